Source: an optimization exercise on an open RTL-to-GDS flow (aim: small area, a short achievable clock period and few clock cycles). Production flows keep margins and buffers that such runs may drop.
The RTL was checked by simulation tests, not by an equivalence proof against the original design.
Runs are listed by start time; runs that overlapped did not see each other's results, and the first one shown may already differ from the original design.
Not every run is shown, and edits may drop behaviour that the tests do not exercise.
No activity file was given, so power comes from the tool's default toggle rates.

==> design/flow/design.v <==
`timescale 1ns / 1ps
`timescale 1ns / 1ps
 `timescale 1ns / 1ps
module adder(
input   [3:0] id_alu_op_r,
input  [31:0] id_ra_value_r,
input  [31:0] alu_opb_w,
output        adder_c_w,
output [31:0] adder_out_w,
output        adder_n_w,
output        adder_v_w,
output        adder_z_w
);
wire adder_sub_w = (4'd1 == id_alu_op_r || 4'd5 == id_alu_op_r || 4'd6 == id_alu_op_r);
wire [31:0] adder_opa_w = id_ra_value_r;
wire [31:0] adder_opb_w = adder_sub_w ? ~alu_opb_w : alu_opb_w;
wire        adder_cin_w = adder_sub_w ? 1'b1 : 1'b0;
assign adder_n_w = adder_out_w[31];
assign adder_v_w = (adder_opa_w[31] == adder_opb_w[31] && adder_out_w[31] != adder_opb_w[31]);
assign adder_z_w = (32'h0 == adder_out_w);
assign { adder_c_w, adder_out_w } = { 1'b0, adder_opa_w } + { 1'b0, adder_opb_w } + adder_cin_w;
endmodule
`timescale 1ns / 1ps
module shifter(
input         id_a_signed_r,
input  [31:0] id_ra_value_r,
input   [4:0] alu_opb_w,
output [31:0] sh_left_w,
output [31:0] sh_right_w
);
wire sh_fill_w = id_a_signed_r && id_ra_value_r[31];
wire [31:0] sl_0_w = alu_opb_w[0] ? { id_ra_value_r[30:0], 1'b0 } : id_ra_value_r;
wire [31:0] sl_1_w = alu_opb_w[1] ? { sl_0_w[29:0],  2'b0 } : sl_0_w;
wire [31:0] sl_2_w = alu_opb_w[2] ? { sl_1_w[27:0],  4'b0 } : sl_1_w;
wire [31:0] sl_3_w = alu_opb_w[3] ? { sl_2_w[23:0],  8'b0 } : sl_2_w;
wire [31:0] sl_4_w = alu_opb_w[4] ? { sl_3_w[15:0], 16'b0 } : sl_3_w;
wire [31:0] sr_0_w = alu_opb_w[0] ? {  {1{sh_fill_w}}, id_ra_value_r[31:1] } : id_ra_value_r;
wire [31:0] sr_1_w = alu_opb_w[1] ? {  {2{sh_fill_w}}, sr_0_w[31:2] }  : sr_0_w;
wire [31:0] sr_2_w = alu_opb_w[2] ? {  {4{sh_fill_w}}, sr_1_w[31:4] }  : sr_1_w;
wire [31:0] sr_3_w = alu_opb_w[3] ? {  {8{sh_fill_w}}, sr_2_w[31:8] }  : sr_2_w;
wire [31:0] sr_4_w = alu_opb_w[4] ? { {16{sh_fill_w}}, sr_3_w[31:16] } : sr_3_w;
assign sh_left_w  = sl_4_w;
assign sh_right_w = sr_4_w;
endmodule
`timescale 1ns / 1ps
module multiplier(
input  [31:0] id_ra_value_r,
input  [31:0] id_rb_value_r,
input         id_a_signed_r,
input         id_b_signed_r,
output [63:0] mul_res_w
);
wire mul_div_negative_w = (id_a_signed_r && id_ra_value_r[31]) ^ (id_b_signed_r && id_rb_value_r[31]);
wire [31:0] mul_div_a_w = (id_a_signed_r && id_ra_value_r[31]) ? -id_ra_value_r : id_ra_value_r;
wire [31:0] mul_div_b_w = (id_b_signed_r && id_rb_value_r[31]) ? -id_rb_value_r : id_rb_value_r;
wire [63:0] mul_opa_a_w = { {32{id_a_signed_r & id_ra_value_r[31]}}, id_ra_value_r };
wire [63:0] mul_opa_b_w = { {32{id_b_signed_r & id_rb_value_r[31]}}, id_rb_value_r };
assign mul_res_w = mul_opa_a_w * mul_opa_b_w;
endmodule
`timescale 1ns / 1ps
 `timescale 1ns / 1ps
module divider(
input clk_i,
input reset_i,
input [3:0] id_alu_op_r,
input mul_div_negative_w,
input mul_div_a_neg_w,
input [31:0] mul_div_a_w,
input [31:0] mul_div_b_w,
output [31:0] div_quotient_w,
output [31:0] div_remainder_w,
output ex_stall_div_w
    );
    reg         div_busy_r;
    reg         div_ready_r;
    reg   [4:0] div_count_r;
    reg  [31:0] div_rem_r;
    reg  [31:0] div_quot_r;
    reg  [31:0] div_b_val;
    reg         div_neg;
    reg         div_rem_neg;
    wire [33:0] div_sub_w = { 1'b0, div_rem_r[31:0], div_quot_r[31] } - { 2'b0, div_b_val };
    wire div_request_w  = (4'd11 == id_alu_op_r || 4'd12 == id_alu_op_r);
    wire [31:0] div_out_spc = (mul_div_b_w == 32'd0) ? 32'hffff_ffff : (mul_div_a_w == 32'b0) ? 32'd0 : (mul_div_b_w == mul_div_a_w) ? 32'd1 : 32'd0;
    wire [31:0] div_rem_spc = (mul_div_b_w == 32'd0) ? mul_div_a_w : 32'd0;
    wire div_spc_case = (mul_div_b_w == 32'd0) || (mul_div_a_w == 32'b0) || (mul_div_b_w == mul_div_a_w);
    assign div_quotient_w  = div_neg ? -div_quot_r : div_quot_r;
    assign div_remainder_w = div_rem_neg ? -div_rem_r : div_rem_r;
    always @(posedge clk_i) begin
      if (reset_i) begin
        div_busy_r  <= 1'b0;
        div_ready_r <= 1'b0;
        div_count_r <= 5'd0;
        div_quot_r  <= 32'h0;
        div_rem_r   <= 32'h0;
        div_b_val   <= 32'h0;
        div_neg     <= 0;
        div_rem_neg <= 0;
      end else begin
        if (div_busy_r) begin
          div_count_r <= div_count_r - 5'd1;
          div_quot_r  <= { div_quot_r[30:0], !div_sub_w[33] };
          if (div_sub_w[33])
            div_rem_r <= { div_rem_r[30:0], div_quot_r[31] };
          else
            div_rem_r <= div_sub_w[31:0];
          if (div_count_r == 5'd0) begin
            div_busy_r  <= 1'b0;
            div_ready_r <= 1'b1;
          end
        end else if (div_ready_r) begin
          div_ready_r <= 1'b0;
        end else if (div_request_w) begin
            if(div_spc_case) begin
                div_count_r <= 5'd0;
                div_busy_r  <= 1'b0;
                div_quot_r  <= div_out_spc;
                div_rem_r   <= div_rem_spc;
                div_ready_r <= 1'b1;
                div_neg     <= mul_div_negative_w && (mul_div_b_w != 32'd0);
                div_rem_neg <= mul_div_a_neg_w;
            end
            else begin
                div_count_r <= 5'd31;
                div_busy_r  <= 1'b1;
                div_quot_r  <= mul_div_a_w;
                div_rem_r   <= 32'h0;
                div_b_val   <= mul_div_b_w;
                div_neg     <= mul_div_negative_w;
                div_rem_neg <= mul_div_a_neg_w;
            end
        end
      end
    end
    assign ex_stall_div_w = div_request_w && !div_ready_r;
endmodule
`timescale 1ns / 1ps
module hazard_detection (
   input         reset_i,
   input   [4:0] id_ra_index_w,
   input   [4:0] id_rb_index_w,
   input   [4:0] id_rd_index_r,
   input   [4:0] ex_rd_index_r,
   input   [4:0] mem_rd_index_w,
   input  [31:0] id_ra_value_r,
   input  [31:0] id_rb_value_r,
   input  [31:0] ex_alu_res_r,
   input  [31:0] mem_wb_alu_result_r,
   input  [31:0] mem_rdata_w,
   input         mem_access_w,
   output [31:0] exe_ra_r,
   output [31:0] exe_rb_r
);
    wire ex_hazard_w_a;
    wire ex_hazard_w_b;
    wire mem_hazard_w_a;
    wire mem_hazard_w_b;
    wire [31:0] rd_value_w;
    assign ex_hazard_w_a  = reset_i      ? 0 : (ex_rd_index_r != 5'd0) && (id_ra_index_w == ex_rd_index_r );
    assign ex_hazard_w_b  = reset_i      ? 0 : (ex_rd_index_r != 5'd0) && (id_rb_index_w == ex_rd_index_r) ;
    assign rd_value_w     = mem_access_w ? mem_rdata_w : mem_wb_alu_result_r;
    assign mem_hazard_w_a = reset_i      ? 0 : (mem_rd_index_w != 5'd0) && (id_ra_index_w == mem_rd_index_w );
    assign mem_hazard_w_b = reset_i      ? 0 : (mem_rd_index_w != 5'd0) && (id_rb_index_w == mem_rd_index_w );
    assign exe_ra_r = reset_i  ? 32'b0 : ex_hazard_w_a ? ex_alu_res_r : ( mem_hazard_w_a ? rd_value_w : id_ra_value_r);
    assign exe_rb_r = reset_i  ? 32'b0 : ex_hazard_w_b ? ex_alu_res_r : ( mem_hazard_w_b ? rd_value_w : id_rb_value_r);
endmodule
`timescale 1ns / 1ps
 `timescale 1ns / 1ps
module stage1 (
input             clk_i,
input             reset_i,
input      [31:0] irdata_i,      
input             branch_taken_w,
input      [31:0] jump_addr_w,  
input             ex_stall_w,
output reg [31:0] id_pc_r,
output reg [31:0] id_next_pc_r,
output reg  [4:0] id_rd_index_r,
output reg  [4:0] addr_1,
output reg  [4:0] addr_2,
output reg        id_a_signed_r,
output reg        id_b_signed_r,
output reg  [3:0] id_alu_op_r,
output reg [31:0] id_imm_r,
output reg        id_op_imm_r,
output reg        id_mem_rd_r,
output reg        id_mem_wr_r,
output reg        id_mem_signed_r,
output reg  [1:0] id_mem_size_r,
output reg  [2:0] id_branch_r,
output reg        id_reg_jump_r,
output reg [31:0] iaddr_o,
output reg        ird_o
);
wire [31:0] if_opcode_w = irdata_i;
reg [6:0] op_w;
reg [4:0] rd_w ;
reg [2:0] f3_w ;
reg [4:0] ra_w;
reg [4:0] rb_w ;
reg [6:0] f7_w ;
reg op_branch_w,op_load_w,op_store_w,op_alu_imm_w,op_alu_reg_w;
reg op_f7_main_w,op_f7_alt_w,op_f7_mul_w;
reg lui_w,auipc_w;
reg jal_w,jalr_w,beq_w,bne_w,blt_w,bltu_w,bgeu_w,bge_w;
reg lb_w,lh_w,lw_w,lbu_w,lhu_w;
reg sb_w,sh_w,sw_w;
reg addi_w,slti_w,sltiu_w,xori_w,ori_w,andi_w,slli_w,srli_w,srai_w;
reg add_w,sub_w,slt_w,sltu_w,xor_w,or_w,and_w,sll_w,srl_w,sra_w;
reg mul_w,mulh_w,mulhsu_w,mulhu_w,div_w,divu_w,rem_w,remu_w;
reg load_w,store_w,alu_imm_w,alu_reg_w,branch_w,jump_w,id_illegal_w;
reg [31:0] id_i_imm_w,id_s_imm_w,id_b_imm_w,id_u_imm_w,id_j_imm_w,id_imm_w;
reg [4:0] id_rd_index_w,id_ra_index_w,id_rb_index_w;
reg [3:0] id_alu_op_w;
reg [2:0] id_branch_w;
reg [1:0] id_mem_size_w;
always @(*) begin
op_w = if_opcode_w[6:0];
rd_w = if_opcode_w[11:7];
f3_w = if_opcode_w[14:12];
ra_w = if_opcode_w[19:15];
rb_w = if_opcode_w[24:20];
f7_w = if_opcode_w[31:25];
op_branch_w  = (7'b1100011 == op_w);
op_load_w    = (7'b0000011 == op_w);
op_store_w   = (7'b0100011 == op_w);
op_alu_imm_w = (7'b0010011 == op_w);
op_alu_reg_w = (7'b0110011 == op_w);
op_f7_main_w = (7'b0000000 == f7_w);
op_f7_alt_w  = (7'b0100000 == f7_w);
op_f7_mul_w  = (7'b0000001 == f7_w);
lui_w    = (7'b0110111 == op_w);
auipc_w  = (7'b0010111 == op_w);
jal_w    = (7'b1101111 == op_w);
jalr_w   = (7'b1100111 == op_w) && (3'b000 == f3_w);
beq_w    = op_branch_w  && (3'b000 == f3_w);
bne_w    = op_branch_w  && (3'b001 == f3_w);
blt_w    = op_branch_w  && (3'b100 == f3_w);
bge_w    = op_branch_w  && (3'b101 == f3_w);
bltu_w   = op_branch_w  && (3'b110 == f3_w);
bgeu_w   = op_branch_w  && (3'b111 == f3_w);
lb_w     = op_load_w    && (3'b000 == f3_w);
lh_w     = op_load_w    && (3'b001 == f3_w);
lw_w     = op_load_w    && (3'b010 == f3_w);
lbu_w    = op_load_w    && (3'b100 == f3_w);
lhu_w    = op_load_w    && (3'b101 == f3_w);
sb_w     = op_store_w   && (3'b000 == f3_w);
sh_w     = op_store_w   && (3'b001 == f3_w);
sw_w     = op_store_w   && (3'b010 == f3_w);
addi_w   = op_alu_imm_w && (3'b000 == f3_w);
slti_w   = op_alu_imm_w && (3'b010 == f3_w);
sltiu_w  = op_alu_imm_w && (3'b011 == f3_w);
xori_w   = op_alu_imm_w && (3'b100 == f3_w);
ori_w    = op_alu_imm_w && (3'b110 == f3_w);
andi_w   = op_alu_imm_w && (3'b111 == f3_w);
slli_w   = op_alu_imm_w && (3'b001 == f3_w) && op_f7_main_w;
srli_w   = op_alu_imm_w && (3'b101 == f3_w) && op_f7_main_w;
srai_w   = op_alu_imm_w && (3'b101 == f3_w) && op_f7_alt_w;
add_w    = op_alu_reg_w && (3'b000 == f3_w) && op_f7_main_w;
sub_w    = op_alu_reg_w && (3'b000 == f3_w) && op_f7_alt_w;
slt_w    = op_alu_reg_w && (3'b010 == f3_w) && op_f7_main_w;
sltu_w   = op_alu_reg_w && (3'b011 == f3_w) && op_f7_main_w;
xor_w    = op_alu_reg_w && (3'b100 == f3_w) && op_f7_main_w;
or_w     = op_alu_reg_w && (3'b110 == f3_w) && op_f7_main_w;
and_w    = op_alu_reg_w && (3'b111 == f3_w) && op_f7_main_w;
sll_w    = op_alu_reg_w && (3'b001 == f3_w) && op_f7_main_w;
srl_w    = op_alu_reg_w && (3'b101 == f3_w) && op_f7_main_w;
sra_w    = op_alu_reg_w && (3'b101 == f3_w) && op_f7_alt_w;
mul_w    = op_alu_reg_w && (3'b000 == f3_w) && op_f7_mul_w;
mulh_w   = op_alu_reg_w && (3'b001 == f3_w) && op_f7_mul_w;
mulhsu_w = op_alu_reg_w && (3'b010 == f3_w) && op_f7_mul_w;
mulhu_w  = op_alu_reg_w && (3'b011 == f3_w) && op_f7_mul_w;
div_w    = op_alu_reg_w && (3'b100 == f3_w) && op_f7_mul_w;
divu_w   = op_alu_reg_w && (3'b101 == f3_w) && op_f7_mul_w;
rem_w    = op_alu_reg_w && (3'b110 == f3_w) && op_f7_mul_w;
remu_w   = op_alu_reg_w && (3'b111 == f3_w) && op_f7_mul_w;
load_w    = lb_w || lh_w || lw_w || lbu_w || lhu_w;
store_w   = sb_w || sh_w || sw_w;
alu_imm_w = addi_w || slti_w || sltiu_w || xori_w || ori_w || andi_w ||
                slli_w || srli_w || srai_w || lui_w || auipc_w;
alu_reg_w = add_w || sub_w || slt_w || sltu_w || xor_w || or_w || and_w ||
                sll_w || srl_w || sra_w || mul_w || mulh_w || mulhsu_w ||
                mulhu_w || div_w || divu_w || rem_w || remu_w;
branch_w  = beq_w || bne_w || blt_w || bge_w || bltu_w || bgeu_w;
jump_w    = jal_w || jalr_w;
id_illegal_w = !(load_w || store_w || alu_imm_w || alu_reg_w || jump_w || branch_w);
id_i_imm_w = { {20{if_opcode_w[31]}}, if_opcode_w[31:20] };
id_s_imm_w = { {20{if_opcode_w[31]}}, if_opcode_w[31:25], if_opcode_w[11:7] };
id_b_imm_w = { {19{if_opcode_w[31]}}, if_opcode_w[31], if_opcode_w[7], if_opcode_w[30:25], if_opcode_w[11:8], 1'b0 };
id_u_imm_w = { if_opcode_w[31:12], 12'h0 };
id_j_imm_w = { {11{if_opcode_w[31]}}, if_opcode_w[31], if_opcode_w[19:12], if_opcode_w[20], if_opcode_w[30:21], 1'b0 };
id_imm_w =
	(lui_w || auipc_w)              ? id_u_imm_w :
	(branch_w)                      ? id_b_imm_w :
	(load_w || jalr_w || alu_imm_w) ? id_i_imm_w :
	(store_w)                       ? id_s_imm_w :
	(jal_w)                         ? id_j_imm_w : 32'h0;
id_rd_index_w = (branch_w || store_w)           ? 5'd0 : rd_w;
id_ra_index_w = (lui_w || auipc_w || jal_w)     ? 5'd0 : ra_w;
id_rb_index_w = (load_w || jump_w || alu_imm_w) ? 5'd0 : rb_w;
id_alu_op_w =
	(add_w || addi_w || lui_w || load_w || store_w) ? 4'd0 :
	(andi_w || and_w)                    ? 4'd2 :
	(ori_w || or_w)                      ? 4'd3 :
	(xori_w || xor_w)                    ? 4'd4 :
	(slti_w || slt_w)                    ? 4'd5 :
	(sltiu_w || sltu_w)                  ? 4'd6 :
	(sll_w || slli_w)                    ? 4'd7 :
	(srl_w || srli_w || sra_w || srai_w) ? 4'd8 :
	(mulh_w || mulhsu_w || mulhu_w)      ? 4'd10 :
	(mul_w)                              ? 4'd9 :
	(div_w || divu_w)                    ? 4'd11 :
	(rem_w || remu_w)                    ? 4'd12 :
	(jal_w || jalr_w)                    ? 4'd13 :
	(auipc_w)                            ? 4'd14 : 4'd1;
id_branch_w =
	beq_w  ? 3'd2 :
	bne_w  ? 3'd3 :
	blt_w  ? 3'd4 :
	bge_w  ? 3'd5 :
	bltu_w ? 3'd6 :
	bgeu_w ? 3'd7 :
	jump_w ? 3'd1 : 3'd0;
id_mem_size_w =
	(lb_w || lbu_w || sb_w) ? 2'd0 :
	(lh_w || lhu_w || sh_w) ? 2'd1 : 2'd2;
end
reg  [31:0] if_pc_r;
reg  [29:0] if_addr_r;
reg         div_instr;
wire [31:0] if_next_pc_w   = if_pc_r + 4;
wire [29:0] if_next_addr_w = reset_i ? 0 
							: branch_taken_w ? jump_addr_w[31:2] 
							: (div_instr || ex_stall_w) ? if_addr_r 
							: if_addr_r + 30'h0000_0001;
always@(posedge clk_i or posedge reset_i) begin
	if (reset_i) begin
		if_addr_r <= 'h0; 
	end else begin
		if_addr_r <= if_next_addr_w;
	end
end
always @(posedge clk_i or posedge reset_i) begin
	if (reset_i) begin
		if_pc_r <= 32'h0;
	end else begin
		if_pc_r <= (if_next_addr_w<<2);
	end
end
always @(posedge clk_i or posedge reset_i) begin
	if (reset_i) begin
		div_instr <= 0;
	end else begin
		if(div_instr == 1) begin
			div_instr <= 0;
		end
		else begin
			if((!branch_taken_w) && (id_alu_op_w == 4'd11) && (!ex_stall_w)) begin
				div_instr <= 1;
			end
		end
	end
end
always @(posedge clk_i or posedge reset_i) begin
	if (reset_i) begin
		id_pc_r         <= 4;
		id_next_pc_r    <= 8;
		id_rd_index_r   <= 5'd0;
		id_imm_r        <= 32'h0;
		id_a_signed_r   <= 1'b0;
		id_b_signed_r   <= 1'b0;
		id_op_imm_r     <= 1'b0;
		id_alu_op_r     <= 4'd0;
		id_mem_rd_r     <= 1'b0;
		id_mem_wr_r     <= 1'b0;
		id_mem_signed_r <= 1'b0;
		id_mem_size_r   <= 2'd0;
		id_branch_r     <= 3'd0;
		id_reg_jump_r   <= 1'b0;
		addr_1          <= 0;
		addr_2          <= 0;
		iaddr_o         <= 0;
		ird_o           <= 0;
	end
	else if (branch_taken_w) begin
		id_pc_r         <= if_pc_r;
		id_next_pc_r    <= if_next_pc_w;
		id_rd_index_r   <= 5'd0;
		id_imm_r        <= 32'h0;
		id_a_signed_r   <= 1'b0;
		id_b_signed_r   <= 1'b0;
		id_op_imm_r     <= 1'b0;
		id_alu_op_r     <= 4'd0;
		id_mem_rd_r     <= 1'b0;
		id_mem_wr_r     <= 1'b0;
		id_mem_signed_r <= 1'b0;
		id_mem_size_r   <= 2'd0;
		id_branch_r     <= 3'd0;
		id_reg_jump_r   <= 1'b0;
		addr_1          <= 0;
		addr_2          <= 0;
		iaddr_o         <= if_next_addr_w<<2;
		ird_o           <= 1;
	end
	else if(div_instr || ex_stall_w) begin
		id_pc_r         <= if_pc_r;
		id_next_pc_r    <= if_next_pc_w;
		id_rd_index_r   <= id_rd_index_r;
		id_imm_r        <= id_imm_r;
		id_a_signed_r   <= id_a_signed_r;
		id_b_signed_r   <= id_b_signed_r;
		id_op_imm_r     <= id_op_imm_r;
		id_alu_op_r     <= id_alu_op_r;
		id_mem_rd_r     <= id_mem_rd_r;
		id_mem_wr_r     <= id_mem_wr_r;
		id_mem_signed_r <= id_mem_signed_r;
		id_mem_size_r   <= id_mem_size_r;
		id_branch_r     <= id_branch_r;
		id_reg_jump_r   <= id_reg_jump_r;
		addr_1          <= addr_1;
		addr_2          <= addr_2;
		iaddr_o         <= if_next_addr_w<<2;
		ird_o           <= 1;
	end
	else begin
		id_pc_r         <= if_pc_r;
		id_next_pc_r    <= if_next_pc_w;
		id_rd_index_r   <= id_rd_index_w;
		id_imm_r        <= id_imm_w;
		id_a_signed_r   <= mulh_w || mulhsu_w || div_w || rem_w || sra_w || srai_w;
		id_b_signed_r   <= mulh_w || div_w || rem_w;
		id_op_imm_r     <= alu_imm_w || jal_w || load_w || store_w;
		id_alu_op_r     <= id_alu_op_w;
		id_mem_rd_r     <= load_w;
		id_mem_wr_r     <= store_w;
		id_mem_signed_r <= !lbu_w && !lhu_w;
		id_mem_size_r   <= id_mem_size_w;
		id_branch_r     <= id_branch_w;
		id_reg_jump_r   <= jalr_w;
		addr_1          <= id_ra_index_w;
		addr_2          <= id_rb_index_w;
		iaddr_o         <= if_next_addr_w<<2;
		ird_o           <= 1;
	end
end
endmodule 
`timescale 1ns / 1ps
 `timescale 1ns / 1ps
module exe_stage(
input             clk_i,
input             reset_i,
input       [3:0] id_alu_op_r,
input      [31:0] id_ra_value_r,
input      [31:0] id_rb_value_r,
input             id_a_signed_r,
input             id_b_signed_r,
input       [4:0] id_rd_index_r,
input      [31:0] id_imm_r,
input             id_op_imm_r,
input      [31:0] id_pc_reg,
input      [31:0] id_next_pc_r,
input             id_reg_jump_r, 
input       [2:0] id_branch_r,
input             id_mem_rd_r,
input             id_mem_wr_r,
input       [1:0] id_mem_size_r,
input             id_mem_signed_r, 
output reg        branch_taken_w,
output reg [31:0] jump_addr_w,
output reg  [4:0] ex_rd_index_r,
output reg [31:0] ex_alu_res_r,
output reg [31:0] ex_mem_data_r,
output reg        ex_mem_rd_r,
output reg        ex_mem_wr_r,
output reg        ex_mem_signed_r,
output reg  [1:0] ex_mem_size_r,
output            ex_stall_w
);
reg [31:0] ex_alu_res_w_internal;
reg epoch;
reg b_w;
reg [31:0] jump_addr_r;
wire [31:0] alu_opb_w = id_op_imm_r ? id_imm_r : id_rb_value_r;
wire adder_c_w;
wire [31:0] adder_out_w;
wire adder_n_w;
wire adder_v_w;
wire adder_z_w;
wire [31:0] sh_left_w;
wire [31:0] sh_right_w;
wire mul_div_negative_w = (id_a_signed_r && id_ra_value_r[31]) ^ (id_b_signed_r && id_rb_value_r[31]);
wire [31:0] mul_div_a_w = (id_a_signed_r && id_ra_value_r[31]) ? -id_ra_value_r : id_ra_value_r;
wire [31:0] mul_div_b_w = (id_b_signed_r && id_rb_value_r[31]) ? -id_rb_value_r : id_rb_value_r;
wire [63:0] mul_res_w;
wire ex_stall_mul_w;
wire [31:0] div_quotient_w;
wire [31:0] div_remainder_w;
wire ex_stall_div_w;
wire exe_bubble_w = b_w && epoch;
assign ex_stall_w = ex_stall_div_w;
adder adder_from_alu(
    .id_alu_op_r(id_alu_op_r),
    .id_ra_value_r(id_ra_value_r),
    .alu_opb_w(alu_opb_w),
    .adder_c_w(adder_c_w),
    .adder_out_w(adder_out_w),
    .adder_n_w(adder_n_w),
    .adder_v_w(adder_v_w),
    .adder_z_w(adder_z_w)
);
shifter shifter_from_alu(
    .id_a_signed_r(id_a_signed_r),
    .id_ra_value_r(id_ra_value_r),
    .alu_opb_w(alu_opb_w[4:0]),
    .sh_left_w(sh_left_w),
    .sh_right_w(sh_right_w)
);
multiplier multiplier_from_alu(
    .id_ra_value_r(id_ra_value_r),
    .id_rb_value_r(id_rb_value_r),
    .id_a_signed_r(id_a_signed_r),
    .id_b_signed_r(id_b_signed_r),
    .mul_res_w(mul_res_w)
);
divider divider_from_alu(
    .clk_i(clk_i),
    .reset_i(reset_i || branch_taken_w),
    .id_alu_op_r(id_alu_op_r),
    .mul_div_negative_w(mul_div_negative_w),
    .mul_div_a_neg_w(id_a_signed_r && id_ra_value_r[31]),
    .mul_div_a_w(mul_div_a_w),
    .mul_div_b_w(mul_div_b_w),
    .div_quotient_w(div_quotient_w),
    .div_remainder_w(div_remainder_w),
    .ex_stall_div_w(ex_stall_div_w)
);
always @(*) begin
b_w = (3'd1 == id_branch_r) ? 1'b1 :
      (3'd2   == id_branch_r) ? adder_z_w :
      (3'd3   == id_branch_r) ? !adder_z_w :
      (3'd4   == id_branch_r) ? adder_n_w != adder_v_w :
      (3'd5   == id_branch_r) ? adder_n_w == adder_v_w :
      (3'd6  == id_branch_r) ? !adder_c_w :
      (3'd7  == id_branch_r) ? adder_c_w : 1'b0; 
jump_addr_r = (id_reg_jump_r ? id_ra_value_r : id_pc_reg) + id_imm_r;
case (id_alu_op_r)
    4'd0   : ex_alu_res_w_internal = adder_out_w;
    4'd1   : ex_alu_res_w_internal = adder_out_w;
    4'd2   : ex_alu_res_w_internal = id_ra_value_r & alu_opb_w;
    4'd3    : ex_alu_res_w_internal = id_ra_value_r | alu_opb_w;
    4'd4   : ex_alu_res_w_internal = id_ra_value_r ^ alu_opb_w;
    4'd5   : ex_alu_res_w_internal = (adder_n_w != adder_v_w) ? 32'h1 : 32'h0;
    4'd6  : ex_alu_res_w_internal = (adder_c_w == 1'b0) ? 32'h1 : 32'h0;
    4'd7   : ex_alu_res_w_internal = sh_left_w;
    4'd8   : ex_alu_res_w_internal = sh_right_w;
    4'd9  : ex_alu_res_w_internal = mul_res_w[31:0];
    4'd10  : ex_alu_res_w_internal = mul_res_w[63:32];
    4'd11   : ex_alu_res_w_internal = div_quotient_w;
    4'd12   : ex_alu_res_w_internal = div_remainder_w;
    4'd13   : ex_alu_res_w_internal = id_next_pc_r;
    4'd14 : ex_alu_res_w_internal = jump_addr_r;
    default   : ex_alu_res_w_internal = 32'h0;
endcase
end
always @(posedge clk_i or posedge reset_i) begin
   if(reset_i) begin
      epoch<=1;
   end else if(exe_bubble_w) begin
      epoch<=0;
   end else begin
      epoch<=1;
   end
end
always @(posedge clk_i or posedge reset_i) begin
       if (reset_i) begin
            ex_rd_index_r   <= 5'd2;  
            ex_alu_res_r    <= 32'h2000;
            ex_mem_data_r   <= 32'h0;
            ex_mem_rd_r     <= 1'b0;
            ex_mem_wr_r     <= 1'b0;
            ex_mem_signed_r <= 1'b0;
            ex_mem_size_r   <= 2'd0;
            branch_taken_w  <= 0;
            jump_addr_w     <= 0;
        end
        else if(~epoch) begin
            ex_rd_index_r   <= 5'd0;  
            ex_alu_res_r    <= 0;
            ex_mem_data_r   <= 32'h0;
            ex_mem_rd_r     <= 1'b0;
            ex_mem_wr_r     <= 1'b0;
            ex_mem_signed_r <= 1'b0;
            ex_mem_size_r   <= 2'd0;
            branch_taken_w  <= 0;
            jump_addr_w     <= 0;
            end
       else begin
            ex_rd_index_r   <= id_rd_index_r;
            ex_alu_res_r    <= ex_alu_res_w_internal;
            ex_mem_data_r   <= id_rb_value_r;
            ex_mem_rd_r     <= id_mem_rd_r;
            ex_mem_wr_r     <= id_mem_wr_r;
            ex_mem_signed_r <= id_mem_signed_r;
            ex_mem_size_r   <= id_mem_size_r;
            jump_addr_w     <= jump_addr_r;
            branch_taken_w  <= b_w;
        end
    end
endmodule
`timescale 1ns / 1ps
 `timescale 1ns / 1ps
module mem_stage(
   input             clk_i,
   input             reset_i,
   input      [31:0] ex_alu_res_r, 
   input      [31:0] ex_mem_data_r,
   input             ex_mem_rd_r,
   input             ex_mem_wr_r,
   input             ex_mem_signed_r,
   input       [1:0] ex_mem_size_r,
   input      [31:0] drdata_i,
   input       [4:0] ex_rd_index_w,
   output reg  [4:0] mem_rd_index_w,
   output reg [31:0] mem_wb_alu_result_r,
   output     [31:0] daddr_o,
   output     [31:0] dwdata_o,
   output      [1:0] dsize_o,
   output            drd_o,
   output            dwr_o,
   output     [31:0] mem_rdata_for_hazard,
   output reg        mem_access_w,
   output reg [31:0] mem_rdata_w,
   output      [3:0] dbe_w
);
   assign daddr_o  = ex_alu_res_r;
   assign dsize_o  = ex_mem_size_r; 
   assign drd_o    = ex_mem_rd_r ;
   assign dwr_o    = ex_mem_wr_r ;
   wire [7:0] rdata_byte_w =
      (2'b00 == ex_alu_res_r[1:0]) ? drdata_i[7:0] :
      (2'b01 == ex_alu_res_r[1:0]) ? drdata_i[15:8] :
      (2'b10 == ex_alu_res_r[1:0]) ? drdata_i[23:16] : drdata_i[31:24];
   wire [15:0] rdata_half_w =
      ex_alu_res_r[1] ? drdata_i[31:16] : drdata_i[15:0];
   wire [31:0] drdata_o1 =
      (2'd0 == ex_mem_size_r) ? { 24'b0, rdata_byte_w } :
      (2'd1 == ex_mem_size_r) ? { 16'b0, rdata_half_w } : drdata_i;
   wire [31:0] mem_rdata_w_internal = 
      (2'd0 == ex_mem_size_r) ? { {24{ex_mem_signed_r & drdata_o1[7]}}, drdata_o1[7:0] } :
      (2'd1 == ex_mem_size_r) ? { {16{ex_mem_signed_r & drdata_o1[15]}}, drdata_o1[15:0] } : drdata_o1;
   assign mem_rdata_for_hazard = mem_rdata_w;
   wire [31:0] dwdata_w =
      (2'd0 == ex_mem_size_r) ? {4{ex_mem_data_r[7:0]}} :
      (2'd1 == ex_mem_size_r) ? {2{ex_mem_data_r[15:0]}} : ex_mem_data_r;
   assign dwdata_o = dwdata_w;
   wire [3:0] dbe_byte_w = 
      (2'b00 == ex_alu_res_r[1:0]) ? 4'b0001 :
      (2'b01 == ex_alu_res_r[1:0]) ? 4'b0010 :
      (2'b10 == ex_alu_res_r[1:0]) ? 4'b0100 : 4'b1000;
   wire [3:0] dbe_half_w =
      ex_alu_res_r[1] ? 4'b1100 : 4'b0011;
   assign dbe_w =
      (2'd0 == ex_mem_size_r) ? dbe_byte_w :
      (2'd1 == ex_mem_size_r) ? dbe_half_w : 4'b1111;
   wire mem_access_r = (ex_mem_rd_r || ex_mem_wr_r);
   always @(posedge clk_i or posedge reset_i) begin
      if(reset_i) begin
         mem_rd_index_w      <= 0;
         mem_wb_alu_result_r <= 0;
		 mem_rdata_w         <= 0;
         mem_access_w        <= 0;
      end
      else begin
         mem_rd_index_w      <= ex_rd_index_w;
         mem_wb_alu_result_r <= ex_alu_res_r;
         mem_rdata_w         <= mem_rdata_w_internal;
         mem_access_w        <= mem_access_r;
      end
    end
endmodule
`timescale 1ns / 1ps
module register_file (
	input 			clk_i,
	input 			reset_i,
	input  [4:0]	addr_1,
	input  [4:0]	addr_2,
	input [31:0]	data_in,
	input  [4:0]	data_write_address,
	input 			write_enable_w,
	output [31:0]	out_1,
	output [31:0]	out_2
);
reg [31:0]	reg_file [31:0];
assign out_1 = reg_file[addr_1];
assign out_2 = reg_file[addr_2];
wire 	  we = (data_write_address == 0) ? 1'b0 : write_enable_w; 
integer i;
always @(posedge clk_i) begin
	if(reset_i) begin
		for (i=0; i<32; i=i+1) begin
			reg_file[i] <= 32'b0;
		end
	end
	else begin
		if(we) begin
			reg_file[data_write_address] <= data_in;
		end
	end
end
endmodule 
`timescale 1ns / 1ps
module top(
input         clk_i,
input         reset_i,
input  [31:0] irdata_i,
output        ird_o,
output [31:0] iaddr_o,
output [31:0] daddr_o,
output [31:0] dwdata_o,
input  [31:0] drdata_i,
output  [1:0] dsize_o,
output  [3:0] dbe_w,
output        drd_o,
output        dwr_o
);
wire [31:0] exe_ra_r;
wire [31:0] exe_rb_r;
wire [31:0] id_pc_r;
wire [31:0] id_next_pc_r;
wire  [4:0] id_rd_index_r;
wire  [4:0] addr_1;
wire  [4:0] addr_2;
wire [31:0] id_imm_r;
wire        id_a_signed_r;
wire        id_b_signed_r;
wire        id_op_imm_r;
wire  [3:0] id_alu_op_r;
wire        id_mem_rd_r;
wire        id_mem_wr_r;
wire        id_mem_signed_r;
wire  [1:0] id_mem_size_r;
wire  [2:0] id_branch_r;
wire        id_reg_jump_r;
wire        branch_taken_w;
wire [31:0] jump_addr_w;
wire        ex_stall_w;
wire  [4:0] ex_rd_index_r;
wire [31:0] ex_alu_res_r;
wire [31:0] ex_mem_data_r;
wire        ex_mem_rd_r;
wire        ex_mem_wr_r;
wire        ex_mem_signed_r;
wire  [1:0] ex_mem_size_r;
wire  [4:0] mem_rd_index_w;
wire [31:0] mem_wb_alu_result_r;
wire        mem_access_w;
wire [31:0] mem_rdata_w;
wire [31:0] mem_rdata_for_hazard;
wire [31:0] rd_value_w;
wire [31:0] id_ra_value_r;
wire [31:0] id_rb_value_r;
hazard_detection hazard_detection_from_top(
	.reset_i(reset_i),
	.id_ra_index_w(addr_1),
	.id_rb_index_w(addr_2),
	.id_rd_index_r(id_rd_index_r),
	.ex_rd_index_r(ex_rd_index_r),
	.mem_rd_index_w(mem_rd_index_w),
	.id_ra_value_r(id_ra_value_r),
	.id_rb_value_r(id_rb_value_r),
	.ex_alu_res_r(ex_alu_res_r),
	.mem_wb_alu_result_r(mem_wb_alu_result_r),
	.mem_rdata_w(mem_rdata_for_hazard),
	.mem_access_w(mem_access_w),
	.exe_ra_r(exe_ra_r),
	.exe_rb_r(exe_rb_r)
);
stage1 if_id_from_top(
	.clk_i(clk_i),
	.reset_i(reset_i),
	.irdata_i(irdata_i),
	.id_branch_r(id_branch_r),
	.id_reg_jump_r(id_reg_jump_r),
	.ex_stall_w(ex_stall_w),
	.id_pc_r(id_pc_r),
	.id_next_pc_r(id_next_pc_r),
	.addr_1(addr_1),
	.addr_2(addr_2),
	.id_rd_index_r(id_rd_index_r),
	.id_alu_op_r(id_alu_op_r),
	.id_a_signed_r(id_a_signed_r),
	.id_b_signed_r(id_b_signed_r),
	.id_op_imm_r(id_op_imm_r),
	.id_imm_r(id_imm_r),
	.id_mem_rd_r(id_mem_rd_r),
	.id_mem_wr_r(id_mem_wr_r),
	.id_mem_signed_r(id_mem_signed_r),
	.id_mem_size_r(id_mem_size_r),
	.branch_taken_w(branch_taken_w), 
	.jump_addr_w(jump_addr_w), 
	.iaddr_o(iaddr_o),
	.ird_o(ird_o)
);
exe_stage exe_Stage_from_top(
	.clk_i(clk_i),
	.reset_i(reset_i),
	.id_alu_op_r(id_alu_op_r),
	.id_op_imm_r(id_op_imm_r),
	.id_a_signed_r(id_a_signed_r),
	.id_b_signed_r(id_b_signed_r),
	.id_ra_value_r(exe_ra_r),
	.id_rb_value_r(exe_rb_r),
	.id_imm_r(id_imm_r),
	.id_rd_index_r(id_rd_index_r),
	.id_pc_reg(id_pc_r),
	.id_next_pc_r(id_next_pc_r),
	.id_branch_r(id_branch_r),
	.id_reg_jump_r(id_reg_jump_r),
	.id_mem_rd_r(id_mem_rd_r),
	.id_mem_wr_r(id_mem_wr_r),
	.id_mem_signed_r(id_mem_signed_r),
	.id_mem_size_r(id_mem_size_r),
	.ex_rd_index_r(ex_rd_index_r),
	.ex_alu_res_r(ex_alu_res_r),
	.ex_mem_data_r(ex_mem_data_r),
	.ex_mem_rd_r(ex_mem_rd_r),
	.ex_mem_wr_r(ex_mem_wr_r),
	.ex_mem_signed_r(ex_mem_signed_r),
	.ex_mem_size_r(ex_mem_size_r),
	.branch_taken_w(branch_taken_w),
	.jump_addr_w(jump_addr_w),
	.ex_stall_w(ex_stall_w)
);
mem_stage mem_stage_from_top(
	.clk_i(clk_i),
	.reset_i(reset_i),
	.ex_alu_res_r(ex_alu_res_r),
	.ex_mem_data_r(ex_mem_data_r),
	.ex_mem_rd_r(ex_mem_rd_r),
	.ex_mem_wr_r(ex_mem_wr_r),
	.ex_mem_signed_r(ex_mem_signed_r),
	.ex_mem_size_r(ex_mem_size_r),
	.drdata_i(drdata_i),
	.ex_rd_index_w(ex_rd_index_r),
	.mem_rd_index_w(mem_rd_index_w),
	.mem_wb_alu_result_r(mem_wb_alu_result_r),
	.mem_access_w(mem_access_w),
	.mem_rdata_w(mem_rdata_w),
	.daddr_o(daddr_o),
	.dwdata_o(dwdata_o),
	.dsize_o(dsize_o),
	.drd_o(drd_o),
	.dwr_o(dwr_o),
	.dbe_w(dbe_w),
	.mem_rdata_for_hazard(mem_rdata_for_hazard)
);
assign rd_value_w = mem_access_w ? mem_rdata_w : mem_wb_alu_result_r; 
register_file register_file_from_top(
	.clk_i(clk_i),
	.reset_i(reset_i),
	.addr_1(addr_1),
	.addr_2(addr_2),
	.out_1(id_ra_value_r),
	.out_2(id_rb_value_r),
	.data_in(rd_value_w),
	.data_write_address(mem_rd_index_w),
	.write_enable_w(1'b1)
);
endmodule
==> design/flow/run.sh <==
#!/bin/bash
# synth_recipe.tcl (not shown) runs the flow's synth.tcl, then flattens the netlist and writes it again
# the make line also repeats each setting of config.mk as NAME=value (left out here)
make -C /OpenROAD-flow-scripts/flow DESIGN_CONFIG=/design/flow/config.mk WORK_HOME=/design/flow/orfs CLKGATE_MAP_FILE= SYNTH_SCRIPT=/design/flow/synth_recipe.tcl finish
==> design/flow/config.mk <==
export PLATFORM = sky130hd
export DESIGN_NAME = top
export DESIGN_NICKNAME = top
export VERILOG_FILES = /design/flow/design.v
export SDC_FILE = /design/flow/constraint.sdc
export NUM_CORES = 4
export LEC_CHECK = 0
export CAP_MARGIN = 20
export CORE_MARGIN = 2
export CORE_UTILIZATION = 30
export SLEW_MARGIN = 20
==> design/flow/constraint.sdc <==
create_clock -name core_clock -period 16.5 [get_ports {clk_i}]
set_input_delay 3.3000 -clock core_clock [delete_from_list [all_inputs] [get_ports {clk_i}]]
set_output_delay 3.3000 -clock core_clock [all_outputs]
set_load 0.01 [all_outputs]
==> results of run 1 <==
==> where the power goes <==
part           leakage, nW  internal, mW  switching [mW]
logic                 39.7          5.32            11.1
clock network         2.34          1.96            1.59
registers             15.7          4.18           0.467
total                 57.7          11.5            13.1
==> flip-flops by register name (all words and copies together) (netlist names), 30 cells and up <==
register,cells
exe_Stage_from_top.divider_from_alu.div_b_val,32
exe_Stage_from_top.divider_from_alu.div_quot_r,32
exe_Stage_from_top.divider_from_alu.div_rem_r,32
exe_Stage_from_top.ex_alu_res_r,32
exe_Stage_from_top.ex_mem_data_r,32
exe_Stage_from_top.jump_addr_w,30
if_id_from_top.id_imm_r,32
if_id_from_top.id_next_pc_r,30
if_id_from_top.id_pc_r,30
if_id_from_top.if_addr_r,30
mem_stage_from_top.mem_rdata_w,32
mem_stage_from_top.mem_wb_alu_result_r,32
register_file_from_top.reg_file,1024
==> Yosys cell counts, types with 88 or more instances <==
cell type and number:
a21o_1 93, a21oi_1 380, a22oi_1 194, a31oi_1 111, and2_1 191, buf_1 96
buf_2 96, clkbuf_1 628, dfrtp_1 326, dfxtp_1 105, edfxtp_1 1024, fa_1 1129
ha_1 379, inv_1 1277, mux2_2 99, mux2i_1 549, mux4_2 344, nand2_1 1502
nand3_1 191, nor2_1 1543, nor3_1 95, o211ai_1 88, o21ai_0 322, xnor2_1 245
xor2_1 154
==> logic make-up after synthesis <==
group | Yosys count | synth area share
DFF | 1460 | 0.3292
and+or+nand+nor | 3974 | 0.1375
AOI/OAI and AO/OA | 1794 | 0.09748
other | 2 | 0.00006010
xor gates and xnor gates | 399 | 0.02796
adders and majority gates | 1508 | 0.2188
muxes | 1003 | 0.1172
buffers and inverters | 2209 | 0.07177
==> metrics by stage <==
| stage | power, mW | std cells | hold WS (ps) | setup slack, ps |
|---|---|---|---|---|
| after detailed placement | 20.36 | 17520 | 429.5 | 1666 |
| after global placement | 20.40 | 17520 | 419.1 | 1658 |
| final | 24.60 | 17830 | 436.1 | 2051 |
| after floorplan | 13.98 | 12380 | 415.3 | 3116 |
| after global routing | 25.76 | 17800 | 460.3 | 1550 |
| after CTS | 23.99 | 17790 | 449.5 | 2440 |
==> worst max-delay path, delay by kind of cell <==
| family | cells | cell delay, ps |
|---|---|---|
| compound gates | 9 | 2710 |
| simple gates | 10 | 2290 |
| fa+ha+maj | 9 | 4330 |
| mux | 1 | 240 |
| buf+inv | 12 | 2200 |
==> worst max-delay path by stage <==
stage            start                             endpoint  slack, ps
2_1_floorplan  reset_i  exe_Stage_from_top.ex_alu_res_r[30]       3120
3_3_place_gp   reset_i  exe_Stage_from_top.ex_alu_res_r[30]       1660
3_5_place_dp   reset_i  exe_Stage_from_top.ex_alu_res_r[30]       1670
4_1_cts        reset_i  exe_Stage_from_top.ex_alu_res_r[30]       2440
5_1_grt        reset_i  exe_Stage_from_top.ex_alu_res_r[30]       1550
6_report       reset_i  exe_Stage_from_top.ex_alu_res_r[19]       2050
==> metal layers <==
| layer | track usage | wire [um] | part of all wire | vias to the layer above |
|---|---|---|---|---|
| met1 | 0.3265 | 203600 | 0.36 | 52450 |
| met4 | 0.1932 | 50550 | 0.090 | 40 |
| met3 | 0.07929 | 73750 | 0.13 | 1720 |
| li1 | - | - | - | 41680 |
| met2 | 0.3764 | 233900 | 0.42 | 7596 |
| met5 | 0 | 230 | 0.00041 | - |
==> cell type report <==
class,count,area share
multi-input cells,8713,0.5482
flip-flops and latches,1460,0.2968
well taps,5497,0.04957
inverters,1290,0.03495
repair buffers,563,0.03469
clock buffers,204,0.03025
clock inverters,71,0.004905
diodes,34,0.0006131
==> impl_metrics.json, run 1 <==
{
  "dieArea_um2": 421700,
  "p_per_area_nw_per_um2": 177.3,
  "numCtsBuffers": 157,
  "post-route-period-util": 0.8757,
  "wire_per_inst_um": 31.52,
  "slowest_stage": "a21boi_0",
  "critPathRequiredTime_ps": 17210,
  "synth_cell_types": 124,
  "clkLatencyLatePin_ps": 900,
  "maxCapViolCount": 0,
  "hold_end": "if_id_from_top.id_pc_r[27]",
  "hold_buffers": 0,
  "async_flop_share": 0.2267,
  "crit_arrival_ps": 15160,
  "rows": 237,
  "multi_input_area_um2": 76070,
  "num_io_pins": 171,
  "post_cts_buffers": 0,
  "drc_errors": 0,
  "cts_resized": 0,
  "start_util": 0.3006,
  "fin_tns_setup_ps": 0,
  "globalRoute.totalOverflow": 0,
  "cts-root-buf": "clkbuf_16",
  "crit_top_cell": "fa_1",
  "cts-htree-levels": 4,
  "core_area_um2": 415700,
  "yosysTopAreaCellShare": 0.2461,
  "synth_top_area_cell": "edfxtp_1",
  "nNetsFinal": 13760,
  "avgSynthCellArea_um2": 10.12,
  "grt_util_all_layers": 0.2601,
  "synthCells": 12350,
  "vdd_drop_max_v": 0.0005719,
  "vias_per_cell": 5.803,
  "antenna_found_initial": 56,
  "critPathLaunchType": "input port",
  "clock_skew_ps": 120.6,
  "synth-seq-cells": 1460,
  "ys.flop_type": "edfxtp_1",
  "timing.rr.end": "exe_Stage_from_top.ex_alu_res_r[30]",
  "worstHoldStart": "if_id_from_top.if_addr_r[25]",
  "fmax_ghz": 0.06921,
  "critPathKind": "input port to flip-flop",
  "cts_tree": "done",
  "synth_enable_flop_cells": 1024,
  "crit_fanout": 27,
  "final-max-slew-violation-count": 0,
  "final_layout_size_suffix_gt1_frac": 0.1102,
  "rsz0062_at_grt": "no",
  "grt_pass1_vias": 100600,
  "dp_hpwl_um": 403000,
  "leakagePower_nw": 57.71,
  "clock_path_buffers": 4,
  "slew_headroom": 0.1578,
  "grt_max_degree": 141,
  "seqCellArea_um2": 41190,
  "yosysSeqAreaShare": 0.3292,
  "first_iter_violations": 15430,
  "ff2ff_path_depth": 36,
  "max_stage_delay_ps": 730,
  "ys_warn_count": 5,
  "grt_pass1_wl_um": 784600,
  "cts_sinks": 1460,
  "r2r-start": "if_id_from_top.addr_2[0]",
  "critPathCaptureType": "flip-flop",
  "fin_area_um2": 138800,
  "yosys-top-cells-area": "edfxtp_1 25%, fa_1 18%, dfrtp_1 6.5%, mux4_2 6.2%, nor2_1 4.6%",
  "period_minus_slack_ps": 14450,
  "holdPathStages": 0,
  "vias": 103500,
  "die_w_um": 649.4,
  "status": "complete, no violations",
  "clk_pin_slew_ps": 60,
  "drt-total-wl_um": 562000,
  "layout_common_cells": "1530 x nor2_1, 1447 x nand2_1, 1274 x inv_1",
  "dr.pass1.iters": 7,
  "final_hold_viol_count": 0,
  "gp_congestion": 1.058,
  "antenna_left": 0,
  "io_buffer_count": 168,
  "setup_violations": 0,
  "die_y_um": 649.4,
  "syn2layout_area_growth_pct": 11.04,
  "final_common_cell": "nor2_1",
  "regToRegSetupSlack_ps": 2860,
  "tightest_slew_ps": 1228,
  "fin_util": 0.3338,
  "fillers": 42150,
  "dpl_cell_area_um2": 133700,
  "hp-class": "flip-flop to flip-flop",
  "syn_area_um2": 125000
}
Testbench counts, summed over its fixed seeds: cycles 15,369.
==> run 2: changes to the inputs <==
==> design/flow/design.v (replaced) <==
`timescale 1ns / 1ps
`timescale 1ns / 1ps
module mul_step (
	input  [32:0] m,
	input   [8:0] digit,
	input  [32:0] h,
	output [41:0] sum
);
wire signed [32:0] ms = m;
wire signed  [8:0] ds = digit;
wire signed [41:0] pp = ms * ds;
assign sum = { {9{h[32]}}, h } + pp;
endmodule
`timescale 1ns / 1ps
module muldiv (
	input             clk_i,
	input             reset_i,
	input             req,       
	input       [2:0] f3,        
	input      [31:0] a,
	input      [31:0] b,
	output reg        done,
	output reg [31:0] res
);
localparam ST_IDLE = 2'd0, ST_MUL = 2'd1, ST_DNORM = 2'd2, ST_DITER = 2'd3;
reg  [1:0] st_r;
reg [32:0] h_r;      
reg [31:0] l_r;      
reg [32:0] m_r;      
reg  [4:0] cnt_r;
reg        neg_q_r;
reg        neg_r_r;
function [5:0] clz32(input [31:0] x);
	integer j;
	begin
		clz32 = 6'd32;
		for (j = 0; j < 32; j = j + 1)
			if (x[j]) clz32 = 6'd31 - j;
	end
endfunction
wire        mul_a_signed = f3[0] ^ f3[1];               
wire        mul_b_signed = (f3[1:0] == 2'b01);          
wire        mul_last     = (cnt_r[1:0] == 2'd3);
wire  [8:0] digit        = { mul_last & mul_b_signed & l_r[7], l_r[7:0] };
wire [41:0] mul_sum;
mul_step mul_step_i (.m(m_r), .digit(digit), .h(h_r), .sum(mul_sum));
wire        div_signed = !f3[0];
wire        a_neg      = div_signed & a[31];
wire        b_neg      = div_signed & b[31];
wire [31:0] a_mag      = a_neg ? -a : a;
wire [31:0] b_mag      = b_neg ? -b : b;
wire  [5:0] za         = clz32(h_r[31:0]);
wire  [5:0] zb         = clz32(m_r[31:0]);
wire        d_zero     = (m_r[31:0] == 32'h0);
wire        r_zero     = (h_r[31:0] == 32'h0);
wire        trivial    = d_zero | r_zero | (zb < za);
wire  [4:0] shamt      = zb[4:0] - za[4:0];
wire [31:0] rem_triv   = neg_r_r ? -h_r[31:0] : h_r[31:0];
wire [32:0] diff       = { 1'b0, h_r[31:0] } - { 1'b0, m_r[31:0] };
wire        ge         = !diff[32];
wire [31:0] rn         = ge ? diff[31:0] : h_r[31:0];
wire [31:0] qn         = { l_r[30:0], ge };
always @(*) begin
	done = 1'b0;
	res  = 32'h0;
	case (st_r)
		ST_MUL: begin
			done = mul_last;
			res  = (f3[1:0] == 2'b00) ? { mul_sum[7:0], l_r[31:8] } : mul_sum[39:8];
		end
		ST_DNORM: begin
			done = trivial;
			res  = f3[1] ? rem_triv : (d_zero ? 32'hffff_ffff : 32'h0);
		end
		ST_DITER: begin
			done = (cnt_r == 5'd0);
			res  = f3[1] ? (neg_r_r ? -rn : rn) : (neg_q_r ? -qn : qn);
		end
		default: ;
	endcase
end
always @(posedge clk_i or posedge reset_i) begin
	if (reset_i)
		st_r <= ST_IDLE;
	else case (st_r)
		ST_IDLE:  if (req) st_r <= f3[2] ? ST_DNORM : ST_MUL;
		ST_MUL:   if (mul_last) st_r <= ST_IDLE;
		ST_DNORM: st_r <= trivial ? ST_IDLE : ST_DITER;
		ST_DITER: if (cnt_r == 5'd0) st_r <= ST_IDLE;
	endcase
end
always @(posedge clk_i) begin
	case (st_r)
		ST_IDLE: begin
			if (!f3[2]) begin
				m_r   <= { mul_a_signed & a[31], a };
				h_r   <= 33'h0;
				l_r   <= b;
				cnt_r <= 5'd0;
			end else begin
				h_r     <= { 1'b0, a_mag };
				m_r     <= { 1'b0, b_mag };
				l_r     <= 32'h0;
				neg_q_r <= a_neg ^ b_neg;
				neg_r_r <= a_neg;
			end
		end
		ST_MUL: begin
			h_r   <= mul_sum[40:8];
			l_r   <= { mul_sum[7:0], l_r[31:8] };
			cnt_r <= cnt_r + 5'd1;
		end
		ST_DNORM: begin
			m_r   <= { 1'b0, m_r[31:0] << shamt };
			cnt_r <= shamt;
		end
		ST_DITER: begin
			h_r   <= { 1'b0, rn };
			l_r   <= qn;
			m_r   <= { 1'b0, m_r[32:1] };
			cnt_r <= cnt_r - 5'd1;
		end
	endcase
end
endmodule
`timescale 1ns / 1ps
 `timescale 1ns / 1ps
module register_file (
	input         clk_i,
	input         reset_i,
	input   [4:0] ra1,
	input   [4:0] ra2,
	input   [4:0] wa,       
	input  [31:0] wd,
	output reg [31:0] rd1,
	output reg [31:0] rd2
);
reg  [31:1] valid_r;
wire [1023:0] rows;
assign rows[31:0] = 32'h0;
genvar i;
generate
	for (i = 1; i < 32; i = i + 1) begin : g_row
		reg [31:0] q;
		always @(posedge clk_i)
			if (wa == i) q <= wd;
		assign rows[32*i +: 32] = q;
	end
endgenerate
always @(posedge clk_i or posedge reset_i) begin
	if (reset_i)
		valid_r <= 31'h0;
	else if (wa != 5'd0)
		valid_r[wa] <= 1'b1;
end
wire [31:0] v = {valid_r, 1'b0};
integer k;
always @(*) begin
	rd1 = 32'h0;
	rd2 = 32'h0;
	for (k = 1; k < 32; k = k + 1) begin
		rd1 = rd1 | ({32{ra1 == k && v[k]}} & rows[32*k +: 32]);
		rd2 = rd2 | ({32{ra2 == k && v[k]}} & rows[32*k +: 32]);
	end
	rd1 = rd1 | ({32{ra1 == 5'd2 && !v[2]}} & 32'h2000);
	rd2 = rd2 | ({32{ra2 == 5'd2 && !v[2]}} & 32'h2000);
end
endmodule
`timescale 1ns / 1ps
 `timescale 1ns / 1ps
module top(
input         clk_i,
input         reset_i,
input  [31:0] irdata_i,
output        ird_o,
output [31:0] iaddr_o,
output [31:0] daddr_o,
output [31:0] dwdata_o,
input  [31:0] drdata_i,
output  [1:0] dsize_o,
output  [3:0] dbe_w,
output        drd_o,
output        dwr_o
);
reg  [29:0] pc_r;
reg         ird_r;
assign iaddr_o = { pc_r, 2'b00 };
assign ird_o   = ird_r;
wire [31:0] ins = irdata_i;
wire  [4:0] opc = ins[6:2];
wire  [2:0] f3  = ins[14:12];
wire op_lui    = (opc == 5'b01101);
wire op_auipc  = (opc == 5'b00101);
wire op_jal    = (opc == 5'b11011);
wire op_jalr   = (opc == 5'b11001);
wire op_branch = (opc == 5'b11000);
wire op_load   = (opc == 5'b00000);
wire op_store  = (opc == 5'b01000);
wire op_imm    = (opc == 5'b00100);
wire op_reg    = (opc == 5'b01100);
wire [31:0] imm_i = { {20{ins[31]}}, ins[31:20] };
wire [31:0] imm_s = { {20{ins[31]}}, ins[31:25], ins[11:7] };
wire [31:0] imm_b = { {20{ins[31]}}, ins[7], ins[30:25], ins[11:8], 1'b0 };
wire [31:0] imm_u = { ins[31:12], 12'h0 };
wire [31:0] imm_j = { {12{ins[31]}}, ins[19:12], ins[20], ins[30:21], 1'b0 };
wire [31:0] dec_imm = (op_lui | op_auipc) ? imm_u :
                      op_store            ? imm_s :
                      op_branch           ? imm_b :
                      op_jal              ? imm_j : imm_i;
wire dec_writes = op_lui | op_auipc | op_jal | op_jalr | op_load | op_imm | op_reg;
reg         e_v;
reg   [4:0] e_rs1, e_rs2, e_rd;
reg  [31:0] e_imm;
reg  [29:0] e_pc;
reg   [2:0] e_f3;
reg         e_alt;         
reg         e_useimm;      
reg         e_alu;         
reg         e_md;          
reg         e_upper;       
reg         e_lui;
reg         e_link;        
reg         e_jal, e_jalr, e_branch, e_load, e_store;
reg   [4:0] m_rd;
reg  [31:0] m_res;
reg  [31:0] m_wdata;
reg   [3:0] m_be;
reg   [1:0] m_size;
reg         m_lsigned;
reg         m_load, m_store;
wire [31:0] rf_rd1, rf_rd2;
wire  [4:0] wb_rd;
wire [31:0] wb_data;
register_file register_file_i (
	.clk_i(clk_i), .reset_i(reset_i),
	.ra1(e_rs1), .ra2(e_rs2),
	.wa(wb_rd), .wd(wb_data),
	.rd1(rf_rd1), .rd2(rf_rd2)
);
wire fwd1 = (m_rd != 5'd0) && (m_rd == e_rs1);
wire fwd2 = (m_rd != 5'd0) && (m_rd == e_rs2);
wire [31:0] opa = fwd1 ? m_res : rf_rd1;
wire [31:0] rs2v = fwd2 ? m_res : rf_rd2;
wire [31:0] opb = e_useimm ? e_imm : rs2v;
wire        is_sub = e_branch | (e_alu & ((e_f3 == 3'b000 & e_alt & !e_useimm) | (e_f3[2:1] == 2'b01)));
wire [32:0] sum = { 1'b0, opa } + { 1'b0, is_sub ? ~opb : opb } + { 32'h0, is_sub };
wire        ltu = !sum[32];
wire        lt  = (opa[31] == opb[31]) ? sum[31] : opa[31];
wire        eq  = (opa == opb);
wire  [4:0] shamt = opb[4:0];
wire [31:0] shl = opa << shamt;
wire signed [32:0] shr_in = { e_alt & opa[31], opa };
wire signed [32:0] shr_w  = shr_in >>> shamt;
wire [31:0] shr = shr_w[31:0];
wire [31:0] pc_w    = { e_pc, 2'b00 };
wire [31:0] pc_imm  = (e_lui ? 32'h0 : pc_w) + e_imm;
wire [31:0] pc_4    = { e_pc + 30'd1, 2'b00 };
wire        md_done;
wire [31:0] md_res;
muldiv muldiv_i (
	.clk_i(clk_i), .reset_i(reset_i),
	.req(e_v & e_md), .f3(e_f3),
	.a(opa), .b(rs2v),
	.done(md_done), .res(md_res)
);
wire stall = e_v & e_md & !md_done;
wire br_cond = e_f3[2] ? (e_f3[1] ? ltu : lt) : eq;
wire taken   = e_v & (e_jal | e_jalr | (e_branch & (br_cond ^ e_f3[0])));
wire [29:0] target = e_jalr ? sum[31:2] : pc_imm[31:2];
reg [31:0] alu_res;
always @(*) begin
	case (e_f3)
		3'b000: alu_res = sum[31:0];
		3'b001: alu_res = shl;
		3'b010: alu_res = { 31'h0, lt };
		3'b011: alu_res = { 31'h0, ltu };
		3'b100: alu_res = opa ^ opb;
		3'b101: alu_res = shr;
		3'b110: alu_res = opa | opb;
		default: alu_res = opa & opb;
	endcase
end
wire [31:0] ex_res = e_md    ? md_res :
                     e_link  ? pc_4 :
                     e_upper ? pc_imm :
                     e_alu   ? alu_res : sum[31:0];
wire [1:0] ex_size = e_f3[1:0];
wire [31:0] st_data = (ex_size == 2'd0) ? {4{rs2v[7:0]}} :
                      (ex_size == 2'd1) ? {2{rs2v[15:0]}} : rs2v;
wire [3:0] st_be = (ex_size == 2'd0) ? (4'b0001 << sum[1:0]) :
                   (ex_size == 2'd1) ? (sum[1] ? 4'b1100 : 4'b0011) : 4'b1111;
wire ex_go = e_v & !stall;
always @(posedge clk_i or posedge reset_i) begin
	if (reset_i) begin
		pc_r    <= 30'h0;
		ird_r   <= 1'b0;
		e_v     <= 1'b0;
		m_rd    <= 5'd0;
		m_load  <= 1'b0;
		m_store <= 1'b0;
	end else begin
		ird_r <= 1'b1;
		if (taken)
			pc_r <= target;
		else if (!stall)
			pc_r <= pc_r + 30'd1;
		if (taken)
			e_v <= 1'b0;
		else if (!stall)
			e_v <= 1'b1;
		m_rd    <= ex_go ? e_rd : 5'd0;
		m_load  <= ex_go & e_load;
		m_store <= ex_go & e_store;
	end
end
always @(posedge clk_i) begin
	if (!stall) begin
		e_rs1    <= ins[19:15];
		e_rs2    <= ins[24:20];
		e_rd     <= dec_writes ? ins[11:7] : 5'd0;
		e_imm    <= dec_imm;
		e_pc     <= pc_r;
		e_f3     <= f3;
		e_alt    <= ins[30];
		e_useimm <= op_imm | op_load | op_store | op_jalr;
		e_alu    <= op_imm | (op_reg & !ins[25]);
		e_md     <= op_reg & ins[25];
		e_upper  <= op_lui | op_auipc;
		e_lui    <= op_lui;
		e_link   <= op_jal | op_jalr;
		e_jal    <= op_jal;
		e_jalr   <= op_jalr;
		e_branch <= op_branch;
		e_load   <= op_load;
		e_store  <= op_store;
	end
	m_res     <= ex_res;
	m_wdata   <= st_data;
	m_be      <= st_be;
	m_size    <= ex_size;
	m_lsigned <= !e_f3[2];
end
assign daddr_o  = m_res;
assign dwdata_o = m_wdata;
assign dbe_w    = m_be;
assign dsize_o  = m_size;
assign drd_o    = m_load;
assign dwr_o    = m_store;
wire  [7:0] ld_byte = drdata_i[8*m_res[1:0] +: 8];
wire [15:0] ld_half = m_res[1] ? drdata_i[31:16] : drdata_i[15:0];
wire [31:0] ld_data = (m_size == 2'd0) ? { {24{m_lsigned & ld_byte[7]}}, ld_byte } :
                      (m_size == 2'd1) ? { {16{m_lsigned & ld_half[15]}}, ld_half } : drdata_i;
assign wb_rd   = m_rd;
assign wb_data = m_load ? ld_data : m_res;
endmodule
==> run 2 against run 1 <==
Routed wire length decreased by 12%; power decreased by 17%; maximum frequency increased by 29%; sequential share of layout area increased by 8.6 points; sequential cell count decreased by 128; critical endpoint is now pc_r[28].
==> impl_metrics.json, run 2 <==
{
  "crit_path_start": "e_rs2[4]",
  "synthSimpleGateAreaFrac": 0.1526,
  "globalRoute.totalOverflow": 0,
  "p_per_area_nw_per_um2": 199.5,
  "critPathCaptureType": "flip-flop",
  "final-max-slew-violation-count": 0,
  "worstHoldStart": "e_store",
  "clkLatencyLatePin_ps": 900,
  "hp-class": "flip-flop to flip-flop",
  "synthCells": 8714,
  "post_cts_buffers": 0,
  "grt_util_all_layers": 0.3139,
  "antenna_left": 0,
  "ff2ff_path_depth": 31,
  "drc_errors": 0,
  "vias_per_cell": 6.638,
  "regToRegSetupSlack_ps": 5300,
  "slew_headroom": 0.1164,
  "io_buffer_count": 166,
  "crit_arrival_ps": 11930,
  "hold_buffers": 0,
  "first_iter_violations": 17360,
  "cts_sinks": 1332,
  "die_w_um": 548.7,
  "vias": 85220,
  "crit_fanout": 51,
  "slowest_stage": "edfxtp_1",
  "synth_top_area_cell": "edfxtp_1",
  "cts_resized": 0,
  "clock_skew_ps": 83.82,
  "largestRegisters": "register_file_i.g_row.q (992), muldiv_i.h_r (33), muldiv_i.m_r (33)",
  "r2r-start": "e_rs2[4]",
  "nNetsFinal": 9387,
  "rsz0062_at_grt": "no",
  "avgSynthCellArea_um2": 10.21,
  "clock_path_buffers": 4,
  "tightest_slew_ps": 1325,
  "crit_top_cell": "buf_4",
  "fin_tns_setup_ps": 0,
  "cts_tree": "done",
  "yosysTopAreaCellShare": 0.4012,
  "dieArea_um2": 301000,
  "fmax_ghz": 0.08930,
  "muxShareOfSynthArea": 0.03542,
  "placed_cells": 12510,
  "drt-total-wl_um": 491900,
  "critPathLaunchType": "flip-flop",
  "gp_congestion": 1.043,
  "synth_top_family_by_area": "compound AO/OA/AOI/OAI gates",
  "synth.most_common_cell": "edfxtp_1",
  "syn_area_um2": 88990,
  "critPathKind": "flip-flop to flip-flop",
  "synth_enable_flop_cells": 1189,
  "dr.pass1.iters": 13,
  "grt_pass1_vias": 79520,
  "regMostFlops": "register_file_i.g_row.q",
  "synth_cell_types": 115,
  "vdd_drop_max_v": 0.0003054,
  "num_io_pins": 171,
  "leakagePower_nw": 37.43,
  "endpoint": "pc_r[28]",
  "start_util": 0.3021,
  "rows": 199,
  "numCtsBuffers": 159,
  "yosysSeqAreaShare": 0.4374,
  "synthAdderAreaFrac": 0.1031,
  "synth-xor-area-share": 0.03435,
  "maxCapViolCount": 0,
  "syn2layout_area_growth_pct": 14.32,
  "clk_pin_slew_ps": 60,
  "whs_ps": 481.5,
  "async_flop_share": 0.05405,
  "antenna_found_initial": 40,
  "core_area_um2": 294600,
  "max_stage_delay_ps": 940,
  "final_common_cell": "edfxtp_1",
  "die_y_um": 548.7,
  "synth_compound_area_frac": 0.1887,
  "layout.cells.non_filler": 12840,
  "post-route-period-util": 0.6786,
  "ys_warn_count": 3,
  "timing.rr.end": "pc_r[28]",
  "wire_per_inst_um": 38.31,
  "status": "complete, no violations",
  "cts-root-buf": "clkbuf_16",
  "synth-seq-cells": 1332,
  "yosys-top-cells-area": "edfxtp_1 40%, fa_1 6.2%, a22oi_1 5.4%, ha_1 4.1%, nand2_1 3.6%",
  "ys.flop_type": "edfxtp_1",
  "final_layout_size_suffix_gt1_frac": 0.1019,
  "grt_pass1_wl_um": 661900,
  "dp_hpwl_um": 324900,
  "setup_violations": 0,
  "final_hold_viol_count": 0,
  "grt_max_degree": 67,
  "largest_reg_flops": 992,
  "synth_common_cells": "1189 x edfxtp_1, 862 x nand2_1, 639 x a22oi_1",
  "period_minus_slack_ps": 11200,
  "cts-htree-levels": 4,
  "critPathRequiredTime_ps": 17230,
  "layout_common_cells": "1189 x edfxtp_1, 860 x nand2_1, 639 x a22oi_1"
}
## run 2: changes by cell type in the layout (fill, tap and decap cells not counted), sizes merged, moves of 334 or more
cell	delta
fa	-853
nand2	-640
mux4	-334
a22oi	+444
mux2i	-367
nor2	-1052
inv	-841
## run 2: cells by family after synthesis
logic type      after synthesis
mux                         278
simple gates               2733
fa+ha+maj                   568
other cells                   2
flops                      1332
buf+inv                    1071
xor+xnor                    349
compound gates             2381
## run 2: worst min-delay path by stage
| stage | cells after the start | end |
|---|---|---|
| 2_1_floorplan | 0 | m_size[1] |
| 3_3_place_gp | 1 | m_store |
| 3_5_place_dp | 1 | m_store |
| 4_1_cts | 1 | m_store |
| 5_1_grt | 1 | m_store |
| 6_report | 1 | m_store |
## run 2: layout make-up
type / count / area (um2)
fill: 29320 / 192800
multi-input combinational: 6312 / 46610
sequential: 1332 / 38930
tap: 3919 / 4903
clock buffer: 191 / 4223
timing repair buffer: 502 / 4184
inverter: 446 / 1679
clock inverter: 87 / 1091
antenna: 49 / 122.6
## run 2: power breakdown
part,internal (mW),switching (mW)
Sequential,4.57,0.718
Combinational,3.69,7.59
Clock,2.19,1.55
## run 2: metal layers
metal,global-route usage,share of wire,vias up
met1,0.3741,0.34,41790
met3,0.1290,0.15,2329
met4,0.2521,0.099,26
met5,0.009022,0.0013,-
met2,0.4421,0.40,8138
li1,-,-,32940
## run 2: worst max-delay path, delay by kind of cell (launching register included)
| family | cells | cell delay, ps |
|---|---|---|
| buffers and inverters | 6 | 2200 |
| DFF | 1 | 940 |
| and+or+nand+nor | 7 | 2790 |
| xor gates and xnor gates | 1 | 160 |
| adders and majority gates | 1 | 380 |
| AOI/OAI and AO/OA | 16 | 4500 |
## run 2: metrics by stage
| stage | utilization | instance area (um2) | power, mW | setup slack (ps) |
|---|---|---|---|---|
| finish | 0.3454 | 101700 | 20.30 | 5302 |
| floorplan | - | 89000 | 11.91 | 8268 |
| global placement | 0.3267 | 96230 | 16.02 | 5300 |
| CTS | 0.3448 | 101600 | 19.87 | 6035 |
| global route | 0.3451 | 101600 | 21.08 | 5181 |
| detailed placement | 0.3268 | 96260 | 16.09 | 6046 |
Testbench counts for the RTL of run 2, summed over its fixed seeds: cycles 14,346.
==> run 3: changes to the inputs <==
==> design/flow/design.v (replaced) <==
`timescale 1ns / 1ps
`timescale 1ns / 1ps
module ks_add #(parameter W = 32, parameter L = 6) (    
	input  [W-1:0] a,
	input  [W-1:0] b,
	input          cin,
	output [W-1:0] s,
	output         cout
);
reg [W:0] g, p;
integer l;
always @(*) begin
	g = { a & b, cin };
	p = { a ^ b, 1'b0 };
	for (l = 0; l < L; l = l + 1) begin
		g = g | (p & (g << (1 << l)));
		p = p & (p << (1 << l));
	end
end
assign s    = (a ^ b) ^ g[W-1:0];
assign cout = g[W];
endmodule
`timescale 1ns / 1ps
module booth_enc (
	input   [8:0] d,        
	output [12:0] enc       
);
wire [9:0] dx = { d, 1'b0 };    
genvar i;
generate
	for (i = 0; i < 4; i = i + 1) begin : g_grp
		wire b2 = dx[2*i+2], b1 = dx[2*i+1], b0 = dx[2*i];
		assign enc[3*i+2] = b2 & !(b1 & b0);                             
		assign enc[3*i+1] = (b2 & !b1 & !b0) | (!b2 & b1 & b0);           
		assign enc[3*i]   = b1 ^ b0;                                      
	end
endgenerate
assign enc[12] = d[7] & !d[8];
endmodule
module mul_step (
	input  [32:0] m,
	input  [12:0] enc,
	input  [32:0] h,
	output [41:0] sum
);
function [33:0] bsel(input [32:0] mm, input neg, input two, input one);
	reg [33:0] r;
	begin
		r = two ? { mm, 1'b0 } : (one ? { mm[32], mm } : 34'h0);
		bsel = neg ? ~r : r;
	end
endfunction
wire [33:0] b0 = bsel(m, enc[2],  enc[1],  enc[0]);
wire [33:0] b1 = bsel(m, enc[5],  enc[4],  enc[3]);
wire [33:0] b2 = bsel(m, enc[8],  enc[7],  enc[6]);
wire [33:0] b3 = bsel(m, enc[11], enc[10], enc[9]);
wire [41:0] r0 = { {8{b0[33]}}, b0 };
wire [41:0] r1 = { {6{b1[33]}}, b1, 2'b00 };
wire [41:0] r2 = { {4{b2[33]}}, b2, 4'h0 };
wire [41:0] r3 = { {2{b3[33]}}, b3, 6'h00 };
wire [41:0] r4 = { {1{enc[12] & m[32]}}, {33{enc[12]}} & m, 1'b0, enc[11], 1'b0, enc[8], 1'b0, enc[5], 1'b0, enc[2] };
wire [41:0] rh = { {9{h[32]}}, h };
wire [41:0] s1a = r0 ^ r1 ^ r2;
wire [41:0] c1a = ((r0 & r1) | (r0 & r2) | (r1 & r2)) << 1;
wire [41:0] s1b = r3 ^ r4 ^ rh;
wire [41:0] c1b = ((r3 & r4) | (r3 & rh) | (r4 & rh)) << 1;
wire [41:0] s2  = s1a ^ c1a ^ s1b;
wire [41:0] c2  = ((s1a & c1a) | (s1a & s1b) | (c1a & s1b)) << 1;
wire [41:0] s3  = s2 ^ c2 ^ c1b;
wire [41:0] c3  = ((s2 & c2) | (s2 & c1b) | (c2 & c1b)) << 1;
wire cout_unused;
ks_add #(.W(42), .L(6)) cpa (.a(s3), .b(c3), .cin(1'b0), .s(sum), .cout(cout_unused));
endmodule
`timescale 1ns / 1ps
module muldiv (
	input             clk_i,
	input             reset_i,
	input             accept,    
	input       [2:0] f3_i,
	input       [4:0] rd_i,
	input      [31:0] a,
	input      [31:0] b,
	output            busy,
	output reg        done,
	output reg  [4:0] rd,
	output reg [31:0] res
);
localparam ST_IDLE = 3'd0, ST_MUL = 3'd1, ST_DNORM = 3'd2, ST_DITER = 3'd3, ST_DFIN = 3'd4;
reg  [2:0] st_r;
reg  [2:0] f3;
reg [32:0] h_r;      
reg [31:0] l_r;      
reg [32:0] m_r;      
reg [12:0] enc_r;    
reg  [4:0] cnt_r;
reg        neg_q_r;
reg        neg_r_r;
assign busy = (st_r != ST_IDLE);
function [5:0] clz32(input [31:0] x);
	integer j;
	begin
		clz32 = 6'd32;
		for (j = 0; j < 32; j = j + 1)
			if (x[j]) clz32 = 6'd31 - j;
	end
endfunction
wire        a_mul_signed = f3_i[0] ^ f3_i[1];           
wire        mul_b_signed = (f3[1:0] == 2'b01);          
wire        mul_last     = (cnt_r[1:0] == 2'd3);
wire        next_last    = (cnt_r[1:0] == 2'd2);
wire [12:0] enc_first, enc_next;
wire [41:0] mul_sum;
booth_enc booth_first (.d({ 1'b0, b[7:0] }), .enc(enc_first));
booth_enc booth_next  (.d({ next_last & mul_b_signed & l_r[15], l_r[15:8] }), .enc(enc_next));
mul_step mul_step_i (.m(m_r), .enc(enc_r), .h(h_r), .sum(mul_sum));
wire        div_signed = !f3_i[0];
wire        a_neg      = div_signed & a[31];
wire        b_neg      = div_signed & b[31];
wire [31:0] a_mag      = a_neg ? -a : a;
wire [31:0] b_mag      = b_neg ? -b : b;
wire  [5:0] za         = clz32(h_r[31:0]);
wire  [5:0] zb         = clz32(m_r[31:0]);
wire        d_zero     = (m_r[31:0] == 32'h0);
wire        r_zero     = (h_r[31:0] == 32'h0);
wire        trivial    = d_zero | r_zero | (zb < za);
wire  [4:0] shamt      = zb[4:0] - za[4:0];
wire [32:0] diff       = { 1'b0, h_r[31:0] } - { 1'b0, m_r[31:0] };
wire        ge         = !diff[32];
wire [31:0] rn         = ge ? diff[31:0] : h_r[31:0];
wire [31:0] qn         = { l_r[30:0], ge };
wire        in_norm  = (st_r == ST_DNORM);
wire [31:0] div_mag  = f3[1] ? h_r[31:0] : (in_norm ? {32{d_zero}} : l_r);
wire        div_neg  = f3[1] ? neg_r_r : (neg_q_r & !in_norm);
wire [31:0] div_res  = div_neg ? -div_mag : div_mag;
wire [31:0] mul_res  = (f3[1:0] == 2'b00) ? { mul_sum[7:0], l_r[31:8] } : mul_sum[39:8];
always @(*) begin
	done = 1'b0;
	res  = div_res;
	case (st_r)
		ST_MUL:   begin done = mul_last; res = mul_res; end
		ST_DNORM: done = trivial;
		ST_DFIN:  done = 1'b1;
		default:  ;
	endcase
end
always @(posedge clk_i or posedge reset_i) begin
	if (reset_i)
		st_r <= ST_IDLE;
	else case (st_r)
		ST_IDLE:  if (accept) st_r <= f3_i[2] ? ST_DNORM : ST_MUL;
		ST_MUL:   if (mul_last) st_r <= ST_IDLE;
		ST_DNORM: st_r <= trivial ? ST_IDLE : ST_DITER;
		ST_DITER: if (cnt_r == 5'd0) st_r <= ST_DFIN;
		default:  st_r <= ST_IDLE;
	endcase
end
always @(posedge clk_i) begin
	case (st_r)
		ST_IDLE: begin
			f3 <= f3_i;
			rd <= rd_i;
			if (!f3_i[2]) begin
				m_r   <= { a_mul_signed & a[31], a };
				h_r   <= 33'h0;
				l_r   <= b;
				enc_r <= enc_first;
				cnt_r <= 5'd0;
			end else begin
				h_r     <= { 1'b0, a_mag };
				m_r     <= { 1'b0, b_mag };
				l_r     <= 32'h0;
				neg_q_r <= a_neg ^ b_neg;
				neg_r_r <= a_neg;
			end
		end
		ST_MUL: begin
			h_r   <= mul_sum[40:8];
			l_r   <= { mul_sum[7:0], l_r[31:8] };
			enc_r <= enc_next;
			cnt_r <= cnt_r + 5'd1;
		end
		ST_DNORM: begin
			m_r   <= { 1'b0, m_r[31:0] << shamt };
			cnt_r <= shamt;
		end
		ST_DITER: begin
			h_r   <= { 1'b0, rn };
			l_r   <= qn;
			m_r   <= { 1'b0, m_r[32:1] };
			cnt_r <= cnt_r - 5'd1;
		end
		default: ;
	endcase
end
endmodule
`timescale 1ns / 1ps
 `timescale 1ns / 1ps
module register_file (
	input         clk_i,
	input         reset_i,
	input   [4:0] ra1,
	input   [4:0] ra2,
	input   [4:0] wa,       
	input  [31:0] wd,
	output reg [31:0] rd1,
	output reg [31:0] rd2
);
reg  [31:1] valid_r;
wire [1023:0] rows;
assign rows[31:0] = 32'h0;
genvar i;
generate
	for (i = 1; i < 32; i = i + 1) begin : g_row
		reg [31:0] q;
		always @(posedge clk_i)
			if (wa == i) q <= wd;
		assign rows[32*i +: 32] = q;
	end
endgenerate
always @(posedge clk_i or posedge reset_i) begin
	if (reset_i)
		valid_r <= 31'h0;
	else if (wa != 5'd0)
		valid_r[wa] <= 1'b1;
end
wire [31:0] v = { valid_r, 1'b0 };
integer k;
always @(*) begin
	rd1 = 32'h0;
	rd2 = 32'h0;
	for (k = 1; k < 32; k = k + 1) begin
		rd1 = rd1 | ({32{ra1 == k && v[k]}} & rows[32*k +: 32]);
		rd2 = rd2 | ({32{ra2 == k && v[k]}} & rows[32*k +: 32]);
	end
	rd1 = rd1 | ({32{ra1 == 5'd2 && !v[2]}} & 32'h2000);
	rd2 = rd2 | ({32{ra2 == 5'd2 && !v[2]}} & 32'h2000);
end
endmodule
`timescale 1ns / 1ps
 `timescale 1ns / 1ps
module top(
input         clk_i,
input         reset_i,
input  [31:0] irdata_i,
output        ird_o,
output [31:0] iaddr_o,
output [31:0] daddr_o,
output [31:0] dwdata_o,
input  [31:0] drdata_i,
output  [1:0] dsize_o,
output  [3:0] dbe_w,
output        drd_o,
output        dwr_o
);
reg  [29:0] pc_r;
reg         ird_r;
assign iaddr_o = { pc_r, 2'b00 };
assign ird_o   = ird_r;
wire [31:0] ins = irdata_i;
wire  [4:0] opc = ins[6:2];
wire  [2:0] f3  = ins[14:12];
wire  [4:0] rs1 = ins[19:15];
wire  [4:0] rs2 = ins[24:20];
wire op_lui    = (opc == 5'b01101);
wire op_auipc  = (opc == 5'b00101);
wire op_jal    = (opc == 5'b11011);
wire op_jalr   = (opc == 5'b11001);
wire op_branch = (opc == 5'b11000);
wire op_load   = (opc == 5'b00000);
wire op_store  = (opc == 5'b01000);
wire op_imm    = (opc == 5'b00100);
wire op_reg    = (opc == 5'b01100);
wire op_alu    = op_imm | (op_reg & !ins[25]);
wire [31:0] imm_i = { {20{ins[31]}}, ins[31:20] };
wire [31:0] imm_s = { {20{ins[31]}}, ins[31:25], ins[11:7] };
wire [31:0] imm_b = { {20{ins[31]}}, ins[7], ins[30:25], ins[11:8], 1'b0 };
wire [31:0] imm_u = { ins[31:12], 12'h0 };
wire [31:0] imm_j = { {12{ins[31]}}, ins[19:12], ins[20], ins[30:21], 1'b0 };
wire [31:0] dec_imm = (op_lui | op_auipc) ? imm_u :
                      op_store            ? imm_s :
                      op_branch           ? imm_b :
                      op_jal              ? imm_j : imm_i;
wire dec_writes = op_lui | op_auipc | op_jal | op_jalr | op_load | op_imm | op_reg;
wire  [4:0] dec_rd = dec_writes ? ins[11:7] : 5'd0;
wire dec_br_next  = op_branch & (imm_b == 32'd4);
wire dec_jal_next = op_jal & (imm_j == 32'd4);
reg         e_v;
reg  [31:0] e_a, e_b;           
reg         e_fwd1, e_fwd2;     
reg   [4:0] e_rd;
reg  [31:0] e_imm;
reg  [29:0] e_pc;
reg   [2:0] e_f3;
reg         e_useimm;           
reg         e_sub;              
reg         e_md;               
reg         e_lui;
reg         e_jal, e_jalr, e_branch, e_load, e_store;
reg         e_r_sum, e_r_shl, e_r_shr, e_r_lt, e_r_ltu, e_r_xor, e_r_or, e_r_and, e_r_pc4, e_r_pcimm;
reg         e_sra;
reg   [4:0] m_rd;
reg  [31:0] m_res;
reg  [31:0] m_wdata;
reg   [3:0] m_be;
reg   [1:0] m_size;
reg         m_lsigned;
reg         m_load, m_store;
wire [31:0] rf_rd1, rf_rd2;
wire  [4:0] wb_rd;
wire [31:0] wb_data;
register_file register_file_i (
	.clk_i(clk_i), .reset_i(reset_i),
	.ra1(rs1), .ra2(rs2),
	.wa(wb_rd), .wd(wb_data),
	.rd1(rf_rd1), .rd2(rf_rd2)
);
wire [31:0] f_a = (wb_rd != 5'd0 && rs1 == wb_rd) ? wb_data : rf_rd1;
wire [31:0] f_b = (wb_rd != 5'd0 && rs2 == wb_rd) ? wb_data : rf_rd2;
wire [31:0] opa  = e_fwd1 ? m_res : e_a;
wire [31:0] rs2v = e_fwd2 ? m_res : e_b;
wire [31:0] opb  = e_useimm ? e_imm : rs2v;
wire [31:0] sum;
wire        sum_c;
ks_add #(.W(32), .L(6)) alu_add (.a(opa), .b(e_sub ? ~opb : opb), .cin(e_sub), .s(sum), .cout(sum_c));
wire        ltu = !sum_c;
wire        lt  = (opa[31] == opb[31]) ? sum[31] : opa[31];
wire        eq  = (opa == opb);
wire  [4:0] shamt = opb[4:0];
wire [31:0] shl = opa << shamt;
wire signed [32:0] shr_in = { e_sra & opa[31], opa };
wire signed [32:0] shr_w  = shr_in >>> shamt;
wire [31:0] shr = shr_w[31:0];
wire [31:0] pc_imm;
wire        pc_imm_c;
ks_add #(.W(32), .L(6)) pc_add (.a(e_lui ? 32'h0 : { e_pc, 2'b00 }), .b(e_imm), .cin(1'b0), .s(pc_imm), .cout(pc_imm_c));
wire [31:0] pc_4 = { e_pc + 30'd1, 2'b00 };
wire        md_busy, md_done;
wire  [4:0] md_rd;
wire [31:0] md_res;
wire        md_accept = e_v & e_md & !md_busy;
muldiv muldiv_i (
	.clk_i(clk_i), .reset_i(reset_i),
	.accept(md_accept), .f3_i(e_f3), .rd_i(e_rd),
	.a(opa), .b(rs2v),
	.busy(md_busy), .done(md_done), .rd(md_rd), .res(md_res)
);
wire exec = e_v & !e_md & !md_busy;
wire advance = !e_v | (!md_busy & !e_md) | md_done;
wire br_cond = e_f3[2] ? (e_f3[1] ? ltu : lt) : eq;
wire taken   = exec & (e_jal | e_jalr | (e_branch & (br_cond ^ e_f3[0])));
wire [29:0] target = e_jalr ? sum[31:2] : pc_imm[31:2];
wire [31:0] ex_res = ({32{e_r_sum}}   & sum)
                   | ({32{e_r_shl}}   & shl)
                   | ({32{e_r_shr}}   & shr)
                   | ({32{e_r_lt}}    & { 31'h0, lt })
                   | ({32{e_r_ltu}}   & { 31'h0, ltu })
                   | ({32{e_r_xor}}   & (opa ^ opb))
                   | ({32{e_r_or}}    & (opa | opb))
                   | ({32{e_r_and}}   & (opa & opb))
                   | ({32{e_r_pc4}}   & pc_4)
                   | ({32{e_r_pcimm}} & pc_imm);
wire [1:0] ex_size = e_f3[1:0];
wire [31:0] st_data = (ex_size == 2'd0) ? {4{rs2v[7:0]}} :
                      (ex_size == 2'd1) ? {2{rs2v[15:0]}} : rs2v;
wire [3:0] st_be = (ex_size == 2'd0) ? (4'b0001 << sum[1:0]) :
                   (ex_size == 2'd1) ? (sum[1] ? 4'b1100 : 4'b0011) : 4'b1111;
wire [4:0] rd_to_m = md_done ? md_rd : (exec ? e_rd : 5'd0);
always @(posedge clk_i or posedge reset_i) begin
	if (reset_i) begin
		pc_r    <= 30'h0;
		ird_r   <= 1'b0;
		e_v     <= 1'b0;
		m_rd    <= 5'd0;
		m_load  <= 1'b0;
		m_store <= 1'b0;
	end else begin
		ird_r <= 1'b1;
		if (taken)
			pc_r <= target;
		else if (advance)
			pc_r <= pc_r + 30'd1;
		e_v     <= !taken;
		m_rd    <= rd_to_m;
		m_load  <= exec & e_load;
		m_store <= exec & e_store;
	end
end
always @(posedge clk_i) begin
	e_a      <= f_a;
	e_b      <= f_b;
	e_fwd1   <= (rd_to_m != 5'd0) && (rs1 == rd_to_m);
	e_fwd2   <= (rd_to_m != 5'd0) && (rs2 == rd_to_m);
	e_rd     <= dec_rd;
	e_imm    <= dec_imm;
	e_pc     <= pc_r;
	e_f3     <= f3;
	e_useimm <= op_imm | op_load | op_store | op_jalr;
	e_sub    <= op_branch | (op_reg & !ins[25] & f3 == 3'b000 & ins[30]) | (op_alu & f3[2:1] == 2'b01);
	e_md     <= op_reg & ins[25];
	e_lui    <= op_lui;
	e_jal    <= op_jal & !dec_jal_next;
	e_jalr   <= op_jalr;
	e_branch <= op_branch & !dec_br_next;
	e_load   <= op_load;
	e_store  <= op_store;
	e_sra    <= ins[30];
	e_r_sum  <= op_load | op_store | (op_alu & f3 == 3'b000);
	e_r_shl  <= op_alu & f3 == 3'b001;
	e_r_lt   <= op_alu & f3 == 3'b010;
	e_r_ltu  <= op_alu & f3 == 3'b011;
	e_r_xor  <= op_alu & f3 == 3'b100;
	e_r_shr  <= op_alu & f3 == 3'b101;
	e_r_or   <= op_alu & f3 == 3'b110;
	e_r_and  <= op_alu & f3 == 3'b111;
	e_r_pc4  <= op_jal | op_jalr;
	e_r_pcimm <= op_lui | op_auipc;
	m_res     <= md_done ? md_res : ex_res;
	m_wdata   <= st_data;
	m_be      <= st_be;
	m_size    <= ex_size;
	m_lsigned <= !e_f3[2];
end
assign daddr_o  = m_res;
assign dwdata_o = m_wdata;
assign dbe_w    = m_be;
assign dsize_o  = m_size;
assign drd_o    = m_load;
assign dwr_o    = m_store;
wire  [7:0] ld_byte = drdata_i[8*m_res[1:0] +: 8];
wire [15:0] ld_half = m_res[1] ? drdata_i[31:16] : drdata_i[15:0];
wire [31:0] ld_data = (m_size == 2'd0) ? { {24{m_lsigned & ld_byte[7]}}, ld_byte } :
                      (m_size == 2'd1) ? { {16{m_lsigned & ld_half[15]}}, ld_half } : drdata_i;
assign wb_rd   = m_rd;
assign wb_data = m_load ? ld_data : m_res;
endmodule
==> design/flow/flow/run.sh (new file) <==
#!/bin/bash
set -euo pipefail
bash standard.sh SETUP_SLACK_MARGIN=10 finish > flow_make.log 2>&1
==> design/flow/standard.sh (new file) <==
#!/bin/bash
# synth_recipe.tcl (not shown) runs the flow's synth.tcl, then flattens the netlist and writes it again
# the make line also repeats each setting of config.mk as NAME=value (left out here)
make -C /OpenROAD-flow-scripts/flow DESIGN_CONFIG=/design/flow/config.mk WORK_HOME=/design/flow/orfs CLKGATE_MAP_FILE= SYNTH_SCRIPT=/design/flow/synth_recipe.tcl "${@:-finish}"
removed: design/flow/run.sh
==> run 3 against run 2 <==
Core utilization rose by 0.053 points; cell count fell by 6.4%; hold slack got worse by 40 ps; routed wire length fell by 13%; highest routed layer unchanged; register-to-register slack improved by 4700 ps; synthesized area fell by 4.0%; worst setup slack improved by 4500 ps; clock skew fell by 6.6 ps; critical path depth fell by 22; synthesized cell count fell by 6.3%; non-clock buffer count fell by 49; via count fell by 8.3%.
==> impl_metrics.json, run 3 <==
{
  "status": "complete, no violations",
  "fin_ws_ps": 9818,
  "grt_util_all_layers": 0.2855,
  "clkLatencyLatePin_ps": 820,
  "globalRoute.totalOverflow": 0,
  "grtUsageMet1": 0.3359,
  "rows": 195,
  "cts_tree": "done",
  "slowest_stage": "and3_2",
  "clk_pin_slew_ps": 60,
  "hp-class": "flip-flop to flip-flop",
  "ys_warn_count": 6,
  "yosysTopAreaCellShare": 0.3927,
  "grt_max_degree": 68,
  "cts-root-buf": "clkbuf_16",
  "wire_per_inst_um": 35.78,
  "setup_violations": 0,
  "cp_cell_sequence": "clkdlybuf4s50_1, nor3b_1, and3_2, buf_4, a22o_1, a221oi_1, nand4_1, nor3_1, a31oi_1",
  "io_buffer_count": 166,
  "crit_path_start": "irdata_i[24]",
  "fin_tns_setup_ps": 0,
  "cts_sinks": 1417,
  "die_w_um": 537.6,
  "post-route-period-util": 0.4050,
  "tightest_slew_ps": 1386,
  "final-max-slew-violation-count": 0,
  "dpl_cell_area_um2": 91740,
  "critPathCaptureType": "flip-flop",
  "synth_cell_types": 95,
  "max_stage_delay_ps": 840,
  "vias_per_cell": 6.504,
  "numCtsBuffers": 148,
  "start_util": 0.3021,
  "ys.flop_type": "edfxtp_1",
  "async_flop_share": 0.05152,
  "critPathRequiredTime_ps": 17140,
  "worstHoldStart": "e_store",
  "avgSynthCellArea_um2": 10.46,
  "die_y_um": 537.6,
  "vias": 78180,
  "dr.pass1.iters": 14,
  "whs_ps": 441.6,
  "synth-seq-cells": 1417,
  "use_met3": 0.09779,
  "maxCapViolCount": 0,
  "place_ws_ps": 8511,
  "rsz0062_at_grt": "yes",
  "critPathLaunchType": "input port",
  "synth_common_cells": "1117 x edfxtp_1, 651 x nand2_1, 519 x clkbuf_1",
  "grt_pass1_wl_um": 582700,
  "synth.most_common_cell": "edfxtp_1",
  "crit_fanout": 18,
  "yosysSeqAreaShare": 0.4673,
  "syn_area_um2": 85410,
  "dp_hpwl_um": 275200,
  "slew_headroom": 0.07598,
  "final_layout_size_suffix_gt1_frac": 0.1034,
  "drc_errors": 0,
  "num_io_pins": 171,
  "antenna_left": 0,
  "grt_pass1_vias": 73420,
  "synthCells": 8167,
  "cts-htree-levels": 4,
  "largest_reg_flops": 992,
  "clock_path_buffers": 3,
  "crit_buf_inv": 2,
  "clock_skew_ps": 77.23,
  "drt-total-wl_um": 430100,
  "core_area_um2": 282800,
  "critPathKind": "input port to flip-flop",
  "yosys-top-cells-area": "edfxtp_1 39%, dfxtp_1 5.3%, ha_1 3.6%, mux2i_1 3.5%, fa_1 3.4%",
  "nNetsFinal": 8596,
  "antenna_found_initial": 41,
  "regMostFlops": "register_file_i.g_row.q",
  "layout_common_cells": "1117 x edfxtp_1, 651 x nand2_1, 403 x nor2_1",
  "synth_top_area_cell": "edfxtp_1",
  "gp_congestion": 1.031,
  "fmax_ghz": 0.1497,
  "path_delay_family": "simple AND/OR/NAND/NOR gates",
  "period_minus_slack_ps": 6682,
  "first_iter_violations": 15310,
  "top_usage_layer": "met2",
  "synth_enable_flop_cells": 1117,
  "dieArea_um2": 289000,
  "final_common_cell": "edfxtp_1",
  "crit_arrival_ps": 7320,
  "fin_area_um2": 97820,
  "final_hold_viol_count": 0,
  "use_met2": 0.4294,
  "r2r-start": "muldiv_i.enc_r[7]",
  "syn2layout_area_growth_pct": 14.53,
  "largestRegisters": "register_file_i.g_row.q (992), muldiv_i.h_r (33), muldiv_i.m_r (33)"
}
[run 3: changes by cell type after synthesis, sizes merged, moves of 136 or more]
cell	before	now
nand2	863	651
dfxtp	71	227
and3	254	117
and2	179	43
a22o	40	280
a22oi	639	384
a221oi	63	317
[run 3: logic make-up after synthesis]
kind of cell	after synthesis	share of synthesized area
buffers and inverters	1024	0.04587
adders and majority gates	391	0.06993
xor gates and xnor gates	439	0.04502
AOI/OAI and AO/OA	2522	0.2108
muxes	384	0.05098
DFF	1417	0.4673
and+or+nand+nor	1988	0.1100
other	2	0.00008793
[run 3: through the flow]
stage,utilization,cells
after floorplan,-,8168
after global placement,0.3244,11690
after detailed placement,0.3244,11690
after CTS,0.3442,12000
after global routing,0.3459,12010
final,0.3459,12020
[run 3: area by class of cell]
class,count,area [um2]
antenna,13,32.53
sequential,1417,39920
clock buffer,196,4140
inverter,392,1488
fill,27960,185000
timing repair buffer,453,3953
tap,3743,4683
clock inverter,78,867.1
multi-input combinational,5727,42730
[run 3: path summary, 6_finish.rpt]
check / endpoint / slack, ps / cells after the start
max: e_b[8] / 9820 / 9
min: m_store / 440 / 1
max reg2reg: m_res[23] / 10040 / 22
min reg2reg: m_store / 440 / 1
max in group asynchronous: muldiv_i.st_r[1] / 12430 / 3
min in group asynchronous: register_file_i.valid_r[1] / 2780 / 2
[run 3: repair_timing]
| action | CTS | global route |
|---|---|---|
| pin swaps | 7 | 13 |
| buffers inserted | 29 | 11 |
| hold buffers | 0 | 0 |
| resized for setup | 57 | 53 |
| setup endpoints to repair | 80 | 74 |
[run 3: metal layers]
metal,vias up,wire length [um]
li1,31220,-
met2,7088,183500
met5,-,263
met3,2014,59780
met4,14,41060
met1,37840,145500
Testbench counts for the RTL of run 3, summed over its fixed seeds: cycles 14,281.
Power of run 3 is not shown: default switching activity piles up to over one toggle a cycle in this logic, so the estimate is an artifact.
==> run 4: changes to the inputs <==
--- a/design/flow/design.v
+++ b/design/flow/design.v
@@ -324,15 +324,18 @@
 ks_add #(.W(32), .L(6)) alu_add (.a(opa), .b(e_sub ? ~opb : opb), .cin(e_sub), .s(sum), .cout(sum_c));
 wire        ltu = !sum_c;
 wire        lt  = (opa[31] == opb[31]) ? sum[31] : opa[31];
-wire        eq  = (opa == opb);
+wire        br_ge_c;
+wire [31:0] br_diff_unused;
+ks_add #(.W(32), .L(6)) br_cmp (.a(opa), .b(~rs2v), .cin(1'b1), .s(br_diff_unused), .cout(br_ge_c));
+wire        br_eq  = (opa == rs2v);
+wire        br_ltu = !br_ge_c;
+wire        br_lt  = (opa[31] == rs2v[31]) ? br_ltu : opa[31];
 wire  [4:0] shamt = opb[4:0];
 wire [31:0] shl = opa << shamt;
 wire signed [32:0] shr_in = { e_sra & opa[31], opa };
 wire signed [32:0] shr_w  = shr_in >>> shamt;
 wire [31:0] shr = shr_w[31:0];
-wire [31:0] pc_imm;
-wire        pc_imm_c;
-ks_add #(.W(32), .L(6)) pc_add (.a(e_lui ? 32'h0 : { e_pc, 2'b00 }), .b(e_imm), .cin(1'b0), .s(pc_imm), .cout(pc_imm_c));
+wire [31:0] pc_imm = (e_lui ? 32'h0 : { e_pc, 2'b00 }) + e_imm;
 wire [31:0] pc_4 = { e_pc + 30'd1, 2'b00 };
 wire        md_busy, md_done;
 wire  [4:0] md_rd;
@@ -346,7 +349,7 @@
 );
 wire exec = e_v & !e_md & !md_busy;
 wire advance = !e_v | (!md_busy & !e_md) | md_done;
-wire br_cond = e_f3[2] ? (e_f3[1] ? ltu : lt) : eq;
+wire br_cond = e_f3[2] ? (e_f3[1] ? br_ltu : br_lt) : br_eq;
 wire taken   = exec & (e_jal | e_jalr | (e_branch & (br_cond ^ e_f3[0])));
 wire [29:0] target = e_jalr ? sum[31:2] : pc_imm[31:2];
 wire [31:0] ex_res = ({32{e_r_sum}}   & sum)
@@ -395,7 +398,7 @@
 	e_pc     <= pc_r;
 	e_f3     <= f3;
 	e_useimm <= op_imm | op_load | op_store | op_jalr;
-	e_sub    <= op_branch | (op_reg & !ins[25] & f3 == 3'b000 & ins[30]) | (op_alu & f3[2:1] == 2'b01);
+	e_sub    <= (op_reg & !ins[25] & f3 == 3'b000 & ins[30]) | (op_alu & f3[2:1] == 2'b01);
 	e_md     <= op_reg & ins[25];
 	e_lui    <= op_lui;
 	e_jal    <= op_jal & !dec_jal_next;
==> design/flow/flow/run.sh (replaced) <==
#!/bin/bash
set -euo pipefail
bash standard.sh SETUP_SLACK_MARGIN=11 finish > flow_make.log 2>&1
--- a/design/flow/config.mk
+++ b/design/flow/config.mk
@@ -7,5 +7,6 @@
 export LEC_CHECK = 0
 export CAP_MARGIN = 20
 export CORE_MARGIN = 2
-export CORE_UTILIZATION = 30
+export CORE_UTILIZATION = 40
+export CTS_BUF_LIST = sky130_fd_sc_hd__clkbuf_8
 export SLEW_MARGIN = 20
==> run 4 against run 3 <==
Routed wire length up 7.5%; synthesized cell count up 3.1%; worst setup slack better by 740 ps; via count up 6.8%; core utilization up 13 points; clock skew up 27 ps; hold slack worse by 5.3 ps; first-iteration DRC count up 12%; die area down 24%; non-clock buffer count up 178; clock-buffer cell count up 55.
==> impl_metrics.json, run 4 <==
{
  "status": "complete, no violations",
  "worstHoldStart": "e_load",
  "globalRoute.totalOverflow": 0,
  "numCtsBuffers": 230,
  "num_io_pins": 171,
  "io_buffer_count": 166,
  "synth_common_cells": "1117 x edfxtp_1, 790 x nand2_1, 518 x clkbuf_1",
  "rsz0062_at_grt": "yes",
  "crit_fanout": 4,
  "drc_errors": 0,
  "critPathCaptureType": "flip-flop",
  "timing.rr.end": "m_res[22]",
  "ys.flop_type": "edfxtp_1",
  "vias": 83470,
  "avgSynthCellArea_um2": 10.32,
  "synth.most_common_cell": "edfxtp_1",
  "max_stage_delay_ps": 540,
  "hp-class": "flip-flop to flip-flop",
  "regToRegSetupSlack_ps": 10560,
  "yosysTopAreaCellShare": 0.3859,
  "period_minus_slack_ps": 5940,
  "layout_common_cells": "1117 x edfxtp_1, 783 x nand2_1, 449 x inv_1",
  "layout.cells.non_filler": 11710,
  "die_y_um": 470.2,
  "gp_congestion": 1.025,
  "setup_violations": 0,
  "async_flop_share": 0.05152,
  "wire_per_inst_um": 39.47,
  "dieArea_um2": 221100,
  "r2r-start": "muldiv_i.enc_r[6]",
  "tightest_slew_ps": 1186,
  "start_util": 0.4014,
  "final_layout_size_suffix_gt1_frac": 0.1609,
  "placed_cells": 11100,
  "largestRegisters": "register_file_i.g_row.q (992), muldiv_i.h_r (33), muldiv_i.m_r (33)",
  "synthCells": 8423,
  "cts-htree-levels": 4,
  "crit_arrival_ps": 6650,
  "drt-total-wl_um": 462200,
  "crit_buf_inv": 6,
  "critPathKind": "flip-flop to flip-flop",
  "final-max-slew-violation-count": 0,
  "syn_area_um2": 86920,
  "critPathRequiredTime_ps": 17210,
  "dp_hpwl_um": 288900,
  "vias_per_cell": 7.129,
  "die_w_um": 470.2,
  "fmax_ghz": 0.1683,
  "regMostFlops": "register_file_i.g_row.q",
  "slew_headroom": 0.2025,
  "cts_tree": "done",
  "ys_warn_count": 6,
  "antenna_left": 0,
  "hold_buffers": 0,
  "nNetsFinal": 9134,
  "clock_skew_ps": 103.9,
  "slowest_stage": "or4b_4",
  "hold_end": "m_load",
  "post-route-period-util": 0.3600,
  "grt_util_all_layers": 0.3999,
  "final_hold_viol_count": 0,
  "yosys-top-cells-area": "edfxtp_1 39%, dfxtp_1 5.2%, ha_1 4.0%, nand2_1 3.4%, fa_1 3.3%",
  "cp_cell_sequence": "buf_12, nor2b_4, buf_12, buf_8, a22oi_2, xnor2_2, fa_2, fa_1, inv_1, fa_1, inv_1, ha_4, nand2_2, or4b_4, o211ai_1, buf_4, o311ai_4, a21oi_2, xnor2_2, nand2_1, o211ai_1, a32oi_2",
  "path_delay_family": "adder cells",
  "maxCapViolCount": 0,
  "fin_tns_setup_ps": 0,
  "grt_pass1_vias": 78160,
  "clk_pin_slew_ps": 70,
  "synth_top_area_cell": "edfxtp_1",
  "ff2ff_path_depth": 22,
  "dr.pass1.iters": 12,
  "holdPathStages": 1,
  "cts_sinks": 1417,
  "largest_reg_flops": 992,
  "grt_max_degree": 79,
  "clkLatencyLatePin_ps": 1040,
  "rows": 171,
  "antenna_found_initial": 36,
  "yosysSeqAreaShare": 0.4592,
  "final_common_cell": "edfxtp_1",
  "synth_cell_types": 110,
  "clock_path_buffers": 3,
  "first_iter_violations": 17110,
  "synth_enable_flop_cells": 1117,
  "synth-seq-cells": 1417,
  "cts-root-buf": "clkbuf_8",
  "syn2layout_area_growth_pct": 17.38,
  "core_area_um2": 216500,
  "critPathLaunchType": "flip-flop",
  "grt_pass1_wl_um": 624600
}
==> run 4: changes by cell type after synthesis, sizes merged, moves of 30 or more <==
cell	before	now
nand2	651	790
nand3	204	117
o211ai	81	160
mux2i	301	228
o21ai	397	468
a22oi	384	315
ha	247	279
nand4	143	173
==> run 4: worst reg2reg max path, stage by stage, from the launching register on <==
cell	delay (ps)
edfxtp_1	420
buf_12	160
nor2b_4	130
buf_12	130
buf_8	130
a22oi_2	210
xnor2_2	160
fa_2	480
fa_1	490
inv_1	50
fa_1	470
inv_1	60
ha_4	290
nand2_2	80
or4b_4	540
o211ai_1	90
buf_4	190
o311ai_4	170
a21oi_2	220
xnor2_2	190
nand2_1	100
o211ai_1	490
a32oi_2	400
==> run 4: cell type report <==
type                    instances  area [um2]
flip-flops and latches       1417       39960
well taps                    2854        3571
inverters                     413        1570
clock inverters               174        1530
diodes                         17       42.54
fillers                     19940      114500
repair buffers                631        5973
clock buffers                 251        3455
multi-input cells            5952       45930
==> run 4: kinds of logic (layout without fill, tap and decap cells) <==
group,count (synthesis),after routing,synth area share
compound gates,2722,2722,0.2246
xor+xnor,414,414,0.04172
fa+ha+maj,423,423,0.07333
buf+inv,1059,1469,0.04720
flops,1417,1417,0.4592
mux,296,296,0.03996
other cells,2,20,0.00008640
simple gates,2090,2094,0.1140
==> run 4: timing repair <==
action,CTS,global route
pin swaps,107,135
buffers inserted,105,49
gates cloned,15,1
gates resized for setup,424,242
endpoints found under the setup margin,287,173
==> run 4: worst max path at each step <==
| stage | start | to | slack (ps) | cells after the start |
|---|---|---|---|---|
| after global routing | muldiv_i.enc_r[9] | m_res[22] | 10500 | 22 |
| after CTS | muldiv_i.enc_r[4] | m_res[21] | 10710 | 21 |
| final | muldiv_i.enc_r[6] | m_res[22] | 10560 | 22 |
| after floorplan | drdata_i[31] | register_file_i.g_row[10].q[21] | 10840 | 5 |
| after global placement | muldiv_i.enc_r[6] | m_res[25] | 8620 | 19 |
| after detailed placement | muldiv_i.enc_r[6] | m_res[25] | 8560 | 19 |
==> run 4: per-stage QoR <==
| step | setup slack, ps | hold slack, ps | area (um2) | util |
|---|---|---|---|---|
| 2_1_floorplan | 10840 | 373.6 | 86930 | - |
| 3_3_place_gp | 8621 | 407.8 | 92420 | 0.4268 |
| 3_5_place_dp | 8557 | 411.8 | 92440 | 0.4269 |
| 4_1_cts | 10710 | 435.7 | 100600 | 0.4647 |
| 5_1_grt | 10500 | 443.0 | 102000 | 0.4711 |
| 6_report | 10560 | 436.4 | 102000 | 0.4712 |
==> run 4: metal layers <==
metal	vias up	track usage	wire length [um]
li1	32850	-	-
met1	40340	0.4786	156000
met2	7903	0.5826	190800
met3	2347	0.1384	67140
met4	33	0.3189	47660
met5	-	0.01319	613
Testbench counts for the RTL of run 4, summed over its fixed seeds: cycles 14,281.
Power of run 4 is left out for the same reason.
==> run 5: changes to the inputs <==
--- a/design/flow/design.v
+++ b/design/flow/design.v
@@ -283,7 +283,10 @@
 wire dec_writes = op_lui | op_auipc | op_jal | op_jalr | op_load | op_imm | op_reg;
 wire  [4:0] dec_rd = dec_writes ? ins[11:7] : 5'd0;
 wire dec_br_next  = op_branch & (imm_b == 32'd4);
-wire dec_jal_next = op_jal & (imm_j == 32'd4);
+wire        f_pred   = op_jal | (op_branch & ins[31]);
+wire [29:0] f_target;
+wire        f_target_c;
+ks_add #(.W(30), .L(5)) f_add (.a(pc_r), .b(ins[3] ? imm_j[31:2] : imm_b[31:2]), .cin(1'b0), .s(f_target), .cout(f_target_c));
 reg         e_v;
 reg  [31:0] e_a, e_b;           
 reg         e_fwd1, e_fwd2;     
@@ -295,7 +298,8 @@
 reg         e_sub;              
 reg         e_md;               
 reg         e_lui;
-reg         e_jal, e_jalr, e_branch, e_load, e_store;
+reg         e_jalr, e_branch, e_load, e_store;
+reg         e_pred;             
 reg         e_r_sum, e_r_shl, e_r_shr, e_r_lt, e_r_ltu, e_r_xor, e_r_or, e_r_and, e_r_pc4, e_r_pcimm;
 reg         e_sra;
 reg   [4:0] m_rd;
@@ -350,8 +354,8 @@
 wire exec = e_v & !e_md & !md_busy;
 wire advance = !e_v | (!md_busy & !e_md) | md_done;
 wire br_cond = e_f3[2] ? (e_f3[1] ? br_ltu : br_lt) : br_eq;
-wire taken   = exec & (e_jal | e_jalr | (e_branch & (br_cond ^ e_f3[0])));
-wire [29:0] target = e_jalr ? sum[31:2] : pc_imm[31:2];
+wire taken   = exec & (e_jalr | (e_branch & (br_cond ^ e_f3[0] ^ e_pred)));
+wire [29:0] target = e_jalr ? sum[31:2] : (e_pred ? pc_4[31:2] : pc_imm[31:2]);
 wire [31:0] ex_res = ({32{e_r_sum}}   & sum)
                    | ({32{e_r_shl}}   & shl)
                    | ({32{e_r_shr}}   & shr)
@@ -381,7 +385,7 @@
 		if (taken)
 			pc_r <= target;
 		else if (advance)
-			pc_r <= pc_r + 30'd1;
+			pc_r <= f_pred ? f_target : pc_r + 30'd1;
 		e_v     <= !taken;
 		m_rd    <= rd_to_m;
 		m_load  <= exec & e_load;
@@ -401,7 +405,7 @@
 	e_sub    <= (op_reg & !ins[25] & f3 == 3'b000 & ins[30]) | (op_alu & f3[2:1] == 2'b01);
 	e_md     <= op_reg & ins[25];
 	e_lui    <= op_lui;
-	e_jal    <= op_jal & !dec_jal_next;
+	e_pred   <= f_pred;
 	e_jalr   <= op_jalr;
 	e_branch <= op_branch & !dec_br_next;
 	e_load   <= op_load;
==> run 5 against run 4 <==
Still clean on timing, DRC and antenna; non-clock buffer count is 23 higher; first-iteration DRC count is 1.9% lower; synthesized area increased by 1.9%; maximum frequency down 2.8%; critical path type unchanged; critical endpoint is now m_res[31].
==> impl_metrics.json, run 5 <==
{
  "period_minus_slack_ps": 6112,
  "critPathCaptureType": "flip-flop",
  "cts_sinks": 1417,
  "async_flop_share": 0.05152,
  "regMostFlops": "register_file_i.g_row.q",
  "drc_errors": 0,
  "final_hold_viol_count": 0,
  "die_w_um": 474.5,
  "fin_tns_setup_ps": 0,
  "clock_path_buffers": 3,
  "nNetsFinal": 9382,
  "synth-seq-cells": 1417,
  "yosysTopAreaCellShare": 0.3788,
  "num_io_pins": 171,
  "largestRegisters": "register_file_i.g_row.q (992), muldiv_i.h_r (33), muldiv_i.m_r (33)",
  "synth.most_common_cell": "edfxtp_1",
  "largest_reg_flops": 992,
  "setup_violations": 0,
  "synthCells": 8613,
  "first_iter_violations": 16790,
  "status": "complete, no violations",
  "synth_cell_types": 108,
  "gp_congestion": 1.040,
  "cts_tree": "done",
  "grt_pass1_vias": 79370,
  "globalRoute.totalOverflow": 0,
  "dieArea_um2": 225200,
  "drt-total-wl_um": 460400,
  "vias": 85190,
  "die_y_um": 474.5,
  "clock_skew_ps": 110.7,
  "yosys-top-cells-area": "edfxtp_1 38%, dfxtp_1 5.1%, ha_1 4.4%, a221oi_1 3.5%, nand2_1 3.3%",
  "vias_per_cell": 7.074,
  "grt_pass1_wl_um": 622500,
  "final_common_cell": "edfxtp_1",
  "syn_area_um2": 88560,
  "clkLatencyLatePin_ps": 1060,
  "maxCapViolCount": 0,
  "rsz0062_at_grt": "yes",
  "use_met3": 0.1467,
  "hp-class": "flip-flop to flip-flop",
  "clk_pin_slew_ps": 70,
  "cts-htree-levels": 4,
  "core_area_um2": 219900,
  "avgSynthCellArea_um2": 10.28,
  "final_layout_size_suffix_gt1_frac": 0.1664,
  "rows": 172,
  "critPathLaunchType": "flip-flop",
  "dr.pass1.iters": 13,
  "numCtsBuffers": 227,
  "synth_enable_flop_cells": 1117,
  "grt_util_all_layers": 0.3924,
  "ys_warn_count": 7,
  "critPathRequiredTime_ps": 17410,
  "layout_common_cells": "1117 x edfxtp_1, 770 x nand2_1, 449 x inv_1",
  "syn2layout_area_growth_pct": 17.96,
  "critPathKind": "flip-flop to flip-flop",
  "fmax_ghz": 0.1636,
  "grt_max_degree": 73,
  "post-route-period-util": 0.3704,
  "dp_hpwl_um": 279000,
  "grtUsageMet1": 0.4743,
  "hold_buffers": 0,
  "antenna_left": 0,
  "crit_fanout": 5,
  "io_buffer_count": 166,
  "start_util": 0.4027,
  "final-max-slew-violation-count": 0,
  "cts-root-buf": "clkbuf_8",
  "tightest_slew_ps": 1307,
  "synth_top_area_cell": "edfxtp_1",
  "slew_headroom": 0.1177,
  "wire_per_inst_um": 38.23,
  "antenna_found_initial": 40,
  "use_met2": 0.5627,
  "yosysSeqAreaShare": 0.4507,
  "crit_arrival_ps": 7020,
  "top_usage_layer": "met2",
  "ys.flop_type": "edfxtp_1",
  "synth_common_cells": "1117 x edfxtp_1, 783 x nand2_1, 528 x clkbuf_1"
}
-- run 5: changes by cell type after synthesis, moves of 22 or more --
cell      previous run  this run
nand3_1            117       203
o211ai_1           158        80
a222oi_1           123        66
mux2i_1            209       262
a221oi_1           310       351
nand4_1            173       132
o21ai_0            458       422
xnor2_1            273       306
xor2_1             141       172
a22o_1             297       327
ha_1               279       309
a22oi_1            315       344
nor2_1             425       447
o31ai_1             43        21
-- run 5: worst max-delay path: stages, from the launching register on --
cell and delay, ps:
edfxtp_1 470, buf_12 180, nor2b_4 240, buf_6 180
a22oi_1 90, xnor2_1 250, fa_2 490, fa_1 490
inv_1 50, fa_1 490, inv_2 50, ha_4 260
nand4_1 120, a21o_1 290, a211oi_4 270, o211ai_1 160
and4_1 240, nor3_4 120, buf_6 150, a211oi_4 80
xnor2_4 390, o211ai_1 330, a22oi_2 550
-- run 5: path summary, 6_finish.rpt --
kind | from | end | slack (ps) | depth (start not counted)
min in group asynchronous | reset_i | register_file_i.valid_r[19] | 2540 | 2
worst max-delay path | muldiv_i.enc_r[7] | m_res[31] | 10390 | 22
worst max register to register | muldiv_i.enc_r[7] | m_res[31] | 10390 | 22
max in group asynchronous | reset_i | pc_r[23] | 12580 | 3
worst min register to register | e_rd[1] | muldiv_i.rd[1] | 380 | 0
worst min-delay path | e_rd[1] | muldiv_i.rd[1] | 380 | 0
-- run 5: area by class of cell --
cell class / instances / area (um2)
sequential: 1417 / 39960
clock buffer: 249 / 3427
fill: 20210 / 115500
timing repair buffer: 654 / 6470
timing repair inverter: 2 / 15.01
multi-input combinational: 6129 / 47810
antenna: 27 / 67.56
inverter: 431 / 1637
clock inverter: 175 / 1385
tap: 2958 / 3701
-- run 5: kinds of logic (layout without fill, tap and decap cells) --
group | count (synthesis) | count (layout) | synth area share
compound gates | 2680 | 2680 | 0.2166
mux | 356 | 356 | 0.04744
other cells | 2 | 30 | 0.00008480
fa+ha+maj | 454 | 454 | 0.07643
simple gates | 2150 | 2157 | 0.1146
flops | 1417 | 1417 | 0.4507
xor+xnor | 478 | 479 | 0.04727
buf+inv | 1076 | 1511 | 0.04686
-- run 5: routing by layer --
metal  vias up  share of wire
met1     41030           0.34
met5         -         0.0013
met4        42          0.099
li1      33510              -
met3      2464           0.15
met2      8145           0.41
-- run 5: per-stage QoR --
step / instance area, um2 / hold slack [ps] / setup slack (ps) / util / instances
after floorplan: 88840 / 373.5 / 10500 / - / 8614
after global placement: 94190 / 414.7 / 8207 / 0.4283 / 11370
after detailed placement: 94210 / 418.1 / 8232 / 0.4284 / 11370
after CTS: 102800 / 384.0 / 10660 / 0.4674 / 11950
after global routing: 104400 / 418.7 / 10320 / 0.4747 / 12020
final: 104500 / 380.4 / 10390 / 0.4750 / 12040
-- run 5: what timing repair did --
item                                   in CTS  in global routing
pin swaps                                  87                120
resized for setup                         500                250
setup endpoints to repair                 420                306
setup buffers                             137                 57
endpoints found under the hold margin       0                  0
cloned                                     25                  7
Testbench counts for the RTL of run 5, summed over its fixed seeds: cycles 14,016.
Power of run 5 is left out for the same reason.
==> run 6: changes to the inputs <==
--- a/design/flow/design.v
+++ b/design/flow/design.v
@@ -21,55 +21,46 @@
 assign cout = g[W];
 endmodule
 `timescale 1ns / 1ps
-module booth_enc (
-	input   [8:0] d,        
-	output [12:0] enc       
-);
-wire [9:0] dx = { d, 1'b0 };    
-genvar i;
-generate
-	for (i = 0; i < 4; i = i + 1) begin : g_grp
-		wire b2 = dx[2*i+2], b1 = dx[2*i+1], b0 = dx[2*i];
-		assign enc[3*i+2] = b2 & !(b1 & b0);                             
-		assign enc[3*i+1] = (b2 & !b1 & !b0) | (!b2 & b1 & b0);           
-		assign enc[3*i]   = b1 ^ b0;                                      
-	end
-endgenerate
-assign enc[12] = d[7] & !d[8];
-endmodule
 module mul_step (
-	input  [32:0] m,
-	input  [12:0] enc,
-	input  [32:0] h,
-	output [41:0] sum
+	input  [31:0] m,
+	input   [7:0] d,
+	input  [33:0] hs,
+	input  [33:0] hc,
+	input         ci,
+	output [33:0] hs_o,
+	output [33:0] hc_o,
+	output  [7:0] lo,
+	output        co
 );
-function [33:0] bsel(input [32:0] mm, input neg, input two, input one);
-	reg [33:0] r;
-	begin
-		r = two ? { mm, 1'b0 } : (one ? { mm[32], mm } : 34'h0);
-		bsel = neg ? ~r : r;
-	end
+function [41:0] csa_s(input [41:0] x, input [41:0] y, input [41:0] z);
+	csa_s = x ^ y ^ z;
+endfunction
+function [41:0] csa_c(input [41:0] x, input [41:0] y, input [41:0] z);
+	csa_c = ((x & y) | (x & z) | (y & z)) << 1;
 endfunction
-wire [33:0] b0 = bsel(m, enc[2],  enc[1],  enc[0]);
-wire [33:0] b1 = bsel(m, enc[5],  enc[4],  enc[3]);
-wire [33:0] b2 = bsel(m, enc[8],  enc[7],  enc[6]);
-wire [33:0] b3 = bsel(m, enc[11], enc[10], enc[9]);
-wire [41:0] r0 = { {8{b0[33]}}, b0 };
-wire [41:0] r1 = { {6{b1[33]}}, b1, 2'b00 };
-wire [41:0] r2 = { {4{b2[33]}}, b2, 4'h0 };
-wire [41:0] r3 = { {2{b3[33]}}, b3, 6'h00 };
-wire [41:0] r4 = { {1{enc[12] & m[32]}}, {33{enc[12]}} & m, 1'b0, enc[11], 1'b0, enc[8], 1'b0, enc[5], 1'b0, enc[2] };
-wire [41:0] rh = { {9{h[32]}}, h };
-wire [41:0] s1a = r0 ^ r1 ^ r2;
-wire [41:0] c1a = ((r0 & r1) | (r0 & r2) | (r1 & r2)) << 1;
-wire [41:0] s1b = r3 ^ r4 ^ rh;
-wire [41:0] c1b = ((r3 & r4) | (r3 & rh) | (r4 & rh)) << 1;
-wire [41:0] s2  = s1a ^ c1a ^ s1b;
-wire [41:0] c2  = ((s1a & c1a) | (s1a & s1b) | (c1a & s1b)) << 1;
-wire [41:0] s3  = s2 ^ c2 ^ c1b;
-wire [41:0] c3  = ((s2 & c2) | (s2 & c1b) | (c2 & c1b)) << 1;
-wire cout_unused;
-ks_add #(.W(42), .L(6)) cpa (.a(s3), .b(c3), .cin(1'b0), .s(sum), .cout(cout_unused));
+wire [41:0] p0 = { 10'h0, {32{d[0]}} & m };
+wire [41:0] p1 = { 9'h0,  {32{d[1]}} & m, 1'b0 };
+wire [41:0] p2 = { 8'h0,  {32{d[2]}} & m, 2'h0 };
+wire [41:0] p3 = { 7'h0,  {32{d[3]}} & m, 3'h0 };
+wire [41:0] p4 = { 6'h0,  {32{d[4]}} & m, 4'h0 };
+wire [41:0] p5 = { 5'h0,  {32{d[5]}} & m, 5'h0 };
+wire [41:0] p6 = { 4'h0,  {32{d[6]}} & m, 6'h0 };
+wire [41:0] p7 = { 3'h0,  {32{d[7]}} & m, 6'h0, ci };
+wire [41:0] rs = { 8'h0, hs };
+wire [41:0] rc = { 8'h0, hc };
+wire [41:0] a1s = csa_s(p0, p1, p2), a1c = csa_c(p0, p1, p2);
+wire [41:0] b1s = csa_s(p3, p4, p5), b1c = csa_c(p3, p4, p5);
+wire [41:0] c1s = csa_s(p6, p7, rs), c1c = csa_c(p6, p7, rs);
+wire [41:0] a2s = csa_s(a1s, a1c, b1s), a2c = csa_c(a1s, a1c, b1s);
+wire [41:0] b2s = csa_s(b1c, c1s, c1c), b2c = csa_c(b1c, c1s, c1c);
+wire [41:0] a3s = csa_s(a2s, a2c, b2s), a3c = csa_c(a2s, a2c, b2s);
+wire [41:0] a4s = csa_s(a3s, a3c, b2c), a4c = csa_c(a3s, a3c, b2c);
+wire [41:0] a5s = csa_s(a4s, a4c, rc),  a5c = csa_c(a4s, a4c, rc);
+wire [8:0] low = { 1'b0, a5s[7:0] } + { 1'b0, a5c[7:0] };
+assign lo   = low[7:0];
+assign co   = low[8];
+assign hs_o = a5s[41:8];
+assign hc_o = a5c[41:8];
 endmodule
 `timescale 1ns / 1ps
 module muldiv (
@@ -85,13 +76,14 @@
 	output reg  [4:0] rd,
 	output reg [31:0] res
 );
-localparam ST_IDLE = 3'd0, ST_MUL = 3'd1, ST_DNORM = 3'd2, ST_DITER = 3'd3, ST_DFIN = 3'd4;
+localparam ST_IDLE = 3'd0, ST_MUL = 3'd1, ST_DNORM = 3'd2, ST_DITER = 3'd3, ST_DFIN = 3'd4, ST_MFIN = 3'd5;
 reg  [2:0] st_r;
 reg  [2:0] f3;
-reg [32:0] h_r;      
+reg [33:0] h_r;      
+reg [33:0] hc_r;     
+reg        c8_r;     
 reg [31:0] l_r;      
-reg [32:0] m_r;      
-reg [12:0] enc_r;    
+reg [31:0] m_r;      
 reg  [4:0] cnt_r;
 reg        neg_q_r;
 reg        neg_r_r;
@@ -104,20 +96,19 @@
 			if (x[j]) clz32 = 6'd31 - j;
 	end
 endfunction
-wire        a_mul_signed = f3_i[0] ^ f3_i[1];           
-wire        mul_b_signed = (f3[1:0] == 2'b01);          
-wire        mul_last     = (cnt_r[1:0] == 2'd3);
-wire        next_last    = (cnt_r[1:0] == 2'd2);
-wire [12:0] enc_first, enc_next;
-wire [41:0] mul_sum;
-booth_enc booth_first (.d({ 1'b0, b[7:0] }), .enc(enc_first));
-booth_enc booth_next  (.d({ next_last & mul_b_signed & l_r[15], l_r[15:8] }), .enc(enc_next));
-mul_step mul_step_i (.m(m_r), .enc(enc_r), .h(h_r), .sum(mul_sum));
-wire        div_signed = !f3_i[0];
-wire        a_neg      = div_signed & a[31];
-wire        b_neg      = div_signed & b[31];
+wire        a_signed   = f3_i[2] ? !f3_i[0] : (f3_i[0] ^ f3_i[1]);    
+wire        b_signed   = f3_i[2] ? !f3_i[0] : (f3_i[1:0] == 2'b01);   
+wire        a_neg      = a_signed & a[31];
+wire        b_neg      = b_signed & b[31];
 wire [31:0] a_mag      = a_neg ? -a : a;
 wire [31:0] b_mag      = b_neg ? -b : b;
+wire        mul_last     = (cnt_r[1:0] == 2'd3);
+wire [33:0] ms_hs, ms_hc;
+wire  [7:0] ms_lo;
+wire        ms_co;
+mul_step mul_step_i (.m(m_r), .d(l_r[7:0]), .hs(h_r), .hc(hc_r), .ci(c8_r),
+                     .hs_o(ms_hs), .hc_o(ms_hc), .lo(ms_lo), .co(ms_co));
+wire [33:0] mul_hi = h_r + hc_r + { 33'h0, c8_r };
 wire  [5:0] za         = clz32(h_r[31:0]);
 wire  [5:0] zb         = clz32(m_r[31:0]);
 wire        d_zero     = (m_r[31:0] == 32'h0);
@@ -129,18 +120,20 @@
 wire [31:0] rn         = ge ? diff[31:0] : h_r[31:0];
 wire [31:0] qn         = { l_r[30:0], ge };
 wire        in_norm  = (st_r == ST_DNORM);
-wire [31:0] div_mag  = f3[1] ? h_r[31:0] : (in_norm ? {32{d_zero}} : l_r);
-wire        div_neg  = f3[1] ? neg_r_r : (neg_q_r & !in_norm);
-wire [31:0] div_res  = div_neg ? -div_mag : div_mag;
-wire [31:0] mul_res  = (f3[1:0] == 2'b00) ? { mul_sum[7:0], l_r[31:8] } : mul_sum[39:8];
+wire        in_mfin  = (st_r == ST_MFIN);
+wire        mul_low  = (f3[1:0] == 2'b00);
+wire [31:0] fin_mag  = in_mfin ? (mul_low ? l_r : mul_hi[31:0])
+                     : f3[1] ? h_r[31:0] : (in_norm ? {32{d_zero}} : l_r);
+wire        fin_neg  = in_mfin ? neg_q_r : f3[1] ? neg_r_r : (neg_q_r & !in_norm);
+wire        fin_cin  = !in_mfin | mul_low | (l_r == 32'h0);
+wire [31:0] fin_res  = (fin_mag ^ {32{fin_neg}}) + { 31'h0, fin_neg & fin_cin };
 always @(*) begin
-	done = 1'b0;
-	res  = div_res;
+	res = fin_res;
 	case (st_r)
-		ST_MUL:   begin done = mul_last; res = mul_res; end
 		ST_DNORM: done = trivial;
-		ST_DFIN:  done = 1'b1;
-		default:  ;
+		ST_DFIN,
+		ST_MFIN:  done = 1'b1;
+		default:  done = 1'b0;
 	endcase
 end
 always @(posedge clk_i or posedge reset_i) begin
@@ -148,7 +141,7 @@
 		st_r <= ST_IDLE;
 	else case (st_r)
 		ST_IDLE:  if (accept) st_r <= f3_i[2] ? ST_DNORM : ST_MUL;
-		ST_MUL:   if (mul_last) st_r <= ST_IDLE;
+		ST_MUL:   if (mul_last) st_r <= ST_MFIN;
 		ST_DNORM: st_r <= trivial ? ST_IDLE : ST_DITER;
 		ST_DITER: if (cnt_r == 5'd0) st_r <= ST_DFIN;
 		default:  st_r <= ST_IDLE;
@@ -157,36 +150,32 @@
 always @(posedge clk_i) begin
 	case (st_r)
 		ST_IDLE: begin
-			f3 <= f3_i;
-			rd <= rd_i;
-			if (!f3_i[2]) begin
-				m_r   <= { a_mul_signed & a[31], a };
-				h_r   <= 33'h0;
-				l_r   <= b;
-				enc_r <= enc_first;
-				cnt_r <= 5'd0;
-			end else begin
-				h_r     <= { 1'b0, a_mag };
-				m_r     <= { 1'b0, b_mag };
-				l_r     <= 32'h0;
-				neg_q_r <= a_neg ^ b_neg;
-				neg_r_r <= a_neg;
-			end
+			f3      <= f3_i;
+			rd      <= rd_i;
+			m_r     <= f3_i[2] ? b_mag : a_mag;
+			h_r     <= f3_i[2] ? { 2'b0, a_mag } : 34'h0;
+			hc_r    <= 34'h0;
+			c8_r    <= 1'b0;
+			l_r     <= f3_i[2] ? 32'h0 : b_mag;
+			cnt_r   <= 5'd0;
+			neg_q_r <= a_neg ^ b_neg;
+			neg_r_r <= a_neg;
 		end
 		ST_MUL: begin
-			h_r   <= mul_sum[40:8];
-			l_r   <= { mul_sum[7:0], l_r[31:8] };
-			enc_r <= enc_next;
+			h_r   <= ms_hs;
+			hc_r  <= ms_hc;
+			c8_r  <= ms_co;
+			l_r   <= { ms_lo, l_r[31:8] };
 			cnt_r <= cnt_r + 5'd1;
 		end
 		ST_DNORM: begin
-			m_r   <= { 1'b0, m_r[31:0] << shamt };
+			m_r   <= m_r << shamt;
 			cnt_r <= shamt;
 		end
 		ST_DITER: begin
-			h_r   <= { 1'b0, rn };
+			h_r   <= { 2'b0, rn };
 			l_r   <= qn;
-			m_r   <= { 1'b0, m_r[32:1] };
+			m_r   <= { 1'b0, m_r[31:1] };
 			cnt_r <= cnt_r - 5'd1;
 		end
 		default: ;
==> design/flow/flow/run.sh (replaced) <==
#!/bin/bash
set -euo pipefail
bash standard.sh SETUP_SLACK_MARGIN=11 "BUFFER_PORTS_ARGS=-buffer_cell sky130_fd_sc_hd__buf_4" finish > flow_make.log 2>&1
==> run 6 against run 5 <==
Still clean; clock-buffer cell count up 1; core utilization down 1.5 points; worst setup slack gained 230 ps; clock skew fell by 4.7 ps; critical path type is now input port to flip-flop; critical endpoint is now e_a[27]; highest routed layer unchanged.
==> impl_metrics.json, run 6 <==
{
  "vias_per_cell": 6.887,
  "cts-htree-levels": 4,
  "wire_per_inst_um": 36.95,
  "yosysSeqAreaShare": 0.4495,
  "slew_headroom": 0.1281,
  "fin_ws_ps": 10620,
  "worstHoldStart": "e_load",
  "synth-seq-cells": 1436,
  "largestRegisters": "register_file_i.g_row.q (992), muldiv_i.hc_r (33)",
  "place_ws_ps": 8936,
  "critPathCaptureType": "flip-flop",
  "crit_fanout": 17,
  "cts-root-buf": "clkbuf_8",
  "p_per_area_nw_per_um2": 196.3,
  "vias": 83610,
  "clock_path_buffers": 3,
  "syn2layout_area_growth_pct": 14.48,
  "grt_pass1_wl_um": 610200,
  "maxCapViolCount": 0,
  "clk_pin_slew_ps": 70,
  "pwr-share-clk": 0.160,
  "power.internal_mw": 10.66,
  "drt-total-wl_um": 448600,
  "largest_reg_flops": 992,
  "whs_ps": 452.4,
  "core_area_um2": 224200,
  "r2r-start": "muldiv_i.m_r[1]",
  "grt_util_all_layers": 0.3758,
  "period_minus_slack_ps": 5885,
  "final_layout_size_suffix_gt1_frac": 0.1476,
  "dp_hpwl_um": 284500,
  "placed_cells": 11560,
  "seqPwrFrac": 0.268,
  "regMostFlops": "register_file_i.g_row.q",
  "antenna_left": 0,
  "antenna_found_initial": 38,
  "first_iter_violations": 16020,
  "status": "complete, no violations",
  "final-max-slew-violation-count": 0,
  "rows": 174,
  "holdPathStages": 1,
  "grt_pass1_vias": 78330,
  "timing.rr.end": "e_fwd1",
  "post-route-period-util": 0.3567,
  "regToRegSetupSlack_ps": 10890,
  "die_w_um": 478.5,
  "hold_end": "m_load",
  "tightest_slew_ps": 1299,
  "critPathKind": "input port to flip-flop",
  "synth_common_cells": "1136 x edfxtp_1, 667 x nand2_1, 605 x inv_1",
  "synth.most_common_cell": "edfxtp_1",
  "synth_cell_types": 98,
  "synth_enable_flop_cells": 1136,
  "synthCells": 8752,
  "grt_max_degree": 73,
  "avgSynthCellArea_um2": 10.29,
  "vdd_drop_max_v": 0.0003625,
  "start_util": 0.4017,
  "layout.cells.non_filler": 12140,
  "dieArea_um2": 229000,
  "clkLatencyLatePin_ps": 1030,
  "nNetsFinal": 9587,
  "yosysTopAreaCellShare": 0.3788,
  "synth_top_area_cell": "edfxtp_1",
  "async_flop_share": 0.05084,
  "io_buffer_count": 166,
  "setup_violations": 0,
  "numCtsBuffers": 234,
  "globalRoute.totalOverflow": 0,
  "dr.pass1.iters": 12,
  "ys.flop_type": "edfxtp_1",
  "leakagePower_nw": 40.07,
  "rsz0062_at_grt": "yes",
  "fin_tns_setup_ps": 0,
  "fin_util": 0.4598,
  "hp-class": "flip-flop to flip-flop",
  "critPathLaunchType": "input port",
  "ys_warn_count": 6,
  "fmax_ghz": 0.1699,
  "cts_tree": "done",
  "clock_skew_ps": 106.0,
  "die_y_um": 478.5,
  "crit_arrival_ps": 6700,
  "comb_power_share": 0.572,
  "critPathRequiredTime_ps": 17310,
  "layout_common_cells": "1136 x edfxtp_1, 663 x nand2_1, 658 x inv_1",
  "gp_congestion": 1.018,
  "final_hold_viol_count": 0,
  "power.switching_mw": 9.577,
  "switching_share": 0.4732,
  "ff2ff_path_depth": 30,
  "drc_errors": 0,
  "yosys-top-cells-area": "edfxtp_1 38%, fa_1 5.6%, dfxtp_1 5.0%, ha_1 4.5%, a22oi_1 3.4%",
  "num_io_pins": 171,
  "syn_area_um2": 90070,
  "final_common_cell": "edfxtp_1",
  "cts_sinks": 1436
}
==> run 6: changes by cell type after synthesis, moves of 52 or more <==
cell / delta
a22o_1: -52
a22oi_1: +64
nor2_1: +65
inv_1: +194
fa_1: +106
and2_1: +129
xnor2_1: -61
xor2_1: -78
nand2_1: -116
==> run 6: logic make-up (layout without fill, tap and decap cells) <==
kind of cell | after synthesis | after routing | share of synthesized area
XOR/XNOR | 339 | 339 | 0.03297
AND/OR/NAND/NOR | 2258 | 2258 | 0.1205
multiplexers | 310 | 310 | 0.03886
flip-flops | 1436 | 1436 | 0.4495
buffers and inverters | 1217 | 1596 | 0.05096
adder cells (fa/ha/maj) | 574 | 574 | 0.1007
other | 2 | 20 | 0.00008338
AO/OA/AOI/OAI | 2616 | 2616 | 0.2064
==> run 6: stage by stage <==
stage / area (um2) / power [mW]
2_1_floorplan: 90260 / 11.91
3_3_place_gp: 95360 / 15.70
3_5_place_dp: 95390 / 15.79
4_1_cts: 101800 / 19.57
5_1_grt: 103100 / 21.18
6_report: 103100 / 20.24
==> run 6: worst max-delay path by stage <==
stage | from | to | slack [ps] | cells past startpoint
final | irdata_i[18] | e_a[27] | 10620 | 10
after global routing | muldiv_i.m_r[1] | e_fwd2 | 10770 | 27
after CTS | muldiv_i.m_r[3] | e_fwd1 | 10830 | 27
after detailed placement | muldiv_i.m_r[0] | m_res[12] | 8940 | 26
after global placement | muldiv_i.m_r[0] | m_res[31] | 9000 | 25
after floorplan | irdata_i[3] | pc_r[28] | 10130 | 18
==> run 6: cell type report <==
class                      instances  area, um2
tap                             2992       3744
fill                           20990     121100
clock buffer                     250       3441
multi-input combinational       6100      46990
antenna                           17      42.54
clock inverter                   171       1297
timing repair buffer             565       4795
inverter                         610       2301
sequential                      1436      40490
==> run 6: layer usage <==
layer	share of wire	vias up	track usage
met5	0.00070	-	0.007457
met4	0.086	26	0.2504
met3	0.14	2043	0.1284
met2	0.42	7480	0.5537
met1	0.35	40650	0.4652
li1	-	33410	-
==> run 6: critical path, cell delays in order <==
cell	delay (ps)
buf_4	170
inv_1	180
nor3_1	670
and3_4	730
buf_4	550
a22o_1	200
a221oi_1	50
nand4_1	170
nor3_1	110
a21oi_1	500
==> run 6: timing repair <==
action / in CTS / in global routing
hold buffers: 0 / 0
resized for setup: 165 / 183
buffers inserted: 95 / 42
cloned: 6 / 1
pin swaps: 51 / 69
setup endpoints to repair: 241 / 157
==> run 6: power groups by stage <==
stage	Sequential [mW]	Clock, mW	Combinational [mW]
after global placement	5.57	0	10.1
after detailed placement	5.58	0	10.2
after floorplan	5.15	0	6.77
after CTS	5.41	3.25	10.9
after global routing	5.43	3.40	12.3
final	5.42	3.24	11.6
Testbench counts for the RTL of run 6, summed over its fixed seeds: cycles 14,475.
==> run 7: changes to the inputs <==
--- a/design/flow/design.v
+++ b/design/flow/design.v
@@ -272,10 +272,7 @@
 wire dec_writes = op_lui | op_auipc | op_jal | op_jalr | op_load | op_imm | op_reg;
 wire  [4:0] dec_rd = dec_writes ? ins[11:7] : 5'd0;
 wire dec_br_next  = op_branch & (imm_b == 32'd4);
-wire        f_pred   = op_jal | (op_branch & ins[31]);
-wire [29:0] f_target;
-wire        f_target_c;
-ks_add #(.W(30), .L(5)) f_add (.a(pc_r), .b(ins[3] ? imm_j[31:2] : imm_b[31:2]), .cin(1'b0), .s(f_target), .cout(f_target_c));
+wire dec_jal_next = op_jal & (imm_j == 32'd4);
 reg         e_v;
 reg  [31:0] e_a, e_b;           
 reg         e_fwd1, e_fwd2;     
@@ -287,8 +284,7 @@
 reg         e_sub;              
 reg         e_md;               
 reg         e_lui;
-reg         e_jalr, e_branch, e_load, e_store;
-reg         e_pred;             
+reg         e_jal, e_jalr, e_branch, e_load, e_store;
 reg         e_r_sum, e_r_shl, e_r_shr, e_r_lt, e_r_ltu, e_r_xor, e_r_or, e_r_and, e_r_pc4, e_r_pcimm;
 reg         e_sra;
 reg   [4:0] m_rd;
@@ -343,8 +339,8 @@
 wire exec = e_v & !e_md & !md_busy;
 wire advance = !e_v | (!md_busy & !e_md) | md_done;
 wire br_cond = e_f3[2] ? (e_f3[1] ? br_ltu : br_lt) : br_eq;
-wire taken   = exec & (e_jalr | (e_branch & (br_cond ^ e_f3[0] ^ e_pred)));
-wire [29:0] target = e_jalr ? sum[31:2] : (e_pred ? pc_4[31:2] : pc_imm[31:2]);
+wire taken   = exec & (e_jal | e_jalr | (e_branch & (br_cond ^ e_f3[0])));
+wire [29:0] target = e_jalr ? sum[31:2] : pc_imm[31:2];
 wire [31:0] ex_res = ({32{e_r_sum}}   & sum)
                    | ({32{e_r_shl}}   & shl)
                    | ({32{e_r_shr}}   & shr)
@@ -361,6 +357,7 @@
 wire [3:0] st_be = (ex_size == 2'd0) ? (4'b0001 << sum[1:0]) :
                    (ex_size == 2'd1) ? (sum[1] ? 4'b1100 : 4'b0011) : 4'b1111;
 wire [4:0] rd_to_m = md_done ? md_rd : (exec ? e_rd : 5'd0);
+wire [4:0] rd_fwd  = md_busy ? md_rd : (exec ? e_rd : 5'd0);
 always @(posedge clk_i or posedge reset_i) begin
 	if (reset_i) begin
 		pc_r    <= 30'h0;
@@ -374,7 +371,7 @@
 		if (taken)
 			pc_r <= target;
 		else if (advance)
-			pc_r <= f_pred ? f_target : pc_r + 30'd1;
+			pc_r <= pc_r + 30'd1;
 		e_v     <= !taken;
 		m_rd    <= rd_to_m;
 		m_load  <= exec & e_load;
@@ -384,8 +381,8 @@
 always @(posedge clk_i) begin
 	e_a      <= f_a;
 	e_b      <= f_b;
-	e_fwd1   <= (rd_to_m != 5'd0) && (rs1 == rd_to_m);
-	e_fwd2   <= (rd_to_m != 5'd0) && (rs2 == rd_to_m);
+	e_fwd1   <= (rd_fwd != 5'd0) && (rs1 == rd_fwd);
+	e_fwd2   <= (rd_fwd != 5'd0) && (rs2 == rd_fwd);
 	e_rd     <= dec_rd;
 	e_imm    <= dec_imm;
 	e_pc     <= pc_r;
@@ -394,7 +391,7 @@
 	e_sub    <= (op_reg & !ins[25] & f3 == 3'b000 & ins[30]) | (op_alu & f3[2:1] == 2'b01);
 	e_md     <= op_reg & ins[25];
 	e_lui    <= op_lui;
-	e_pred   <= f_pred;
+	e_jal    <= op_jal & !dec_jal_next;
 	e_jalr   <= op_jalr;
 	e_branch <= op_branch & !dec_br_next;
 	e_load   <= op_load;
==> run 7 against run 6 <==
Register-to-register slack worse by 140 ps; still clean; sequential share of layout area up 0.76 points; worst setup slack improved by 140 ps; maximum frequency up 2.4%; largest cell class unchanged; core utilization up 0.19 points; routed wire length decreased by 1.8%; cell count down 3.3%; non-clock buffer count is 32 higher; first-iteration DRC count is 1.0% lower; highest routed layer unchanged.
==> impl_metrics.json, run 7 <==
{
  "critPathCaptureType": "flip-flop",
  "ff2ff_path_depth": 29,
  "final_hold_viol_count": 0,
  "antenna_found_initial": 27,
  "gp_congestion": 1.005,
  "rsz0062_at_grt": "yes",
  "max_stage_delay_ps": 530,
  "dp_hpwl_um": 281900,
  "cts-htree-levels": 4,
  "grt_max_degree": 81,
  "fin_area_um2": 101100,
  "clkLatencyLatePin_ps": 1050,
  "globalRoute.totalOverflow": 0,
  "leakagePower_nw": 39.26,
  "layout_common_cells": "1136 x edfxtp_1, 645 x inv_1, 642 x nand2_1",
  "drc_errors": 0,
  "final-max-slew-violation-count": 0,
  "critPathRequiredTime_ps": 17370,
  "grt_pass1_wl_um": 598100,
  "core_area_um2": 219100,
  "regToRegSetupSlack_ps": 10750,
  "p_per_area_nw_per_um2": 209.5,
  "synth_top_family_by_area": "compound AO/OA/AOI/OAI gates",
  "hold_end": "e_pc[7]",
  "slew_headroom": 0.1289,
  "first_iter_violations": 15850,
  "synth_compound_area_frac": 0.2013,
  "vdd_drop_max_v": 0.0004137,
  "whs_ps": 436.1,
  "critPathKind": "flip-flop to flip-flop",
  "timing.rr.end": "pc_r[24]",
  "synth_enable_flop_cells": 1136,
  "cts-root-buf": "clkbuf_8",
  "synth_top_area_cell": "edfxtp_1",
  "synth-seq-cells": 1436,
  "tightest_slew_ps": 1293,
  "drt-total-wl_um": 440700,
  "dieArea_um2": 223500,
  "avgSynthCellArea_um2": 10.43,
  "antenna_left": 0,
  "final_layout_size_suffix_gt1_frac": 0.1569,
  "synth_common_cells": "1136 x edfxtp_1, 648 x nand2_1, 586 x inv_1",
  "slowest_stage": "fa_4",
  "fin_tns_setup_ps": 0,
  "vias": 80880,
  "clock_skew_ps": 98.72,
  "die_w_um": 472.8,
  "crit_arrival_ps": 6620,
  "synthCells": 8425,
  "clock_path_buffers": 3,
  "period_minus_slack_ps": 5746,
  "setup_violations": 0,
  "wire_per_inst_um": 37.52,
  "async_flop_share": 0.05084,
  "synth_cell_types": 91,
  "worstHoldStart": "pc_r[7]",
  "synthAdderAreaFrac": 0.09892,
  "dpl_cell_area_um2": 93040,
  "crit_fanout": 6,
  "muxShareOfSynthArea": 0.03974,
  "yosys-top-cells-area": "edfxtp_1 39%, fa_1 5.7%, dfxtp_1 5.2%, ha_1 4.2%, a22oi_1 3.3%",
  "fmax_ghz": 0.1741,
  "critPathLaunchType": "flip-flop",
  "synthSimpleGateAreaFrac": 0.1201,
  "die_y_um": 472.8,
  "cts_sinks": 1436,
  "ys.flop_type": "edfxtp_1",
  "largest_reg_flops": 992,
  "clk_pin_slew_ps": 60,
  "grt_util_all_layers": 0.3790,
  "rows": 172,
  "placed_cells": 11130,
  "grt_pass1_vias": 75970,
  "yosysTopAreaCellShare": 0.3880,
  "nNetsFinal": 9266,
  "syn2layout_area_growth_pct": 15.06,
  "syn_area_um2": 87910,
  "numCtsBuffers": 232,
  "synth.most_common_cell": "edfxtp_1",
  "r2r-start": "muldiv_i.h_r[5]",
  "num_io_pins": 171,
  "maxCapViolCount": 0,
  "vias_per_cell": 6.886,
  "post-route-period-util": 0.3482,
  "largestRegisters": "register_file_i.g_row.q (992), muldiv_i.hc_r (33)",
  "cts_tree": "done",
  "dr.pass1.iters": 11,
  "synth-xor-area-share": 0.02800,
  "ys_warn_count": 5,
  "status": "complete, no violations",
  "io_buffer_count": 166,
  "yosysSeqAreaShare": 0.4605,
  "path_delay_family": "compound AO/OA/AOI/OAI gates",
  "holdPathStages": 0,
  "regMostFlops": "register_file_i.g_row.q",
  "start_util": 0.4013,
  "layout.cells.non_filler": 11750,
  "hp-class": "flip-flop to flip-flop",
  "final_common_cell": "edfxtp_1",
  "crit_buf_inv": 6
}
-- run 7: cell types whose count changed after synthesis, sizes merged, moves of 27 or more --
cell    previous run  this run
a21oi            471       420
a222oi            67        96
a31oi             47        74
ha               323       295
nor2             512       473
o21ai            422       373
xnor2            245       211
-- run 7: area by class of cell --
type / instances / area [um2]
Sequential cell: 1436 / 40490
Fill cell: 20310 / 117900
Timing Repair Buffer: 597 / 5036
Inverter: 595 / 2236
Antenna cell: 21 / 52.55
Clock inverter: 182 / 1241
Clock buffer: 251 / 3455
Tap cell: 2871 / 3592
Multi-Input combinational cell: 5793 / 45040
-- run 7: routing by layer --
layer | track usage | part of all wire | vias up
met3 | 0.1353 | 0.14 | 2105
li1 | - | - | 32370
met4 | 0.2587 | 0.087 | 24
met2 | 0.5634 | 0.42 | 7157
met1 | 0.4588 | 0.35 | 39220
met5 | 0.007571 | 0.0014 | -
-- run 7: logic make-up (layout without fill, tap and decap cells) --
kind of cell	after synthesis	count (layout)
AOI/OAI and AO/OA	2472	2472
xor gates and xnor gates	281	282
adders and majority gates	545	545
buffers and inverters	1198	1625
DFF	1436	1436
muxes	311	311
other	2	24
and+or+nand+nor	2180	2180
-- run 7: report_power, final --
part | switching (mW) | internal (mW)
registers | 0.646 | 4.77
clock network | 1.59 | 1.62
logic | 7.79 | 4.78
-- run 7: stage by stage --
| stage | power [mW] | setup WS, ps | utilization |
|---|---|---|---|
| after floorplan | 11.80 | 10840 | - |
| after global placement | 15.65 | 9325 | 0.4246 |
| after detailed placement | 15.75 | 9302 | 0.4247 |
| after CTS | 19.50 | 10970 | 0.4521 |
| after global routing | 22.11 | 10670 | 0.4615 |
| final | 21.19 | 10750 | 0.4617 |
-- run 7: how the worst max path moves through the flow --
stage,from,endpoint,slack [ps],depth (start not counted)
after floorplan,drdata_i[31],register_file_i.g_row[10].q[22],10840,8
after global placement,muldiv_i.h_r[3],pc_r[28],9320,25
after detailed placement,muldiv_i.h_r[3],pc_r[28],9300,25
after CTS,irdata_i[23],e_b[20],10970,9
after global routing,muldiv_i.h_r[5],pc_r[24],10670,29
final,muldiv_i.h_r[5],pc_r[24],10750,29
-- run 7: repair_timing --
item | 4_1_cts | 5_1_grt
cloned | 3 | 5
gates resized for setup | 124 | 291
endpoints found under the setup margin | 153 | 133
pin swaps | 27 | 112
hold buffers | 0 | 0
setup buffers | 82 | 73
Testbench counts for the RTL of run 7, summed over its fixed seeds: cycles 14,740.
==> run 8: changes to the inputs <==
--- a/design/flow/design.v
+++ b/design/flow/design.v
@@ -21,46 +21,55 @@
 assign cout = g[W];
 endmodule
 `timescale 1ns / 1ps
+module booth_enc (
+	input   [8:0] d,        
+	output [12:0] enc       
+);
+wire [9:0] dx = { d, 1'b0 };    
+genvar i;
+generate
+	for (i = 0; i < 4; i = i + 1) begin : g_grp
+		wire b2 = dx[2*i+2], b1 = dx[2*i+1], b0 = dx[2*i];
+		assign enc[3*i+2] = b2 & !(b1 & b0);                             
+		assign enc[3*i+1] = (b2 & !b1 & !b0) | (!b2 & b1 & b0);           
+		assign enc[3*i]   = b1 ^ b0;                                      
+	end
+endgenerate
+assign enc[12] = d[7] & !d[8];
+endmodule
 module mul_step (
-	input  [31:0] m,
-	input   [7:0] d,
-	input  [33:0] hs,
-	input  [33:0] hc,
-	input         ci,
-	output [33:0] hs_o,
-	output [33:0] hc_o,
-	output  [7:0] lo,
-	output        co
+	input  [32:0] m,
+	input  [12:0] enc,
+	input  [32:0] h,
+	output [41:0] sum
 );
-function [41:0] csa_s(input [41:0] x, input [41:0] y, input [41:0] z);
-	csa_s = x ^ y ^ z;
-endfunction
-function [41:0] csa_c(input [41:0] x, input [41:0] y, input [41:0] z);
-	csa_c = ((x & y) | (x & z) | (y & z)) << 1;
+function [33:0] bsel(input [32:0] mm, input neg, input two, input one);
+	reg [33:0] r;
+	begin
+		r = two ? { mm, 1'b0 } : (one ? { mm[32], mm } : 34'h0);
+		bsel = neg ? ~r : r;
+	end
 endfunction
-wire [41:0] p0 = { 10'h0, {32{d[0]}} & m };
-wire [41:0] p1 = { 9'h0,  {32{d[1]}} & m, 1'b0 };
-wire [41:0] p2 = { 8'h0,  {32{d[2]}} & m, 2'h0 };
-wire [41:0] p3 = { 7'h0,  {32{d[3]}} & m, 3'h0 };
-wire [41:0] p4 = { 6'h0,  {32{d[4]}} & m, 4'h0 };
-wire [41:0] p5 = { 5'h0,  {32{d[5]}} & m, 5'h0 };
-wire [41:0] p6 = { 4'h0,  {32{d[6]}} & m, 6'h0 };
-wire [41:0] p7 = { 3'h0,  {32{d[7]}} & m, 6'h0, ci };
-wire [41:0] rs = { 8'h0, hs };
-wire [41:0] rc = { 8'h0, hc };
-wire [41:0] a1s = csa_s(p0, p1, p2), a1c = csa_c(p0, p1, p2);
-wire [41:0] b1s = csa_s(p3, p4, p5), b1c = csa_c(p3, p4, p5);
-wire [41:0] c1s = csa_s(p6, p7, rs), c1c = csa_c(p6, p7, rs);
-wire [41:0] a2s = csa_s(a1s, a1c, b1s), a2c = csa_c(a1s, a1c, b1s);
-wire [41:0] b2s = csa_s(b1c, c1s, c1c), b2c = csa_c(b1c, c1s, c1c);
-wire [41:0] a3s = csa_s(a2s, a2c, b2s), a3c = csa_c(a2s, a2c, b2s);
-wire [41:0] a4s = csa_s(a3s, a3c, b2c), a4c = csa_c(a3s, a3c, b2c);
-wire [41:0] a5s = csa_s(a4s, a4c, rc),  a5c = csa_c(a4s, a4c, rc);
-wire [8:0] low = { 1'b0, a5s[7:0] } + { 1'b0, a5c[7:0] };
-assign lo   = low[7:0];
-assign co   = low[8];
-assign hs_o = a5s[41:8];
-assign hc_o = a5c[41:8];
+wire [33:0] b0 = bsel(m, enc[2],  enc[1],  enc[0]);
+wire [33:0] b1 = bsel(m, enc[5],  enc[4],  enc[3]);
+wire [33:0] b2 = bsel(m, enc[8],  enc[7],  enc[6]);
+wire [33:0] b3 = bsel(m, enc[11], enc[10], enc[9]);
+wire [41:0] r0 = { {8{b0[33]}}, b0 };
+wire [41:0] r1 = { {6{b1[33]}}, b1, 2'b00 };
+wire [41:0] r2 = { {4{b2[33]}}, b2, 4'h0 };
+wire [41:0] r3 = { {2{b3[33]}}, b3, 6'h00 };
+wire [41:0] r4 = { {1{enc[12] & m[32]}}, {33{enc[12]}} & m, 1'b0, enc[11], 1'b0, enc[8], 1'b0, enc[5], 1'b0, enc[2] };
+wire [41:0] rh = { {9{h[32]}}, h };
+wire [41:0] s1a = r0 ^ r1 ^ r2;
+wire [41:0] c1a = ((r0 & r1) | (r0 & r2) | (r1 & r2)) << 1;
+wire [41:0] s1b = r3 ^ r4 ^ rh;
+wire [41:0] c1b = ((r3 & r4) | (r3 & rh) | (r4 & rh)) << 1;
+wire [41:0] s2  = s1a ^ c1a ^ s1b;
+wire [41:0] c2  = ((s1a & c1a) | (s1a & s1b) | (c1a & s1b)) << 1;
+wire [41:0] s3  = s2 ^ c2 ^ c1b;
+wire [41:0] c3  = ((s2 & c2) | (s2 & c1b) | (c2 & c1b)) << 1;
+wire cout_unused;
+ks_add #(.W(42), .L(6)) cpa (.a(s3), .b(c3), .cin(1'b0), .s(sum), .cout(cout_unused));
 endmodule
 `timescale 1ns / 1ps
 module muldiv (
@@ -76,14 +85,13 @@
 	output reg  [4:0] rd,
 	output reg [31:0] res
 );
-localparam ST_IDLE = 3'd0, ST_MUL = 3'd1, ST_DNORM = 3'd2, ST_DITER = 3'd3, ST_DFIN = 3'd4, ST_MFIN = 3'd5;
+localparam ST_IDLE = 3'd0, ST_MUL = 3'd1, ST_DNORM = 3'd2, ST_DITER = 3'd3, ST_DFIN = 3'd4;
 reg  [2:0] st_r;
 reg  [2:0] f3;
-reg [33:0] h_r;      
-reg [33:0] hc_r;     
-reg        c8_r;     
+reg [32:0] h_r;      
 reg [31:0] l_r;      
-reg [31:0] m_r;      
+reg [32:0] m_r;      
+reg [12:0] enc_r;    
 reg  [4:0] cnt_r;
 reg        neg_q_r;
 reg        neg_r_r;
@@ -96,19 +104,20 @@
 			if (x[j]) clz32 = 6'd31 - j;
 	end
 endfunction
-wire        a_signed   = f3_i[2] ? !f3_i[0] : (f3_i[0] ^ f3_i[1]);    
-wire        b_signed   = f3_i[2] ? !f3_i[0] : (f3_i[1:0] == 2'b01);   
-wire        a_neg      = a_signed & a[31];
-wire        b_neg      = b_signed & b[31];
+wire        a_mul_signed = f3_i[0] ^ f3_i[1];           
+wire        mul_b_signed = (f3[1:0] == 2'b01);          
+wire        mul_last     = (cnt_r[1:0] == 2'd3);
+wire        next_last    = (cnt_r[1:0] == 2'd2);
+wire [12:0] enc_first, enc_next;
+wire [41:0] mul_sum;
+booth_enc booth_first (.d({ 1'b0, b[7:0] }), .enc(enc_first));
+booth_enc booth_next  (.d({ next_last & mul_b_signed & l_r[15], l_r[15:8] }), .enc(enc_next));
+mul_step mul_step_i (.m(m_r), .enc(enc_r), .h(h_r), .sum(mul_sum));
+wire        div_signed = !f3_i[0];
+wire        a_neg      = div_signed & a[31];
+wire        b_neg      = div_signed & b[31];
 wire [31:0] a_mag      = a_neg ? -a : a;
 wire [31:0] b_mag      = b_neg ? -b : b;
-wire        mul_last     = (cnt_r[1:0] == 2'd3);
-wire [33:0] ms_hs, ms_hc;
-wire  [7:0] ms_lo;
-wire        ms_co;
-mul_step mul_step_i (.m(m_r), .d(l_r[7:0]), .hs(h_r), .hc(hc_r), .ci(c8_r),
-                     .hs_o(ms_hs), .hc_o(ms_hc), .lo(ms_lo), .co(ms_co));
-wire [33:0] mul_hi = h_r + hc_r + { 33'h0, c8_r };
 wire  [5:0] za         = clz32(h_r[31:0]);
 wire  [5:0] zb         = clz32(m_r[31:0]);
 wire        d_zero     = (m_r[31:0] == 32'h0);
@@ -120,20 +129,18 @@
 wire [31:0] rn         = ge ? diff[31:0] : h_r[31:0];
 wire [31:0] qn         = { l_r[30:0], ge };
 wire        in_norm  = (st_r == ST_DNORM);
-wire        in_mfin  = (st_r == ST_MFIN);
-wire        mul_low  = (f3[1:0] == 2'b00);
-wire [31:0] fin_mag  = in_mfin ? (mul_low ? l_r : mul_hi[31:0])
-                     : f3[1] ? h_r[31:0] : (in_norm ? {32{d_zero}} : l_r);
-wire        fin_neg  = in_mfin ? neg_q_r : f3[1] ? neg_r_r : (neg_q_r & !in_norm);
-wire        fin_cin  = !in_mfin | mul_low | (l_r == 32'h0);
-wire [31:0] fin_res  = (fin_mag ^ {32{fin_neg}}) + { 31'h0, fin_neg & fin_cin };
+wire [31:0] div_mag  = f3[1] ? h_r[31:0] : (in_norm ? {32{d_zero}} : l_r);
+wire        div_neg  = f3[1] ? neg_r_r : (neg_q_r & !in_norm);
+wire [31:0] div_res  = div_neg ? -div_mag : div_mag;
+wire [31:0] mul_res  = (f3[1:0] == 2'b00) ? { mul_sum[7:0], l_r[31:8] } : mul_sum[39:8];
 always @(*) begin
-	res = fin_res;
+	done = 1'b0;
+	res  = div_res;
 	case (st_r)
+		ST_MUL:   begin done = mul_last; res = mul_res; end
 		ST_DNORM: done = trivial;
-		ST_DFIN,
-		ST_MFIN:  done = 1'b1;
-		default:  done = 1'b0;
+		ST_DFIN:  done = 1'b1;
+		default:  ;
 	endcase
 end
 always @(posedge clk_i or posedge reset_i) begin
@@ -141,7 +148,7 @@
 		st_r <= ST_IDLE;
 	else case (st_r)
 		ST_IDLE:  if (accept) st_r <= f3_i[2] ? ST_DNORM : ST_MUL;
-		ST_MUL:   if (mul_last) st_r <= ST_MFIN;
+		ST_MUL:   if (mul_last) st_r <= ST_IDLE;
 		ST_DNORM: st_r <= trivial ? ST_IDLE : ST_DITER;
 		ST_DITER: if (cnt_r == 5'd0) st_r <= ST_DFIN;
 		default:  st_r <= ST_IDLE;
@@ -150,32 +157,36 @@
 always @(posedge clk_i) begin
 	case (st_r)
 		ST_IDLE: begin
-			f3      <= f3_i;
-			rd      <= rd_i;
-			m_r     <= f3_i[2] ? b_mag : a_mag;
-			h_r     <= f3_i[2] ? { 2'b0, a_mag } : 34'h0;
-			hc_r    <= 34'h0;
-			c8_r    <= 1'b0;
-			l_r     <= f3_i[2] ? 32'h0 : b_mag;
-			cnt_r   <= 5'd0;
-			neg_q_r <= a_neg ^ b_neg;
-			neg_r_r <= a_neg;
+			f3 <= f3_i;
+			rd <= rd_i;
+			if (!f3_i[2]) begin
+				m_r   <= { a_mul_signed & a[31], a };
+				h_r   <= 33'h0;
+				l_r   <= b;
+				enc_r <= enc_first;
+				cnt_r <= 5'd0;
+			end else begin
+				h_r     <= { 1'b0, a_mag };
+				m_r     <= { 1'b0, b_mag };
+				l_r     <= 32'h0;
+				neg_q_r <= a_neg ^ b_neg;
+				neg_r_r <= a_neg;
+			end
 		end
 		ST_MUL: begin
-			h_r   <= ms_hs;
-			hc_r  <= ms_hc;
-			c8_r  <= ms_co;
-			l_r   <= { ms_lo, l_r[31:8] };
+			h_r   <= mul_sum[40:8];
+			l_r   <= { mul_sum[7:0], l_r[31:8] };
+			enc_r <= enc_next;
 			cnt_r <= cnt_r + 5'd1;
 		end
 		ST_DNORM: begin
-			m_r   <= m_r << shamt;
+			m_r   <= { 1'b0, m_r[31:0] << shamt };
 			cnt_r <= shamt;
 		end
 		ST_DITER: begin
-			h_r   <= { 2'b0, rn };
+			h_r   <= { 1'b0, rn };
 			l_r   <= qn;
-			m_r   <= { 1'b0, m_r[31:1] };
+			m_r   <= { 1'b0, m_r[32:1] };
 			cnt_r <= cnt_r - 5'd1;
 		end
 		default: ;
==> run 8 against run 7 <==
Cell area is 0.29% lower; sequential cell count is 19 lower; hold slack hardly changed; first-iteration DRC count is 8.0% higher; routed wire length is 4.1% higher; synthesized cell count is 0.26% lower; global-route usage is 1.8 points higher; maximum frequency is 1.4% lower; critical path depth is 20 lower.
==> impl_metrics.json, run 8 <==
{
  "hp-class": "flip-flop to flip-flop",
  "dp_hpwl_um": 288800,
  "synth-seq-cells": 1417,
  "syn2layout_area_growth_pct": 15.90,
  "ff2ff_path_depth": 25,
  "grt_max_degree": 69,
  "r2r-start": "muldiv_i.enc_r[10]",
  "largestRegisters": "register_file_i.g_row.q (992), muldiv_i.h_r (33), muldiv_i.m_r (33)",
  "numCtsBuffers": 226,
  "clock_skew_ps": 114.2,
  "drc_errors": 0,
  "regMostFlops": "register_file_i.g_row.q",
  "fillers": 19940,
  "final_layout_size_suffix_gt1_frac": 0.1698,
  "cts_tree": "done",
  "clk_pin_slew_ps": 60,
  "seqCellArea_um2": 39920,
  "setup_violations": 0,
  "synth.most_common_cell": "edfxtp_1",
  "status": "complete, no violations",
  "synthCells": 8403,
  "final_hold_viol_count": 0,
  "tightest_slew_ps": 1266,
  "fin_tns_setup_ps": 0,
  "cts_sinks": 1417,
  "die_y_um": 470.4,
  "critPathCaptureType": "flip-flop",
  "async_flop_share": 0.05152,
  "clkLatencyLatePin_ps": 1050,
  "yosysTopAreaCellShare": 0.3855,
  "cts-htree-levels": 4,
  "crit_path_start": "irdata_i[15]",
  "vias_per_cell": 7.151,
  "rows": 171,
  "maxCapViolCount": 0,
  "critPathKind": "input port to flip-flop",
  "timing.rr.end": "m_res[26]",
  "endpoint": "e_a[16]",
  "globalRoute.totalOverflow": 0,
  "max_stage_delay_ps": 710,
  "critPathLaunchType": "input port",
  "fin_area_um2": 100900,
  "syn_area_um2": 87020,
  "slowest_stage": "and3_2",
  "fmax_ghz": 0.1715,
  "nNetsFinal": 9099,
  "clock_path_buffers": 3,
  "final_common_cell": "edfxtp_1",
  "cp_cell_sequence": "buf_4, inv_1, nor2_1, and3_2, buf_4, a222oi_1, nand3_1, nor3_1, a21oi_1",
  "antenna_found_initial": 21,
  "critPathRequiredTime_ps": 17330,
  "dieArea_um2": 221300,
  "largest_reg_flops": 992,
  "drt-total-wl_um": 458800,
  "synth_top_area_cell": "edfxtp_1",
  "grt_pass1_wl_um": 620800,
  "ys_warn_count": 6,
  "wire_per_inst_um": 39.28,
  "post-route-period-util": 0.3533,
  "slew_headroom": 0.1483,
  "antenna_left": 0,
  "start_util": 0.4015,
  "yosys-top-cells-area": "edfxtp_1 39%, dfxtp_1 5.2%, ha_1 4.0%, a22oi_1 3.5%, fa_1 3.3%",
  "cts-root-buf": "clkbuf_8",
  "crit_top_cell": "buf_4",
  "grt_util_all_layers": 0.3969,
  "dr.pass1.iters": 10,
  "grt_pass1_vias": 77220,
  "vias": 83530,
  "avgSynthCellArea_um2": 10.36,
  "crit_arrival_ps": 6660,
  "multi_input_area_um2": 45570,
  "synth_common_cells": "1117 x edfxtp_1, 724 x nand2_1, 557 x clkbuf_1",
  "core_area_um2": 216700,
  "yosysSeqAreaShare": 0.4587,
  "gp_congestion": 1.025,
  "first_iter_violations": 17120,
  "final-max-slew-violation-count": 0,
  "rsz0062_at_grt": "yes",
  "period_minus_slack_ps": 5830,
  "hold_buffers": 0,
  "dpl_cell_area_um2": 91980,
  "io_buffer_count": 166,
  "ys.flop_type": "edfxtp_1",
  "whs_ps": 435.7,
  "regToRegSetupSlack_ps": 10730,
  "num_io_pins": 171,
  "synth_cell_types": 103,
  "crit_fanout": 24,
  "die_w_um": 470.4,
  "synth_enable_flop_cells": 1117,
  "layout_common_cells": "1117 x edfxtp_1, 716 x nand2_1, 546 x buf_4"
}
==> run 8: cell types whose count changed after synthesis, moves of 51 or more <==
| cell | delta |
|---|---|
| fa_1 | -106 |
| xnor2_1 | +73 |
| inv_1 | -195 |
| xor2_1 | +66 |
| nand2_1 | +76 |
| and2_1 | -138 |
| o22ai_1 | +51 |
==> run 8: logic make-up after synthesis <==
| group | share of synthesized area |
|---|---|
| AOI/OAI and AO/OA | 0.2145 |
| xor gates and xnor gates | 0.04227 |
| adders and majority gates | 0.07324 |
| buffers and inverters | 0.04706 |
| DFF | 0.4587 |
| muxes | 0.05015 |
| other | 0.00008630 |
| and+or+nand+nor | 0.1140 |
==> run 8: worst min-delay path by stage <==
stage | startpoint | end | slack (ps) | depth (start not counted)
2_1_floorplan | e_f3[1] | m_size[1] | 370 | 0
3_3_place_gp | pc_r[27] | e_pc[27] | 410 | 0
3_5_place_dp | e_store | m_store | 430 | 1
4_1_cts | e_store | m_store | 440 | 1
5_1_grt | pc_r[27] | e_pc[27] | 460 | 0
6_report | e_store | m_store | 440 | 1
==> run 8: final cells by class <==
class / count / area share
multi-input combinational: 5926 / 0.4518
sequential: 1417 / 0.3958
timing repair buffer: 630 / 0.05491
tap: 2854 / 0.03541
clock buffer: 247 / 0.03371
inverter: 409 / 0.01542
clock inverter: 176 / 0.01239
antenna: 21 / 0.0005210
==> run 8: metal layers <==
layer	up-vias	track usage	routed length, um
met4	24	0.3050	44720
met5	-	0.0008652	363
met2	8172	0.5724	189000
li1	32740	-	-
met3	2296	0.1481	69250
met1	40290	0.4785	155400
==> run 8: worst max-delay path: cells and delay by family <==
family	cells	cell delay (ps)
compound gates	2	830
buf+inv	3	970
simple gates	4	1500
==> run 8: per-stage QoR <==
| stage | util | cells | worst slack, ps |
|---|---|---|---|
| final | 0.4653 | 11680 | 10670 |
| after global routing | 0.4651 | 11660 | 10710 |
| after CTS | 0.4579 | 11600 | 10870 |
| after detailed placement | 0.4244 | 11050 | 8868 |
| after global placement | 0.4243 | 11050 | 8425 |
| after floorplan | - | 8404 | 10840 |
==> run 8: repair_timing <==
item,4_1_cts,5_1_grt
pin swaps,79,98
setup buffers,114,55
setup endpoints to repair,185,108
gates cloned,10,3
resized for setup,270,224
Testbench counts for the RTL of run 8, summed over its fixed seeds: cycles 14,281.
Power of run 8 is not shown: the default activity estimate is doubtful for this run.
==> run 9: changes to the inputs <==
==> design/flow/design.v: back to that of run 7 <==
==> design/flow/flow/run.sh (replaced) <==
#!/bin/bash
set -euo pipefail
bash standard.sh SETUP_SLACK_MARGIN=11.5 "BUFFER_PORTS_ARGS=-buffer_cell sky130_fd_sc_hd__buf_4" finish > flow_make.log 2>&1
==> run 9 against run 8 <==
Core utilization up 0.92 points; first-iteration DRC count is 4.5% lower; cell area grew 3.1%; critical path depth grew 14; worst setup slack better by 320 ps; sequential share of layout area down 0.55 points; clock skew fell by 17 ps; register-to-register slack better by 260 ps; clock-buffer cell count increased by 21; highest routed layer unchanged.
==> impl_metrics.json, run 9 <==
{
  "power.switching_mw": 10.40,
  "layout_common_cells": "1136 x edfxtp_1, 632 x nand2_1, 619 x inv_1",
  "wire_per_inst_um": 37.25,
  "syn_area_um2": 87910,
  "yosysTopAreaCellShare": 0.3880,
  "clkLatencyLatePin_ps": 1060,
  "total_power_mw": 22.24,
  "cts-htree-levels": 4,
  "drc_errors": 0,
  "ys.flop_type": "edfxtp_1",
  "synth_cell_types": 91,
  "async_flop_share": 0.05084,
  "yosys-top-cells-area": "edfxtp_1 39%, fa_1 5.7%, dfxtp_1 5.2%, ha_1 4.2%, a22oi_1 3.3%",
  "placed_cells": 11120,
  "use_met2": 0.5475,
  "synth-seq-cells": 1436,
  "final_hold_viol_count": 0,
  "antenna_found_initial": 32,
  "core_area_um2": 219100,
  "grtUsageMet1": 0.4616,
  "fin_ws_ps": 10990,
  "maxCapViolCount": 0,
  "synth.most_common_cell": "edfxtp_1",
  "post-route-period-util": 0.3340,
  "grt_pass1_vias": 76870,
  "clock_path_buffers": 3,
  "ys_warn_count": 5,
  "p_per_area_nw_per_um2": 213.9,
  "vias": 82220,
  "hp-class": "flip-flop to flip-flop",
  "cts-root-buf": "clkbuf_8",
  "largestRegisters": "register_file_i.g_row.q (992), muldiv_i.hc_r (33)",
  "status": "complete, no violations",
  "largest_reg_flops": 992,
  "final-max-slew-violation-count": 0,
  "synth_common_cells": "1136 x edfxtp_1, 648 x nand2_1, 586 x inv_1",
  "fin_tns_setup_ps": 0,
  "synth_enable_flop_cells": 1136,
  "cts_sinks": 1436,
  "crit_fanout": 4,
  "slowest_stage": "fa_4",
  "fin_area_um2": 104000,
  "die_y_um": 472.8,
  "switching_share": 0.4679,
  "synth_top_area_cell": "edfxtp_1",
  "dpl_cell_area_um2": 93130,
  "io_buffer_count": 166,
  "crit_top_cell": "nor3_1",
  "hold_buffers": 0,
  "num_io_pins": 171,
  "die_w_um": 472.8,
  "leakagePower_nw": 40.18,
  "max_stage_delay_ps": 910,
  "grt_pass1_wl_um": 595900,
  "layout.cells.non_filler": 11820,
  "grt_util_all_layers": 0.3758,
  "synthCells": 8425,
  "cp_cell_sequence": "nor2_1, o31ai_2, a311oi_2, nor3_2, o311ai_2, a311oi_2, nor3_1, nor3_1, nor3_1, nor3_1, o31ai_1, inv_1, fa_4, buf_12, buf_16, mux4_2, mux2_4, nor2_4, a21oi_2, nor2_1, a21oi_2, mux2i_1, a21oi_1",
  "worstHoldStart": "pc_r[5]",
  "slew_headroom": 0.2011,
  "top_usage_layer": "met2",
  "setup_violations": 0,
  "syn2layout_area_growth_pct": 18.26,
  "comb_power_share": 0.607,
  "rows": 172,
  "crit_path_start": "muldiv_i.h_r[0]",
  "rsz0062_at_grt": "yes",
  "vdd_drop_max_v": 0.0003467,
  "dr.pass1.iters": 14,
  "pwr-share-clk": 0.151,
  "final_common_cell": "edfxtp_1",
  "clock_skew_ps": 97.44,
  "tightest_slew_ps": 1180,
  "numCtsBuffers": 230,
  "fillers": 20010,
  "final_layout_size_suffix_gt1_frac": 0.1841,
  "nNetsFinal": 9339,
  "regMostFlops": "register_file_i.g_row.q",
  "whs_ps": 435.2,
  "yosysSeqAreaShare": 0.4605,
  "critPathLaunchType": "flip-flop",
  "clk_pin_slew_ps": 70,
  "critPathKind": "flip-flop to flip-flop",
  "start_util": 0.4013,
  "vias_per_cell": 6.958,
  "crit_arrival_ps": 6220,
  "drt-total-wl_um": 440200,
  "use_met3": 0.1364,
  "dieArea_um2": 223500,
  "fin_util": 0.4745,
  "fmax_ghz": 0.1815,
  "cts_tree": "done",
  "gp_congestion": 1.017,
  "critPathRequiredTime_ps": 17210,
  "dp_hpwl_um": 275700,
  "first_iter_violations": 16360,
  "power.internal_mw": 11.83,
  "critPathCaptureType": "flip-flop",
  "avgSynthCellArea_um2": 10.43,
  "antenna_left": 0,
  "r2r-start": "muldiv_i.h_r[0]",
  "period_minus_slack_ps": 5511,
  "globalRoute.totalOverflow": 0,
  "seqPwrFrac": 0.241,
  "place_ws_ps": 9689,
  "grt_max_degree": 80
}
run 9: logic make-up (layout without fill, tap and decap cells):
kind of cell             count (synthesis)  in the layout  synth area share
other                                    2             18        0.00008543
XOR/XNOR                               281            282           0.02800
adder cells (fa/ha/maj)                545            545           0.09892
multiplexers                           311            312           0.03974
AND/OR/NAND/NOR                       2180           2181            0.1201
flip-flops                            1436           1436            0.4605
AO/OA/AOI/OAI                         2472           2475            0.2013
buffers and inverters                 1198           1697           0.05134
run 9: area by class of cell:
type	instances	area, um2	area share
Clock inverter	167	1296	0.01247
Inverter	595	2277	0.02190
Multi-Input combinational cell	5798	46190	0.4443
Tap cell	2871	3592	0.03455
Sequential cell	1436	40580	0.3903
Timing Repair inverter	2	15.01	0.0001444
Clock buffer	268	3689	0.03548
Antenna cell	15	37.54	0.0003611
Timing Repair Buffer	665	6286	0.06047
run 9: timing repair:
action | CTS | global route
cloned | 14 | 10
buffers inserted | 152 | 75
endpoints found under the setup margin | 271 | 304
pin swaps | 79 | 104
gates resized for setup | 522 | 288
run 9: power groups by stage:
| stage | clock, mW | combinational (mW) | sequential, mW |
|---|---|---|---|
| floorplan | 0 | 6.66 | 5.16 |
| global placement | 0 | 9.98 | 5.53 |
| detailed placement | 0 | 10.1 | 5.54 |
| CTS | 3.35 | 12.0 | 5.32 |
| global route | 3.51 | 14.2 | 5.38 |
| finish | 3.36 | 13.5 | 5.37 |
run 9: worst max-delay path: cells and delay by family, from the launching register on:
kind                       cells  cell delay (ps)
buffers and inverters          3              380
AOI/OAI and AO/OA              8             1350
DFF                            1              450
adders and majority gates      1              910
and+or+nand+nor                8             1070
muxes                          3             1050
run 9: path summary, 6_finish.rpt:
check                              endpoint  slack (ps)  cells past startpoint
max                        muldiv_i.m_r[30]       10990                     23
min                                 e_pc[5]         440                      0
max reg2reg                muldiv_i.m_r[30]       10990                     23
min reg2reg                         e_pc[5]         440                      0
max in group asynchronous  muldiv_i.st_r[1]       12870                      3
min in group asynchronous             ird_r        2430                      2
run 9: per-layer routing:
layer	up-vias	part of all wire
met3	2160	0.15
met4	26	0.092
met5	-	0.0012
met2	7653	0.41
li1	32510	-
met1	39870	0.34
Testbench counts for the RTL of run 9, summed over its fixed seeds: cycles 14,740.

-- what the ideal ports hide --
No port has a modelled driver above. Below, the same layouts with a new extraction and two added sets of constraints.
Step 1: set_driving_cell puts a clkbuf_16 on clk_i and a buf_2 on each other input, an assumption about the parent block.
Step 2, shift: input delay + t, output delay - t, t = (earliest + latest rising clock arrival at the registers) / 2. This alone moves slack from input paths to output paths.
Three values: no drivers, after step 1, after step 2; two values: the first two.
| run | t, ns | setup slack, ns | pins driven straight from the clock port |
|---|---|---|---|
| run 1 | 0.933 | 2.051 / 2.072 / 1.138 | 1 |
| run 2 | 0.943 | 5.302 / 5.302 / 5.302 | 1 |
| run 3 | 0.875 | 9.818 / 9.885 / 9.009 | 1 |
| run 4 | 1.074 | 10.560 / 10.560 / 9.818 | 1 |
| run 5 | 1.084 | 10.388 / 10.388 / 9.575 | 1 |
| run 6 | 1.065 | 10.615 / 10.673 / 9.609 | 1 |
| run 7 | 1.087 | 10.755 / 10.755 / 9.749 | 1 |
| run 8 | 1.085 | 10.670 / 10.729 / 9.644 | 1 |
| run 9 | 1.106 | 10.989 / 10.989 / 10.257 | 1 |
After both steps setup and hold are still met in every run listed. For run 8, which loses most, drivers alone change the setup slack by +0.059 ns; drivers and shift together by -1.026 ns.
